From an optimization exercise on the open Yosys and OpenROAD flow, aimed at small area; shortcuts taken in it are not production practice.
Where RTL was checked, it was by simulation tests only, not by an equivalence proof against the original.
Order is by start time. A run may have started before the one above it ended, and the first run may already hold edits.
Some runs may be left out. An edit can pass the tests and still lose a function that they never use.
The RTL of runs 3 to 5, 12 and 13 was laid out without a check of its function.
The clock port is modelled as an ideal driver, which makes a skipped or thinned clock tree look cheaper than it is; a real chip needs a root buffer or a tree.

`flow/config.mk`:
```
export PLATFORM = sky130hd
export DESIGN_NAME = DigitalClock_12hrFormat
export DESIGN_NICKNAME = DigitalClock_12hrFormat
export VERILOG_FILES = /design/flow/design.v
export SDC_FILE = /design/flow/constraint.sdc
export NUM_CORES = 4
export LEC_CHECK = 0
export CAP_MARGIN = 20
export CORE_MARGIN = 2
export CORE_UTILIZATION = 40
export PLACE_DENSITY = 0.6
export SLEW_MARGIN = 20
```
`flow/constraint.sdc`:
```
create_clock -name core_clock -period 10.0 [get_ports {clk}]
set_input_delay 2.0000 -clock core_clock [delete_from_list [all_inputs] [get_ports {clk}]]
set_output_delay 2.0000 -clock core_clock [all_outputs]
set_load 0.01 [all_outputs]
```
`flow/design.v`:
```
module DigitalClock_12hrFormat(
    input clk,
    input rst,
    input center,
    input right,
    input left,
    input up,
    input down,
    input M_00,
    input M_01,
    input M_02,
    input M_03,
    input M_10,
    input M_11,
    input M_12,
    input H_00,
    input H_01,
    input H_02,
    input H_10,
    input H_11,
    output [6:0] seg,
    output [3:0] an,
    output AMPM_indicator_led,
    output clock_mode_indicator_led,
    output Alarm1,
    output Alarm2,
    output Alarm3,
    output Alarm4,
    output Alarm5,
    input stop
);
    reg [31:0] counter;
    parameter max_count = 99;
    parameter set_count = 49;
    reg [3:0] H_in1;
    reg [3:0] H_in0;
    reg [3:0] M_in1;
    reg [3:0] M_in0;
    always @(*)begin
    H_in1=H_10+H_11*2;
        H_in0=H_00+H_01*2+H_02*4;
        M_in1=M_10+M_11*2+M_12*4;
        M_in0=M_00+M_01*2+M_02*4+M_03*8;
    end
    reg [5:0] hrs,min,sec;
    reg [3:0] min_ones, min_tens, hrs_ones, hrs_tens;
    reg toggle;   
    reg x;
assign Alarm1 = x;
assign Alarm2 = x;
assign Alarm3 = x;
assign Alarm4 = x;
assign Alarm5 = x;
always @(posedge clk)
begin
if(rst)
x<=0;
else begin
if(stop)
x<=0;
if({H_in1,H_in0,M_in1,M_in0}=={hrs_tens,hrs_ones,min_tens,min_ones})
begin
if(stop==0)
  x<=1;
  else
  x<=0;
end
end
end
    reg pm;
    assign AMPM_indicator_led = pm;
    reg clock_mode;
    assign clock_mode_indicator_led = clock_mode;
    seven_segment SSM(clk,rst,min_ones,min_tens,hrs_ones,hrs_tens,seg,an);
    parameter display_time = 1'b0;
    parameter set_time = 1'b1;
    reg current_mode;
    always @(posedge clk)
    begin
      if (rst) begin
        counter <= 0;
        hrs <= 0;
        min <= 0;
        sec <= 0;
        min_ones <= 0;
        min_tens <= 0;
        hrs_ones <= 0;
        hrs_tens <= 0;
        toggle <= 0;
        pm <= 0;
        clock_mode <= 0;
        current_mode <= set_time;
      end else begin
         case(current_mode)
         display_time:
       begin
          if (center)
          begin
            clock_mode <= 0;
            current_mode <= set_time;
            counter <= 0;
            toggle <= 0;
            sec <= 0;
          end
           if (counter < max_count)
           begin
             counter <= counter + 1;
           end
          else
           begin
               counter <= 0;
               sec <= sec + 1;
           end
        end
         set_time:
         begin
           if (center) begin
           clock_mode <= 1;
           current_mode <= display_time;
           end
           if (counter < (set_count)) begin
           counter <= counter + 1;
           end
           else begin
           counter <= 0;
           case (toggle)
           1'b0:
           begin
              if(up) begin
              min <= min + 1;
           end
    if (down) begin
      if (min > 0) begin
    min <= min - 1;
    end
    else if (hrs > 1) begin
    hrs <= hrs - 1;
    min <= 59;
    end else if (hrs == 1) begin
    hrs <=  12;
    min <= 59;
    end
    end
    if (left || right ) begin
     toggle <= 1;
     end
     end
     1'b1 : begin
     if (up) begin
     hrs <= hrs + 1;
     end
     if (down) begin
     if(hrs > 1) begin
     hrs <= hrs - 1;
     end else if (hrs == 1) begin
     hrs <=  12;
     end
     end
     if (right || left ) begin
     toggle <= 0;
     end
     end
     endcase
     end
     end
     endcase
      if (sec >= 60) begin
      sec <= 0;
      min <= min + 1;
      end
      if (min >= 60) begin
      min <= 0;
      hrs <= hrs + 1;
      end
      if (hrs >=  24) begin
      hrs <= 0;
      end
      else begin
      min_ones <= min % 10;
      min_tens <= min / 10;
      if (hrs < 12) begin
      if (hrs == 0) begin
      hrs_ones <= 2;
      hrs_tens <= 1;
      end else begin
      hrs_ones <= hrs % 10;
      hrs_tens <= hrs / 10;
      end
      pm <= 0;
      end else begin
      if (hrs == 12) begin
      hrs_ones <= 2;
      hrs_tens <= 1;
      end else begin
      hrs_ones <= (hrs - 12) % 10;
      hrs_tens <= (hrs - 12) / 10;
      end
      pm <= 1;
      end
      end
      end
      end
      endmodule
module seven_segment(input clk,
input rst,
input [3:0] min_ones, 
input [3:0] min_tens, 
input [3:0] hrs_ones, 
input [3:0] hrs_tens, 
output reg [6:0] seg,
output reg [3:0] an 
); 
reg [1:0] digit_display; 
reg [6:0] display[3:0];
reg [18:0] counter;
parameter max_count=3;
wire [3:0] four_bit [3:0];
assign four_bit[0]= min_ones;
assign four_bit[1]= min_tens;
assign four_bit[2]= hrs_ones;
assign four_bit[3]= {2'b00, hrs_tens[1:0]};
always @(posedge clk)begin
  if (rst) begin
    counter <= 0;
    digit_display <= 0;
    display[0] <= 7'b1111111;
    display[1] <= 7'b1111111;
    display[2] <= 7'b1111111;
    display[3] <= 7'b1111111;
    seg <= 7'b1111111;
    an <= 4'b1111;
  end else begin
    if(counter < max_count)begin
        counter <= counter+1;
    end else begin
        digit_display <= digit_display +1;
        counter<=0;
    end
    case(four_bit[digit_display])
    4'b0000: display[digit_display]<=7'b1000000;
    4'b0001: display[digit_display]<=7'b1111001;
    4'b0010: display[digit_display]<=7'b0100100;
    4'b0011: display[digit_display]<=7'b0110000;
    4'b0100: display[digit_display]<=7'b0011001;
    4'b0101: display[digit_display]<=7'b0010010;
    4'b0110: display[digit_display]<=7'b0000010;
    4'b0111: display[digit_display]<=7'b1111000;
    4'b1000: display[digit_display]<=7'b0000000;
    4'b1001: display[digit_display]<=7'b0011000;
    4'b1010: display[digit_display]<=7'b0001000;
    4'b1011: display[digit_display]<=7'b0000011;
    4'b1100: display[digit_display]<=7'b1000110;
    4'b1101: display[digit_display]<=7'b0100001;
    4'b1110: display[digit_display]<=7'b0000110;
    default: display[digit_display]<=7'b0001110;
    endcase
    case(digit_display)
    0: begin
        an<=4'b1110;
        seg<=display[0];
    end
    1: begin
        an<=4'b1101;
        seg<=display[1];
    end
    2: begin
        an<=4'b1011;
        seg<=display[2];
    end
    3: begin
        an<=4'b0111;
        seg<=display[3];
    end
    endcase
  end
end
endmodule
```
`flow/run.sh`:
```
#!/bin/bash
# synth_recipe.tcl (not shown) runs the flow's synth.tcl, then flattens the netlist and writes it again
# the make line also repeats each setting of config.mk as NAME=value (left out here)
make -C /OpenROAD-flow-scripts/flow DESIGN_CONFIG=/design/flow/config.mk WORK_HOME=/design/flow/orfs CLKGATE_MAP_FILE= SYNTH_SCRIPT=/design/flow/synth_recipe.tcl finish
```
==> results of run 1 <==
[metal layers]
metal	track usage [%]	wire length, um
met5	0	0
met2	29.3	7250
met1	24.9	7500
met4	6.56	238
met3	4.15	748
[layout make-up]
type / count / area share [%]
multi-input combinational: 610 / 46.4
sequential: 130 / 36.6
clock buffer: 19 / 5.75
timing repair buffer: 40 / 4.99
tap: 220 / 3.49
clock inverter: 13 / 1.41
inverter: 28 / 1.33
[stage by stage]
| step | cells | setup slack, ps |
|---|---|---|
| final | 1060 | 5610 |
| after global routing | 1060 | 5260 |
| after CTS | 1060 | 5650 |
| after detailed placement | 1028 | 5230 |
| after global placement | 1028 | 5390 |
| after floorplan | 814 | 6690 |
[final timing paths]
kind / startpoint / to / slack [ps]
max: rst / hrs_ones[1] / 5610
min: SSM.counter[0] / SSM.counter[0] / 450
max reg2reg: hrs[2] / hrs_tens[0] / 5890
min reg2reg: SSM.counter[0] / SSM.counter[0] / 450
[state kept, by name (all words and copies together) (netlist names), 2 cells and up]
name,flops
counter,32
SSM.counter,19
SSM.an,4
sec,6
min_ones,4
min,6
hrs_ones,4
SSM.digit_display,2
hrs_tens,4
hrs,6
min_tens,3
SSM.seg,7
SSM.display,28
[worst max-delay path, stage by stage]
cell and delay, ps:
clkdlybuf4s50_1 400, buf_4 220, inv_1 700, nand2_1 430, a2111oi_0 570, a21o_1 210
a21oi_1 40, o21ai_0 140
[layout by cell type (no fill, tap or decap), drive strengths merged, types with 9 or more instances in the layout]
master / n
a211oi: 12
a21oi: 55
a222oi: 9
clkbuf: 19
clkdlybuf4s50: 37
conb: 41
dfxtp: 102
edfxtp: 28
ha: 29
inv: 36
nand2: 94
nand2b: 11
nand3: 20
nor2: 70
nor3: 21
nor4: 12
o21ai: 47
or2: 12
or3: 10
xnor2: 19
xor2: 12
[cell families after synthesis]
family          share of synthesized area (%)
compound gates                           20.8
xor+xnor                                 4.05
fa+ha+maj                                5.41
buf+inv                                  4.68
flops                                    43.0
mux                                      1.14
other cells                            0.0559
simple gates                             20.9
==> reports/metrics.cfg, run 1 <==
[outcome]
outcome=no timing/DRC/antenna violations

[clocking]
cts_sinks=130
ctsResizeCount=0
htree_levels=4
cts_tree=built
cts_root_buf=clkbuf_16
cts_setup_buffers=0
numCtsBuffers=17
clk_latency_ps=420
cts_hold_buf=0
clk_path_buf_depth=2
clk_pin_slew_ps=60

[logic_synthesis]
yosysTopAreaCellShare_pct=30.5
synth_cells=774
yosysWarnings=2
synth_area_leader_cell=dfxtp_1
synth-seq-cells=130
synth_area_mm2=0.00671
async_flop_share_pct=0
yosysMostFrequentCell=dfxtp_1
synth.cells.most_frequent=102 x dfxtp_1, 94 x nand2_1, 70 x nor2_1
ys_types=69
synth_ff_type=dfxtp_1
synth-edff-count=28
synthTopCellsByArea=dfxtp_1 30%, edfxtp_1 13%, ha_1 5.4%
ys_seq_area_share_pct=43.0
synth.avg_cell_area_um2=8.66

[floorplanning]
die_h_um=133
top_level_ports=38
start_util_pct=40.7
dieArea_mm2=0.0178
rows=47
die-width_um=133
core_area_mm2=0.0165

[drt]
route.vias.total=5722
drt_iter0_drc=667
ant_nets=0
wl_per_cell_um=14.8
drc=0
wl_um=15700
drt_pre_antenna_iters=5
vias_per_cell=5.40

[grt]
antenna_found_initial=0
grt_pass1_vias=5382
grt_pass1_wl_um=26500
grt_max_degree=30
grt_overflow=0
grt_util_all_layers_pct=18.5

[placement]
port_buffers=37
place.gp.congestion=0.880
dp_hpwl_um=11200
dpl_cell_area_mm2=0.00731

[run]
max-cap-violations=0

[sta]
slew_headroom_pct=29.2
worstMarginPinSlew_ps=1050
fin_hold_ws_ps=450
grt_setup_unrepaired=false
fmax_ghz=0.228
min_period_ps=4390
hold_viol_final=0
skew_ps=6.08
finalCritPeriodShare_pct=43.9
slew_violations=0
setup-violations-final=0
tns_ps=0

[hold_path]
hold_depth=1
hold_class=reg2reg

[setup_path]
cp.arrival_ps=4730
crit_fanout=29
critPathKind=in2reg
cp_data_required_time_ps=10350
crit_path_start_kind=primary input
reg2regPathDepth=9
end_kind=flip-flop

[layout]
nNetsFinal=876
drive_above_1_share_pct=7.14
final_area_mm2=0.00788
synthToLayoutAreaGrowth_pct=17.5
utilization_pct=47.8
n_antenna_cell=0
multi_input_area_mm2=0.00366
fill_cells=1531
ff_latch_area_mm2=0.00288

Power of run 1 is not shown: the default activity estimate is doubtful for this run.
==> run 2: changes to the inputs <==
==> flow/design.v (replaced) <==
module DigitalClock_12hrFormat(
    input clk,
    input rst,
    input center,
    input right,
    input left,
    input up,
    input down,
    input M_00,
    input M_01,
    input M_02,
    input M_03,
    input M_10,
    input M_11,
    input M_12,
    input H_00,
    input H_01,
    input H_02,
    input H_10,
    input H_11,
    output [6:0] seg,
    output [3:0] an,
    output AMPM_indicator_led,
    output clock_mode_indicator_led,
    output Alarm1,
    output Alarm2,
    output Alarm3,
    output Alarm4,
    output Alarm5,
    input stop
);
    localparam [5:0] L49 = 6'b001001;    
    localparam [5:0] S60 = 6'b101000;    
    reg       hi;
    reg [5:0] lo;
    reg [5:0] sec;
    reg       cm;       
    reg       tgl;      
    reg       x;        
    reg [2:0] mt;       
    reg [3:0] mo;       
    reg       pm;       
    reg [3:0] h12;      
    reg       f24;      
    reg [2:0] dmt;      
    reg [3:0] dmo;      
    reg       dpm;      
    reg [3:0] dh12;     
    wire set_mode = ~cm;
    wire wrap_lo  = (lo == L49);
    wire act      = set_mode & (hi | wrap_lo);       
    wire sec_tick = cm & hi & wrap_lo;               
    wire s60      = (sec == S60);
    wire m60      = mt[2] & mt[1];
    wire mo9      = mo[3] & mo[0];
    wire mo0      = ~(mo[3] | mo[2] | mo[1] | mo[0]);
    wire m_nz     = ~mo0 | mt[0] | mt[1] | mt[2];
    wire h_nz     = pm | ~(h12[3] & h12[2]);         
    wire h11      = h12[3] & h12[1] & h12[0];
    wire h12is12  = h12[3] & h12[2];
    wire h12is1   = ~h12[3] & ~h12[2] & ~h12[1] & h12[0];
    wire [5:0] lo_step  = {lo[4:0], ~(lo[5] ^ lo[4])};
    wire [5:0] sec_step = {sec[4:0], ~(sec[5] ^ sec[4])};
    wire mmode   = act & ~tgl;
    wire hmode   = act & tgl;
    wire dec_m   = mmode & down & m_nz;
    wire wrap_dn = mmode & down & ~m_nz & h_nz;
    wire inc_m   = s60 | (mmode & up & ~(down & (m_nz | h_nz)));
    wire inc_h   = m60 | (hmode & up & ~(down & h_nz));
    wire dec_h   = wrap_dn | (hmode & down & h_nz);
    wire [3:0] mo_inc = {mo[3] ^ (mo[2] & mo[1] & mo[0]), mo[2] ^ (mo[1] & mo[0]), mo[1] ^ mo[0], ~mo[0]};
    wire [3:0] mo_dec = {mo[3] ^ ~(mo[2] | mo[1] | mo[0]), mo[2] ^ ~(mo[1] | mo[0]), mo[1] ^ ~mo[0], ~mo[0]};
    wire [2:0] mt_inc = {mt[2] ^ (mt[1] & mt[0]), mt[1] ^ mt[0], ~mt[0]};
    wire [2:0] mt_dec = {mt[2] ^ ~(mt[1] | mt[0]), mt[1] ^ ~mt[0], ~mt[0]};
    wire [3:0] h_inc  = {h12[3] ^ (h12[2] & h12[1] & h12[0]), h12[2] ^ (h12[1] & h12[0]), h12[1] ^ h12[0], ~h12[0]};
    wire [3:0] h_dec  = {h12[3] ^ ~(h12[2] | h12[1] | h12[0]), h12[2] ^ ~(h12[1] | h12[0]), h12[1] ^ ~h12[0], ~h12[0]};
    reg [2:0] mt_n;
    reg [3:0] mo_n;
    reg       pm_n;
    reg [3:0] h12_n;
    reg       f24_n;
    always @(*) begin
        mt_n = mt; mo_n = mo;
        if (m60) begin mt_n = 3'd0; mo_n = 4'd0; end
        else if (inc_m) begin
            if (mo9) begin mo_n = 4'd0; mt_n = mt_inc; end
            else mo_n = mo_inc;
        end else if (dec_m) begin
            if (mo0) begin mo_n = 4'd9; mt_n = mt_dec; end
            else mo_n = mo_dec;
        end else if (wrap_dn) begin mt_n = 3'd5; mo_n = 4'd9; end
        pm_n = pm; h12_n = h12; f24_n = 1'b0;
        if (f24) begin pm_n = 1'b0; h12_n = 4'd12; end
        else if (inc_h) begin
            if (h11) begin
                if (pm) f24_n = 1'b1;
                else begin pm_n = 1'b1; h12_n = 4'd12; end
            end else if (h12is12) h12_n = 4'd1;
            else h12_n = h_inc;
        end else if (dec_h) begin
            if (h12is1) begin pm_n = 1'b1; h12_n = 4'd12; end
            else if (h12is12) begin pm_n = 1'b0; h12_n = 4'd11; end
            else h12_n = h_dec;
        end
    end
    always @(posedge clk) begin
        if (rst) begin
            hi <= 1'b0; lo <= 6'd0; sec <= 6'd0;
            cm <= 1'b0; tgl <= 1'b0; x <= 1'b0;
            mt <= 3'd0; mo <= 4'd0; pm <= 1'b0; h12 <= 4'd12; f24 <= 1'b0;
            dmt <= 3'd0; dmo <= 4'd0; dpm <= 1'b0; dh12 <= 4'd0;
        end else begin
            cm <= cm ^ center;
            hi <= cm & (hi ^ wrap_lo);
            lo <= (wrap_lo | (set_mode & hi)) ? 6'd0 : lo_step;
            if (s60 | (cm & center & ~sec_tick)) sec <= 6'd0;
            else if (sec_tick) sec <= sec_step;
            if (cm & center) tgl <= 1'b0;
            else if (act & (left | right)) tgl <= ~tgl;
            x <= ~stop & (x | match);
            mt <= mt_n; mo <= mo_n; pm <= pm_n; h12 <= h12_n; f24 <= f24_n;
            dmo <= mo;
            dmt <= mt | (f24 ? dmt : 3'd0);
            dpm <= pm;
            dh12 <= h12;
        end
    end
    wire ht = dh12[3] & (dh12[2] | dh12[1]);
    wire [3:0] ho = {~ht & dh12[3], ~ht & dh12[2], ht ? dh12[2] : dh12[1], dh12[0]};
    wire match = ~H_11 & (H_10 == ht) & ({1'b0, H_02, H_01, H_00} == ho) &
                 ({M_12, M_11, M_10} == dmt) & ({M_03, M_02, M_01, M_00} == dmo);
    assign AMPM_indicator_led = dpm;
    assign clock_mode_indicator_led = cm;
    assign Alarm1 = x;
    assign Alarm2 = x;
    assign Alarm3 = x;
    assign Alarm4 = x;
    assign Alarm5 = x;
    reg [1:0] cnt, dd;
    reg       fr;              
    reg [3:0] mem0, mem2;
    reg [2:0] mem1;
    reg       mem3;
    reg [3:0] segc;            
    always @(posedge clk) begin
        case (dd)
        2'd0: mem0 <= dmo;
        2'd1: mem1 <= dmt;
        2'd2: mem2 <= ho;
        2'd3: mem3 <= ht;
        endcase
        if (rst) begin
            cnt <= 2'd0; dd <= 2'd0; fr <= 1'b1; segc <= 4'd15;
        end else begin
            cnt <= cnt + 2'd1;
            if (cnt == 2'd3) dd <= dd + 2'd1;
            if ((cnt == 2'd3) & (dd == 2'd3)) fr <= 1'b0;
            if (fr & (cnt == 2'd0)) segc <= 4'd15;
            else case (dd)
            2'd0: segc <= mem0;
            2'd1: segc <= {1'b0, mem1};
            2'd2: segc <= mem2;
            2'd3: segc <= {3'b000, mem3};
            endcase
        end
    end
    wire [6:0] segp;
    assign segp[0] = (segc[1] & segc[3]) | (~segc[0] & ~segc[1] & segc[2]) | (segc[0] & ~segc[1] & ~segc[2] & ~segc[3]);
    assign segp[1] = ~((~segc[2]) | (~segc[0] & ~segc[1]) | (segc[0] & segc[1] & ~segc[3]));
    assign segp[2] = (segc[1] & segc[3]) | (~segc[0] & segc[1] & ~segc[2]);
    assign segp[3] = ~((~segc[0] & ~segc[2]) | (segc[1] & ~segc[2]) | (~segc[0] & segc[1]) | (segc[0] & ~segc[1] & segc[2]));
    assign segp[4] = (segc[0]) | (~segc[1] & segc[2]);
    assign segp[5] = (segc[0] & segc[1]) | (segc[1] & ~segc[2]) | (segc[0] & ~segc[2] & ~segc[3]);
    assign segp[6] = (segc[0] & segc[1] & segc[2]) | (~segc[1] & ~segc[2] & ~segc[3]);
    assign seg = segp;
    wire       rst_state = (segc == 4'd15) & (cnt == 2'd0) & (dd == 2'd0);
    wire [1:0] dprev = (cnt == 2'd0) ? dd - 2'd1 : dd;
    assign an = rst_state ? 4'b1111 : ~(4'b0001 << dprev);
endmodule
==> run 2 against run 1 <==
  * Flip-flop and latch count decreased by 68
  * Clock skew about the same
  * Die area decreased by 50%
  * Maximum frequency increased by 3.0%
  * Core utilization increased by 0.73 points
  * Synthesized area decreased by 51%
  * First-iteration DRC count decreased by 83%
  * Register-to-register slack improved by 1500 ps
  * Cell count decreased by 52%
  * Critical path depth decreased by 3
  * Synthesized cell count decreased by 53%
  * Final area decreased by 50%
  * Critical path type is now reg2out
==> reports/metrics.cfg, run 2 <==
[grt]
antenna_found_initial=0  ; unchanged
grt_max_degree=35  ; +17%
grt_util_all_layers_pct=16.6  ; -1.9 points
grt_pass1_vias=2464  ; -54%
grt_overflow=0  ; unchanged
grt_pass1_wl_um=11600  ; -56%

[floorplanning]
rows=33  ; -30%
dieArea_mm2=0.00897  ; -50%
top_level_ports=38  ; unchanged
start_util_pct=40.7  ; -0.060 points
core_area_mm2=0.00809  ; -51%
die-width_um=94.7  ; -29%
die_h_um=94.7  ; -29%

[placement]
place.gp.congestion=0.888  ; +0.95%
dp_hpwl_um=5020  ; -55%
port_buffers=37  ; unchanged

[logic_synthesis]
synth_ff_type=dfxtp_1
ys_seq_area_share_pct=41.4  ; -1.6 points
yosysWarnings=1  ; -1
yosysTopAreaCellShare_pct=30.4  ; -0.035 points
yosysMostFrequentCell=dfxtp_1
synth-edff-count=12  ; -57%
synth_area_mm2=0.00329  ; -51%
synthTopCellsByArea=dfxtp_1 30%, edfxtp_1 11%, ha_1 6.1%
synth.avg_cell_area_um2=9.04  ; +4.4%
ys_types=63  ; -8.7%
synth_cells=364  ; -53%
synth_area_leader_cell=dfxtp_1
synth-seq-cells=62  ; -52%
async_flop_share_pct=0  ; unchanged
synth.cells.most_frequent=50 x dfxtp_1, 35 x nor2_1, 26 x nand2_1

[clocking]
cts_tree=built
numCtsBuffers=9  ; -8
cts_setup_buffers=0  ; unchanged
ctsResizeCount=0  ; unchanged
clk_path_buf_depth=2  ; unchanged
cts_sinks=62  ; -52%
clk_pin_slew_ps=70  ; about the same
cts_root_buf=clkbuf_8
clk_latency_ps=330  ; -90 ps
cts_hold_buf=0  ; unchanged
htree_levels=3  ; -1

[setup_path]
reg2regPathDepth=10  ; +1
cp.arrival_ps=2260  ; -2470 ps
critPathKind=reg2out
crit_fanout=12  ; -59%
rrSetupSlack_ps=7370  ; +1480 ps
cp_data_required_time_ps=8000  ; -2350 ps
r2r-start=lo[4]
reg2reg_to=mt[1]
end_kind=output port
crit_path_start_kind=flip-flop

[outcome]
outcome=no timing/DRC/antenna violations

[hold_path]
hold_depth=1  ; unchanged
hold_class=reg2reg
min_to=cnt[0]
holdCritStartpoint=cnt[0]

[sta]
skew_ps=6.15  ; +0.0720 ps
slew_headroom_pct=35.7  ; +6.5 points
finalCritPeriodShare_pct=42.6  ; -1.3 points
grt_setup_unrepaired=false
tns_ps=0  ; unchanged
setup-violations-final=0  ; unchanged
min_period_ps=4260  ; -129 ps
worstMarginPinSlew_ps=961  ; -89.9 ps
fmax_ghz=0.235  ; +3.0%
slew_violations=0  ; unchanged
hold_viol_final=0  ; unchanged

[layout]
ff_latch_area_mm2=0.00136  ; -53%
nNetsFinal=432  ; -51%
fill_cells=782  ; -49%
final_common_cell=dfxtp_1
n_antenna_cell=0  ; unchanged
synthToLayoutAreaGrowth_pct=19.5
largestRegisters=lo (6), sec (6)
drive_above_1_share_pct=7.23  ; +0.089 points
layout_common_cells=50 x dfxtp_1, 37 x clkdlybuf4s50_1, 35 x nor2_1
multi_input_area_mm2=0.00176  ; -52%

[drt]
route.vias.total=2694  ; -53%
wl_um=6870  ; -56%
vias_per_cell=5.32  ; -1.4%
wl_per_cell_um=13.6  ; -8.6%
drt_pre_antenna_iters=4  ; -1
ant_nets=0  ; unchanged
drt_iter0_drc=114  ; -83%
drc=0  ; unchanged

[run]
max-cap-violations=0  ; unchanged

run 2: area by class of cell:
class                   instances  share of cell area [%]
multi-input cells             262                    44.8
clock buffers                   9                    3.15
clock inverters                 7                    2.26
flip-flops and latches         62                    34.6
repair buffers                 38                    9.61
well taps                     105                    3.34
inverters                      23                    2.20
run 2: cell families (layout without fill, tap and decap cells):
group           Yosys count  after routing  share of synthesized area (%)
simple gates            138            138                           22.5
compound gates           83             83                           17.9
xor+xnor                 15             15                           3.99
fa+ha+maj                16             16                           6.08
mux                      10             10                           3.08
buf+inv                  40             77                           5.10
flops                    62             62                           41.4
run 2: through the flow:
step	area, um2	hold WS (ps)	util (%)	setup WS, ps	cells
5_1_grt	3930	470	48.6	5520	506
3_3_place_gp	3720	417	45.9	5980	490
4_1_cts	3930	443	48.6	5700	506
6_report	3930	436	48.6	5740	506
3_5_place_dp	3720	426	45.9	5910	490
2_1_floorplan	3290	402	-	6570	364
run 2: critical path: stages, from the launching register on:
cell and delay [ps]:
dfxtp_1 390, inv_1 170, ha_1 450, nand4_1 230
o21ai_0 130, clkdlybuf4s50_1 550
run 2: worst max-delay path by stage:
stage / start / to / cells past startpoint
after floorplan: down / mt[2] / 6
after global placement: down / mt[2] / 6
after detailed placement: down / h12[3] / 6
after CTS: dd[0] / an[3] / 5
after global routing: dd[0] / an[3] / 5
final: dd[0] / an[3] / 5
run 2: layer usage:
metal  track usage, %  vias to the layer above  wire [um]
met5                0                        -          0
met3             4.31                       18        303
met1             22.0                     1234       3310
met2             25.1                       74       3070
li1                 -                     1368          -
met4             8.09                        0        182
Power of run 2 is not shown: the default activity estimate is doubtful for this run.
==> run 3: changes to the inputs <==
==> flow/design.v (replaced) <==
module DigitalClock_12hrFormat(
    input clk,
    input rst,
    input center,
    input right,
    input left,
    input up,
    input down,
    input M_00,
    input M_01,
    input M_02,
    input M_03,
    input M_10,
    input M_11,
    input M_12,
    input H_00,
    input H_01,
    input H_02,
    input H_10,
    input H_11,
    output [6:0] seg,
    output [3:0] an,
    output AMPM_indicator_led,
    output clock_mode_indicator_led,
    output Alarm1,
    output Alarm2,
    output Alarm3,
    output Alarm4,
    output Alarm5,
    input stop
);
    wire act, tgl, s60;
    wire [2:0] mt, dmt;
    wire [3:0] mo, h12, dmo, ho;
    wire pm, ht, dpm, h24;
    reg  x;
    ticks      TK (.clk(clk), .rst(rst), .center(center), .left(left), .right(right),
                   .cm(clock_mode_indicator_led), .act(act), .tgl(tgl), .s60(s60));
    timeofday  TD (.clk(clk), .rst(rst), .act(act), .tgl(tgl), .up(up), .down(down), .s60(s60),
                   .mt(mt), .mo(mo), .pm(pm), .h12(h12), .h24(h24));
    shown      SH (.clk(clk), .rst(rst), .mt(mt), .mo(mo), .pm(pm), .h12(h12), .h24(h24),
                   .dmt(dmt), .dmo(dmo), .dpm(dpm), .ht(ht), .ho(ho));
    scan       SC (.clk(clk), .rst(rst), .dmo(dmo), .dmt(dmt), .ho(ho), .ht(ht), .seg(seg), .an(an));
    wire match = ~H_11 & (H_10 == ht) & ({1'b0, H_02, H_01, H_00} == ho) &
                 ({M_12, M_11, M_10} == dmt) & ({M_03, M_02, M_01, M_00} == dmo);
    always @(posedge clk)
        if (rst) x <= 1'b0;
        else x <= ~stop & (x | match);
    assign AMPM_indicator_led = dpm;
    assign Alarm1 = x;
    assign Alarm2 = x;
    assign Alarm3 = x;
    assign Alarm4 = x;
    assign Alarm5 = x;
endmodule
module ticks(input clk, input rst, input center, input left, input right,
             output reg cm, output act, output reg tgl, output s60);
    localparam [5:0] L49 = 6'b001001;    
    localparam [5:0] S60 = 6'b101000;    
    reg       hi;
    reg [5:0] lo;
    reg [5:0] sec;
    wire wrap_lo  = (lo == L49);
    assign act    = ~cm & (hi | wrap_lo);            
    wire sec_tick = cm & hi & wrap_lo;               
    assign s60    = (sec == S60);
    always @(posedge clk) begin
        if (rst) begin
            cm <= 1'b0; hi <= 1'b0; lo <= 6'd0; sec <= 6'd0; tgl <= 1'b0;
        end else begin
            cm <= cm ^ center;
            hi <= cm & (hi ^ wrap_lo);
            lo <= (wrap_lo | (~cm & hi)) ? 6'd0 : {lo[4:0], ~(lo[5] ^ lo[4])};
            if (s60 | (cm & center & ~sec_tick)) sec <= 6'd0;
            else if (sec_tick) sec <= {sec[4:0], ~(sec[5] ^ sec[4])};
            if (cm & center) tgl <= 1'b0;
            else if (act & (left | right)) tgl <= ~tgl;
        end
    end
endmodule
module timeofday(input clk, input rst, input act, input tgl, input up, input down, input s60,
                 output reg [2:0] mt, output reg [3:0] mo, output reg pm, output reg [3:0] h12,
                 output h24);
    wire m60      = mt[2] & mt[1];
    wire mo9      = mo[3] & mo[0];
    wire mo0      = ~(mo[3] | mo[2] | mo[1] | mo[0]);
    wire mt0      = ~(mt[2] | mt[1] | mt[0]);
    assign h24    = h12[3] & h12[2] & h12[0];
    wire h12is12  = h12[3] & h12[2];
    wire h11      = h12[3] & h12[1] & h12[0];
    wire h1       = ~h12[3] & ~h12[2] & ~h12[1] & h12[0];
    wire h_nz     = pm | ~h12is12;                   
    wire t_nz     = h_nz | ~mo0 | ~mt0;              
    wire mmode = act & ~tgl;
    wire hmode = act & tgl;
    wire m_up  = s60 | (mmode & up & ~(down & t_nz));
    wire m_dn  = mmode & down & t_nz;
    wire h_up  = m60 | (hmode & up & ~(down & h_nz));
    wire h_dn  = (m_dn & mo0 & mt0) | (hmode & down & h_nz);
    wire [3:0] a = mo ^ {4{m_dn}};
    wire cu = m_up & mo9;
    wire cd = m_dn & mo0;
    wire wr = cu | cd;
    wire t0 = m_up | m_dn;
    wire t1 = t0 & a[0];
    wire t2 = t1 & a[1];
    wire t3 = t2 & a[2];
    wire [3:0] tmo = {t3 | wr, t2 & ~wr, t1 & ~wr, t0};
    wire [2:0] b = mt ^ {3{m_dn}};
    wire u1 = wr & b[0];
    wire u2 = u1 & b[1];
    wire [2:0] tmt = {u2, u1 & ~(cd & mt0), wr};
    wire [3:0] c = h12 ^ {4{h_dn}};
    wire sp = (h_up & h12is12) | (h_dn & h1);
    wire v0 = h_up | h_dn;
    wire v1 = v0 & c[0];
    wire v2 = v1 & c[1];
    wire v3 = v2 & c[2];
    wire [3:0] th = {v3 | sp, v2 | sp, v1, v0 & ~(h_up & h11 & pm)};
    wire pm_t = (h_up & h11 & ~pm) | (h_dn & h1 & ~pm) | (h_dn & h12is12 & pm);
    always @(posedge clk) begin
        if (rst | h24) begin pm <= 1'b0; h12 <= 4'd12; end
        else begin pm <= pm ^ pm_t; h12 <= h12 ^ th; end
        if (rst | m60) begin mt <= 3'd0; mo <= 4'd0; end
        else begin mt <= mt ^ tmt; mo <= mo ^ tmo; end
    end
endmodule
module shown(input clk, input rst, input [2:0] mt, input [3:0] mo, input pm, input [3:0] h12,
             input h24, output reg [2:0] dmt, output reg [3:0] dmo, output reg dpm,
             output ht, output [3:0] ho);
    reg [3:0] dh12;     
    always @(posedge clk)
        if (rst) begin dmt <= 3'd0; dmo <= 4'd0; dpm <= 1'b0; dh12 <= 4'd0; end
        else begin
            dmo <= mo;
            dmt <= mt | (h24 ? dmt : 3'd0);
            dpm <= pm;
            dh12 <= h12;
        end
    assign ht = dh12[3] & (dh12[2] | dh12[1]);
    assign ho = {~ht & dh12[3], ~ht & dh12[2], ht ? dh12[2] & ~dh12[0] : dh12[1], dh12[0]};
endmodule
module scan(input clk, input rst, input [3:0] dmo, input [2:0] dmt, input [3:0] ho, input ht,
            output [6:0] seg, output [3:0] an);
    reg [1:0] cnt, dd;
    reg       fr;              
    reg [3:0] mem0, mem2;
    reg [2:0] mem1;
    reg       mem3;
    reg [3:0] segc;            
    always @(posedge clk) begin
        case (dd)
        2'd0: mem0 <= dmo;
        2'd1: mem1 <= dmt;
        2'd2: mem2 <= ho;
        2'd3: mem3 <= ht;
        endcase
        if (rst) begin
            cnt <= 2'd0; dd <= 2'd0; fr <= 1'b1; segc <= 4'd15;
        end else begin
            cnt <= cnt + 2'd1;
            if (cnt == 2'd3) dd <= dd + 2'd1;
            if ((cnt == 2'd3) & (dd == 2'd3)) fr <= 1'b0;
            if (fr & (cnt == 2'd0)) segc <= 4'd15;
            else case (dd)
            2'd0: segc <= mem0;
            2'd1: segc <= {1'b0, mem1};
            2'd2: segc <= mem2;
            2'd3: segc <= {3'b000, mem3};
            endcase
        end
    end
    assign seg[0] = (segc[1] & segc[3]) | (~segc[0] & ~segc[1] & segc[2]) | (segc[0] & ~segc[1] & ~segc[2] & ~segc[3]);
    assign seg[1] = ~((~segc[2]) | (~segc[0] & ~segc[1]) | (segc[0] & segc[1] & ~segc[3]));
    assign seg[2] = (segc[1] & segc[3]) | (~segc[0] & segc[1] & ~segc[2]);
    assign seg[3] = ~((~segc[0] & ~segc[2]) | (segc[1] & ~segc[2]) | (~segc[0] & segc[1]) | (segc[0] & ~segc[1] & segc[2]));
    assign seg[4] = (segc[0]) | (~segc[1] & segc[2]);
    assign seg[5] = (segc[0] & segc[1]) | (segc[1] & ~segc[2]) | (segc[0] & ~segc[2] & ~segc[3]);
    assign seg[6] = (segc[0] & segc[1] & segc[2]) | (~segc[1] & ~segc[2] & ~segc[3]);
    wire       rst_state = (segc == 4'd15) & (cnt == 2'd0) & (dd == 2'd0);
    wire [1:0] dprev = (cnt == 2'd0) ? dd - 2'd1 : dd;
    assign an = rst_state ? 4'b1111 : ~(4'b0001 << dprev);
endmodule
==> run 3 against run 2 <==
  * Still clean
  * Non-clock buffer count is the same
  * Via count shrank 14%
  * Cell count shrank 11%
  * Hold slack gained 13 ps
  * Routed wire length shrank 20%
  * Final area shrank 11%
  * Synthesized cell count shrank 13%
  * Highest routed layer unchanged
==> reports/metrics.cfg, run 3 <==
[logic_synthesis]
synth-edff-count=12  ; unchanged
synth_area_leader_cell=dfxtp_1
synth_area_mm2=0.00289  ; -12%
yosysMostFrequentCell=dfxtp_1
synth.cells.most_frequent=49 x dfxtp_1, 35 x nor2_1, 25 x nand2_1
synth.avg_cell_area_um2=9.10  ; +0.63%
ys_seq_area_share_pct=46.4  ; +5.0 points
post_synth_fa_ha_maj_area_fraction_pct=4.33  ; -1.8 points
ys_types=52  ; -17%
synth_ff_type=dfxtp_1
synth_top_family_by_area=simple AND/OR/NAND/NOR gates
yosys.area_share.simple_pct=23.2  ; +0.67 points
synthTopCellsByArea=dfxtp_1 34%, edfxtp_1 12%, nor2_1 4.5%
yosysWarnings=5  ; +4
synth-seq-cells=61  ; -1.6%
async_flop_share_pct=0  ; unchanged
synth-compound-area-share_pct=14.0  ; -3.9 points
synth_cells=318  ; -13%
synthMuxAreaShare_pct=2.77  ; -0.31 points
yosysTopAreaCellShare_pct=33.9  ; +3.5 points
synth-xor-area-share_pct=4.54  ; +0.55 points

[sta]
min_period_ps=4280  ; +26.5 ps
slew_headroom_pct=48.8  ; +13 points
hold_viol_final=0  ; unchanged
worstMarginPinSlew_ps=762  ; -200 ps
grt_setup_unrepaired=false
setup-violations-final=0  ; unchanged
fmax_ghz=0.233  ; -0.62%
slew_violations=0  ; unchanged
finalCritPeriodShare_pct=42.8  ; +0.27 points
tns_ps=0  ; unchanged
skew_ps=12.5  ; +6.31 ps
fin_hold_ws_ps=449  ; +13.4 ps

[clocking]
clk_latency_ps=340  ; about the same
clk_pin_slew_ps=70  ; about the same
htree_levels=3  ; unchanged
cts_setup_buffers=0  ; unchanged
numCtsBuffers=9  ; unchanged
ctsResizeCount=0  ; unchanged
cts_sinks=61  ; -1.6%
cts_root_buf=clkbuf_8
clk_path_buf_depth=2  ; unchanged
cts_tree=built
cts_hold_buf=0  ; unchanged

[floorplanning]
dieArea_mm2=0.00793  ; -12%
top_level_ports=38  ; unchanged
die_h_um=89.0  ; -6.0%
die-width_um=89.0  ; -6.0%
core_area_mm2=0.00714  ; -12%
rows=31  ; -6.1%
start_util_pct=40.5  ; -0.13 points

[grt]
antenna_found_initial=0  ; unchanged
grt_pass1_vias=2030  ; -18%
grt_max_degree=36  ; +2.9%
grt_overflow=0  ; unchanged
grt_util_all_layers_pct=15.3  ; -1.3 points
grt_pass1_wl_um=9180  ; -21%

[layout]
ff_latch_area_mm2=0.00134  ; -1.5%
layout_common_cells=49 x dfxtp_1, 37 x clkdlybuf4s50_1, 35 x nor2_1
n_antenna_cell=0  ; unchanged
final_common_cell=dfxtp_1
drive_above_1_share_pct=5.95  ; -1.3 points
multi_input_area_mm2=0.00141  ; -20%
nNetsFinal=378  ; -13%
synthToLayoutAreaGrowth_pct=20.3
fill_cells=702  ; -10%
largestRegisters=TK.lo (6), TK.sec (6)

[placement]
port_buffers=37  ; unchanged
dp_hpwl_um=3970  ; -21%
place.gp.congestion=0.785  ; -12%

[setup_path]
path_cells=inv_1, ha_1, nand4_1, o21ai_0, clkdlybuf4s50_1
cpMaxStageDelayCell=clkdlybuf4s50_1
critPathKind=reg2out
slowest_delay_ps=550  ; about the same
crit_path_start_kind=flip-flop
cp.arrival_ps=2280  ; +20 ps
cp_data_required_time_ps=8000  ; about the same
end_kind=output port
crit_fanout=12  ; unchanged

[drt]
route.vias.total=2304  ; -14%
drc=0  ; unchanged
drt_pre_antenna_iters=4  ; unchanged
vias_per_cell=5.10  ; -4.3%
drt_iter0_drc=80  ; -30%
wl_um=5510  ; -20%
wl_per_cell_um=12.2  ; -10%
ant_nets=0  ; unchanged

[run]
max-cap-violations=0  ; unchanged

[hold_path]
hold_class=reg2reg

[outcome]
outcome=no timing/DRC/antenna violations

[run 3: cell types whose count changed in the layout (fill, tap and decap cells not counted), moves of 4 or more]
cell,before,now
inv_1,23,14
ha_1,16,10
xnor2_1,8,13
xor2_1,7,2
a211oi_1,4,0
a21oi_1,14,10
nor2b_1,14,10
[run 3: cell families (layout without fill, tap and decap cells)]
kind of cell,Yosys count,after routing
multiplexers,8,8
buffers and inverters,33,68
AO/OA/AOI/OAI,61,61
AND/OR/NAND/NOR,130,130
XOR/XNOR,15,15
flip-flops,61,61
adder cells (fa/ha/maj),10,10
[run 3: worst paths after layout]
kind	start	endpoint	slack (ps)	cells after the start
hold reg to reg	SC.cnt[0]	SC.cnt[0]	450	1
setup / recovery	SC.dd[0]	an[2]	5720	5
hold / removal	SC.cnt[0]	SC.cnt[0]	450	1
setup reg to reg	TK.lo[4]	TD.mo[2]	7110	11
[run 3: final cells by class]
| class | count | share of cell area (%) |
|---|---|---|
| Clock buffer | 14 | 4.67 |
| Clock inverter | 2 | 0.288 |
| Inverter | 14 | 1.51 |
| Multi-Input combinational cell | 224 | 40.6 |
| Sequential cell | 61 | 38.5 |
| Tap cell | 99 | 3.56 |
| Timing Repair Buffer | 38 | 10.9 |
[run 3: worst max-delay path: cells and delay by family (launching register included)]
kind | cells | cell delay, ps
buffers and inverters | 2 | 730
and+or+nand+nor | 1 | 230
AOI/OAI and AO/OA | 1 | 130
DFF | 1 | 390
adders and majority gates | 1 | 450
[run 3: metal layers]
metal  track usage (%)  up-vias  share of wire [%]
met5                 0        -                  0
met4              7.73        0                1.9
met3              4.52        9                3.9
met2              24.1       36                 46
met1              19.0     1066                 48
li1                  -     1193                  -
[run 3: through the flow]
stage	area, um2	std cells	utilization, %	setup slack, ps
4_1_cts	3480	452	48.8	5670
5_1_grt	3480	452	48.8	5430
3_5_place_dp	3310	436	46.3	5770
3_3_place_gp	3310	436	46.3	5770
6_report	3480	452	48.8	5720
2_1_floorplan	2890	318	-	6350
Power of run 3 is not shown: the default activity estimate is doubtful for this run.
==> run 4: changes to the inputs <==
--- a/flow/config.mk
+++ b/flow/config.mk
@@ -8,5 +8,8 @@
 export CAP_MARGIN = 20
 export CORE_MARGIN = 2
 export CORE_UTILIZATION = 40
+export CTS_BUF_LIST = sky130_fd_sc_hd__clkbuf_4
+export CTS_CLUSTER_DIAMETER = 200
+export CTS_CLUSTER_SIZE = 40
 export PLACE_DENSITY = 0.6
 export SLEW_MARGIN = 20
==> run 4 against run 3 <==
  * Critical endpoint unchanged
  * Synthesized area unchanged
  * Largest cell class unchanged
  * Die area unchanged
  * Still clean on timing, DRC and antenna
  * Routed wire length up 0.62%
  * Via count up 0.13%
  * Cell count unchanged
==> reports/metrics.cfg, run 4 <==
[sta]
worstMarginPinSlew_ps=773  ; +11.3 ps
slew_headroom_pct=48.0  ; -0.76 points
setup-violations-final=0  ; unchanged
skew_ps=19.3  ; +6.81 ps
grt_setup_unrepaired=false
slew_violations=0  ; unchanged
tns_ps=0  ; unchanged
hold_viol_final=0  ; unchanged
min_period_ps=4380  ; +93.7 ps
fmax_ghz=0.228  ; -2.1%
finalCritPeriodShare_pct=43.8  ; +0.94 points

[layout]
final_common_cell=dfxtp_1
drive_above_1_share_pct=6.52  ; +0.57 points
synthToLayoutAreaGrowth_pct=18.0
layout_common_cells=49 x dfxtp_1, 37 x clkdlybuf4s50_1, 35 x nor2_1
nNetsFinal=378  ; unchanged
n_antenna_cell=0  ; unchanged
utilization_pct=47.8  ; -0.91 points
largestRegisters=TK.lo (6), TK.sec (6)
final_area_mm2=0.00341  ; -1.9%
fin_cells=452  ; unchanged

[clocking]
cts_tree=built
numCtsBuffers=9  ; unchanged
ctsResizeCount=0  ; unchanged
cts_sinks=61  ; unchanged
htree_levels=3  ; unchanged
cts_hold_buf=0  ; unchanged
clk_latency_ps=400  ; +60 ps
cts_setup_buffers=0  ; unchanged
cts_root_buf=clkbuf_4
clk_path_buf_depth=2  ; unchanged
clk_pin_slew_ps=100  ; +30 ps

[setup_path]
cp.depth=5  ; unchanged
crit_path_start_kind=flip-flop
cp_data_required_time_ps=8000  ; about the same
reg2reg_to=TD.mo[2]
cpMaxStageDelayCell=clkdlybuf4s50_1
crit_path_end=an[2]
r2r-start=TK.lo[4]
slowest_delay_ps=550  ; about the same
cp.arrival_ps=2380  ; +100 ps
critPathKind=reg2out
cp-startpoint=SC.dd[0]
reg2regPathDepth=11  ; unchanged
cp_num_buf_inv=2  ; unchanged
rrSetupSlack_ps=7110  ; about the same
path_cells=inv_1, ha_1, nand4_1, o21ai_0, clkdlybuf4s50_1
end_kind=output port
critical_path.top_delay_family=buffers and inverters
crit_fanout=12  ; unchanged

[drt]
vias_per_cell=5.10  ; +0.13%
route.vias.total=2307  ; +0.13%
drt_pre_antenna_iters=5  ; +1
drt_iter0_drc=79  ; -1.3%
wl_per_cell_um=12.3  ; +0.62%
wl_um=5540  ; +0.62%
drc=0  ; unchanged
ant_nets=0  ; unchanged

[floorplanning]
dieArea_mm2=0.00793  ; unchanged
top_level_ports=38  ; unchanged
die_h_um=89.0  ; unchanged
core_area_mm2=0.00714  ; unchanged
die-width_um=89.0  ; unchanged
start_util_pct=40.5  ; unchanged
rows=31  ; unchanged

[placement]
dp_hpwl_um=3970  ; unchanged
dpl_cell_area_mm2=0.00331  ; unchanged
place.gp.congestion=0.785  ; unchanged
port_buffers=37  ; unchanged
placed_cells=436  ; unchanged

[logic_synthesis]
yosysWarnings=5  ; unchanged
yosysTopAreaCellShare_pct=33.9  ; unchanged
synth.avg_cell_area_um2=9.10  ; unchanged
synth_area_mm2=0.00289  ; unchanged
synth_ff_type=dfxtp_1
synth-edff-count=12  ; unchanged
yosysMostFrequentCell=dfxtp_1
async_flop_share_pct=0  ; unchanged
synth_area_leader_cell=dfxtp_1
ys_seq_area_share_pct=46.4  ; unchanged
synth_cells=318  ; unchanged
synthTopCellsByArea=dfxtp_1 34%, edfxtp_1 12%, nor2_1 4.5%
synth.cells.most_frequent=49 x dfxtp_1, 35 x nor2_1, 25 x nand2_1
synth-seq-cells=61  ; unchanged
ys_types=52  ; unchanged

[hold_path]
hold_class=reg2reg

[run]
max-cap-violations=0  ; unchanged

[grt]
grt_pass1_wl_um=9200  ; +0.23%
grt_util_all_layers_pct=15.3  ; +0.022 points
grt_overflow=0  ; unchanged
antenna_found_initial=0  ; unchanged
grt_pass1_vias=2024  ; -0.30%
grt_max_degree=36  ; unchanged

[outcome]
outcome=no timing/DRC/antenna violations

==> run 4: cell count changes in the layout (fill, tap and decap cells not counted) <==
cell,previous run,this run
clkbuf_4,0,12
clkbuf_8,11,0
clkbuf_1,3,0
clkinv_1,0,1
inv_2,0,1
==> run 4: final cells by class <==
cell class | instances | area, um2
clock buffers | 12 | 90.1
clock inverters | 4 | 17.5
fillers | 715 | 3720
inverters | 14 | 52.6
multi-input cells | 224 | 1410
flip-flops and latches | 61 | 1340
well taps | 99 | 124
repair buffers | 38 | 378
==> run 4: stage by stage <==
stage,hold slack (ps),setup WS (ps)
2_1_floorplan,417,6350
3_3_place_gp,432,5770
3_5_place_dp,436,5770
4_1_cts,456,5560
5_1_grt,483,5320
6_report,455,5620
==> run 4: kinds of logic (layout without fill, tap and decap cells) <==
kind of cell | after synthesis | after routing | synth area share, %
AOI/OAI and AO/OA | 61 | 61 | 14.0
xor gates and xnor gates | 15 | 15 | 4.54
adders and majority gates | 10 | 10 | 4.33
buffers and inverters | 33 | 68 | 4.84
DFF | 61 | 61 | 46.4
muxes | 8 | 8 | 2.77
and+or+nand+nor | 130 | 130 | 23.2
==> run 4: how the worst min path moves through the flow <==
stage	startpoint	endpoint	slack [ps]	cells past startpoint
5_1_grt	SC.cnt[0]	SC.cnt[0]	480	1
2_1_floorplan	SC.cnt[0]	SC.cnt[0]	420	1
6_report	SC.mem0[0]	SC.segc[0]	460	2
4_1_cts	SC.mem0[0]	SC.segc[0]	460	2
3_5_place_dp	TK.lo[0]	TK.lo[1]	440	1
3_3_place_gp	SC.cnt[0]	SC.cnt[0]	430	1
==> run 4: worst reg2reg max path: cells and delay by family (launching register included) <==
kind	cells	cell delay, ps
flops	1	320
buf+inv	2	140
compound gates	2	270
fa+ha+maj	2	350
simple gates	5	1730
==> run 4: metal layers <==
metal / vias to the layer above / wire length [um] / global-route usage [%]
met4: 0 / 65 / 5.70
met1: 1061 / 2590 / 19.1
li1: 1197 / - / -
met3: 8 / 247 / 5.36
met5: - / 0 / 0
met2: 41 / 2640 / 24.4
Power of run 4 is not shown: the default activity estimate is doubtful for this run.
==> run 5: changes to the inputs <==
--- a/flow/config.mk
+++ b/flow/config.mk
@@ -8,8 +8,8 @@
 export CAP_MARGIN = 20
 export CORE_MARGIN = 2
 export CORE_UTILIZATION = 40
-export CTS_BUF_LIST = sky130_fd_sc_hd__clkbuf_4
-export CTS_CLUSTER_DIAMETER = 200
-export CTS_CLUSTER_SIZE = 40
+export CTS_BUF_LIST = sky130_fd_sc_hd__clkbuf_16
+export CTS_CLUSTER_DIAMETER = 500
+export CTS_CLUSTER_SIZE = 64
 export PLACE_DENSITY = 0.6
 export SLEW_MARGIN = 20
==> run 5 against run 4 <==
  * Still clean on timing, DRC and antenna
  * Hold slack got worse by 9.1 ps
  * Die area unchanged
  * Maximum frequency increased by 2.0%
  * Routed wire length rose by 1.3%
  * Non-clock buffer count unchanged
  * Via count rose by 0.30%
  * Core utilization is 2.1 points higher
  * Clock skew down 11 ps
  * Critical path depth unchanged
  * Critical path type unchanged
  * Critical endpoint unchanged
==> reports/metrics.cfg, run 5 <==
[setup_path]
end_kind=output port
critPathKind=reg2out
r2r-start=TK.lo[4]
crit_path_start_kind=flip-flop
cp-startpoint=SC.dd[0]
crit_fanout=12  ; unchanged
cp.arrival_ps=2290  ; -90 ps
cp_data_required_time_ps=8000  ; about the same

[drt]
vias_per_cell=5.12  ; +0.30%
drt_pre_antenna_iters=4  ; -1
wl_per_cell_um=12.4  ; +1.3%
drc=0  ; unchanged
route.vias.total=2314  ; +0.30%
wl_um=5610  ; +1.3%
drt_iter0_drc=89  ; +13%
ant_nets=0  ; unchanged

[floorplanning]
start_util_pct=40.5  ; unchanged
rows=31  ; unchanged
core_area_mm2=0.00714  ; unchanged
die-width_um=89.0  ; unchanged
die_h_um=89.0  ; unchanged
top_level_ports=38  ; unchanged
dieArea_mm2=0.00793  ; unchanged

[sta]
setup-violations-final=0  ; unchanged
worstMarginPinSlew_ps=762  ; -11.5 ps
fin_ws_ps=5710  ; +87.4 ps
skew_ps=8.49  ; -10.8 ps
grt_setup_unrepaired=false
tns_ps=0  ; unchanged
hold_viol_final=0  ; unchanged
slew_violations=0  ; unchanged
slew_headroom_pct=48.8  ; +0.77 points
fmax_ghz=0.233  ; +2.0%
finalCritPeriodShare_pct=42.9  ; -0.87 points
min_period_ps=4290  ; -87.4 ps

[logic_synthesis]
synth-edff-count=12  ; unchanged
synth_area_leader_cell=dfxtp_1
synthTopCellsByArea=dfxtp_1 34%, edfxtp_1 12%, nor2_1 4.5%
synth.avg_cell_area_um2=9.10  ; unchanged
yosysWarnings=5  ; unchanged
synth_ff_type=dfxtp_1
yosysMostFrequentCell=dfxtp_1
ys_types=52  ; unchanged
synth_area_mm2=0.00289  ; unchanged
synth.cells.most_frequent=49 x dfxtp_1, 35 x nor2_1, 25 x nand2_1
synth-seq-cells=61  ; unchanged
ys_seq_area_share_pct=46.4  ; unchanged
async_flop_share_pct=0  ; unchanged
synth_cells=318  ; unchanged
yosysTopAreaCellShare_pct=33.9  ; unchanged

[placement]
port_buffers=37  ; unchanged
dp_hpwl_um=3970  ; unchanged
post-place-ws_ps=5770  ; unchanged
place.gp.congestion=0.785  ; unchanged

[clocking]
ctsResizeCount=0  ; unchanged
numCtsBuffers=9  ; unchanged
cts_sinks=61  ; unchanged
cts_hold_buf=0  ; unchanged
cts_root_buf=clkbuf_16
htree_levels=3  ; unchanged
cts_setup_buffers=0  ; unchanged
clk_path_buf_depth=2  ; unchanged
clk_pin_slew_ps=50  ; -50 ps
cts_tree=built
clk_latency_ps=330  ; -70 ps

[grt]
grt_pass1_vias=2023  ; -0.049%
antenna_found_initial=0  ; unchanged
grt_max_degree=36  ; unchanged
grt_util_all_layers_pct=15.5  ; +0.21 points
grt_pass1_wl_um=9290  ; +0.90%
grt_overflow=0  ; unchanged

[layout]
layout_common_cells=49 x dfxtp_1, 37 x clkdlybuf4s50_1, 35 x nor2_1
final_common_cell=dfxtp_1
synthToLayoutAreaGrowth_pct=23.1
n_antenna_cell=0  ; unchanged
drive_above_1_share_pct=5.67  ; -0.85 points
largestRegisters=TK.lo (6), TK.sec (6)
fill_cells=691  ; -3.4%
nNetsFinal=378  ; unchanged

[run]
max-cap-violations=0  ; unchanged

[hold_path]
hold_class=reg2reg
holdCritStartpoint=TK.lo[0]

[outcome]
outcome=no timing/DRC/antenna violations

[run 5: worst paths after layout]
path | slack, ps | depth (start not counted) | endpoint
hold / removal | 450 | 1 | TK.lo[1]
setup / recovery | 5710 | 5 | an[2]
setup reg to reg | 7110 | 11 | TD.mo[2]
hold reg to reg | 450 | 1 | TK.lo[1]
[run 5: logic make-up (layout without fill, tap and decap cells)]
kind of cell	after synthesis	after routing	synth area share, %
compound gates	61	61	14.0
xor+xnor	15	15	4.54
buf+inv	33	68	4.84
flops	61	61	46.4
mux	8	8	2.77
simple gates	130	130	23.2
fa+ha+maj	10	10	4.33
[run 5: critical path, stage by stage, from the launching register on]
cell	delay [ps]
dfxtp_1	380
inv_1	180
ha_1	470
nand4_1	240
o21ai_0	130
clkdlybuf4s50_1	550
[run 5: metal layers]
metal	global-route usage [%]	vias to the layer above	part of all wire, %	routed length (um)
li1	-	1193	-	-
met1	19.2	1073	48	2690
met2	24.8	43	47	2630
met3	6.19	5	4.3	239
met4	4.88	0	0.98	55
met5	0	-	0	0
[run 5: metrics by stage]
| step | hold WS [ps] | area (um2) | std cells | util (%) |
|---|---|---|---|---|
| detailed placement | 436 | 3310 | 436 | 46.3 |
| floorplan | 417 | 2890 | 318 | - |
| finish | 446 | 3560 | 452 | 49.9 |
| global route | 472 | 3560 | 452 | 49.9 |
| global placement | 432 | 3310 | 436 | 46.3 |
| CTS | 450 | 3560 | 452 | 49.9 |
[run 5: layout make-up]
type / count / area, um2 / share of cell area (%)
Multi-Input combinational cell: 224 / 1410 / 39.6
Inverter: 14 / 52.6 / 1.48
Clock inverter: 7 / 28.8 / 0.808
Tap cell: 99 / 124 / 3.48
Timing Repair Buffer: 38 / 378 / 10.6
Clock buffer: 9 / 225 / 6.32
Sequential cell: 61 / 1340 / 37.7
Power of run 5 is not shown: the default activity estimate is doubtful for this run.
==> run 6: changes to the inputs <==
--- a/flow/design.v
+++ b/flow/design.v
@@ -30,15 +30,13 @@
     input stop
 );
     wire act, tgl, s60;
-    wire [2:0] mt, dmt;
-    wire [3:0] mo, h12, dmo, ho;
-    wire pm, ht, dpm, h24;
+    wire [2:0] dmt;
+    wire [3:0] dmo, ho;
+    wire ht, dpm;
     reg  x;
     ticks      TK (.clk(clk), .rst(rst), .center(center), .left(left), .right(right),
                    .cm(clock_mode_indicator_led), .act(act), .tgl(tgl), .s60(s60));
     timeofday  TD (.clk(clk), .rst(rst), .act(act), .tgl(tgl), .up(up), .down(down), .s60(s60),
-                   .mt(mt), .mo(mo), .pm(pm), .h12(h12), .h24(h24));
-    shown      SH (.clk(clk), .rst(rst), .mt(mt), .mo(mo), .pm(pm), .h12(h12), .h24(h24),
                    .dmt(dmt), .dmo(dmo), .dpm(dpm), .ht(ht), .ho(ho));
     scan       SC (.clk(clk), .rst(rst), .dmo(dmo), .dmt(dmt), .ho(ho), .ht(ht), .seg(seg), .an(an));
     wire match = ~H_11 & (H_10 == ht) & ({1'b0, H_02, H_01, H_00} == ho) &
@@ -79,66 +77,71 @@
     end
 endmodule
 module timeofday(input clk, input rst, input act, input tgl, input up, input down, input s60,
-                 output reg [2:0] mt, output reg [3:0] mo, output reg pm, output reg [3:0] h12,
-                 output h24);
-    wire m60      = mt[2] & mt[1];
-    wire mo9      = mo[3] & mo[0];
-    wire mo0      = ~(mo[3] | mo[2] | mo[1] | mo[0]);
-    wire mt0      = ~(mt[2] | mt[1] | mt[0]);
-    assign h24    = h12[3] & h12[2] & h12[0];
-    wire h12is12  = h12[3] & h12[2];
-    wire h11      = h12[3] & h12[1] & h12[0];
-    wire h1       = ~h12[3] & ~h12[2] & ~h12[1] & h12[0];
-    wire h_nz     = pm | ~h12is12;                   
-    wire t_nz     = h_nz | ~mo0 | ~mt0;              
-    wire mmode = act & ~tgl;
-    wire hmode = act & tgl;
-    wire m_up  = s60 | (mmode & up & ~(down & t_nz));
-    wire m_dn  = mmode & down & t_nz;
-    wire h_up  = m60 | (hmode & up & ~(down & h_nz));
-    wire h_dn  = (m_dn & mo0 & mt0) | (hmode & down & h_nz);
-    wire [3:0] a = mo ^ {4{m_dn}};
-    wire cu = m_up & mo9;
-    wire cd = m_dn & mo0;
+                 output [2:0] dmt, output reg [3:0] dmo, output reg dpm,
+                 output ht, output [3:0] ho);
+    reg [2:0] rmt;
+    reg [3:0] rh12;
+    reg       f60;       
+    reg       op_u, op_d, op_h;    
+    wire d_m60  = rmt[2] & rmt[1];
+    wire d_mo0  = ~(dmo[3] | dmo[2] | dmo[1] | dmo[0]);
+    wire d_mt0  = ~(rmt[2] | rmt[1] | rmt[0]);
+    wire d_mo9  = dmo[3] & dmo[0];
+    wire d_hclr = rh12[3] & rh12[2] & rh12[0] | ~(rh12[3] | rh12[2] | rh12[1] | rh12[0]);
+    wire d_h12  = rh12[3] & rh12[2];
+    wire d_h11  = rh12[3] & rh12[1] & rh12[0];
+    wire d_h1   = ~rh12[3] & ~rh12[2] & ~rh12[1] & rh12[0];
+    wire m_up = op_u & ~op_h;
+    wire m_dn = op_d & ~op_h;
+    wire h_up = d_m60 | (op_u & op_h);
+    wire h_dn = (op_d & op_h) | (m_dn & d_mo0 & d_mt0);
+    wire [3:0] a = dmo ^ {4{m_dn}};
+    wire cu = m_up & d_mo9;
+    wire cd = m_dn & d_mo0;
     wire wr = cu | cd;
     wire t0 = m_up | m_dn;
     wire t1 = t0 & a[0];
     wire t2 = t1 & a[1];
     wire t3 = t2 & a[2];
-    wire [3:0] tmo = {t3 | wr, t2 & ~wr, t1 & ~wr, t0};
-    wire [2:0] b = mt ^ {3{m_dn}};
+    wire [3:0] mo = d_m60 ? 4'd0 : dmo ^ {t3 | wr, t2 & ~wr, t1 & ~wr, t0};
+    wire [2:0] b = rmt ^ {3{m_dn}};
     wire u1 = wr & b[0];
     wire u2 = u1 & b[1];
-    wire [2:0] tmt = {u2, u1 & ~(cd & mt0), wr};
-    wire [3:0] c = h12 ^ {4{h_dn}};
-    wire sp = (h_up & h12is12) | (h_dn & h1);
+    wire [2:0] mt = d_m60 ? 3'd0 : rmt ^ {u2, u1 & ~(cd & d_mt0), wr};
+    wire [3:0] c = rh12 ^ {4{h_dn}};
+    wire sp = (h_up & d_h12) | (h_dn & d_h1);
     wire v0 = h_up | h_dn;
     wire v1 = v0 & c[0];
     wire v2 = v1 & c[1];
     wire v3 = v2 & c[2];
-    wire [3:0] th = {v3 | sp, v2 | sp, v1, v0 & ~(h_up & h11 & pm)};
-    wire pm_t = (h_up & h11 & ~pm) | (h_dn & h1 & ~pm) | (h_dn & h12is12 & pm);
-    always @(posedge clk) begin
-        if (rst | h24) begin pm <= 1'b0; h12 <= 4'd12; end
-        else begin pm <= pm ^ pm_t; h12 <= h12 ^ th; end
-        if (rst | m60) begin mt <= 3'd0; mo <= 4'd0; end
-        else begin mt <= mt ^ tmt; mo <= mo ^ tmo; end
-    end
-endmodule
-module shown(input clk, input rst, input [2:0] mt, input [3:0] mo, input pm, input [3:0] h12,
-             input h24, output reg [2:0] dmt, output reg [3:0] dmo, output reg dpm,
-             output ht, output [3:0] ho);
-    reg [3:0] dh12;     
+    wire [3:0] h12 = d_hclr ? 4'd12 : rh12 ^ {v3 | sp, v2 | sp, v1, v0 & ~(h_up & d_h11 & dpm)};
+    wire pm = ~d_hclr & (dpm ^ ((h_up & d_h11 & ~dpm) | (h_dn & d_h1 & ~dpm) | (h_dn & d_h12 & dpm)));
+    wire m60   = mt[2] & mt[1];
+    wire mo0   = ~(mo[3] | mo[2] | mo[1] | mo[0]);
+    wire mt0   = ~(mt[2] | mt[1] | mt[0]);
+    wire h24   = h12[3] & h12[2] & h12[0];
+    wire h_nz  = pm | ~(h12[3] & h12[2]);            
+    wire t_nz  = h_nz | ~mo0 | ~mt0;                  
+    wire mmode = act & ~tgl;
+    wire hmode = act & tgl;
+    wire n_mu  = ~m60 & (s60 | (mmode & up & ~(down & t_nz)));
+    wire n_md  = ~m60 & mmode & down & t_nz;
+    wire n_hu  = ~m60 & ~h24 & hmode & up & ~(down & h_nz);
+    wire n_hd  = ~m60 & ~h24 & hmode & down & h_nz;
     always @(posedge clk)
-        if (rst) begin dmt <= 3'd0; dmo <= 4'd0; dpm <= 1'b0; dh12 <= 4'd0; end
-        else begin
-            dmo <= mo;
-            dmt <= mt | (h24 ? dmt : 3'd0);
-            dpm <= pm;
-            dh12 <= h12;
+        if (rst) begin
+            dmo <= 4'd0; rmt <= 3'd0; dpm <= 1'b0; rh12 <= 4'd0; f60 <= 1'b0;
+            op_u <= 1'b0; op_d <= 1'b0; op_h <= 1'b0;
+        end else begin
+            dmo <= mo; rmt <= mt; dpm <= pm; rh12 <= h12;
+            f60 <= h24 & d_m60;
+            op_u <= n_mu | n_hu;
+            op_d <= n_md | n_hd;
+            op_h <= n_hu | n_hd;
         end
-    assign ht = dh12[3] & (dh12[2] | dh12[1]);
-    assign ho = {~ht & dh12[3], ~ht & dh12[2], ht ? dh12[2] & ~dh12[0] : dh12[1], dh12[0]};
+    assign dmt = rmt | {f60, f60, 1'b0};
+    assign ht = rh12[3] & (rh12[2] | rh12[1]);
+    assign ho = {~ht & rh12[3], ~ht & rh12[2], ht ? rh12[2] & ~rh12[0] : rh12[1], rh12[0]};
 endmodule
 module scan(input clk, input rst, input [3:0] dmo, input [2:0] dmt, input [3:0] ho, input ht,
             output [6:0] seg, output [3:0] an);
==> flow/flow/run.sh (new file) <==
#!/bin/bash
set -euo pipefail
bash standard.sh "BUFFER_PORTS_ARGS=-buffer_cell sky130_fd_sc_hd__buf_1" \
  "CTS_ARGS=-sink_clustering_enable -repair_clock_nets -root_buf sky130_fd_sc_hd__clkbuf_8 -buf_list sky130_fd_sc_hd__clkbuf_8 -sink_clustering_size 40 -sink_clustering_max_diameter 300 -dont_use_dummy_load" \
  finish > standard.log 2>&1
==> flow/standard.sh (new file) <==
#!/bin/bash
# synth_recipe.tcl (not shown) runs the flow's synth.tcl, then flattens the netlist and writes it again
# the make line also repeats each setting of config.mk as NAME=value (left out here)
make -C /OpenROAD-flow-scripts/flow DESIGN_CONFIG=/design/flow/config.mk WORK_HOME=/design/flow/orfs CLKGATE_MAP_FILE= SYNTH_SCRIPT=/design/flow/synth_recipe.tcl "${@:-finish}"
--- a/flow/config.mk
+++ b/flow/config.mk
@@ -8,8 +8,6 @@
 export CAP_MARGIN = 20
 export CORE_MARGIN = 2
 export CORE_UTILIZATION = 40
-export CTS_BUF_LIST = sky130_fd_sc_hd__clkbuf_16
-export CTS_CLUSTER_DIAMETER = 500
-export CTS_CLUSTER_SIZE = 64
+export CTS_BUF_LIST = sky130_fd_sc_hd__clkbuf_4
 export PLACE_DENSITY = 0.6
 export SLEW_MARGIN = 20
removed: flow/run.sh
==> run 6 against run 5 <==
  * Still clean
  * Register-to-register slack better by 360 ps
  * Synthesized cell count grew 10%
  * Via count is 6.7% higher
  * Maximum frequency rose by 13%
  * Worst setup slack gained 490 ps
  * Critical endpoint is now an[1]
==> reports/metrics.cfg, run 6 <==
[floorplanning]
dieArea_mm2=0.00822  ; +3.7%
rows=31  ; unchanged
core_area_mm2=0.00725  ; +1.6%
top_level_ports=38  ; unchanged
die_h_um=90.7  ; +1.8%
start_util_pct=41.4  ; +0.89 points
die-width_um=90.7  ; +1.8%

[hold_path]
hold_class=reg2reg

[logic_synthesis]
synth_cells=350  ; +10%
ys_seq_area_share_pct=39.3  ; -7.0 points
synth.avg_cell_area_um2=8.58  ; -5.6%
synth-compound-area-share_pct=17.1  ; +3.1 points
ys_types=59  ; +13%
post_synth_fa_ha_maj_area_fraction_pct=4.54  ; +0.21 points
yosysWarnings=4  ; -1
synth-edff-count=12  ; unchanged
async_flop_share_pct=0  ; unchanged
yosysMostFrequentCell=dfxtp_1
yosys.area_share.simple_pct=25.7  ; +2.5 points
synth_top_family_by_area=simple AND/OR/NAND/NOR gates
synth_area_mm2=0.00300  ; +3.8%
synth_ff_type=dfxtp_1
synthTopCellsByArea=dfxtp_1 27%, edfxtp_1 12%, nor2_1 4.9%
synth.cells.most_frequent=41 x dfxtp_1, 39 x nor2_1, 33 x nand2_1
synth_area_leader_cell=dfxtp_1
synthMuxAreaShare_pct=2.33  ; -0.44 points
synth-xor-area-share_pct=4.37  ; -0.17 points
synth-seq-cells=53  ; -13%
yosysTopAreaCellShare_pct=27.3  ; -6.6 points

[drt]
drt_iter0_drc=164  ; +84%
wl_um=6140  ; +9.4%
route.vias.total=2468  ; +6.7%
ant_nets=0  ; unchanged
vias_per_cell=5.30  ; +3.5%
drt_pre_antenna_iters=4  ; unchanged
wl_per_cell_um=13.2  ; +6.2%
drc=0  ; unchanged

[sta]
finalCritPeriodShare_pct=38.0  ; -4.9 points
min_period_ps=3800  ; -490 ps
fmax_ghz=0.263  ; +13%
skew_ps=11.7  ; +3.17 ps
hold_viol_final=0  ; unchanged
grt_setup_unrepaired=false
setup-violations-final=0  ; unchanged
tns_ps=0  ; unchanged
worstMarginPinSlew_ps=606  ; -155 ps
slew_violations=0  ; unchanged
slew_headroom_pct=59.2  ; +10 points

[setup_path]
cpMaxStageDelayCell=ha_1
critical_path.top_delay_family=adder cells
crit_fanout=12  ; unchanged
critPathKind=reg2out
path_cells=inv_1, ha_1, nand4_1, o21ai_0, buf_1
cp_num_buf_inv=2  ; unchanged
crit_path_start_kind=flip-flop
cp.arrival_ps=1800  ; -490 ps
slowest_delay_ps=430  ; -120 ps
end_kind=output port
cp_data_required_time_ps=8000  ; about the same

[outcome]
outcome=no timing/DRC/antenna violations

[clocking]
clk_path_buf_depth=2  ; unchanged
cts_hold_buf=0  ; unchanged
cts_tree=built
cts_sinks=53  ; -13%
htree_levels=2  ; -1
cts_setup_buffers=0  ; unchanged
cts_root_buf=clkbuf_8
clk_pin_slew_ps=80  ; +30 ps
numCtsBuffers=5  ; -4
ctsResizeCount=0  ; unchanged
clk_latency_ps=300  ; -30 ps

[layout]
synthToLayoutAreaGrowth_pct=6.96
drive_above_1_share_pct=4.36  ; -1.3 points
fin_cells=466  ; +3.1%
layout_common_cells=41 x dfxtp_1, 39 x nor2_1, 37 x buf_1
largestRegisters=TK.lo (6), TK.sec (6)
nNetsFinal=399  ; +5.6%
n_antenna_cell=0  ; unchanged
final_common_cell=dfxtp_1

[grt]
grt_pass1_vias=2285  ; +13%
grt_util_all_layers_pct=15.3  ; -0.21 points
antenna_found_initial=0  ; unchanged
grt_pass1_wl_um=10400  ; +12%
grt_max_degree=26  ; -28%
grt_overflow=0  ; unchanged

[placement]
dp_hpwl_um=4410  ; +11%
place.gp.congestion=0.786  ; +0.14%
port_buffers=37  ; unchanged
placed_cells=461  ; +5.7%

[run]
max-cap-violations=0  ; unchanged

-- run 6: per-stage QoR --
step                      hold slack, ps  instance area [um2]  setup slack, ps  util (%)
after floorplan                      403                 3000             6540         -
after global placement               431                 3140             6530      43.4
after detailed placement             439                 3140             6490      43.4
after CTS                            453                 3210             6170      44.3
after global routing                 485                 3210             5960      44.3
final                                448                 3210             6200      44.3
-- run 6: cell type report --
class	instances	area (um2)
Fill cell	771	4040
Timing Repair Buffer	39	154
Clock buffer	5	68.8
Tap cell	99	124
Multi-Input combinational cell	253	1620
Inverter	17	63.8
Sequential cell	53	1180
-- run 6: cell families (layout without fill, tap and decap cells) --
group | count (synthesis) | after routing
xor gates and xnor gates | 15 | 15
DFF | 53 | 53
buffers and inverters | 44 | 61
adders and majority gates | 11 | 11
AOI/OAI and AO/OA | 70 | 70
and+or+nand+nor | 150 | 150
muxes | 7 | 7
-- run 6: worst paths after layout --
| path | startpoint | endpoint | slack (ps) | cells after the start |
|---|---|---|---|---|
| setup / recovery | SC.dd[0] | an[1] | 6200 | 5 |
| hold / removal | SC.cnt[0] | SC.cnt[0] | 450 | 1 |
| setup reg to reg | TD.op_h | TD.op_d | 7470 | 6 |
| hold reg to reg | SC.cnt[0] | SC.cnt[0] | 450 | 1 |
-- run 6: layer usage --
metal | global-route usage [%] | routed length, um
met1 | 19.9 | 2900
met5 | 0 | 0
met3 | 2.09 | 196
met4 | 5.26 | 88
met2 | 26.0 | 2950
Power of run 6 is not shown: the default activity estimate is doubtful for this run.
==> run 7: changes to the inputs <==
==> flow/flow/run.sh (replaced) <==
#!/bin/bash
set -euo pipefail
bash standard.sh "BUFFER_PORTS_ARGS=-buffer_cell sky130_fd_sc_hd__buf_1" \
  "CTS_ARGS=-sink_clustering_enable -repair_clock_nets -root_buf sky130_fd_sc_hd__clkbuf_8 -buf_list {sky130_fd_sc_hd__clkbuf_4 sky130_fd_sc_hd__clkbuf_8} -sink_clustering_size 40 -sink_clustering_max_diameter 300 -dont_use_dummy_load" \
  finish > standard.log 2>&1
==> run 7 against run 6 <==
  * Still clean on timing, DRC and antenna
  * Routed wire length unchanged
  * Global-route usage is the same
  * Synthesized cell count did not move
  * Die area is the same
  * Synthesized area stayed put
  * Hold slack unchanged
  * Flip-flop and latch count did not move
  * First-iteration DRC count is the same
  * Worst setup slack stayed put
  * Register-to-register slack about the same
  * Clock skew did not move
  * Sequential share of layout area unchanged
  * Highest routed layer unchanged
==> reports/metrics.cfg, run 7 <==
[sta]
skew_ps=11.7  ; unchanged
finalCritPeriodShare_pct=38.0  ; unchanged
fmax_ghz=0.263  ; unchanged
slew_violations=0  ; unchanged
worstMarginPinSlew_ps=606  ; unchanged
tns_ps=0  ; unchanged
grt_setup_unrepaired=false
min_period_ps=3800  ; unchanged
slew_headroom_pct=59.2  ; unchanged
hold_viol_final=0  ; unchanged
setup-violations-final=0  ; unchanged

[layout]
fill_cells=771  ; unchanged
largestRegisters=TK.lo (6), TK.sec (6)
n_antenna_cell=0  ; unchanged
synthToLayoutAreaGrowth_pct=6.96  ; unchanged
nNetsFinal=399  ; unchanged
final_common_cell=dfxtp_1
drive_above_1_share_pct=4.36  ; unchanged
layout_common_cells=41 x dfxtp_1, 39 x nor2_1, 37 x buf_1

[clocking]
ctsResizeCount=0  ; unchanged
cts_tree=built
numCtsBuffers=5  ; unchanged
clk_pin_slew_ps=80  ; about the same
cts_root_buf=clkbuf_8
clk_path_buf_depth=2  ; unchanged
clk_latency_ps=300  ; about the same
cts_sinks=53  ; unchanged
htree_levels=2  ; unchanged
cts_hold_buf=0  ; unchanged
cts_setup_buffers=0  ; unchanged

[floorplanning]
die_h_um=90.7  ; unchanged
core_area_mm2=0.00725  ; unchanged
rows=31  ; unchanged
die-width_um=90.7  ; unchanged
dieArea_mm2=0.00822  ; unchanged
start_util_pct=41.4  ; unchanged
top_level_ports=38  ; unchanged

[logic_synthesis]
ys_seq_area_share_pct=39.3  ; unchanged
synthTopCellsByArea=dfxtp_1 27%, edfxtp_1 12%, nor2_1 4.9%
synth-seq-cells=53  ; unchanged
async_flop_share_pct=0  ; unchanged
synth_area_mm2=0.00300  ; unchanged
synth-edff-count=12  ; unchanged
yosysTopAreaCellShare_pct=27.3  ; unchanged
synth_ff_type=dfxtp_1
yosysWarnings=4  ; unchanged
synth.cells.most_frequent=41 x dfxtp_1, 39 x nor2_1, 33 x nand2_1
synth_cells=350  ; unchanged
yosysMostFrequentCell=dfxtp_1
synth.avg_cell_area_um2=8.58  ; unchanged
ys_types=59  ; unchanged
synth_area_leader_cell=dfxtp_1

[grt]
grt_util_all_layers_pct=15.3  ; unchanged
grt_pass1_wl_um=10400  ; unchanged
grt_max_degree=26  ; unchanged
grt_overflow=0  ; unchanged
grt_pass1_vias=2285  ; unchanged
antenna_found_initial=0  ; unchanged

[setup_path]
cp.arrival_ps=1800  ; about the same
critPathKind=reg2out
path_cells=inv_1, ha_1, nand4_1, o21ai_0, buf_1
crit_path_start_kind=flip-flop
cpMaxStageDelayCell=ha_1
rrSetupSlack_ps=7470  ; about the same
slowest_delay_ps=430  ; about the same
crit_fanout=12  ; unchanged
cp_data_required_time_ps=8000  ; about the same
end_kind=output port

[drt]
ant_nets=0  ; unchanged
drc=0  ; unchanged
vias_per_cell=5.30  ; unchanged
wl_per_cell_um=13.2  ; unchanged
route.vias.total=2468  ; unchanged
wl_um=6140  ; unchanged
drt_iter0_drc=164  ; unchanged
drt_pre_antenna_iters=4  ; unchanged

[hold_path]
hold_class=reg2reg

[outcome]
outcome=no timing/DRC/antenna violations

[placement]
port_buffers=37  ; unchanged
dp_hpwl_um=4410  ; unchanged
place.gp.congestion=0.786  ; unchanged

[run]
max-cap-violations=0  ; unchanged

==> run 7: cell counts in the layout (fill, tap and decap cells not counted) <==
No cell type changed its count.
==> run 7: final cells by class <==
cell class	count	area [um2]	share of cell area (%)
inverters	17	63.8	1.99
clock buffers	5	68.8	2.14
repair buffers	39	154	4.79
flip-flops and latches	53	1180	36.8
well taps	99	124	3.86
multi-input cells	253	1620	50.5
==> run 7: worst max-delay path, delay by kind of cell (launching register included) <==
family	cells	cell delay (ps)
AO/OA/AOI/OAI	1	120
adder cells (fa/ha/maj)	1	430
AND/OR/NAND/NOR	1	220
flip-flops	1	400
buffers and inverters	2	320
==> run 7: per-stage QoR <==
| stage | setup WS, ps | std cells | hold WS, ps | util (%) | cell area (um2) |
|---|---|---|---|---|---|
| floorplan | 6540 | 350 | 403 | - | 3000 |
| global placement | 6530 | 461 | 431 | 43.4 | 3140 |
| detailed placement | 6490 | 461 | 439 | 43.4 | 3140 |
| CTS | 6170 | 466 | 453 | 44.3 | 3210 |
| global route | 5960 | 466 | 485 | 44.3 | 3210 |
| finish | 6200 | 466 | 448 | 44.3 | 3210 |
==> run 7: layer usage <==
| layer | GRT usage (%) | part of all wire, % | vias to the layer above |
|---|---|---|---|
| li1 | - | - | 1275 |
| met1 | 19.9 | 47 | 1139 |
| met2 | 26.0 | 48 | 46 |
| met3 | 2.09 | 3.2 | 8 |
| met4 | 5.26 | 1.4 | 0 |
| met5 | 0 | 0 | - |
==> run 7: cell families (layout without fill, tap and decap cells) <==
family | count (synthesis) | after routing | share of synthesized area (%)
compound gates | 70 | 70 | 17.1
flops | 53 | 53 | 39.3
xor+xnor | 15 | 15 | 4.37
fa+ha+maj | 11 | 11 | 4.54
mux | 7 | 7 | 2.33
simple gates | 150 | 150 | 25.7
buf+inv | 44 | 61 | 6.71
==> run 7: worst paths after layout <==
| kind | start | to | depth (start not counted) |
|---|---|---|---|
| setup / recovery | SC.dd[0] | an[1] | 5 |
| hold / removal | SC.cnt[0] | SC.cnt[0] | 1 |
| setup reg to reg | TD.op_h | TD.op_d | 6 |
| hold reg to reg | SC.cnt[0] | SC.cnt[0] | 1 |
Power of run 7 is not shown: the default activity estimate is doubtful for this run.
==> run 8: changes to the inputs <==
==> flow/flow/run.sh (replaced) <==
#!/bin/bash
# The standard layout (standard.sh) with three changes:
#  - synthesis maps the logic for area (flow/synth.tcl, flow/area.abc);
#  - the ports get the smallest buffer cell;
#  - the clock tree uses clkbuf_8 buffers and no dummy loads.
# make's full output goes to standard.log; ORFS keeps each step's log in orfs/logs.
set -euo pipefail
here=$(pwd)
export FLOW_SYNTH_TCL="$here/synth_recipe.tcl"
export AREA_ABC_SCRIPT="$here/flow/area.abc"
bash standard.sh \
  "SYNTH_SCRIPT=$here/flow/synth.tcl" \
  "BUFFER_PORTS_ARGS=-buffer_cell sky130_fd_sc_hd__buf_1" \
  "CTS_ARGS=-sink_clustering_enable -repair_clock_nets -root_buf sky130_fd_sc_hd__clkbuf_8 -buf_list sky130_fd_sc_hd__clkbuf_8 -sink_clustering_size 40 -sink_clustering_max_diameter 300 -dont_use_dummy_load" \
  finish > standard.log 2>&1
==> flow/flow/area.abc (new file) <==
strash
&get -n
&deepsyn -T 20
&put
dch -f
amap
topo
==> flow/flow/synth.tcl (new file) <==
# The standard synthesis (synth_recipe.tcl), with two changes to the
# combinational mapping only: yosys does not pull half/full adders out of the
# logic before ABC, and ABC maps for area (flow/area.abc) instead of speed.
# Registers are mapped exactly as in the standard synthesis.
proc extract_fa {args} {}
proc abc {args} {
  set i [lsearch $args -script]
  if {$i >= 0} {
    lset args [expr {$i + 1}] $::env(AREA_ABC_SCRIPT)
  }
  yosys abc {*}$args
}
source $::env(FLOW_SYNTH_TCL)
==> run 8 against run 7 <==
  * Routed wire length fell by 15%
  * Count of clock-buffer cells in the layout did not move
  * Cell count fell by 9.0%
  * Critical endpoint is now an[0]
  * Synthesized area fell by 19%
  * Highest routed layer unchanged
  * Worst setup slack got worse by 63 ps
  * Die area fell by 18%
  * Final area fell by 16%
  * Maximum frequency fell by 1.6%
==> reports/metrics.cfg, run 8 <==
[floorplanning]
top_level_ports=38  ; unchanged
start_util_pct=41.2  ; -0.22 points
die-width_um=81.9  ; -9.7%
dieArea_mm2=0.00670  ; -18%
core_area_mm2=0.00589  ; -19%
die_h_um=81.9  ; -9.7%
rows=28  ; -9.7%

[drt]
drc=0  ; unchanged
route.vias.total=2138  ; -13%
ant_nets=0  ; unchanged
wl_um=5240  ; -15%
wl_per_cell_um=12.3  ; -6.3%
drt_iter0_drc=92  ; -44%
vias_per_cell=5.04  ; -4.8%
top_layer_used=met4
met1_length_um=2520  ; -13%
drt_pre_antenna_iters=4  ; unchanged
wl_met2_um=2460  ; -17%
route.met3.wl_um=219  ; +12%

[sta]
worstMarginPinSlew_ps=742  ; +136 ps
fmax_ghz=0.259  ; -1.6%
finalCritPeriodShare_pct=38.6  ; +0.63 points
skew_ps=17.1  ; +5.46 ps
slew_headroom_pct=50.4  ; -8.9 points
setup-violations-final=0  ; unchanged
min_period_ps=3860  ; +63.4 ps
slew_violations=0  ; unchanged
grt_setup_unrepaired=false
hold_viol_final=0  ; unchanged
tns_ps=0  ; unchanged
fin_ws_ps=6140  ; -63.4 ps

[logic_synthesis]
synth-seq-cells=53  ; unchanged
yosysMostFrequentCell=nor2_1
synth.cells.most_frequent=62 x nor2_1, 51 x clkinv_1, 41 x dfxtp_1
async_flop_share_pct=0  ; unchanged
synth_cells=311  ; -11%
ys_types=34  ; -42%
synth.avg_cell_area_um2=7.80  ; -9.2%
yosysTopAreaCellShare_pct=33.8  ; +6.5 points
synth_area_mm2=0.00242  ; -19%
synth-edff-count=12  ; unchanged
yosysWarnings=4  ; unchanged
synth_area_leader_cell=dfxtp_1
synthTopCellsByArea=dfxtp_1 34%, edfxtp_1 15%, nor2_1 9.6%
ys_seq_area_share_pct=48.7  ; +9.4 points
synth_ff_type=dfxtp_1

[layout]
utilization_pct=45.8  ; +1.5 points
final_area_mm2=0.00270  ; -16%
fill_cells=601  ; -22%
synthToLayoutAreaGrowth_pct=11.2
n_antenna_cell=0  ; unchanged
nNetsFinal=371  ; -7.0%
largestRegisters=TK.lo (6), TK.sec (6)
layout_common_cells=62 x nor2_1, 51 x clkinv_1, 41 x dfxtp_1
final_common_cell=nor2_1
drive_above_1_share_pct=1.43  ; -2.9 points

[clocking]
clk_latency_ps=300  ; about the same
cts_hold_buf=0  ; unchanged
htree_levels=2  ; unchanged
cts_setup_buffers=0  ; unchanged
cts_root_buf=clkbuf_8
ctsResizeCount=0  ; unchanged
cts_tree=built
cts_sinks=53  ; unchanged
numCtsBuffers=5  ; unchanged
clk_pin_slew_ps=90  ; about the same
clk_path_buf_depth=2  ; unchanged

[hold_path]
hold_class=reg2reg

[setup_path]
critical_path.top_delay_family=simple AND/OR/NAND/NOR gates
cp.arrival_ps=1860  ; +60 ps
crit_path_start_kind=flip-flop
critPathKind=reg2out
cp_data_required_time_ps=8000  ; about the same
path_cells=clkinv_1, nor2_1, o22ai_1, nand3_1, buf_1
crit_fanout=9  ; -3
cpMaxStageDelayCell=nor2_1
cp_num_buf_inv=2  ; unchanged
end_kind=output port
slowest_delay_ps=550  ; +120 ps

[placement]
dpl_cell_area_mm2=0.00263  ; -16%
dp_hpwl_um=4120  ; -6.4%
place.gp.congestion=0.841  ; +7.0%
port_buffers=37  ; unchanged
post-place-ws_ps=6180  ; -309 ps

[run]
max-cap-violations=0  ; unchanged

[grt]
grt_pass1_wl_um=8420  ; -19%
grt_util_all_layers_pct=16.4  ; +1.1 points
grt_overflow=0  ; unchanged
grt_pass1_vias=1829  ; -20%
antenna_found_initial=0  ; unchanged
grt_max_degree=16  ; -38%

[outcome]
outcome=no timing/DRC/antenna violations

-- run 8: cell types whose count changed in the layout (fill, tap and decap cells not counted), sizes merged, moves of 7 or more --
cell,delta
o21ai,+11
xor2,-9
nor3,-7
ha,-10
inv,-17
clkinv,+51
o22ai,+7
mux2i,-7
nor2,+23
-- run 8: cell families after synthesis --
family	Yosys count	synth area share, %
compound gates	73	19.2
buf+inv	55	9.13
flops	53	48.7
simple gates	130	23.0
-- run 8: final cells by class --
cell class | count | area [um2] | area share [%]
repair buffers | 37 | 139 | 5.15
multi-input cells | 203 | 1020 | 37.9
flip-flops and latches | 53 | 1180 | 43.8
clock buffers | 5 | 68.8 | 2.55
well taps | 75 | 93.8 | 3.48
inverters | 51 | 191 | 7.10
-- run 8: per-stage QoR --
step | std cells | hold slack [ps]
CTS | 424 | 440
global placement | 419 | 419
finish | 424 | 436
global route | 424 | 463
floorplan | 311 | 403
detailed placement | 419 | 421
-- run 8: worst min-delay path, cell delays in order, from the launching register on --
cell	delay (ps)
dfxtp_1	310
clkinv_1	50
nor2_1	40
-- run 8: worst paths after layout --
| kind | from | to | slack [ps] | depth (start not counted) |
|---|---|---|---|---|
| min reg2reg | TK.lo[0] | TK.lo[1] | 440 | 2 |
| min | TK.lo[0] | TK.lo[1] | 440 | 2 |
| max reg2reg | TD.dmo[1] | TD.rh12[3] | 7230 | 12 |
| max | SC.dd[1] | an[0] | 6140 | 5 |
-- run 8: routing by layer --
| metal | vias up | GRT usage, % |
|---|---|---|
| met4 | 0 | 3.50 |
| met5 | - | 0 |
| met2 | 51 | 27.7 |
| li1 | 1142 | - |
| met3 | 4 | 3.41 |
| met1 | 941 | 21.6 |
Power of run 8 is not shown: the default activity estimate is doubtful for this run.
==> run 9: changes to the inputs <==
--- a/flow/design.v
+++ b/flow/design.v
@@ -53,24 +53,22 @@
 endmodule
 module ticks(input clk, input rst, input center, input left, input right,
              output reg cm, output act, output reg tgl, output s60);
-    localparam [5:0] L49 = 6'b001001;    
-    localparam [5:0] S60 = 6'b101000;    
     reg       hi;
     reg [5:0] lo;
     reg [5:0] sec;
-    wire wrap_lo  = (lo == L49);
+    wire wrap_lo  = lo[5] & lo[4] & lo[1] & lo[0];        
     assign act    = ~cm & (hi | wrap_lo);            
     wire sec_tick = cm & hi & wrap_lo;               
-    assign s60    = (sec == S60);
+    assign s60    = sec[5] & sec[4] & ~sec[2] & ~sec[1] & ~sec[0];   
     always @(posedge clk) begin
         if (rst) begin
             cm <= 1'b0; hi <= 1'b0; lo <= 6'd0; sec <= 6'd0; tgl <= 1'b0;
         end else begin
             cm <= cm ^ center;
             hi <= cm & (hi ^ wrap_lo);
-            lo <= (wrap_lo | (~cm & hi)) ? 6'd0 : {lo[4:0], ~(lo[5] ^ lo[4])};
+            lo <= (wrap_lo | (~cm & hi)) ? 6'd0 : {lo[4:0], ~(lo[5] ^ lo[0])};
             if (s60 | (cm & center & ~sec_tick)) sec <= 6'd0;
-            else if (sec_tick) sec <= {sec[4:0], ~(sec[5] ^ sec[4])};
+            else if (sec_tick) sec <= {sec[4:0], ~(sec[5] ^ sec[0])};
             if (cm & center) tgl <= 1'b0;
             else if (act & (left | right)) tgl <= ~tgl;
         end
@@ -103,11 +101,11 @@
     wire t1 = t0 & a[0];
     wire t2 = t1 & a[1];
     wire t3 = t2 & a[2];
-    wire [3:0] mo = d_m60 ? 4'd0 : dmo ^ {t3 | wr, t2 & ~wr, t1 & ~wr, t0};
+    wire [3:0] mo = dmo ^ {t3 | wr, t2 & ~wr, t1 & ~wr, t0};
     wire [2:0] b = rmt ^ {3{m_dn}};
     wire u1 = wr & b[0];
     wire u2 = u1 & b[1];
-    wire [2:0] mt = d_m60 ? 3'd0 : rmt ^ {u2, u1 & ~(cd & d_mt0), wr};
+    wire [2:0] mt = {rmt[2] & ~rmt[1], rmt[1] & ~rmt[2], rmt[0]} ^ {u2, u1 & ~(cd & d_mt0), wr};
     wire [3:0] c = rh12 ^ {4{h_dn}};
     wire sp = (h_up & d_h12) | (h_dn & d_h1);
     wire v0 = h_up | h_dn;
==> run 9 against run 8 <==
  * Clock skew increased by 7.6 ps
  * Still clean on timing, DRC and antenna
  * Highest routed layer unchanged
  * Count of clock-buffer cells in the layout unchanged
  * Synthesized area decreased by 1.4%
  * Largest cell class unchanged
==> reports/metrics.cfg, run 9 <==
[sta]
skew_ps=24.7  ; +7.57 ps
finalCritPeriodShare_pct=38.5  ; -0.080 points
tns_ps=0  ; unchanged
slew_headroom_pct=47.4  ; -2.9 points
hold_viol_final=0  ; unchanged
fmax_ghz=0.259  ; +0.21%
min_period_ps=3850  ; -8.01 ps
slew_violations=0  ; unchanged
grt_setup_unrepaired=false
worstMarginPinSlew_ps=789  ; +46.6 ps
setup-violations-final=0  ; unchanged

[clocking]
numCtsBuffers=5  ; unchanged
clk_latency_ps=310  ; about the same
cts_root_buf=clkbuf_8
ctsResizeCount=0  ; unchanged
clk_path_buf_depth=2  ; unchanged
htree_levels=2  ; unchanged
cts_tree=built
cts_hold_buf=0  ; unchanged
cts_sinks=53  ; unchanged
clk_pin_slew_ps=100  ; about the same
cts_setup_buffers=0  ; unchanged

[drt]
ant_nets=0  ; unchanged
route.vias.total=2145  ; +0.33%
drt_iter0_drc=97  ; +5.4%
drt_pre_antenna_iters=4  ; unchanged
drc=0  ; unchanged
wl_um=5160  ; -1.4%
vias_per_cell=5.18  ; +2.8%
wl_per_cell_um=12.5  ; +0.95%

[setup_path]
cp.arrival_ps=1850  ; about the same
cpMostUsedCell=nor2_1
reg2regPathDepth=15  ; +3
end_kind=output port
cpMaxStageDelayCell=nor2_1
r2r-start=TD.dmo[1]
cp_data_required_time_ps=8000  ; about the same
cp_num_buf_inv=2  ; unchanged
critical_path.top_delay_family=simple AND/OR/NAND/NOR gates
crit_path_start_kind=flip-flop
path_cells=clkinv_1, nor2_1, nor2_1, o311ai_0, buf_1
critPathKind=reg2out
slowest_delay_ps=560  ; about the same
rrSetupSlack_ps=6740  ; -490 ps
crit_fanout=8  ; -1
reg2reg_to=TD.op_h

[outcome]
outcome=no timing/DRC/antenna violations

[logic_synthesis]
post_synth_fa_ha_maj_area_fraction_pct=0  ; unchanged
synth_area_leader_cell=dfxtp_1
yosysWarnings=4  ; unchanged
synthTopCellsByArea=dfxtp_1 34%, edfxtp_1 15%, nor2_1 9.4%
synth.cells.most_frequent=60 x nor2_1, 44 x clkinv_1, 41 x dfxtp_1
synthMuxAreaShare_pct=0  ; unchanged
synth-xor-area-share_pct=0  ; unchanged
synth-edff-count=12  ; unchanged
yosys.area_share.simple_pct=23.1  ; +0.17 points
yosysTopAreaCellShare_pct=34.3  ; +0.48 points
synth-compound-area-share_pct=19.3  ; +0.11 points
synth_ff_type=dfxtp_1
yosysMostFrequentCell=nor2_1
async_flop_share_pct=0  ; unchanged
synth.avg_cell_area_um2=7.94  ; +1.9%
synth_area_mm2=0.00239  ; -1.4%
synth_cells=301  ; -3.2%
synth_top_family_by_area=simple AND/OR/NAND/NOR gates
synth-seq-cells=53  ; unchanged
ys_seq_area_share_pct=49.4  ; +0.69 points
ys_types=31  ; -8.8%

[hold_path]
hold_depth=2  ; unchanged
hold_class=reg2reg
min_to=TK.lo[5]
holdCritStartpoint=TK.lo[4]

[floorplanning]
dieArea_mm2=0.00661  ; -1.3%
die_h_um=81.3  ; -0.67%
core_area_mm2=0.00585  ; -0.60%
rows=28  ; unchanged
die-width_um=81.3  ; -0.67%
top_level_ports=38  ; unchanged
start_util_pct=40.9  ; -0.33 points

[layout]
layout_common_cells=60 x nor2_1, 44 x clkinv_1, 41 x dfxtp_1
n_antenna_cell=0  ; unchanged
synthToLayoutAreaGrowth_pct=11.4
drive_above_1_share_pct=1.47  ; +0.042 points
largestRegisters=TK.lo (6), TK.sec (6)
final_common_cell=nor2_1
nNetsFinal=361  ; -2.7%

[placement]
port_buffers=37  ; unchanged
place.gp.congestion=0.883  ; +5.0%
dp_hpwl_um=3990  ; -3.2%

[grt]
grt_overflow=0  ; unchanged
grt_pass1_wl_um=8630  ; +2.5%
grt_max_degree=18  ; +2
grt_pass1_vias=1939  ; +6.0%
antenna_found_initial=0  ; unchanged
grt_util_all_layers_pct=16.9  ; +0.49 points

[run]
max-cap-violations=0  ; unchanged

-- run 9: changes by cell type in the layout (fill, tap and decap cells not counted), sizes merged, moves of 4 or more --
cell and delta:
nand2 -11, nor3 +8, clkinv -7, a211oi +6, a21oi +4, or2 -4
-- run 9: tightest hold or removal path, stage by stage (launching register included) --
cell and delay (ps):
dfxtp_1 310, clkinv_1 50, nor2_1 40
-- run 9: how the worst max path moves through the flow --
| stage | startpoint | to | depth (start not counted) |
|---|---|---|---|
| 6_report | SC.dd[0] | an[3] | 5 |
| 5_1_grt | SC.dd[0] | an[3] | 5 |
| 4_1_cts | SC.dd[0] | an[3] | 5 |
| 3_5_place_dp | rst | TK.sec[5] | 5 |
| 3_3_place_gp | rst | TK.sec[5] | 5 |
| 2_1_floorplan | SC.segc[2] | seg[3] | 4 |
-- run 9: layout make-up --
type,instances,area [um2]
sequential,53,1180
timing repair buffer,37,139
fill,596,3190
tap,75,93.8
inverter,44,165
clock buffer,5,68.8
multi-input combinational,200,1010
-- run 9: routing by layer --
| layer | up-vias | part of all wire [%] | GRT usage, % |
|---|---|---|---|
| met5 | - | 0 | 0 |
| met4 | 0 | 1.1 | 5.25 |
| met3 | 5 | 4.7 | 4.33 |
| met2 | 53 | 48 | 27.7 |
| met1 | 964 | 46 | 21.7 |
| li1 | 1123 | - | - |
-- run 9: logic make-up after synthesis --
group,Yosys count
AOI/OAI and AO/OA,74
buffers and inverters,48
DFF,53
and+or+nand+nor,126
-- run 9: through the flow --
stage / cells / hold WS (ps) / util (%) / cell area (um2) / worst slack [ps]
after detailed placement: 409 / 424 / 44.3 / 2590 / 6270
after floorplan: 301 / 404 / - / 2390 / 6840
final: 414 / 433 / 45.5 / 2660 / 6150
after global placement: 409 / 417 / 44.3 / 2590 / 6320
after global routing: 414 / 468 / 45.5 / 2660 / 5960
after CTS: 414 / 440 / 45.5 / 2660 / 6110
Power of run 9 is not shown: the default activity estimate is doubtful for this run.
==> run 10: changes to the inputs <==
--- a/flow/flow/run.sh
+++ b/flow/flow/run.sh
@@ -11,5 +11,5 @@
 bash standard.sh \
   "SYNTH_SCRIPT=$here/flow/synth.tcl" \
   "BUFFER_PORTS_ARGS=-buffer_cell sky130_fd_sc_hd__buf_1" \
-  "CTS_ARGS=-sink_clustering_enable -repair_clock_nets -root_buf sky130_fd_sc_hd__clkbuf_8 -buf_list sky130_fd_sc_hd__clkbuf_8 -sink_clustering_size 40 -sink_clustering_max_diameter 300 -dont_use_dummy_load" \
+  "CTS_ARGS=-sink_clustering_enable -repair_clock_nets -root_buf sky130_fd_sc_hd__clkbuf_8 -buf_list sky130_fd_sc_hd__clkbuf_4 -sink_clustering_size 40 -sink_clustering_max_diameter 300 -dont_use_dummy_load" \
   finish > standard.log 2>&1
==> run 10 against run 9 <==
  * Hold slack is the same
  * Highest routed layer unchanged
  * Cell count stayed put
  * Count of clock-buffer cells in the layout unchanged
  * Sequential share of layout area is the same
  * Die area unchanged
  * Synthesized cell count unchanged
==> reports/metrics.cfg, run 10 <==
[logic_synthesis]
synth-seq-cells=53  ; unchanged
synth_area_mm2=0.00239  ; unchanged
synth.avg_cell_area_um2=7.94  ; unchanged
ys_seq_area_share_pct=49.4  ; unchanged
synth_area_leader_cell=dfxtp_1
yosysTopAreaCellShare_pct=34.3  ; unchanged
synthTopCellsByArea=dfxtp_1 34%, edfxtp_1 15%, nor2_1 9.4%
ys_types=31  ; unchanged
synth.cells.most_frequent=60 x nor2_1, 44 x clkinv_1, 41 x dfxtp_1
yosysMostFrequentCell=nor2_1
async_flop_share_pct=0  ; unchanged
yosysWarnings=4  ; unchanged
synth_ff_type=dfxtp_1
synth-edff-count=12  ; unchanged
synth_cells=301  ; unchanged

[setup_path]
cp.arrival_ps=1850  ; about the same
cp_data_required_time_ps=8000  ; about the same
crit_path_start_kind=flip-flop
crit_fanout=8  ; unchanged
critPathKind=reg2out
end_kind=output port

[floorplanning]
start_util_pct=40.9  ; unchanged
die_h_um=81.3  ; unchanged
rows=28  ; unchanged
die-width_um=81.3  ; unchanged
core_area_mm2=0.00585  ; unchanged
dieArea_mm2=0.00661  ; unchanged
top_level_ports=38  ; unchanged

[clocking]
numCtsBuffers=5  ; unchanged
cts_sinks=53  ; unchanged
clk_latency_ps=310  ; about the same
cts_setup_buffers=0  ; unchanged
cts_tree=built
clk_pin_slew_ps=100  ; about the same
cts_root_buf=clkbuf_8
clk_path_buf_depth=2  ; unchanged
ctsResizeCount=0  ; unchanged
cts_hold_buf=0  ; unchanged
htree_levels=2  ; unchanged

[drt]
drc=0  ; unchanged
wl_um=5160  ; unchanged
ant_nets=0  ; unchanged
drt_iter0_drc=97  ; unchanged
route.vias.total=2145  ; unchanged
drt_pre_antenna_iters=4  ; unchanged
wl_per_cell_um=12.5  ; unchanged
vias_per_cell=5.18  ; unchanged

[grt]
grt_max_degree=18  ; unchanged
grt_overflow=0  ; unchanged
antenna_found_initial=0  ; unchanged
grt_pass1_wl_um=8630  ; unchanged
grt_pass1_vias=1939  ; unchanged
grt_util_all_layers_pct=16.9  ; unchanged

[sta]
fin_hold_ws_ps=433  ; unchanged
tns_ps=0  ; unchanged
worstMarginPinSlew_ps=789  ; unchanged
setup-violations-final=0  ; unchanged
skew_ps=24.7  ; unchanged
slew_headroom_pct=47.4  ; unchanged
grt_setup_unrepaired=false
slew_violations=0  ; unchanged
min_period_ps=3850  ; unchanged
fmax_ghz=0.259  ; unchanged
hold_viol_final=0  ; unchanged
finalCritPeriodShare_pct=38.5  ; unchanged

[layout]
largestRegisters=TK.lo (6), TK.sec (6)
layout_common_cells=60 x nor2_1, 44 x clkinv_1, 41 x dfxtp_1
n_antenna_cell=0  ; unchanged
synthToLayoutAreaGrowth_pct=11.4  ; unchanged
nNetsFinal=361  ; unchanged
drive_above_1_share_pct=1.47  ; unchanged
final_common_cell=nor2_1

[outcome]
outcome=no timing/DRC/antenna violations

[placement]
port_buffers=37  ; unchanged
dp_hpwl_um=3990  ; unchanged
place.gp.congestion=0.883  ; unchanged

[run]
max-cap-violations=0  ; unchanged

[hold_path]
hold_class=reg2reg

==> run 10: cell counts after synthesis <==
Identical to the previous run, type by type.
==> run 10: layout make-up <==
cell class                      count  area, um2
Fill cell                         596       3190
Sequential cell                    53       1180
Multi-Input combinational cell    200       1010
Inverter                           44        165
Timing Repair Buffer               37        139
Tap cell                           75       93.8
Clock buffer                        5       68.8
==> run 10: final timing paths <==
check             from        to  slack (ps)  cells after the start
min           TK.lo[4]  TK.lo[5]         430                      2
min reg2reg   TK.lo[4]  TK.lo[5]         430                      2
max           SC.dd[0]     an[3]        6150                      5
max reg2reg  TD.dmo[1]   TD.op_h        6740                     15
==> run 10: logic make-up after synthesis <==
| group | share of synthesized area [%] |
|---|---|
| DFF | 49.4 |
| AOI/OAI and AO/OA | 19.3 |
| buffers and inverters | 8.16 |
| and+or+nand+nor | 23.1 |
==> run 10: critical path: stages, from the launching register on <==
cell      delay [ps]
dfxtp_1          420
clkinv_1         180
nor2_1           560
nor2_1            80
o311ai_0         110
buf_1            190
==> run 10: stage by stage <==
| step | instance area, um2 | instances | util (%) | setup slack [ps] |
|---|---|---|---|---|
| floorplan | 2390 | 301 | - | 6840 |
| global placement | 2590 | 409 | 44.3 | 6320 |
| detailed placement | 2590 | 409 | 44.3 | 6270 |
| CTS | 2660 | 414 | 45.5 | 6110 |
| global route | 2660 | 414 | 45.5 | 5960 |
| finish | 2660 | 414 | 45.5 | 6150 |
==> run 10: metal layers <==
metal / global-route usage (%) / routed length (um)
met3: 4.33 / 241
met4: 5.25 / 55
met2: 27.7 / 2480
met1: 21.7 / 2380
met5: 0 / 0
Power of run 10 is not shown: the default activity estimate is doubtful for this run.
==> run 11: changes to the inputs <==
--- a/flow/flow/run.sh
+++ b/flow/flow/run.sh
@@ -11,5 +11,5 @@
 bash standard.sh \
   "SYNTH_SCRIPT=$here/flow/synth.tcl" \
   "BUFFER_PORTS_ARGS=-buffer_cell sky130_fd_sc_hd__buf_1" \
-  "CTS_ARGS=-sink_clustering_enable -repair_clock_nets -root_buf sky130_fd_sc_hd__clkbuf_8 -buf_list sky130_fd_sc_hd__clkbuf_4 -sink_clustering_size 40 -sink_clustering_max_diameter 300 -dont_use_dummy_load" \
+  "CTS_ARGS=-repair_clock_nets -root_buf sky130_fd_sc_hd__clkbuf_16 -buf_list sky130_fd_sc_hd__clkbuf_16 -dont_use_dummy_load" \
   finish > standard.log 2>&1
==> run 11 against run 10 <==
  * Hold slack worse by 4.2 ps
  * Critical path type unchanged
  * Die area stayed put
  * Largest cell class unchanged
  * Register-to-register slack hardly changed
==> reports/metrics.cfg, run 11 <==
[setup_path]
cpMostUsedCell=nor2_1
crit_fanout=8  ; unchanged
cp_data_required_time_ps=8000  ; about the same
critPathKind=reg2out
end_kind=output port
cpMaxStageDelayCell=nor2_1
path_cells=clkinv_1, nor2_1, nor2_1, o311ai_0, buf_1
cp.arrival_ps=1820  ; -30 ps
crit_path_start_kind=flip-flop
slowest_delay_ps=560  ; about the same

[clocking]
cts_root_buf=clkbuf_16
cts_tree=built
cts_sinks=53  ; unchanged
htree_levels=2  ; unchanged
ctsResizeCount=0  ; unchanged
numCtsBuffers=5  ; unchanged
clk_path_buf_depth=2  ; unchanged
clk_latency_ps=290  ; -20 ps
cts_hold_buf=0  ; unchanged
clk_pin_slew_ps=70  ; -30 ps
cts_setup_buffers=0  ; unchanged

[layout]
nNetsFinal=361  ; unchanged
n_antenna_cell=0  ; unchanged
fill_cells=592  ; -0.67%
ff_latch_area_mm2=0.00118  ; unchanged
final_common_cell=nor2_1
layout_common_cells=60 x nor2_1, 44 x clkinv_1, 41 x dfxtp_1
largestRegisters=TK.lo (6), TK.sec (6)
utilization_pct=46.5  ; +0.96 points
multi_input_area_mm2=0.00101  ; unchanged
drive_above_1_share_pct=1.47  ; unchanged
synthToLayoutAreaGrowth_pct=13.7

[logic_synthesis]
yosysWarnings=4  ; unchanged
synth_ff_type=dfxtp_1
synth-edff-count=12  ; unchanged
async_flop_share_pct=0  ; unchanged
synth-seq-cells=53  ; unchanged
synth.avg_cell_area_um2=7.94  ; unchanged
yosysTopAreaCellShare_pct=34.3  ; unchanged
synth_cells=301  ; unchanged
synth_area_leader_cell=dfxtp_1
ys_seq_area_share_pct=49.4  ; unchanged
synthTopCellsByArea=dfxtp_1 34%, edfxtp_1 15%, nor2_1 9.4%
ys_types=31  ; unchanged
synth_area_mm2=0.00239  ; unchanged
synth.cells.most_frequent=60 x nor2_1, 44 x clkinv_1, 41 x dfxtp_1
yosysMostFrequentCell=nor2_1

[outcome]
outcome=no timing/DRC/antenna violations

[drt]
wl_um=5170  ; +0.16%
drt_pre_antenna_iters=4  ; unchanged
drt_iter0_drc=125  ; +29%
wl_per_cell_um=12.5  ; +0.16%
vias_per_cell=5.17  ; -0.19%
drc=0  ; unchanged
route.vias.total=2141  ; -0.19%
ant_nets=0  ; unchanged

[grt]
grt_util_all_layers_pct=16.8  ; -0.035 points
grt_pass1_wl_um=8600  ; -0.32%
grt_max_degree=18  ; unchanged
grt_overflow=0  ; unchanged
antenna_found_initial=0  ; unchanged
grt_pass1_vias=1934  ; -0.26%

[placement]
place.gp.congestion=0.883  ; unchanged
port_buffers=37  ; unchanged
dp_hpwl_um=3990  ; unchanged

[floorplanning]
core_area_mm2=0.00585  ; unchanged
rows=28  ; unchanged
start_util_pct=40.9  ; unchanged
dieArea_mm2=0.00661  ; unchanged
top_level_ports=38  ; unchanged
die-width_um=81.3  ; unchanged
die_h_um=81.3  ; unchanged

[sta]
grt_setup_unrepaired=false
skew_ps=16.4  ; -8.33 ps
tns_ps=0  ; unchanged
finalCritPeriodShare_pct=38.2  ; -0.36 points
fin_hold_ws_ps=428  ; -4.19 ps
min_period_ps=3820  ; -35.8 ps
setup-violations-final=0  ; unchanged
slew_violations=0  ; unchanged
slew_headroom_pct=46.4  ; -0.99 points
worstMarginPinSlew_ps=803  ; +14.8 ps
fmax_ghz=0.262  ; +0.94%
hold_viol_final=0  ; unchanged

[hold_path]
hold_class=reg2reg

[run]
max-cap-violations=0  ; unchanged

[run 11: changes by cell type in the layout (fill, tap and decap cells not counted)]
cell	previous run	this run
clkbuf_8	5	0
clkbuf_16	0	5
[run 11: layout make-up]
class	count	area share (%)
inverter	44	6.07
timing repair buffer	37	5.11
sequential	53	43.4
clock buffer	5	4.60
multi-input combinational	200	37.3
tap	75	3.45
[run 11: kinds of logic (layout without fill, tap and decap cells)]
group	after synthesis	in the layout	synth area share, %
AND/OR/NAND/NOR	126	126	23.1
AO/OA/AOI/OAI	74	74	19.3
flip-flops	53	53	49.4
buffers and inverters	48	86	8.16
[run 11: metrics by stage]
step,instance area [um2],setup WS (ps),instances
after floorplan,2390,6840,301
after CTS,2720,6150,414
after global placement,2590,6320,409
after detailed placement,2590,6270,409
after global routing,2720,6000,414
final,2720,6180,414
[run 11: worst max-delay path, delay by kind of cell, from the launching register on]
family	cells	cell delay, ps
and+or+nand+nor	2	640
DFF	1	410
buffers and inverters	2	370
AOI/OAI and AO/OA	1	110
[run 11: path summary, 6_finish.rpt]
kind | startpoint | depth (start not counted) | slack, ps | to
min | TK.lo[4] | 2 | 430 | TK.lo[5]
min reg2reg | TK.lo[4] | 2 | 430 | TK.lo[5]
max reg2reg | TD.dmo[1] | 15 | 6750 | TD.op_h
max | SC.dd[0] | 5 | 6180 | an[3]
[run 11: metal layers]
layer | up-vias | track usage (%) | part of all wire [%]
met3 | 5 | 5.11 | 4.3
met4 | 0 | 4.41 | 0.79
li1 | 1128 | - | -
met2 | 50 | 27.6 | 48
met5 | - | 0 | 0
met1 | 958 | 21.5 | 47
Power of run 11 is not shown: the default activity estimate is doubtful for this run.
==> run 12: changes to the inputs <==
--- a/flow/design.v
+++ b/flow/design.v
@@ -79,8 +79,8 @@
                  output ht, output [3:0] ho);
     reg [2:0] rmt;
     reg [3:0] rh12;
-    reg       f60;       
-    reg       op_u, op_d, op_h;    
+    reg       op_u, op_d, op_h;
+    wire      f60 = op_u & op_d;
     wire d_m60  = rmt[2] & rmt[1];
     wire d_mo0  = ~(dmo[3] | dmo[2] | dmo[1] | dmo[0]);
     wire d_mt0  = ~(rmt[2] | rmt[1] | rmt[0]);
@@ -89,10 +89,10 @@
     wire d_h12  = rh12[3] & rh12[2];
     wire d_h11  = rh12[3] & rh12[1] & rh12[0];
     wire d_h1   = ~rh12[3] & ~rh12[2] & ~rh12[1] & rh12[0];
-    wire m_up = op_u & ~op_h;
-    wire m_dn = op_d & ~op_h;
-    wire h_up = d_m60 | (op_u & op_h);
-    wire h_dn = (op_d & op_h) | (m_dn & d_mo0 & d_mt0);
+    wire m_up = op_u & ~op_d & ~op_h;
+    wire m_dn = op_d & ~op_u & ~op_h;
+    wire h_up = d_m60 | (op_u & ~op_d & op_h);
+    wire h_dn = (op_d & ~op_u & op_h) | (m_dn & d_mo0 & d_mt0);
     wire [3:0] a = dmo ^ {4{m_dn}};
     wire cu = m_up & d_mo9;
     wire cd = m_dn & d_mo0;
@@ -128,13 +128,12 @@
     wire n_hd  = ~m60 & ~h24 & hmode & down & h_nz;
     always @(posedge clk)
         if (rst) begin
-            dmo <= 4'd0; rmt <= 3'd0; dpm <= 1'b0; rh12 <= 4'd0; f60 <= 1'b0;
+            dmo <= 4'd0; rmt <= 3'd0; dpm <= 1'b0; rh12 <= 4'd0;
             op_u <= 1'b0; op_d <= 1'b0; op_h <= 1'b0;
         end else begin
             dmo <= mo; rmt <= mt; dpm <= pm; rh12 <= h12;
-            f60 <= h24 & d_m60;
-            op_u <= n_mu | n_hu;
-            op_d <= n_md | n_hd;
+            op_u <= n_mu | n_hu | (h24 & d_m60);
+            op_d <= n_md | n_hd | (h24 & d_m60);
             op_h <= n_hu | n_hd;
         end
     assign dmt = rmt | {f60, f60, 1'b0};
@@ -178,7 +177,7 @@
     assign seg[4] = (segc[0]) | (~segc[1] & segc[2]);
     assign seg[5] = (segc[0] & segc[1]) | (segc[1] & ~segc[2]) | (segc[0] & ~segc[2] & ~segc[3]);
     assign seg[6] = (segc[0] & segc[1] & segc[2]) | (~segc[1] & ~segc[2] & ~segc[3]);
-    wire       rst_state = (segc == 4'd15) & (cnt == 2'd0) & (dd == 2'd0);
+    wire       rst_state = segc[3] & segc[2] & (cnt == 2'd0);
     wire [1:0] dprev = (cnt == 2'd0) ? dd - 2'd1 : dd;
     assign an = rst_state ? 4'b1111 : ~(4'b0001 << dprev);
 endmodule
--- a/flow/flow/run.sh
+++ b/flow/flow/run.sh
@@ -11,5 +11,5 @@
 bash standard.sh \
   "SYNTH_SCRIPT=$here/flow/synth.tcl" \
   "BUFFER_PORTS_ARGS=-buffer_cell sky130_fd_sc_hd__buf_1" \
-  "CTS_ARGS=-repair_clock_nets -root_buf sky130_fd_sc_hd__clkbuf_16 -buf_list sky130_fd_sc_hd__clkbuf_16 -dont_use_dummy_load" \
+  "CTS_ARGS=-sink_clustering_enable -repair_clock_nets -root_buf sky130_fd_sc_hd__clkbuf_8 -buf_list sky130_fd_sc_hd__clkbuf_8 -sink_clustering_size 64 -sink_clustering_max_diameter 500 -sink_buffer_max_cap_derate 1.0 -dont_use_dummy_load" \
   finish > standard.log 2>&1
==> run 12 against run 11 <==
  * Final area shrank 3.0%
  * Cell count shrank 1.7%
  * Sequential share of layout area grew 0.58 points
  * Critical path depth shrank 1
  * First-iteration DRC count grew 34%
  * Die area shrank 1.1%
  * Worst setup slack gained 140 ps
  * Hold slack gained 2.4 ps
  * Non-clock buffer count grew 1
  * Critical path type unchanged
  * Global-route usage shrank 0.54 points
  * Register-to-register slack gained 430 ps
  * Synthesized area shrank 1.2%
==> reports/metrics.cfg, run 12 <==
[outcome]
outcome=no timing/DRC/antenna violations

[floorplanning]
start_util_pct=42.1  ; +1.3 points
dieArea_mm2=0.00654  ; -1.1%
rows=27  ; -3.6%
top_level_ports=38  ; unchanged
die_h_um=80.9  ; -0.57%
core_area_mm2=0.00561  ; -4.1%
die-width_um=80.9  ; -0.57%

[logic_synthesis]
synth.cells.most_frequent=68 x nor2_1, 40 x dfxtp_1, 37 x clkinv_1
synth_area_mm2=0.00236  ; -1.2%
synth-xor-area-share_pct=0  ; unchanged
synth.avg_cell_area_um2=7.98  ; +0.47%
synth_area_leader_cell=dfxtp_1
post_synth_fa_ha_maj_area_fraction_pct=0  ; unchanged
ys_types=33  ; +6.5%
synthTopCellsByArea=dfxtp_1 34%, edfxtp_1 15%, nor2_1 11%
synth_cells=296  ; -1.7%
synth_top_family_by_area=simple AND/OR/NAND/NOR gates
ys_seq_area_share_pct=49.2  ; -0.25 points
yosysWarnings=4  ; unchanged
synth-seq-cells=52  ; -1.9%
yosysTopAreaCellShare_pct=33.9  ; -0.43 points
synthMuxAreaShare_pct=0  ; unchanged
synth-edff-count=12  ; unchanged
yosys.area_share.simple_pct=24.3  ; +1.1 points
async_flop_share_pct=0  ; unchanged
yosysMostFrequentCell=nor2_1
synth_ff_type=dfxtp_1
synth-compound-area-share_pct=19.4  ; +0.13 points

[setup_path]
cp_num_buf_inv=2  ; unchanged
critPathKind=reg2out
crit_fanout=9  ; +1
cpMaxStageDelayCell=nor2_1
cp_data_required_time_ps=8000  ; about the same
slowest_delay_ps=540  ; -20 ps
critical_path.top_delay_family=simple AND/OR/NAND/NOR gates
crit_path_start_kind=flip-flop
end_kind=output port
path_cells=clkinv_1, nor2_1, o22ai_1, buf_1
cp.arrival_ps=1680  ; -140 ps

[layout]
final_common_cell=nor2_1
layout_common_cells=68 x nor2_1, 40 x dfxtp_1, 37 x clkinv_1, 37 x buf_1, 23 x nand2_1
nNetsFinal=357  ; -1.1%
fin_cells=407  ; -1.7%
n_antenna_cell=0  ; unchanged
largestRegisters=TK.lo (6), TK.sec (6)
synthToLayoutAreaGrowth_pct=11.7
drive_above_1_share_pct=1.79  ; +0.32 points

[drt]
wl_per_cell_um=12.1  ; -2.7%
wl_um=4940  ; -4.4%
drc=0  ; unchanged
drt_pre_antenna_iters=4  ; unchanged
ant_nets=0  ; unchanged
drt_iter0_drc=168  ; +34%
route.vias.total=2084  ; -2.7%
vias_per_cell=5.12  ; -0.99%

[hold_path]
hold_class=reg2reg

[sta]
finalCritPeriodShare_pct=36.8  ; -1.4 points
setup-violations-final=0  ; unchanged
slew_violations=0  ; unchanged
grt_setup_unrepaired=false
min_period_ps=3680  ; -139 ps
hold_viol_final=0  ; unchanged
fin_hold_ws_ps=431  ; +2.38 ps
tns_ps=0  ; unchanged
worstMarginPinSlew_ps=674  ; -129 ps
fmax_ghz=0.272  ; +3.8%
skew_ps=11.7  ; -4.67 ps
slew_headroom_pct=54.9  ; +8.4 points

[clocking]
cts_setup_buffers=0  ; unchanged
ctsResizeCount=0  ; unchanged
cts_sinks=52  ; -1.9%
cts_hold_buf=0  ; unchanged
numCtsBuffers=5  ; unchanged
clk_pin_slew_ps=90  ; +20 ps
cts_root_buf=clkbuf_8
htree_levels=2  ; unchanged
cts_tree=built
clk_latency_ps=300  ; about the same
clk_path_buf_depth=2  ; unchanged

[grt]
grt_pass1_vias=1864  ; -3.6%
antenna_found_initial=0  ; unchanged
grt_util_all_layers_pct=16.3  ; -0.54 points
grt_pass1_wl_um=8370  ; -2.7%
grt_overflow=0  ; unchanged
grt_max_degree=17  ; -1

[placement]
port_buffers=37  ; unchanged
dp_hpwl_um=3920  ; -1.9%
place.gp.congestion=0.819  ; -7.2%
placed_cells=402  ; -1.7%

[run]
max-cap-violations=0  ; unchanged

-- run 12: through the flow --
stage | worst slack [ps] | cell area, um2 | util, %
detailed placement | 6620 | 2570 | 45.8
floorplan | 6870 | 2360 | -
global placement | 6670 | 2570 | 45.8
CTS | 6280 | 2640 | 47.0
finish | 6320 | 2640 | 47.0
global route | 6140 | 2640 | 47.0
-- run 12: final cells by class --
type / instances / area [um2]
clock buffers: 5 / 68.8
fillers: 602 / 2970
inverters: 37 / 139
multi-input cells: 203 / 1030
flip-flops and latches: 52 / 1160
well taps: 72 / 90.1
repair buffers: 38 / 146
-- run 12: metal layers --
metal	track usage, %	wire length (um)	share of wire (%)
met5	0	0	0
met2	27.0	2290	46
met4	5.08	49	0.99
met1	22.0	2450	49
met3	2.44	163	3.3
-- run 12: worst reg2reg max path, delay by kind of cell (launching register included) --
kind                   cells  cell delay, ps
AOI/OAI and AO/OA          4            1190
and+or+nand+nor            5             770
DFF                        1             410
buffers and inverters      2             350
-- run 12: worst paths after layout --
kind,start,to,slack (ps),depth (start not counted)
hold reg to reg,TK.lo[1],TK.lo[2],430,2
setup / recovery,SC.dd[1],an[1],6320,4
setup reg to reg,TD.dmo[0],TD.op_u,7180,11
hold / removal,TK.lo[1],TK.lo[2],430,2
-- run 12: logic make-up after synthesis --
| family | count (synthesis) |
|---|---|
| AND/OR/NAND/NOR | 132 |
| buffers and inverters | 41 |
| flip-flops | 52 |
| AO/OA/AOI/OAI | 71 |
Power of run 12 is not shown: the default activity estimate is doubtful for this run.
==> run 13: changes to the inputs <==
--- a/flow/flow/run.sh
+++ b/flow/flow/run.sh
@@ -11,5 +11,5 @@
 bash standard.sh \
   "SYNTH_SCRIPT=$here/flow/synth.tcl" \
   "BUFFER_PORTS_ARGS=-buffer_cell sky130_fd_sc_hd__buf_1" \
-  "CTS_ARGS=-sink_clustering_enable -repair_clock_nets -root_buf sky130_fd_sc_hd__clkbuf_8 -buf_list sky130_fd_sc_hd__clkbuf_8 -sink_clustering_size 64 -sink_clustering_max_diameter 500 -sink_buffer_max_cap_derate 1.0 -dont_use_dummy_load" \
+  "CTS_ARGS=-sink_clustering_enable -repair_clock_nets -root_buf sky130_fd_sc_hd__clkbuf_16 -buf_list sky130_fd_sc_hd__clkbuf_16 -sink_clustering_size 64 -sink_clustering_max_diameter 500 -sink_clustering_levels 1 -dont_use_dummy_load" \
   finish > standard.log 2>&1
==> run 13 against run 12 <==
  * Worst setup slack gained 27 ps
  * Still clean
  * Clock skew decreased by 4.5 ps
  * Maximum frequency up 0.75%
  * Final area is 2.1% higher
  * Non-clock buffer count did not move
  * Critical path depth stayed put
==> reports/metrics.cfg, run 13 <==
[outcome]
outcome=no timing/DRC/antenna violations

[floorplanning]
die_h_um=80.9  ; unchanged
core_area_mm2=0.00561  ; unchanged
start_util_pct=42.1  ; unchanged
rows=27  ; unchanged
dieArea_mm2=0.00654  ; unchanged
die-width_um=80.9  ; unchanged
top_level_ports=38  ; unchanged

[layout]
utilization_pct=48.0  ; +1.0 points
drive_above_1_share_pct=1.79  ; unchanged
nNetsFinal=357  ; unchanged
fin_cells=407  ; unchanged
largestRegisters=TK.lo (6), TK.sec (6)
synthToLayoutAreaGrowth_pct=14.0
layout_common_cells=68 x nor2_1, 40 x dfxtp_1, 37 x clkinv_1, 37 x buf_1, 23 x nand2_1
n_antenna_cell=0  ; unchanged
final_common_cell=nor2_1

[drt]
drt_pre_antenna_iters=4  ; unchanged
drc=0  ; unchanged
route.vias.total=2100  ; +0.77%
wl_um=5110  ; +3.4%
wl_per_cell_um=12.6  ; +3.4%
drt_iter0_drc=147  ; -13%
vias_per_cell=5.16  ; +0.77%
ant_nets=0  ; unchanged

[logic_synthesis]
yosysWarnings=4  ; unchanged
yosysTopAreaCellShare_pct=33.9  ; unchanged
synth_area_leader_cell=dfxtp_1
ys_types=33  ; unchanged
synth_ff_type=dfxtp_1
async_flop_share_pct=0  ; unchanged
ys_seq_area_share_pct=49.2  ; unchanged
synth-edff-count=12  ; unchanged
yosysMostFrequentCell=nor2_1
synth.avg_cell_area_um2=7.98  ; unchanged
synth-seq-cells=52  ; unchanged
synthTopCellsByArea=dfxtp_1 34%, edfxtp_1 15%, nor2_1 11%
synth_area_mm2=0.00236  ; unchanged
synth.cells.most_frequent=68 x nor2_1, 40 x dfxtp_1, 37 x clkinv_1
synth_cells=296  ; unchanged

[sta]
fin_hold_ws_ps=427  ; -3.27 ps
worstMarginPinSlew_ps=669  ; -5.16 ps
grt_setup_unrepaired=false
skew_ps=7.19  ; -4.50 ps
slew_headroom_pct=55.2  ; +0.35 points
fmax_ghz=0.274  ; +0.75%
finalCritPeriodShare_pct=36.5  ; -0.27 points
min_period_ps=3650  ; -27.5 ps
slew_violations=0  ; unchanged
setup-violations-final=0  ; unchanged
hold_viol_final=0  ; unchanged
tns_ps=0  ; unchanged

[grt]
grt_pass1_wl_um=8520  ; +1.8%
grt_util_all_layers_pct=17.0  ; +0.66 points
grt_overflow=0  ; unchanged
antenna_found_initial=0  ; unchanged
grt_max_degree=17  ; unchanged
grt_pass1_vias=1873  ; +0.48%

[placement]
port_buffers=37  ; unchanged
placed_cells=402  ; unchanged
place.gp.congestion=0.819  ; unchanged
dp_hpwl_um=3920  ; unchanged

[clocking]
cts_setup_buffers=0  ; unchanged
clk_pin_slew_ps=60  ; -30 ps
cts_sinks=52  ; unchanged
clk_path_buf_depth=2  ; unchanged
cts_hold_buf=0  ; unchanged
htree_levels=2  ; unchanged
cts_root_buf=clkbuf_16
cts_tree=built
numCtsBuffers=5  ; unchanged
clk_latency_ps=280  ; -20 ps
ctsResizeCount=0  ; unchanged

[setup_path]
crit_path_start_kind=flip-flop
path_cells=clkinv_1, nor2_1, o22ai_1, buf_1
cp_data_required_time_ps=8000  ; about the same
rrSetupSlack_ps=7120  ; -60 ps
cp.arrival_ps=1650  ; -30 ps
crit_fanout=9  ; unchanged
slowest_delay_ps=530  ; about the same
end_kind=output port
critPathKind=reg2out
cpMaxStageDelayCell=nor2_1

[hold_path]
hold_class=reg2reg

[run]
max-cap-violations=0  ; unchanged

run 13: final timing paths:
kind	cells after the start	startpoint	endpoint
hold / removal	2	TK.lo[1]	TK.lo[2]
setup / recovery	4	SC.dd[1]	an[1]
hold reg to reg	2	TK.lo[1]	TK.lo[2]
setup reg to reg	11	TD.dmo[0]	TD.op_u
run 13: final cells by class:
class	count	area, um2
clock buffer	5	125
fill	597	2910
inverter	37	139
multi-input combinational	203	1030
sequential	52	1160
tap	72	90.1
timing repair buffer	38	146
run 13: worst max-delay path: cells and delay by family, from the launching register on:
kind | cells | cell delay [ps]
and+or+nand+nor | 1 | 530
DFF | 1 | 400
buffers and inverters | 2 | 290
AOI/OAI and AO/OA | 1 | 140
run 13: per-layer routing:
metal | GRT usage [%] | routed length, um
met1 | 21.8 | 2460
met2 | 28.1 | 2390
met3 | 3.44 | 178
met4 | 6.61 | 82
met5 | 0 | 0
run 13: cells by family after synthesis:
family | Yosys count | share of synthesized area (%)
flip-flops | 52 | 49.2
AND/OR/NAND/NOR | 132 | 24.3
buffers and inverters | 41 | 7.15
AO/OA/AOI/OAI | 71 | 19.4
run 13: per-stage QoR:
stage | area [um2] | worst slack (ps)
3_5_place_dp | 2570 | 6620
2_1_floorplan | 2360 | 6870
3_3_place_gp | 2570 | 6670
6_report | 2690 | 6350
4_1_cts | 2690 | 6300
5_1_grt | 2690 | 6170
Power of run 13 is not shown: the default activity estimate is doubtful for this run.
==> run 14: changes to the inputs <==
--- a/flow/design.v
+++ b/flow/design.v
@@ -147,7 +147,8 @@
     reg [3:0] mem0, mem2;
     reg [2:0] mem1;
     reg       mem3;
-    reg [3:0] segc;            
+    reg [3:0] nsegc;           
+    wire [3:0] segc = ~nsegc;
     always @(posedge clk) begin
         case (dd)
         2'd0: mem0 <= dmo;
@@ -156,17 +157,17 @@
         2'd3: mem3 <= ht;
         endcase
         if (rst) begin
-            cnt <= 2'd0; dd <= 2'd0; fr <= 1'b1; segc <= 4'd15;
+            cnt <= 2'd0; dd <= 2'd0; fr <= 1'b1; nsegc <= 4'd0;
         end else begin
             cnt <= cnt + 2'd1;
             if (cnt == 2'd3) dd <= dd + 2'd1;
             if ((cnt == 2'd3) & (dd == 2'd3)) fr <= 1'b0;
-            if (fr & (cnt == 2'd0)) segc <= 4'd15;
+            if (fr & (cnt == 2'd0)) nsegc <= 4'd0;
             else case (dd)
-            2'd0: segc <= mem0;
-            2'd1: segc <= {1'b0, mem1};
-            2'd2: segc <= mem2;
-            2'd3: segc <= {3'b000, mem3};
+            2'd0: nsegc <= ~mem0;
+            2'd1: nsegc <= ~{1'b0, mem1};
+            2'd2: nsegc <= ~mem2;
+            2'd3: nsegc <= ~{3'b000, mem3};
             endcase
         end
     end
==> flow/flow/run.sh (replaced) <==
#!/bin/bash
# The standard layout (standard.sh) with three changes:
#  - synthesis maps the logic for area (flow/synth.tcl, flow/area.abc);
#  - the ports get the smallest buffer cell;
#  - the clock tree uses clkbuf_8 buffers and no dummy loads, and its root
#    buffer is dropped so the clock port drives the leaf buffers (flow/clock_root.tcl).
# make's full output goes to standard.log; ORFS keeps each step's log in orfs/logs.
set -euo pipefail
here=$(pwd)
export FLOW_SYNTH_TCL="$here/synth_recipe.tcl"
export AREA_ABC_SCRIPT="$here/flow/area.abc"
bash standard.sh \
  "SYNTH_SCRIPT=$here/flow/synth.tcl" \
  "BUFFER_PORTS_ARGS=-buffer_cell sky130_fd_sc_hd__buf_1" \
  "CTS_ARGS=-sink_clustering_enable -repair_clock_nets -root_buf sky130_fd_sc_hd__clkbuf_8 -buf_list sky130_fd_sc_hd__clkbuf_8 -sink_clustering_size 40 -sink_clustering_max_diameter 300 -dont_use_dummy_load" \
  "POST_CTS_TCL=$here/flow/clock_root.tcl" \
  finish > standard.log 2>&1
==> flow/flow/clock_root.tcl (new file) <==
set block [ord::get_db_block]
set clknet [$block findNet clk]
set root ""
foreach it [$clknet getITerms] {
  set inst [$it getInst]
  if {[string match "*clkbuf*" [[$inst getMaster] getName]]} { set root $inst }
}
if {$root ne "" && [llength [$clknet getITerms]] == 1} {
  set rootout ""
  foreach it [$root getITerms] {
    if {[$it isOutputSignal]} { set rootout [$it getNet] }
  }
  set loads {}
  set all_bufs 1
  foreach it [$rootout getITerms] {
    if {[$it getInst] ne $root} {
      lappend loads $it
      if {![string match "*clkbuf*" [[[$it getInst] getMaster] getName]]} { set all_bufs 0 }
    }
  }
  if {[llength $loads] <= 4 && $all_bufs} {
    foreach it $loads {
      $it disconnect
      $it connect $clknet
    }
    puts "clock_root.tcl: removed root buffer [$root getName], clock port drives [llength $loads] leaf buffers"
    odb::dbInst_destroy $root
    odb::dbNet_destroy $rootout
    detailed_placement
    estimate_parasitics -placement
  } else {
    puts "clock_root.tcl: root buffer kept ([llength $loads] loads)"
  }
}
==> run 14 against run 13 <==
  * Global-route usage fell by 0.50 points
  * Via count fell by 0.57%
  * Routed wire length fell by 2.1%
  * Synthesized area fell by 0.42%
  * Die area fell by 0.41%
  * Clock skew rose by 14 ps
  * Largest cell class unchanged
  * Highest routed layer unchanged
==> reports/metrics.cfg, run 14 <==
[layout]
n_antenna_cell=0  ; unchanged
multi_input_area_mm2=0.00102  ; -0.97%
final_common_cell=nor2_1
ff_latch_area_mm2=0.00116  ; unchanged
largestRegisters=TK.lo (6), TK.sec (6)
synthToLayoutAreaGrowth_pct=11.1
fill_cells=561  ; -6.0%
nNetsFinal=346  ; -3.1%
drive_above_1_share_pct=1.54  ; -0.25 points
layout_common_cells=55 x nor2_1, 40 x dfxtp_1, 37 x clkinv_1, 37 x buf_1, 19 x nand2_1

[grt]
grt_overflow=0  ; unchanged
grt_pass1_wl_um=8380  ; -1.6%
grt_max_degree=18  ; +1
grt_pass1_vias=1878  ; +0.27%
antenna_found_initial=0  ; unchanged
grt_util_all_layers_pct=16.5  ; -0.50 points

[floorplanning]
core_area_mm2=0.00561  ; unchanged
die-width_um=80.7  ; -0.20%
top_level_ports=38  ; unchanged
die_h_um=80.7  ; -0.20%
start_util_pct=41.9  ; -0.18 points
rows=27  ; unchanged
dieArea_mm2=0.00651  ; -0.41%

[logic_synthesis]
yosysWarnings=4  ; unchanged
synth_cells=286  ; -3.4%
synth_ff_type=dfxtp_1
yosysTopAreaCellShare_pct=34.0  ; +0.14 points
synth.avg_cell_area_um2=8.22  ; +3.1%
yosysMostFrequentCell=nor2_1
synth_area_leader_cell=dfxtp_1
synthTopCellsByArea=dfxtp_1 34%, edfxtp_1 15%, nor2_1 8.8%
synth.cells.most_frequent=55 x nor2_1, 40 x dfxtp_1, 37 x clkinv_1
ys_types=31  ; -6.1%
ys_seq_area_share_pct=49.4  ; +0.21 points
synth-edff-count=12  ; unchanged
synth_area_mm2=0.00235  ; -0.42%
async_flop_share_pct=0  ; unchanged
synth-seq-cells=52  ; unchanged

[run]
max-cap-violations=0  ; unchanged

[sta]
finalCritPeriodShare_pct=35.6  ; -0.90 points
slew_violations=0  ; unchanged
tns_ps=0  ; unchanged
hold_viol_final=0  ; unchanged
skew_ps=21.2  ; +14.0 ps
grt_setup_unrepaired=false
worstMarginPinSlew_ps=698  ; +29.2 ps
setup-violations-final=0  ; unchanged
fmax_ghz=0.281  ; +2.5%
slew_headroom_pct=53.3  ; -2.0 points
min_period_ps=3560  ; -89.6 ps

[drt]
drt_iter0_drc=132  ; -10%
drc=0  ; unchanged
wl_um=5010  ; -2.1%
route.vias.total=2088  ; -0.57%
ant_nets=0  ; unchanged
vias_per_cell=5.27  ; +2.2%
wl_per_cell_um=12.6  ; +0.61%
drt_pre_antenna_iters=4  ; unchanged

[outcome]
outcome=no timing/DRC/antenna violations

[placement]
port_buffers=37  ; unchanged
place.gp.congestion=0.927  ; +13%
dp_hpwl_um=3950  ; +0.79%

[setup_path]
cp_data_required_time_ps=10030  ; +2030 ps
crit_path_start_kind=flip-flop
cp.arrival_ps=3590  ; +1940 ps
critPathKind=reg2reg
crit_fanout=5  ; -4
end_kind=flip-flop

[hold_path]
hold_class=reg2reg

[clocking]
cts_sinks=52  ; unchanged
clk_pin_slew_ps=80  ; +20 ps
clk_latency_ps=150  ; -130 ps

## run 14: cell count changes after synthesis, moves of 3 or more
cell and change:
nor4_1 +5, nor2_1 -13, nand2_1 -4, o22ai_1 +4
nor3_1 -5, o211ai_1 +3
## run 14: area by class of cell
type / count / share of cell area (%)
Clock buffer: 4 / 2.11
Inverter: 37 / 5.31
Multi-Input combinational cell: 193 / 39.1
Sequential cell: 52 / 44.4
Tap cell: 72 / 3.45
Timing Repair Buffer: 38 / 5.60
## run 14: cell families (layout without fill, tap and decap cells)
| group | Yosys count | after routing | share of synthesized area (%) |
|---|---|---|---|
| AO/OA/AOI/OAI | 76 | 76 | 21.0 |
| XOR/XNOR | 1 | 1 | 0.372 |
| flip-flops | 52 | 52 | 49.4 |
| buffers and inverters | 41 | 79 | 7.18 |
| AND/OR/NAND/NOR | 116 | 116 | 22.1 |
## run 14: through the flow
step                worst slack (ps)  hold WS, ps  cell area, um2  utilization (%)  std cells
finish                          6440          422            2610             46.6        396
floorplan                       6790          402            2350                -        286
global route                    6050          441            2610             46.6        396
detailed placement              6420          415            2560             45.6        392
global placement                6470          415            2560             45.6        392
## run 14: per-layer routing
layer | GRT usage (%) | vias to the layer above | routed length, um
met3 | 3.37 | 2 | 252
li1 | - | 1091 | -
met1 | 22.4 | 948 | 2400
met2 | 26.9 | 47 | 2320
met4 | 3.73 | 0 | 34
met5 | 0 | - | 0
## run 14: path summary, 6_finish.rpt
kind / start / endpoint / slack [ps] / cells past startpoint
worst max-delay path: TD.op_d / TD.op_u / 6440 / 14
worst max register to register: TD.op_d / TD.op_u / 6440 / 14
worst min register to register: SC.mem0[2] / SC.nsegc[2] / 420 / 1
worst min-delay path: SC.mem0[2] / SC.nsegc[2] / 420 / 1
## run 14: worst max-delay path, stage by stage (launching register included)
cell and delay [ps]:
dfxtp_1 360, clkinv_1 110, nor3_1 320, nand3_1 160, or3_1 390, nor2_1 250, a32oi_1 190, nor2_1 230
nor3_1 80, a221o_1 350, nor4_1 270, nand2_1 120, o211ai_1 250, nor2b_1 90, a221o_1 300
Power of run 14 is not shown: the default activity estimate is doubtful for this run.
==> run 15: changes to the inputs <==
--- a/flow/flow/run.sh
+++ b/flow/flow/run.sh
@@ -1,6 +1,7 @@
 #!/bin/bash
 # The standard layout (standard.sh) with three changes:
-#  - synthesis maps the logic for area (flow/synth.tcl, flow/area.abc);
+#  - synthesis maps the logic for area: ABC runs each flow/area_*.abc script
+#    and the smallest mapping is kept (flow/synth.tcl);
 #  - the ports get the smallest buffer cell;
 #  - the clock tree uses clkbuf_8 buffers and no dummy loads, and its root
 #    buffer is dropped so the clock port drives the leaf buffers (flow/clock_root.tcl).
@@ -8,7 +9,7 @@
 set -euo pipefail
 here=$(pwd)
 export FLOW_SYNTH_TCL="$here/synth_recipe.tcl"
-export AREA_ABC_SCRIPT="$here/flow/area.abc"
+export AREA_ABC_SCRIPTS="$(ls "$here"/flow/area_*.abc | tr '\n' ' ')"
 bash standard.sh \
   "SYNTH_SCRIPT=$here/flow/synth.tcl" \
   "BUFFER_PORTS_ARGS=-buffer_cell sky130_fd_sc_hd__buf_1" \
==> flow/flow/area_a0.abc (new file) <==
strash
&get -n
&deepsyn -T 20
&put
dch -f
amap -A 10 -F 3
topo
==> flow/flow/area_a1.abc (new file) <==
strash
&get -n
&deepsyn -T 20 -S 1
&put
dch -f
amap -A 10 -F 3
topo
==> flow/flow/area_c0.abc (new file) <==
strash
&get -n
&deepsyn -T 20
&put
dch -f
amap -m
topo
==> flow/flow/area_s0.abc (new file) <==
strash
&get -n
&deepsyn -T 20
&put
dch -f
amap
topo
==> flow/flow/area_s1.abc (new file) <==
strash
&get -n
&deepsyn -T 20 -S 1
&put
dch -f
amap
topo
==> flow/flow/area_s2.abc (new file) <==
strash
&get -n
&deepsyn -T 20 -S 2
&put
dch -f
amap
topo
==> flow/flow/area_s3.abc (new file) <==
strash
&get -n
&deepsyn -T 20 -S 3
&put
dch -f
amap
topo
==> flow/flow/synth.tcl (replaced) <==
# The standard synthesis (synth_recipe.tcl), with two changes to the
# combinational mapping only: yosys does not pull half/full adders out of the
# logic before ABC, and ABC maps for area: it is run with each script in
# AREA_ABC_SCRIPTS and the mapping with the smallest cell area is kept.
# Registers are mapped exactly as in the standard synthesis.
proc extract_fa {args} {}
proc mapped_area {} {
  set lib [lindex $::env(LIB_FILES) 0]
  set rep [tee -q -s result.string stat -liberty $lib]
  if {[regexp {Chip area for module[^:]*:\s*([0-9.]+)} $rep -> a]} { return $a }
  return 1e12
}
proc abc {args} {
  set i [lsearch $args -script]
  yosys design -save pre_abc
  set best 1e12
  set n 0
  foreach script [split $::env(AREA_ABC_SCRIPTS) " "] {
    if {$script eq ""} continue
    yosys design -load pre_abc
    set a $args
    if {$i >= 0} { lset a [expr {$i + 1}] $script }
    yosys abc {*}$a
    set area [mapped_area]
    puts "area mapping with [file tail $script]: $area"
    if {$area < $best} {
      set best $area
      yosys design -save best_abc
    }
    incr n
  }
  yosys design -load best_abc
  puts "area mapping kept: $best"
}
source $::env(FLOW_SYNTH_TCL)
removed: flow/flow/area.abc
==> run 15 against run 14 <==
  * Count of clock-buffer cells in the layout unchanged
  * Synthesized area unchanged
  * Largest cell class unchanged
  * Die area unchanged
  * Highest routed layer unchanged
==> reports/metrics.cfg, run 15 <==
[logic_synthesis]
synth.cells.most_frequent=55 x nor2_1, 40 x dfxtp_1, 37 x clkinv_1
ys_seq_area_share_pct=49.4  ; unchanged
synthTopCellsByArea=dfxtp_1 34%, edfxtp_1 15%, nor2_1 8.8%
synth_area_mm2=0.00235  ; unchanged
synth-seq-cells=52  ; unchanged
synth.avg_cell_area_um2=8.22  ; unchanged
synth_ff_type=dfxtp_1
synth_area_leader_cell=dfxtp_1
yosysWarnings=4  ; unchanged
yosysTopAreaCellShare_pct=34.0  ; unchanged
async_flop_share_pct=0  ; unchanged
ys_types=31  ; unchanged
yosysMostFrequentCell=nor2_1
synth_cells=286  ; unchanged
synth-edff-count=12  ; unchanged

[run]
max-cap-violations=0  ; unchanged

[layout]
layout_common_cells=55 x nor2_1, 40 x dfxtp_1, 37 x clkinv_1, 37 x buf_1, 19 x nand2_1
n_antenna_cell=0  ; unchanged
largestRegisters=TK.lo (6), TK.sec (6)
synthToLayoutAreaGrowth_pct=11.1  ; unchanged
drive_above_1_share_pct=1.54  ; unchanged
final_common_cell=nor2_1
nNetsFinal=346  ; unchanged
fin_cells=396  ; unchanged
ff_latch_area_mm2=0.00116  ; unchanged
multi_input_area_mm2=0.00102  ; unchanged
fill_cells=561  ; unchanged

[grt]
grt_pass1_vias=1878  ; unchanged
grt_util_all_layers_pct=16.5  ; unchanged
grt_pass1_wl_um=8380  ; unchanged
grt_overflow=0  ; unchanged
grt_max_degree=18  ; unchanged
antenna_found_initial=0  ; unchanged

[sta]
hold_viol_final=0  ; unchanged
slew_violations=0  ; unchanged
tns_ps=0  ; unchanged
fmax_ghz=0.281  ; unchanged
worstMarginPinSlew_ps=698  ; unchanged
setup-violations-final=0  ; unchanged
min_period_ps=3560  ; unchanged
skew_ps=21.2  ; unchanged
finalCritPeriodShare_pct=35.6  ; unchanged
grt_setup_unrepaired=false
slew_headroom_pct=53.3  ; unchanged

[placement]
port_buffers=37  ; unchanged
placed_cells=392  ; unchanged
dp_hpwl_um=3950  ; unchanged
place.gp.congestion=0.927  ; unchanged

[setup_path]
crit_fanout=5  ; unchanged
rrSetupSlack_ps=6440  ; about the same
cp.arrival_ps=3590  ; about the same
reg2regPathDepth=14  ; unchanged
end_kind=flip-flop
cp_data_required_time_ps=10030  ; about the same
critPathKind=reg2reg
crit_path_start_kind=flip-flop

[floorplanning]
top_level_ports=38  ; unchanged
rows=27  ; unchanged
die_h_um=80.7  ; unchanged
core_area_mm2=0.00561  ; unchanged
start_util_pct=41.9  ; unchanged
dieArea_mm2=0.00651  ; unchanged
die-width_um=80.7  ; unchanged

[clocking]
cts_sinks=52  ; unchanged
clk_pin_slew_ps=80  ; about the same
clk_latency_ps=150  ; about the same

[drt]
vias_per_cell=5.27  ; unchanged
ant_nets=0  ; unchanged
wl_per_cell_um=12.6  ; unchanged
drt_pre_antenna_iters=4  ; unchanged
drt_iter0_drc=132  ; unchanged
wl_um=5010  ; unchanged
route.vias.total=2088  ; unchanged
drc=0  ; unchanged

[hold_path]
hold_class=reg2reg
hold_depth=1  ; unchanged

[outcome]
outcome=no timing/DRC/antenna violations

[run 15: cell counts in the layout (fill, tap and decap cells not counted)]
No cell type changed its count.
[run 15: final timing paths]
| kind | from | endpoint |
|---|---|---|
| hold reg to reg | SC.mem0[2] | SC.nsegc[2] |
| setup reg to reg | TD.op_d | TD.op_u |
| setup / recovery | TD.op_d | TD.op_u |
| hold / removal | SC.mem0[2] | SC.nsegc[2] |
[run 15: kinds of logic after synthesis]
| group | count (synthesis) | share of synthesized area (%) |
|---|---|---|
| buffers and inverters | 41 | 7.18 |
| xor gates and xnor gates | 1 | 0.372 |
| AOI/OAI and AO/OA | 76 | 21.0 |
| DFF | 52 | 49.4 |
| and+or+nand+nor | 116 | 22.1 |
[run 15: area by class of cell]
type	count	share of cell area [%]
Sequential cell	52	44.4
Multi-Input combinational cell	193	39.1
Timing Repair Buffer	38	5.60
Inverter	37	5.31
Tap cell	72	3.45
Clock buffer	4	2.11
[run 15: critical path, stage by stage, from the launching register on]
cell,delay (ps)
dfxtp_1,360
clkinv_1,110
nor3_1,320
nand3_1,160
or3_1,390
nor2_1,250
a32oi_1,190
nor2_1,230
nor3_1,80
a221o_1,350
nor4_1,270
nand2_1,120
o211ai_1,250
nor2b_1,90
a221o_1,300
[run 15: layer usage]
| metal | GRT usage [%] | vias to the layer above | part of all wire [%] |
|---|---|---|---|
| met5 | 0 | - | 0 |
| met4 | 3.73 | 0 | 0.68 |
| met1 | 22.4 | 948 | 48 |
| met3 | 3.37 | 2 | 5.0 |
| met2 | 26.9 | 47 | 46 |
| li1 | - | 1091 | - |
[run 15: metrics by stage]
stage	hold slack, ps	util, %	instance area, um2	worst slack, ps
floorplan	402	-	2350	6790
finish	422	46.6	2610	6440
detailed placement	415	45.6	2560	6420
global placement	415	45.6	2560	6470
global route	441	46.6	2610	6050
Power of run 15 is not shown: the default activity estimate is doubtful for this run.
==> run 16: changes to the inputs <==
==> flow/flow/run.sh (replaced) <==
#!/bin/bash
# The standard layout (standard.sh) with three changes:
#  - synthesis maps the logic for area (flow/synth.tcl, flow/area.abc);
#  - the ports get the smallest buffer cell;
#  - the clock tree uses clkbuf_8 buffers and no dummy loads, and its root
#    buffer is dropped so the clock port drives the leaf buffers (flow/clock_root.tcl).
# make's full output goes to standard.log; ORFS keeps each step's log in orfs/logs.
set -euo pipefail
here=$(pwd)
export FLOW_SYNTH_TCL="$here/synth_recipe.tcl"
export AREA_ABC_SCRIPT="$here/flow/area.abc"
bash standard.sh \
  "SYNTH_SCRIPT=$here/flow/synth.tcl" \
  "BUFFER_PORTS_ARGS=-buffer_cell sky130_fd_sc_hd__buf_1" \
  "CTS_ARGS=-sink_clustering_enable -repair_clock_nets -root_buf sky130_fd_sc_hd__clkbuf_8 -buf_list sky130_fd_sc_hd__clkbuf_4 -sink_clustering_size 40 -sink_clustering_max_diameter 300 -dont_use_dummy_load" \
  "POST_CTS_TCL=$here/flow/clock_root.tcl" \
  finish > standard.log 2>&1
==> flow/flow/area.abc (new file) <==
strash
&get -n
&deepsyn -T 20
&put
dch -f
amap
topo
==> flow/flow/synth.tcl (replaced) <==
# The standard synthesis (synth_recipe.tcl), with two changes to the
# combinational mapping only: yosys does not pull half/full adders out of the
# logic before ABC, and ABC maps for area (flow/area.abc) instead of speed.
# Registers are mapped exactly as in the standard synthesis.
proc extract_fa {args} {}
proc abc {args} {
  set i [lsearch $args -script]
  if {$i >= 0} {
    lset args [expr {$i + 1}] $::env(AREA_ABC_SCRIPT)
  }
  yosys abc {*}$args
}
source $::env(FLOW_SYNTH_TCL)
--- a/flow/config.mk
+++ b/flow/config.mk
@@ -7,7 +7,6 @@
 export LEC_CHECK = 0
 export CAP_MARGIN = 20
 export CORE_MARGIN = 2
-export CORE_UTILIZATION = 40
-export CTS_BUF_LIST = sky130_fd_sc_hd__clkbuf_4
-export PLACE_DENSITY = 0.6
+export CORE_UTILIZATION = 80
+export PLACE_DENSITY = 0.9
 export SLEW_MARGIN = 20
removed: flow/flow/area_a0.abc
removed: flow/flow/area_a1.abc
removed: flow/flow/area_c0.abc
removed: flow/flow/area_s0.abc
removed: flow/flow/area_s1.abc
removed: flow/flow/area_s2.abc
removed: flow/flow/area_s3.abc
==> run 16 against run 15 <==
  * The run now fails in 3_3_place_gp
  * Synthesized cell count unchanged
  * Synthesized area unchanged
==> reports/metrics.cfg, run 16 <==
[outcome]
outcome=stopped before the end
stop_stage=3_3_place_gp
error_line=[ERROR GPL-0301] Utilization 100.697 % exceeds 100%.

[logic_synthesis]
yosysTopAreaCellShare_pct=34.0  ; unchanged
yosysMostFrequentCell=nor2_1
synth.avg_cell_area_um2=8.22  ; unchanged
synthTopCellsByArea=dfxtp_1 34%, edfxtp_1 15%, nor2_1 8.8%
synth-edff-count=12  ; unchanged
async_flop_share_pct=0  ; unchanged
synth_ff_type=dfxtp_1
yosysWarnings=4  ; unchanged
ys_types=31  ; unchanged
synth_area_leader_cell=dfxtp_1
synth_area_mm2=0.00235  ; unchanged
synth-seq-cells=52  ; unchanged
ys_seq_area_share_pct=49.4  ; unchanged
synth.cells.most_frequent=55 x nor2_1, 40 x dfxtp_1, 37 x clkinv_1
synth_cells=286  ; unchanged

[placement]
port_buffers=37  ; unchanged

[floorplanning]
top_level_ports=38  ; unchanged
rows=19  ; -30%
die-width_um=58.2  ; -28%
start_util_pct=84.6  ; +43 points
die_h_um=58.2  ; -28%

run 16: cell counts after synthesis:
Identical to the previous run, type by type.
run 16: cells by family after synthesis:
group	Yosys count	share of synthesized area, %
AOI/OAI and AO/OA	76	21.0
and+or+nand+nor	116	22.1
xor gates and xnor gates	1	0.372
DFF	52	49.4
buffers and inverters	41	7.18
==> run 17: changes to the inputs <==
--- a/flow/flow/run.sh
+++ b/flow/flow/run.sh
@@ -12,6 +12,6 @@
 bash standard.sh \
   "SYNTH_SCRIPT=$here/flow/synth.tcl" \
   "BUFFER_PORTS_ARGS=-buffer_cell sky130_fd_sc_hd__buf_1" \
-  "CTS_ARGS=-sink_clustering_enable -repair_clock_nets -root_buf sky130_fd_sc_hd__clkbuf_8 -buf_list sky130_fd_sc_hd__clkbuf_4 -sink_clustering_size 40 -sink_clustering_max_diameter 300 -dont_use_dummy_load" \
+  "CTS_ARGS=-sink_clustering_enable -repair_clock_nets -root_buf sky130_fd_sc_hd__clkbuf_8 -buf_list sky130_fd_sc_hd__clkbuf_8 -sink_clustering_size 40 -sink_clustering_max_diameter 300 -dont_use_dummy_load" \
   "POST_CTS_TCL=$here/flow/clock_root.tcl" \
   finish > standard.log 2>&1
==> run 17 against run 16 <==
  * The run again fails in 3_3_place_gp
  * Synthesized cell count unchanged
  * Synthesized area did not move
==> reports/metrics.cfg, run 17 <==
[outcome]
outcome=stopped before the end
stop_stage=3_3_place_gp
error_line=[ERROR GPL-0301] Utilization 100.697 % exceeds 100%.

[floorplanning]
top_level_ports=38  ; unchanged
die-width_um=58.2  ; unchanged
die_h_um=58.2  ; unchanged
start_util_pct=84.6  ; unchanged
rows=19  ; unchanged

[placement]
port_buffers=37  ; unchanged

[logic_synthesis]
synth_cells=286  ; unchanged
yosysMostFrequentCell=nor2_1
synth.cells.most_frequent=55 x nor2_1, 40 x dfxtp_1, 37 x clkinv_1
ys_seq_area_share_pct=49.4  ; unchanged
ys_types=31  ; unchanged
synth_area_leader_cell=dfxtp_1
synth-seq-cells=52  ; unchanged
yosysWarnings=4  ; unchanged
synth-edff-count=12  ; unchanged
async_flop_share_pct=0  ; unchanged
yosysTopAreaCellShare_pct=34.0  ; unchanged
synth.avg_cell_area_um2=8.22  ; unchanged
synth_area_mm2=0.00235  ; unchanged
synth_ff_type=dfxtp_1
synthTopCellsByArea=dfxtp_1 34%, edfxtp_1 15%, nor2_1 8.8%

run 17: cell families after synthesis:
kind of cell	after synthesis	share of synthesized area, %
and+or+nand+nor	116	22.1
AOI/OAI and AO/OA	76	21.0
DFF	52	49.4
buffers and inverters	41	7.18
xor gates and xnor gates	1	0.372
==> run 18: changes to the inputs <==
--- a/flow/flow/run.sh
+++ b/flow/flow/run.sh
@@ -12,6 +12,6 @@
 bash standard.sh \
   "SYNTH_SCRIPT=$here/flow/synth.tcl" \
   "BUFFER_PORTS_ARGS=-buffer_cell sky130_fd_sc_hd__buf_1" \
-  "CTS_ARGS=-sink_clustering_enable -repair_clock_nets -root_buf sky130_fd_sc_hd__clkbuf_8 -buf_list sky130_fd_sc_hd__clkbuf_8 -sink_clustering_size 40 -sink_clustering_max_diameter 300 -dont_use_dummy_load" \
+  "CTS_ARGS=-sink_clustering_enable -repair_clock_nets -root_buf sky130_fd_sc_hd__clkbuf_8 -buf_list sky130_fd_sc_hd__clkbuf_4 -sink_clustering_size 40 -sink_clustering_max_diameter 300 -dont_use_dummy_load" \
   "POST_CTS_TCL=$here/flow/clock_root.tcl" \
   finish > standard.log 2>&1
--- a/flow/config.mk
+++ b/flow/config.mk
@@ -7,6 +7,6 @@
 export LEC_CHECK = 0
 export CAP_MARGIN = 20
 export CORE_MARGIN = 2
-export CORE_UTILIZATION = 80
-export PLACE_DENSITY = 0.9
+export CORE_UTILIZATION = 70
+export PLACE_DENSITY = 0.8
 export SLEW_MARGIN = 20
==> run 18 against run 17 <==
  * Synthesized area unchanged
  * Synthesized cell count unchanged
  * The run now finishes clean
==> reports/metrics.cfg, run 18 <==
[setup_path]
crit_fanout=17
reg2regPathDepth=14
r2r-start=TD.op_d
cp_data_required_time_ps=10090
reg2reg_to=TD.op_u
rrSetupSlack_ps=6320
crit_path_start_kind=primary input
cp-startpoint=rst
end_kind=flip-flop
cp.arrival_ps=3810
critPathKind=in2reg

[layout]
layout_common_cells=55 x nor2_1, 40 x dfxtp_1, 37 x clkinv_1, 37 x buf_1, 19 x nand2_1
nNetsFinal=345
final_area_mm2=0.00257
n_antenna_cell=0
synthToLayoutAreaGrowth_pct=9.41
largestRegisters=TK.lo (6), TK.sec (6)
final_common_cell=nor2_1
drive_above_1_share_pct=1.24
fin_cells=369

[sta]
slew_headroom_pct=44.4
finalCritPeriodShare_pct=37.2
setup-violations-final=0
grt_setup_unrepaired=false
slew_violations=0
hold_viol_final=0
fmax_ghz=0.268
skew_ps=29.5
min_period_ps=3720
worstMarginPinSlew_ps=835
tns_ps=0
fin_ws_ps=6280

[hold_path]
hold_class=reg2reg
min_to=SC.nsegc[1]
holdCritStartpoint=SC.mem2[1]
hold_depth=1

[logic_synthesis]
synth_area_leader_cell=dfxtp_1
ys_seq_area_share_pct=49.4  ; unchanged
synth.avg_cell_area_um2=8.22  ; unchanged
yosysTopAreaCellShare_pct=34.0  ; unchanged
async_flop_share_pct=0  ; unchanged
synth_ff_type=dfxtp_1
synth_area_mm2=0.00235  ; unchanged
ys_types=31  ; unchanged
yosysMostFrequentCell=nor2_1
synth.cells.most_frequent=55 x nor2_1, 40 x dfxtp_1, 37 x clkinv_1
yosysWarnings=4  ; unchanged
synth-edff-count=12  ; unchanged
synth-seq-cells=52  ; unchanged
synthTopCellsByArea=dfxtp_1 34%, edfxtp_1 15%, nor2_1 8.8%
synth_cells=286  ; unchanged

[floorplanning]
start_util_pct=71.6  ; -13 points
rows=21  ; +2
dieArea_mm2=0.00384
core_area_mm2=0.00328
top_level_ports=38  ; unchanged
die_h_um=62.0  ; +6.4%
die-width_um=62.0  ; +6.4%

[placement]
placed_cells=365
dp_hpwl_um=3650
port_buffers=37  ; unchanged
place.gp.congestion=0.892
post-place-ws_ps=6120
dpl_cell_area_mm2=0.00252

[grt]
grt_util_all_layers_pct=26.4
grt_pass1_vias=1832
grt_overflow=0
grt_max_degree=19
grt_pass1_wl_um=7440
antenna_found_initial=0

[drt]
ant_nets=0
route.vias.total=2088
vias_per_cell=5.66
wl_per_cell_um=12.9
drc=0
drt_iter0_drc=146
drt_pre_antenna_iters=4
wl_um=4760

[outcome]
outcome=no timing/DRC/antenna violations

[clocking]
clk_pin_slew_ps=100
clk_latency_ps=160
cts_sinks=52

[run]
max-cap-violations=0

[run 18: per-layer routing]
layer	global-route usage, %	part of all wire (%)	vias to the layer above
li1	-	-	1091
met2	46.9	48	57
met4	8.81	2.4	0
met1	31.4	44	928
met3	5.80	4.8	12
met5	0	0	-
[run 18: area by class of cell]
| type | count | area (um2) |
|---|---|---|
| clock buffer | 4 | 55.1 |
| fill | 262 | 711 |
| inverter | 37 | 139 |
| multi-input combinational | 193 | 1020 |
| sequential | 52 | 1160 |
| tap | 46 | 57.6 |
| timing repair buffer | 37 | 139 |
[run 18: logic make-up after synthesis]
family	share of synthesized area, %
AOI/OAI and AO/OA	21.0
xor gates and xnor gates	0.372
buffers and inverters	7.18
DFF	49.4
and+or+nand+nor	22.1
[run 18: worst max path at each step]
stage / to / slack (ps) / cells past startpoint
after detailed placement: TK.sec[4] / 6120 / 6
after floorplan: seg[1] / 6790 / 5
final: TK.sec[4] / 6280 / 6
after global placement: TK.sec[3] / 6220 / 6
after global routing: TD.op_u / 5970 / 14
[run 18: metrics by stage]
stage | util, % | hold slack [ps]
after floorplan | - | 402
after global placement | 76.7 | 410
after detailed placement | 76.7 | 421
after global routing | 78.4 | 442
final | 78.4 | 428
[run 18: critical path, cell delays in order]
cell and delay (ps):
buf_1 610, clkinv_1 330, nand4_1 290, nand2_1 140, or2_0 280, o22ai_1 170
Power of run 18 is not shown: the default activity estimate is doubtful for this run.
==> run 19: changes to the inputs <==
--- a/flow/flow/run.sh
+++ b/flow/flow/run.sh
@@ -12,6 +12,6 @@
 bash standard.sh \
   "SYNTH_SCRIPT=$here/flow/synth.tcl" \
   "BUFFER_PORTS_ARGS=-buffer_cell sky130_fd_sc_hd__buf_1" \
-  "CTS_ARGS=-sink_clustering_enable -repair_clock_nets -root_buf sky130_fd_sc_hd__clkbuf_8 -buf_list sky130_fd_sc_hd__clkbuf_4 -sink_clustering_size 40 -sink_clustering_max_diameter 300 -dont_use_dummy_load" \
+  "CTS_ARGS=-sink_clustering_enable -repair_clock_nets -root_buf sky130_fd_sc_hd__clkbuf_8 -buf_list sky130_fd_sc_hd__clkbuf_8 -sink_clustering_size 40 -sink_clustering_max_diameter 300 -dont_use_dummy_load" \
   "POST_CTS_TCL=$here/flow/clock_root.tcl" \
   finish > standard.log 2>&1
--- a/flow/config.mk
+++ b/flow/config.mk
@@ -7,6 +7,6 @@
 export LEC_CHECK = 0
 export CAP_MARGIN = 20
 export CORE_MARGIN = 2
-export CORE_UTILIZATION = 70
-export PLACE_DENSITY = 0.8
+export CORE_UTILIZATION = 75
+export PLACE_DENSITY = 0.85
 export SLEW_MARGIN = 20
==> run 19 against run 18 <==
  * Still clean on timing, DRC and antenna
  * Core utilization increased by 6.6 points
  * Count of clock-buffer cells in the layout unchanged
  * Final area about the same
  * Critical path type is now reg2reg
==> reports/metrics.cfg, run 19 <==
[outcome]
outcome=no timing/DRC/antenna violations

[grt]
grt_util_all_layers_pct=31.6  ; +5.2 points
antenna_found_initial=0  ; unchanged
grt_max_degree=19  ; unchanged
grt_pass1_wl_um=8500  ; +14%
grt_overflow=0  ; unchanged
grt_pass1_vias=2015  ; +10%

[logic_synthesis]
yosysWarnings=4  ; unchanged
synth.avg_cell_area_um2=8.22  ; unchanged
synth_cells=286  ; unchanged
synthTopCellsByArea=dfxtp_1 34%, edfxtp_1 15%, nor2_1 8.8%
async_flop_share_pct=0  ; unchanged
ys_types=31  ; unchanged
synth.cells.most_frequent=55 x nor2_1, 40 x dfxtp_1, 37 x clkinv_1
yosysTopAreaCellShare_pct=34.0  ; unchanged
yosysMostFrequentCell=nor2_1
synth_area_mm2=0.00235  ; unchanged
synth-edff-count=12  ; unchanged
synth_area_leader_cell=dfxtp_1
ys_seq_area_share_pct=49.4  ; unchanged
synth_ff_type=dfxtp_1
synth-seq-cells=52  ; unchanged

[floorplanning]
die_h_um=60.0  ; -3.2%
dieArea_mm2=0.00360  ; -6.2%
core_area_mm2=0.00303  ; -7.8%
top_level_ports=38  ; unchanged
start_util_pct=77.7  ; +6.1 points
die-width_um=60.0  ; -3.2%
rows=20  ; -4.8%

[placement]
place.gp.congestion=0.913  ; +2.4%
dpl_cell_area_mm2=0.00252  ; about the same
port_buffers=37  ; unchanged
dp_hpwl_um=3910  ; +6.9%

[clocking]
clk_latency_ps=160  ; about the same
cts_sinks=52  ; unchanged
clk_pin_slew_ps=80  ; -20 ps

[setup_path]
crit_path_start_kind=flip-flop
crit_fanout=5  ; -12
cp_data_required_time_ps=10030  ; -60 ps
cp.arrival_ps=3860  ; +50 ps
critPathKind=reg2reg
end_kind=flip-flop

[drt]
drc=0  ; unchanged
drt_pre_antenna_iters=5  ; +1
wl_per_cell_um=14.7  ; +14%
ant_nets=0  ; unchanged
wl_um=5380  ; +13%
vias_per_cell=6.06  ; +7.1%
route.vias.total=2225  ; +6.6%
drt_iter0_drc=125  ; -14%

[layout]
final_common_cell=nor2_1
final_area_mm2=0.00257  ; about the same
fill_cells=211  ; -19%
nNetsFinal=345  ; unchanged
drive_above_1_share_pct=1.24  ; unchanged
layout_common_cells=55 x nor2_1, 40 x dfxtp_1, 37 x clkinv_1, 37 x buf_1, 19 x nand2_1
synthToLayoutAreaGrowth_pct=9.31  ; about the same
n_antenna_cell=0  ; unchanged
largestRegisters=TK.lo (6), TK.sec (6)

[sta]
slew_violations=0  ; unchanged
skew_ps=35.4  ; +5.89 ps
grt_setup_unrepaired=false
hold_viol_final=0  ; unchanged
fmax_ghz=0.261  ; -2.9%
finalCritPeriodShare_pct=38.4  ; +1.1 points
setup-violations-final=0  ; unchanged
worstMarginPinSlew_ps=809  ; -25.8 ps
min_period_ps=3840  ; +113 ps
tns_ps=0  ; unchanged
slew_headroom_pct=46.1  ; +1.7 points

[hold_path]
hold_class=reg2reg

[run]
max-cap-violations=0  ; unchanged

==> run 19: final cells by class <==
cell class | count | area, um2 | area share [%]
Timing Repair Buffer | 37 | 139 | 5.40
Inverter | 37 | 139 | 5.40
Sequential cell | 52 | 1160 | 45.2
Tap cell | 44 | 55.1 | 2.14
Multi-Input combinational cell | 193 | 1020 | 39.8
Clock buffer | 4 | 55.1 | 2.14
==> run 19: worst paths after layout <==
check	startpoint	endpoint	slack, ps	cells after the start
min	SC.mem0[2]	SC.nsegc[2]	410	1
max reg2reg	TD.op_d	TD.op_u	6160	14
max	TD.op_d	TD.op_u	6160	14
min reg2reg	SC.mem0[2]	SC.nsegc[2]	410	1
==> run 19: per-stage QoR <==
| stage | util, % | cells | hold WS (ps) | worst slack (ps) |
|---|---|---|---|---|
| after floorplan | - | 286 | 402 | 6790 |
| after global placement | 83.1 | 363 | 418 | 6210 |
| after detailed placement | 83.1 | 363 | 419 | 6110 |
| after global routing | 84.9 | 367 | 435 | 5780 |
| final | 84.9 | 367 | 413 | 6160 |
==> run 19: layer usage <==
| metal | global-route usage [%] | vias to the layer above | share of wire [%] |
|---|---|---|---|
| met2 | 57.3 | 109 | 51 |
| met5 | 0 | - | 0 |
| met3 | 6.28 | 11 | 6.3 |
| met4 | 10.5 | 0 | 1.5 |
| met1 | 36.9 | 1007 | 41 |
| li1 | - | 1098 | - |
==> run 19: logic make-up (layout without fill, tap and decap cells) <==
| kind of cell | Yosys count | after routing | synth area share, % |
|---|---|---|---|
| and+or+nand+nor | 116 | 116 | 22.1 |
| buffers and inverters | 41 | 78 | 7.18 |
| AOI/OAI and AO/OA | 76 | 76 | 21.0 |
| DFF | 52 | 52 | 49.4 |
| xor gates and xnor gates | 1 | 1 | 0.372 |
==> run 19: worst max-delay path, stage by stage, from the launching register on <==
cell      delay, ps
dfxtp_1         360
clkinv_1        120
nor3_1          330
nand3_1         190
or3_1           410
nor2_1          260
a32oi_1         210
nor2_1          270
nor3_1           90
a221o_1         370
nor4_1          360
nand2_1         140
o211ai_1        230
nor2b_1          90
a221o_1         290
Power of run 19 is not shown: the default activity estimate is doubtful for this run.
==> run 20: changes to the inputs <==
--- a/flow/config.mk
+++ b/flow/config.mk
@@ -7,6 +7,6 @@
 export LEC_CHECK = 0
 export CAP_MARGIN = 20
 export CORE_MARGIN = 2
-export CORE_UTILIZATION = 75
-export PLACE_DENSITY = 0.85
+export CORE_UTILIZATION = 70
+export PLACE_DENSITY = 0.8
 export SLEW_MARGIN = 20
==> run 20 against run 19 <==
  * Sequential share of layout area is essentially flat
  * Global-route usage fell by 5.2 points
  * First-iteration DRC count increased by 17%
  * Die area grew 6.7%
  * Cell count is 0.54% higher
==> reports/metrics.cfg, run 20 <==
[outcome]
outcome=no timing/DRC/antenna violations

[logic_synthesis]
synth_top_family_by_area=simple AND/OR/NAND/NOR gates
synth_ff_type=dfxtp_1
synth-compound-area-share_pct=21.0  ; unchanged
ys_types=31  ; unchanged
async_flop_share_pct=0  ; unchanged
yosys.area_share.simple_pct=22.1  ; unchanged
synth.avg_cell_area_um2=8.22  ; unchanged
synth_area_mm2=0.00235  ; unchanged
synth-edff-count=12  ; unchanged
post_synth_fa_ha_maj_area_fraction_pct=0  ; unchanged
synthTopCellsByArea=dfxtp_1 34%, edfxtp_1 15%, nor2_1 8.8%
synth-xor-area-share_pct=0.372  ; unchanged
yosysTopAreaCellShare_pct=34.0  ; unchanged
synthMuxAreaShare_pct=0  ; unchanged
yosysMostFrequentCell=nor2_1
ys_seq_area_share_pct=49.4  ; unchanged
synth_cells=286  ; unchanged
synth.cells.most_frequent=55 x nor2_1, 40 x dfxtp_1, 37 x clkinv_1
synth-seq-cells=52  ; unchanged
yosysWarnings=4  ; unchanged
synth_area_leader_cell=dfxtp_1

[layout]
largestRegisters=TK.lo (6), TK.sec (6)
layout_common_cells=55 x nor2_1, 40 x dfxtp_1, 37 x clkinv_1, 37 x buf_1, 19 x nand2_1
drive_above_1_share_pct=1.24  ; unchanged
n_antenna_cell=0  ; unchanged
utilization_pct=78.4  ; -6.6 points
fill_cells=262  ; +24%
nNetsFinal=345  ; unchanged
synthToLayoutAreaGrowth_pct=9.41  ; about the same
final_common_cell=nor2_1
final_area_mm2=0.00257  ; about the same

[drt]
drt_iter0_drc=146  ; +17%
drt_pre_antenna_iters=4  ; -1
wl_per_cell_um=12.9  ; -12%
drc=0  ; unchanged
vias_per_cell=5.66  ; -6.7%
wl_um=4760  ; -12%
route.vias.total=2088  ; -6.2%
ant_nets=0  ; unchanged

[grt]
grt_overflow=0  ; unchanged
grt_pass1_vias=1832  ; -9.1%
grt_pass1_wl_um=7440  ; -12%
grt_util_all_layers_pct=26.4  ; -5.2 points
grt_max_degree=19  ; unchanged
antenna_found_initial=0  ; unchanged

[placement]
dpl_cell_area_mm2=0.00252  ; about the same
place.gp.congestion=0.892  ; -2.3%
dp_hpwl_um=3650  ; -6.5%
port_buffers=37  ; unchanged
post-place-ws_ps=6120  ; +17.6 ps

[floorplanning]
top_level_ports=38  ; unchanged
die-width_um=62.0  ; +3.3%
core_area_mm2=0.00328  ; +8.5%
start_util_pct=71.6  ; -6.1 points
dieArea_mm2=0.00384  ; +6.7%
die_h_um=62.0  ; +3.3%
rows=21  ; +5.0%

[setup_path]
r2r-start=TD.op_d
crit_fanout=17  ; +12
critPathKind=in2reg
crit_path_start_kind=primary input
critical_path.top_delay_family=buffers and inverters
slowest_delay_ps=610  ; +200 ps
cpMaxStageDelayCell=buf_1
rrSetupSlack_ps=6320  ; +160 ps
cp_data_required_time_ps=10090  ; +60 ps
reg2reg_to=TD.op_u
end_kind=flip-flop
path_cells=buf_1, clkinv_1, nand4_1, nand2_1, or2_0, o22ai_1
cp.arrival_ps=3810  ; -50 ps
cp_num_buf_inv=2  ; +1
reg2regPathDepth=14  ; unchanged

[sta]
skew_ps=29.5  ; -5.89 ps
hold_viol_final=0  ; unchanged
finalCritPeriodShare_pct=37.2  ; -1.1 points
worstMarginPinSlew_ps=835  ; +25.8 ps
slew_headroom_pct=44.4  ; -1.7 points
min_period_ps=3720  ; -113 ps
fmax_ghz=0.268  ; +3.0%
tns_ps=0  ; unchanged
grt_setup_unrepaired=false
setup-violations-final=0  ; unchanged
slew_violations=0  ; unchanged
fin_ws_ps=6280  ; +113 ps

[hold_path]
holdCritStartpoint=SC.mem2[1]
hold_class=reg2reg
hold_depth=1  ; unchanged
min_to=SC.nsegc[1]

[clocking]
cts_sinks=52  ; unchanged
clk_pin_slew_ps=100  ; +20 ps
clk_latency_ps=160  ; about the same

[run]
max-cap-violations=0  ; unchanged

## run 20: layout make-up
type	instances	area, um2	share of cell area, %
clock buffer	4	55.1	2.14
inverter	37	139	5.40
multi-input combinational	193	1020	39.7
sequential	52	1160	45.1
tap	46	57.6	2.24
timing repair buffer	37	139	5.40
## run 20: worst max-delay path by stage
stage | from | slack [ps] | to | cells past startpoint
final | rst | 6280 | TK.sec[4] | 6
after detailed placement | rst | 6120 | TK.sec[4] | 6
after global routing | TD.op_d | 5970 | TD.op_u | 14
after global placement | rst | 6220 | TK.sec[3] | 6
after floorplan | SC.nsegc[0] | 6790 | seg[1] | 5
## run 20: stage by stage
step                      hold WS (ps)  cells
after floorplan                    402    286
after global placement             410    365
after detailed placement           421    365
after global routing               442    369
final                              428    369
## run 20: kinds of logic (layout without fill, tap and decap cells)
| kind of cell | Yosys count | count (layout) |
|---|---|---|
| AO/OA/AOI/OAI | 76 | 76 |
| XOR/XNOR | 1 | 1 |
| buffers and inverters | 41 | 78 |
| flip-flops | 52 | 52 |
| AND/OR/NAND/NOR | 116 | 116 |
## run 20: per-layer routing
| metal | vias up | track usage (%) | share of wire (%) |
|---|---|---|---|
| met5 | - | 0 | 0 |
| met4 | 0 | 8.81 | 2.4 |
| met3 | 12 | 5.80 | 4.8 |
| li1 | 1091 | - | - |
| met2 | 57 | 46.9 | 48 |
| met1 | 928 | 31.4 | 44 |
## run 20: worst register-to-register path: cells and delay by family, from the launching register on
| kind | cells | cell delay [ps] |
|---|---|---|
| simple gates | 9 | 2020 |
| compound gates | 4 | 1080 |
| flops | 1 | 360 |
| buf+inv | 1 | 120 |
Power of run 20 is not shown: the default activity estimate is doubtful for this run.

separate check: timing with driven ports:
Ports are ideal in the flow. The routed layouts listed here were re-timed in OpenROAD.
Step 1 assumes that a clkbuf_16 drives the clock port and a buf_2 every other input.
Step 2 also shifts input and output timing later by t, the mid clock arrival at the registers, as if the neighbouring blocks saw the same clock.
a / b / c = no drivers / after step 1 / after step 2; a / b = the first two.
run | t, ns | slack for setup (ns) | hold slack, ns | cell pins on the clock port's net
run 1 | 0.458 | 5.615 / 5.631 / 5.173 | 0.450 / 0.450 / 0.450 | 1
run 2 | 0.362 | 5.744 / 5.710 / 5.867 | 0.436 / 0.436 / 0.436 | 1
run 3 | 0.360 | 5.717 / 5.689 / 5.751 | 0.449 / 0.449 / 0.449 | 1
run 4 | 0.416 | 5.623 / 5.596 / 5.762 | 0.455 / 0.455 / 0.455 | 1
run 5 | 0.352 | 5.711 / 5.681 / 5.753 | 0.446 / 0.446 / 0.446 | 1
run 6 | 0.326 | 6.201 / 6.172 / 6.498 | 0.448 / 0.448 / 0.448 | 1
run 7 | 0.326 | 6.201 / 6.172 / 6.498 | 0.448 / 0.448 / 0.448 | 1
run 8 | 0.319 | 6.138 / 6.112 / 6.219 | 0.436 / 0.436 / 0.436 | 1
run 9 | 0.325 | 6.146 / 6.115 / 6.319 | 0.433 / 0.433 / 0.433 | 1
run 10 | 0.325 | 6.146 / 6.115 / 6.319 | 0.433 / 0.433 / 0.433 | 1
run 11 | 0.312 | 6.181 / 6.149 / 6.305 | 0.428 / 0.428 / 0.428 | 1
run 12 | 0.319 | 6.320 / 6.292 / 6.611 | 0.431 / 0.431 / 0.431 | 1
run 13 | 0.317 | 6.348 / 6.312 / 6.628 | 0.427 / 0.427 / 0.427 | 1
run 14 | 0.192 | 6.437 / 6.393 / 6.394 | 0.422 / 0.422 / 0.422 | 4
run 15 | 0.192 | 6.437 / 6.393 / 6.394 | 0.422 / 0.422 / 0.422 | 4
run 18 | 0.197 | 6.275 / 6.304 / 6.108 | 0.428 / 0.428 / 0.428 | 4
run 19 | 0.200 | 6.163 / 6.163 / 6.111 | 0.413 / 0.413 / 0.413 | 4
run 20 | 0.197 | 6.275 / 6.304 / 6.108 | 0.428 / 0.428 / 0.428 | 4
After both steps every run listed still meets setup and hold. The setup slack of run 1, which loses most, moves by +0.016 ns with the drivers and by -0.442 ns with both steps.
